Context: an optimization exercise on an open-source flow, tuned for small area. The choices shown serve that exercise and are no tape-out recipe. At most, simulation tests tie the RTL to the original design; equivalence was not proved. Order is by start time. A run may have started before the one above it ended, and the first run may already hold edits. Some runs may be left out. An edit can pass the tests and still lose a function that they never use. No functional check of the RTL was part of runs 3 to 6, 8 to 15 and 20. Power is estimated from default activity; no workload was simulated.

$ cat flow/config.mk
export PLATFORM = sky130hd
export DESIGN_NAME = planeController
export DESIGN_NICKNAME = planeController
export VERILOG_FILES = /design/flow/design.v
export SDC_FILE = /design/flow/constraint.sdc
export NUM_CORES = 4
export LEC_CHECK = 0
export CAP_MARGIN = 20
export CORE_MARGIN = 2
export CORE_UTILIZATION = 40
export SLEW_MARGIN = 20
$ cat flow/constraint.sdc
create_clock -name core_clock -period 10.0 [get_ports {clk}]
set_input_delay 2.0000 -clock core_clock [delete_from_list [all_inputs] [get_ports {clk}]]
set_output_delay 2.0000 -clock core_clock [all_outputs]
set_load 0.01 [all_outputs]
$ cat flow/design.v
module planeController 
#(
    parameter   OUT_NUM = 64,
    parameter   D_WIDTH = 8,     
    parameter   C_WIDTH = 5,      
    parameter   MCU_CLK_DIVIDER = 2  
)
(
    input       clk,
    input       reset,
    input       [D_WIDTH - 1:0] dataIn,
    input       dataEn,
    input       rs,
    output      [OUT_NUM - 1:0] pwmOut,
    output      mcuClk
);
reg [C_WIDTH - 1:0] mem [0:OUT_NUM - 1];
reg [D_WIDTH - 2:0] memAddr;  
reg [C_WIDTH - 1:0] cnt;  
reg incDec;  
reg pwmEnabled;  
reg prevDataEn;
reg syncDataEn;
reg dataEnNegEdge;
assign mcuClk = cnt[MCU_CLK_DIVIDER];
always @(posedge clk) begin
    if (!reset) begin
        pwmEnabled <= 1'b0;
        memAddr <= 1'b0;
        incDec <= 1'b0;
    end else begin
        if (dataEnNegEdge) begin
            if (rs == 1'b1) begin
                casez(dataIn)  
                    8'b0000_001?: memAddr <= 'b0;  
                    8'b0000_01??: incDec <= dataIn[1];
                    8'b0000_1???: pwmEnabled <= dataIn[2];
                    8'b1???_????: memAddr <= dataIn[D_WIDTH - 2:0];  
                endcase
            end else begin
                if (incDec)
                    memAddr <= memAddr + 1'b1;
                else
                    memAddr <= memAddr - 1'b1;
            end
        end
    end
end
always @(posedge clk) begin
 dataEnNegEdge <= (prevDataEn == 1'b1 && syncDataEn == 1'b0);
end
always @(posedge clk) begin
    syncDataEn <= dataEn;
end
always @(posedge clk) begin
    prevDataEn <= syncDataEn;
end
always @(posedge clk)
begin
    if (!reset) begin
        cnt <= 0;
    end else begin
        if (cnt <= 8'b11101) begin 
            cnt <= cnt + 1'b1;
        end else begin
            cnt <= 0;
        end
    end
end
genvar i;
generate
for (i = 0; i < OUT_NUM; i = i + 1) begin: pwmOuts
    always @(posedge clk) begin
        if (reset) begin
            if (dataEnNegEdge) begin
                if (rs == 1'b1 && dataIn == 8'b0000_0001) begin  
                    mem[i] <= 'b0;
                end else if (rs == 1'b0) begin
                    if (memAddr == i) begin
                        mem[i] <= dataIn[C_WIDTH - 1:0];  
                    end
                end
            end
        end
    end
    assign pwmOut[i] = pwmEnabled ? ({1'b0, cnt} < mem[i]) : 1'b0;
end
endgenerate
endmodule  
$ cat flow/run.sh
#!/bin/bash
# synth_recipe.tcl (not shown) runs the flow's synth.tcl, then flattens the netlist and writes it again
# the make line also repeats each setting of config.mk as NAME=value (left out here)
make -C /OpenROAD-flow-scripts/flow DESIGN_CONFIG=/design/flow/config.mk WORK_HOME=/design/flow/orfs CLKGATE_MAP_FILE= SYNTH_SCRIPT=/design/flow/synth_recipe.tcl finish
==> results.cfg, run 1 <==
[layout]
seq_area_sq_um = 9960
multi_input_area_sq_um = 7090
drive_gt1_share_pct = 4.98
nets = 1876
diodes = 0
area_growth_pct = 13.5
fin_util_pct = 45.8
fin_area_sq_um = 20800
fillers = 4066

[yosys]
syn_area_sq_um = 18300
synth_area_per_cell_sq_um = 12.0
postSynthCellCount = 1526
synth-edff-count = 320
synth_cell_type_count = 49
synth_seq_cells = 337
ys_seq_area_share_pct = 54.4
syn-num-nets = 1801
ys_warn_count = 2
synth-main-ff-cell = edfxtp_1
async_reset_ff_share_pct = 0

[sta]
final-hold-violation-count = 0
fmax_mhz = 175
min_period_over_period_pct = 57.0
fin_tns_setup_ns = 0
tightestPinTransition_ns = 1.08
period_needed_ns = 5.70
setup_viol = 0
rsz0062_at_grt = no
clock_skew_ns = 0.0150
slew_violations = 0
slew_headroom_pct = 28.2

[setup_path]
crit_path_end_kind = primary output
cp_cell_sequence = buf_4 -> ha_1 -> nand2_1 -> nand3b_1 -> a31oi_1 -> clkdlybuf4s50_1
crit_family = buffers and inverters
crit_path_top_delay_cell = dfxtp_2
crit_path_max_fanout = 40
crit_required_ns = 8.00
crit_type = flop to primary output
arrival_ns = 3.70
start_kind = flop
max_stage_delay_ns = 0.85
cp_num_buf_inv = 2

[routing]
wire_per_inst_microns = 18.8
ant_nets = 0
wl_mm = 41.8
via_per_inst = 5.14
vias = 11400
drc = 0
drt_iter0_drc = 805
first_pass_iters = 5

[grt]
grt_max_degree = 72
track_usage_pct = 18.0
grt_pass1_vias = 11500
antenna_found_initial = 0
grt-ovfl-total = 0
grt_pass1_wl_mm = 65.6

[floorplan]
core_area_sq_um = 45300
die_area_sq_um = 47400
die_w_microns = 218
num_rows = 78
boundaryPins = 77
fp.dieH_microns = 218
start_util_pct = 40.4

[clock_network]
clockBufferDepth = 3
numClockSinks = 337
cts_tree = done
clk_latency_ns = 0.53
cts_root_buf = clkbuf_16
postCtsHoldBufs = 0
cts_resized = 0
cts_buffers = 37
cts_setup_buffers = 0
clkTransAtPathRegs_ns = 0.06
h-tree-depth = 2

[power]
p_sw_mw = 0.668
p_comb_share_pct = 6.7
p_seq_share_pct = 51.2
p_leak_nw = 9.41
power.density_nw_per_um2 = 148
ir_drop_v = 0.0000905
power_mw = 3.06
swShare_pct = 21.8
clkPwrFrac_pct = 42.1
internal_power_mw = 2.39

[place]
gp_congestion = 0.755
portBuffers = 76
placed_area_sq_um = 19600
dpl.hpwl_mm = 23.3

[hold_path]
hold_class = flop to flop

[flow_run]
cap_viol_max_count = 0

[status]
status = complete, no violations
[worst reg2reg max path, cell delays in order, from the launching register on]
cell,delay [ns]
dfxtp_2,0.89
buf_4,0.71
nand4b_1,0.18
o21ai_0,0.63
nor2_1,0.11
[layout make-up]
class / count / area share [%]
sequential: 337 / 48.0
tap: 600 / 3.62
clock inverter: 16 / 0.585
inverter: 262 / 4.74
clock buffer: 49 / 4.88
multi-input combinational: 877 / 34.2
timing repair buffer: 86 / 3.98
[layout by cell type (no fill, tap or decap), types with 4 or more instances in the layout]
| cell type | instances |
|---|---|
| and2_1 | 9 |
| inv_1 | 262 |
| clkbuf_1 | 10 |
| a31oi_1 | 66 |
| nand2_1 | 120 |
| nor2b_1 | 6 |
| nand3b_1 | 64 |
| and3_1 | 4 |
| nand4_1 | 4 |
| a21oi_1 | 66 |
| edfxtp_1 | 320 |
| a21o_1 | 129 |
| nor2_1 | 9 |
| clkinv_1 | 10 |
| xor2_1 | 4 |
| nand3_1 | 26 |
| buf_4 | 14 |
| clkbuf_16 | 39 |
| nand2b_1 | 64 |
| dfxtp_1 | 11 |
| ha_1 | 263 |
| clkdlybuf4s50_1 | 72 |
| o21ai_0 | 5 |
[power groups by stage]
stage               Clock (mW)  Combinational, mW  Sequential, mW
floorplan                    0              0.138            1.59
global placement             0              0.201            1.60
detailed placement           0              0.205            1.60
CTS                       1.31              0.208            1.57
global route              1.36              0.230            1.57
finish                    1.29              0.205            1.57
[state kept, by name (all words and copies together), names as in the netlist]
register / flops
mem: 320
memAddr: 7
cnt: 5
dataEnNegEdge: 1
incDec: 1
prevDataEn: 1
pwmEnabled: 1
syncDataEn: 1
[through the flow]
stage          hold WS, ns  worst slack [ns]  cells
4_1_cts              0.355              4.27   2227
3_5_place_dp         0.344              4.64   2162
6_report             0.354              4.30   2227
3_3_place_gp         0.339              4.67   2162
5_1_grt              0.358              4.15   2227
2_1_floorplan        0.331              5.38   1526
[layer usage]
metal / wire length (microns) / global-route usage (%)
met1: 19300 / 25.0
met2: 19500 / 29.5
met3: 2030 / 2.48
met4: 990 / 5.01
met5: 0 / 0
[Yosys cell counts, types with 2 or more instances]
| cell type | count | area [sq um] |
|---|---|---|
| mux2i_1 | 3 | 30.0 |
| nand4_1 | 4 | 25.0 |
| and3_1 | 4 | 25.0 |
| a21o_1 | 129 | 968 |
| a21oi_1 | 66 | 330 |
| clkbuf_8 | 2 | 27.5 |
| o21ai_0 | 5 | 25.0 |
| xor2_1 | 4 | 35.0 |
| a31o_2 | 2 | 17.5 |
| nand3_1 | 26 | 130 |
| nand4b_1 | 3 | 26.3 |
| nor4b_4 | 2 | 47.6 |
| nand3b_1 | 64 | 480 |
| nand2b_1 | 64 | 400 |
| o211ai_1 | 2 | 15.0 |
| a31oi_1 | 66 | 413 |
| inv_1 | 262 | 983 |
| and2_1 | 10 | 62.6 |
| ha_1 | 263 | 3290 |
| nor2b_1 | 6 | 37.5 |
| dfxtp_1 | 17 | 340 |
| buf_6 | 7 | 78.8 |
| a21boi_0 | 2 | 15.0 |
| buf_2 | 7 | 35.0 |
| nor2_1 | 10 | 37.5 |
| edfxtp_1 | 320 | 9610 |
| o211a_1 | 2 | 20.0 |
| nor4bb_1 | 2 | 20.0 |
| nand2_1 | 121 | 454 |
| clkbuf_1 | 32 | 120 |
[cells by family (layout without fill, tap and decap cells)]
family | after synthesis | count (layout) | synth area share (%)
fa+ha+maj | 263 | 263 | 18.0
compound gates | 281 | 281 | 10.2
mux | 4 | 4 | 0.226
buf+inv | 312 | 413 | 6.88
flops | 337 | 337 | 54.4
simple gates | 324 | 324 | 9.99
xor+xnor | 5 | 5 | 0.240
[final timing paths]
path,end,cells past startpoint,slack [ns],startpoint
min reg2reg,prevDataEn,0,0.35,syncDataEn
max,pwmOut[5],6,4.30,cnt[4]
min,prevDataEn,0,0.35,syncDataEn
max reg2reg,cnt[2],4,7.34,cnt[3]
==> run 2, diff against run 1 <==
==> flow/design.v (replaced) <==
module planeController
#(
    parameter   OUT_NUM = 64,
    parameter   D_WIDTH = 8,     
    parameter   C_WIDTH = 5,      
    parameter   MCU_CLK_DIVIDER = 2  
)
(
    input       clk,
    input       reset,
    input       [D_WIDTH - 1:0] dataIn,
    input       dataEn,
    input       rs,
    output      [OUT_NUM - 1:0] pwmOut,
    output      mcuClk
);
reg [C_WIDTH - 1:0] mem [0:OUT_NUM - 1];
reg [D_WIDTH - 2:0] memAddr;  
reg [C_WIDTH - 1:0] cnt;  
reg incDec;  
reg pwmEnabled;  
reg prevDataEn;
reg syncDataEn;
reg dataEnNegEdge;
assign mcuClk = cnt[MCU_CLK_DIVIDER];
wire exec   = reset & dataEnNegEdge;
wire cmd    = exec & rs;
wire wr     = exec & ~rs;
wire clean  = cmd & (dataIn == 8'b0000_0001);
always @(posedge clk) begin
    if (!reset) begin
        pwmEnabled <= 1'b0;
        memAddr <= 1'b0;
        incDec <= 1'b0;
    end else begin
        if (dataEnNegEdge) begin
            if (rs == 1'b1) begin
                casez(dataIn)
                    8'b0000_001?: memAddr <= 'b0;  
                    8'b0000_01??: incDec <= dataIn[1];
                    8'b0000_1???: pwmEnabled <= dataIn[2];
                    8'b1???_????: memAddr <= dataIn[D_WIDTH - 2:0];  
                    default: ;
                endcase
            end else begin
                if (incDec)
                    memAddr <= memAddr + 1'b1;
                else
                    memAddr <= memAddr - 1'b1;
            end
        end
    end
end
always @(posedge clk) begin
    dataEnNegEdge <= prevDataEn & ~syncDataEn;
    syncDataEn <= dataEn;
    prevDataEn <= syncDataEn;
end
always @(posedge clk) begin
    if (!reset)
        cnt <= 0;
    else if (cnt[4] & cnt[3] & cnt[2] & cnt[1])
        cnt <= 0;
    else
        cnt <= cnt + 1'b1;
end
wire [C_WIDTH - 1:0] wdata = {dataIn[C_WIDTH - 1:1] & {(C_WIDTH - 1){~clean}},
                              ~dataIn[0] | clean};
wire [C_WIDTH - 1:0] c = cnt | {C_WIDTH{~pwmEnabled}};
genvar i;
generate
for (i = 0; i < OUT_NUM; i = i + 1) begin: pwmOuts
    wire we = clean | (wr & (memAddr == i));
    always @(posedge clk) begin
        if (we)
            mem[i] <= wdata;
    end
    wire [C_WIDTH - 1:0] s = mem[i];
    wire [C_WIDTH - 1:0] g;
    assign g[0] = ~(s[0] | c[0]);
    planeController_maj m1 (.a(s[1]), .b(~c[1]), .c(g[0]), .o(g[1]));
    planeController_maj m2 (.a(s[2]), .b(~c[2]), .c(g[1]), .o(g[2]));
    planeController_maj m3 (.a(s[3]), .b(~c[3]), .c(g[2]), .o(g[3]));
    planeController_maj m4 (.a(s[4]), .b(~c[4]), .c(g[3]), .o(g[4]));
    assign pwmOut[i] = g[4];
end
endgenerate
endmodule  
module planeController_maj (
    input  a,
    input  b,
    input  c,
    output o
);
    assign o = (a & b) | (a & c) | (b & c);
endmodule
--- a/flow/config.mk
+++ b/flow/config.mk
@@ -9,3 +9,4 @@
 export CORE_MARGIN = 2
 export CORE_UTILIZATION = 40
 export SLEW_MARGIN = 20
+export SYNTH_HIERARCHICAL = 1
==> run 2 against run 1 <==
Against the previous run:
- wire length fell by 26%
- clock power is 4% higher
- core utilization is 0.37 points higher
- flip-flop and latch count stayed put
- clock skew down 0.0064 ns
- first-iteration DRC count down 29%
- non-clock buffer count down 4
- largest cell class unchanged
==> results.cfg, run 2 <==
[yosys]
yosysMostFrequentCell = edfxtp_1
synth_common_cells = 320 x edfxtp_1, 256 x maj3_2, 80 x nor2_1
async_reset_ff_share_pct = 0
synth_fa_ha_area_share_pct = 19.9
synth-edff-count = 320
synthMuxAreaShare_pct = 0.278
synth-main-ff-cell = edfxtp_1
synth_cell_type_count = 47
synth_simple_gate_area_share_pct = 4.89
syn-num-nets = 973
ys_seq_area_share_pct = 67.1
synth_top_area_cell = edfxtp_1
synth-compound-area-share_pct = 3.58
postSynthCellCount = 956
syn_area_sq_um = 14800
synth_top_family_by_area = adder cells
synth_seq_cells = 337
synth_area_per_cell_sq_um = 15.5
synth_xor_area_share_pct = 0.118
ys_warn_count = 8
synth.area.top_cells = edfxtp_1 65%, maj3_2 19%, buf_4 3.3%
synth_top_cell_area_share_pct = 64.8

[floorplan]
core_area_sq_um = 36500
die_area_sq_um = 38600
start_util_pct = 40.6
die_w_microns = 197
num_rows = 70
boundaryPins = 77
fp.dieH_microns = 197

[sta]
period_needed_ns = 5.70
slew_headroom_pct = 28.9
setup_viol = 0
rsz0062_at_grt = no
fmax_mhz = 176
min_period_over_period_pct = 57.0
setup_slack_ns = 4.30
final-hold-violation-count = 0
tightestPinTransition_ns = 1.07
fin_tns_setup_ns = 0
slew_violations = 0
clock_skew_ns = 0.00861

[setup_path]
crit_required_ns = 8.00
crit_type = flop to primary output
crit_path_end_kind = primary output
start_kind = flop
rrSetupSlack_ns = 6.89
crit_path_max_fanout = 44
arrival_ns = 3.70

[power]
p_leak_nw = 5.64
ir_drop_v = 0.0000988
power.density_nw_per_um2 = 176
power_mw = 2.96

[grt]
grt_pass1_wl_mm = 47.2
grt-ovfl-total = 0
grt_pass1_vias = 7977
grt_max_degree = 71
antenna_found_initial = 0
track_usage_pct = 16.1

[clock_network]
numClockSinks = 337
cts_setup_buffers = 0
postCtsHoldBufs = 0
cts_buffers = 38
cts_root_buf = clkbuf_16
cts_tree = done
clk_latency_ns = 0.52
h-tree-depth = 2
clkTransAtPathRegs_ns = 0.05
cts_resized = 0
clockBufferDepth = 3

[place]
dpl.hpwl_mm = 16.1
portBuffers = 76
placed_area_sq_um = 15600
place_ws_ns = 4.78
gp_congestion = 0.740

[layout]
top_register = mem
final_cell_mix = 320 x edfxtp_1, 256 x maj3_2, 80 x nor2_1
largest_reg_flops = 320
diodes = 0
fillers = 3181
drive_gt1_share_pct = 32.7
reg.largest.list = mem: 320 flops, memAddr: 7 flops, cnt: 5 flops
fin_area_sq_um = 16900
area_growth_pct = 13.8
nets = 1000
final_common_cell = edfxtp_1

[routing]
wire_per_inst_microns = 20.8
wl_mm = 30.8
via_per_inst = 5.27
drt_iter0_drc = 573
vias = 7805
drc = 0
first_pass_iters = 5
ant_nets = 0

[hold_path]
hold_class = flop to flop

[flow_run]
cap_viol_max_count = 0

[status]
status = complete, no violations
[run 2: cell types whose count changed in the layout (fill, tap and decap cells not counted), moves of 59 or more]
cell / previous run / this run
a21oi_1: 66 / 7
nand2b_1: 64 / 4
a31oi_1: 66 / 2
ha_1: 263 / 5
nor2_1: 9 / 80
maj3_2: 0 / 256
nand2_1: 120 / 30
o21ai_0: 5 / 66
a21o_1: 129 / 1
inv_1: 262 / 5
nand3b_1: 64 / 0
[run 2: worst max-delay path: stages, from the launching register on]
cell             delay, ns
dfxtp_1               0.46
nor2b_4               0.66
buf_4                 0.73
maj3_2                0.33
maj3_2                0.19
maj3_2                0.22
clkdlybuf4s50_1       0.54
[run 2: power by group]
group          internal (mW)  switching, mW  leakage [nW]  total [mW]
clock network          0.819          0.525         0.600        1.34
registers               1.55        0.00737          3.01        1.56
logic                 0.0174         0.0473          2.03      0.0647
total                   2.39          0.579          5.64        2.96
[run 2: path summary, 6_finish.rpt]
check / from / end / cells past startpoint
worst max register to register: dataEnNegEdge / mem[60][0] / 5
worst min register to register: syncDataEn / prevDataEn / 0
worst min-delay path: syncDataEn / prevDataEn / 0
worst max-delay path: pwmEnabled / pwmOut[32] / 6
[run 2: stage by stage]
step / hold slack [ns] / utilization, % / cells
2_1_floorplan: 0.331 / - / 956
3_3_place_gp: 0.340 / 42.8 / 1411
3_5_place_dp: 0.349 / 42.8 / 1411
4_1_cts: 0.361 / 46.2 / 1480
5_1_grt: 0.371 / 46.2 / 1480
6_report: 0.357 / 46.2 / 1480
[run 2: cells by family after synthesis]
kind of cell	count (synthesis)
flops	337
xor+xnor	2
buf+inv	100
simple gates	157
compound gates	95
mux	4
fa+ha+maj	261
[run 2: layout make-up]
type	instances	area, sq um	share of cell area [%]
clock buffers	54	1100	6.55
clock inverters	15	120	0.712
inverters	5	18.8	0.111
multi-input cells	519	4300	25.5
flip-flops and latches	337	9950	59.0
well taps	468	586	3.47
repair buffers	82	796	4.72
[run 2: per-layer routing]
layer,track usage [%],share of wire (%)
met1,21.9,46
met4,4.60,2.0
met3,2.64,4.5
met2,26.9,48
met5,0,0
[run 2: modules after synthesis (local to each module, per instance)]
module               copies in the design  cells  area (sq um)  flops+latches
planeController                         1    700         11900            337
planeController_maj                   256      1          11.3              0
==> run 3, diff against run 2 <==
--- a/flow/design.v
+++ b/flow/design.v
@@ -67,30 +67,37 @@
 wire [C_WIDTH - 1:0] wdata = {dataIn[C_WIDTH - 1:1] & {(C_WIDTH - 1){~clean}},
                               ~dataIn[0] | clean};
 wire [C_WIDTH - 1:0] c = cnt | {C_WIDTH{~pwmEnabled}};
+wire [C_WIDTH - 1:0] nc = ~c;
+wire [7:0] ga, gb;
+genvar j;
+generate
+for (j = 0; j < 8; j = j + 1) begin: dec
+    assign ga[j] = clean | (wr & ~memAddr[6] & (memAddr[2:0] == j));
+    assign gb[j] = clean | (memAddr[5:3] == j);
+end
+endgenerate
 genvar i;
 generate
 for (i = 0; i < OUT_NUM; i = i + 1) begin: pwmOuts
-    wire we = clean | (wr & (memAddr == i));
+    wire we = ga[i % 8] & gb[i / 8];
     always @(posedge clk) begin
         if (we)
             mem[i] <= wdata;
     end
-    wire [C_WIDTH - 1:0] s = mem[i];
-    wire [C_WIDTH - 1:0] g;
-    assign g[0] = ~(s[0] | c[0]);
-    planeController_maj m1 (.a(s[1]), .b(~c[1]), .c(g[0]), .o(g[1]));
-    planeController_maj m2 (.a(s[2]), .b(~c[2]), .c(g[1]), .o(g[2]));
-    planeController_maj m3 (.a(s[3]), .b(~c[3]), .c(g[2]), .o(g[3]));
-    planeController_maj m4 (.a(s[4]), .b(~c[4]), .c(g[3]), .o(g[4]));
-    assign pwmOut[i] = g[4];
+    wire [C_WIDTH - 1:0] m = mem[i];
+    wire g0 = ~(m[0] | c[0]);
+    wire g2;
+    planeController_cmp2 lo (.m(m[2:1]), .n(nc[2:1]), .ci(g0), .o(g2));
+    planeController_cmp2 hi (.m(m[4:3]), .n(nc[4:3]), .ci(g2), .o(pwmOut[i]));
 end
 endgenerate
 endmodule  
-module planeController_maj (
-    input  a,
-    input  b,
-    input  c,
+module planeController_cmp2 (
+    input  [1:0] m,
+    input  [1:0] n,
+    input  ci,
     output o
 );
-    assign o = (a & b) | (a & c) | (b & c);
+    wire g0 = (m[0] & n[0]) | (m[0] & ci) | (n[0] & ci);
+    assign o = (m[1] & n[1]) | (m[1] & g0) | (n[1] & g0);
 endmodule
--- a/flow/config.mk
+++ b/flow/config.mk
@@ -8,5 +8,7 @@
 export CAP_MARGIN = 20
 export CORE_MARGIN = 2
 export CORE_UTILIZATION = 40
+export CTS_BUF_LIST = sky130_fd_sc_hd__clkbuf_2
+export CTS_CLUSTER_SIZE = 30
 export SLEW_MARGIN = 20
 export SYNTH_HIERARCHICAL = 1
==> run 3 against run 2 <==
Against the previous run:
- count of clock-buffer cells in the layout grew 76
- critical endpoint is now pwmOut[35]
- register-to-register slack gained 0.64 ns
- critical path type unchanged
- non-clock buffer count grew 1
- synthesized area shrank 5.3%
- maximum frequency shrank 7.0%
- setup slack lost 0.43 ns
- largest cell class unchanged
- synthesized cell count grew 17%
- still clean
==> results.cfg, run 3 <==
[status]
status = complete, no violations

[routing]
met2_wirelength_mm = 16.0
wire_per_inst_microns = 18.8
vias = 9916
via_per_inst = 5.56
wl_met3_mm = 1.91
wl_met1_mm = 15.1
wl_mm = 33.6
drt_iter0_drc = 781
routed.top_layer = met4
drc = 0
first_pass_iters = 5
ant_nets = 0

[sta]
slew_violations = 0
clock_skew_ns = 0.0661
tightestPinTransition_ns = 1.06
final-hold-violation-count = 0
slew_headroom_pct = 28.7
fmax_mhz = 163
min_period_over_period_pct = 61.2
period_needed_ns = 6.12
timing.hold.ws_ns = 0.355
rsz0062_at_grt = no
setup_viol = 0
setup_slack_ns = 3.88
fin_tns_setup_ns = 0

[yosys]
synth_cell_type_count = 46
synth_top_cell_area_share_pct = 68.4
async_reset_ff_share_pct = 0
synth_top_area_cell = edfxtp_1
ys_seq_area_share_pct = 70.8
synth_seq_cells = 337
ys_warn_count = 8
synth_common_cells = 320 x edfxtp_1, 135 x nand2_1, 131 x a21oi_1, 131 x nor2_1
yosysMostFrequentCell = edfxtp_1
syn-num-nets = 1140
postSynthCellCount = 1121
synth_area_per_cell_sq_um = 12.5
synth-main-ff-cell = edfxtp_1
synth.area.top_cells = edfxtp_1 68%, o22ai_1 5.7%, a21oi_1 4.7%
syn_area_sq_um = 14000
synth-edff-count = 320

[setup_path]
cp_num_buf_inv = 2
arrival_ns = 4.12
crit_family = buffers and inverters
start_kind = flop
crit_path_max_fanout = 102
max_stage_delay_ns = 0.69
cp_common_cell = o21ai_1
crit_required_ns = 8.00
crit_path_top_delay_cell = buf_6
crit_type = flop to primary output
crit_path_end_kind = primary output
cp_cell_sequence = nor2b_4 -> buf_6 -> o22ai_1 -> o21ai_1 -> a21oi_1 -> o21ai_1 -> clkdlybuf4s50_1

[grt]
grt-ovfl-total = 0
antenna_found_initial = 1
track_usage_pct = 18.4
grt_pass1_wl_mm = 51.4
grt_max_degree = 103
grt_pass1_vias = 9571

[clock_network]
clockBufferDepth = 3
clk_latency_ns = 0.88
clkTransAtPathRegs_ns = 0.10
h-tree-depth = 3
cts_root_buf = clkbuf_2
numClockSinks = 337
cts_buffers = 86
cts_resized = 0
cts_setup_buffers = 0
cts_tree = done
postCtsHoldBufs = 0

[power]
p_leak_nw = 4.85
ir_drop_v = 0.0000718
power_mw = 2.54
power.density_nw_per_um2 = 157

[place]
portBuffers = 76
placed_area_sq_um = 15400
dp_cells = 1643
dpl.hpwl_mm = 17.1
gp_congestion = 0.732
place_ws_ns = 4.52

[floorplan]
die_area_sq_um = 36600
fp.dieH_microns = 191
die_w_microns = 191
core_area_sq_um = 34500
num_rows = 68
boundaryPins = 77
start_util_pct = 40.7

[layout]
fin_area_sq_um = 16200
top_register = mem
reg.largest.list = mem: 320 flops, memAddr: 7 flops, cnt: 5 flops
area_growth_pct = 15.0
final_cell_mix = 320 x edfxtp_1, 135 x nand2_1, 131 x nor2_1, 131 x a21oi_1, 130 x clkbuf_2
drive_gt1_share_pct = 12.7
final_common_cell = edfxtp_1
fin_util_pct = 46.8
nets = 1295
largest_reg_flops = 320
stdcell_count = 1785

[flow_run]
cap_viol_max_count = 0

[hold_path]
hold_class = flop to flop
## run 3: cell count changes after synthesis, sizes merged, moves of 4 or more
cell	change
a21oi	+129
a31oi	+11
buf	-60
clkbuf	-19
maj3	-256
nand2	+105
nor2	+51
nor2b	+4
o21ai	+72
o22ai	+127
## run 3: final cells by class
class / count / area (sq um)
clock inverter: 11 / 113
fill: 3181 / 18400
antenna: 1 / 2.50
timing repair buffer: 83 / 807
sequential: 337 / 9950
inverter: 8 / 30.0
clock buffer: 130 / 651
multi-input combinational: 760 / 4030
tap: 455 / 569
## run 3: cell families (layout without fill, tap and decap cells)
logic type | Yosys count | in the layout | share of synthesized area, %
DFF | 337 | 337 | 70.8
xor gates and xnor gates | 2 | 2 | 0.125
muxes | 3 | 3 | 0.214
AOI/OAI and AO/OA | 437 | 437 | 18.1
adders and majority gates | 7 | 7 | 0.677
other | 0 | 1 | 0
buffers and inverters | 24 | 232 | 0.775
and+or+nand+nor | 311 | 311 | 9.31
## run 3: layer usage
metal  up-vias  track usage, %
li1       4730               -
met1      4835            24.5
met2       295            30.7
met3        56            3.27
met4         0            6.01
met5         -               0
## run 3: power by group
group          switching (mW)  internal, mW
sequential            0.00734          1.55
clock                   0.523         0.392
combinational          0.0548        0.0197
## run 3: Yosys stat by module, one instance, submodules excluded
module	area (sq um)	cells	flops+latches
planeController_cmp2	20.0	4	0
planeController	11500	609	337
## run 3: worst paths after layout
check                 from    endpoint  slack, ns  cells past startpoint
max             pwmEnabled  pwmOut[35]       3.88                      7
min             syncDataEn  prevDataEn       0.36                      0
max reg2reg  dataEnNegEdge  mem[63][3]       7.53                      4
min reg2reg     syncDataEn  prevDataEn       0.36                      0
==> run 4, diff against run 3 <==
--- a/flow/config.mk
+++ b/flow/config.mk
@@ -8,7 +8,6 @@
 export CAP_MARGIN = 20
 export CORE_MARGIN = 2
 export CORE_UTILIZATION = 40
-export CTS_BUF_LIST = sky130_fd_sc_hd__clkbuf_2
-export CTS_CLUSTER_SIZE = 30
+export CTS_BUF_LIST = sky130_fd_sc_hd__clkbuf_4
 export SLEW_MARGIN = 20
 export SYNTH_HIERARCHICAL = 1
==> run 4 against run 3 <==
Against the previous run:
- still clean on timing, DRC and antenna
- clock power is 32% higher
- highest routed layer unchanged
- cell area is 2.4% higher
- sequential share of layout area down 1.5 points
- total power rose by 12%
- non-clock buffer count did not move
- synthesized area did not move
- clock skew is 0.017 ns lower
- sequential power hardly changed
- synthesized cell count is the same
- maximum frequency up 2.8%
==> results.cfg, run 4 <==
[setup_path]
crit_path_max_fanout = 102
crit_path_end_kind = primary output
arrival_ns = 3.95
cp-startpoint = pwmEnabled
crit_required_ns = 8.00
rrSetupSlack_ns = 7.52
crit_type = flop to primary output
cp_common_cell = o21ai_1
rr_endpoint = mem[63][1]
start_kind = flop
endpoint = pwmOut[35]
crit_path_top_delay_cell = buf_6
cp_cell_sequence = nor2b_4 -> buf_6 -> o22ai_1 -> o21ai_1 -> a21oi_1 -> o21ai_1 -> clkdlybuf4s50_1
max_stage_delay_ns = 0.70
r2r_start = dataEnNegEdge
r2r.worst_path.cells = 4

[sta]
period_needed_ns = 5.95
rsz0062_at_grt = no
tightestPinTransition_ns = 1.06
min_period_over_period_pct = 59.5
fin_tns_setup_ns = 0
clock_skew_ns = 0.0494
fmax_mhz = 168
setup_slack_ns = 4.05
final-hold-violation-count = 0
setup_viol = 0
slew_violations = 0
slew_headroom_pct = 28.7

[clock_network]
clkTransAtPathRegs_ns = 0.06
numClockSinks = 337
clockBufferDepth = 3
cts_tree = done
cts_setup_buffers = 0
postCtsHoldBufs = 0
cts_resized = 0
h-tree-depth = 3
cts_root_buf = clkbuf_4
clk_latency_ns = 0.71
cts_buffers = 87

[layout]
area_growth_pct = 17.8
fin_util_pct = 47.9
final_cell_mix = 320 x edfxtp_1, 135 x nand2_1, 131 x nor2_1, 131 x a21oi_1, 130 x clkbuf_4
largest_reg_flops = 320
reg.largest.list = mem: 320 flops, memAddr: 7 flops, cnt: 5 flops
final_common_cell = edfxtp_1
drive_gt1_share_pct = 12.8
top_register = mem
nets = 1296
fin_area_sq_um = 16500

[yosys]
async_reset_ff_share_pct = 0
synth-edff-count = 320
yosysMostFrequentCell = edfxtp_1
synth.area.top_cells = edfxtp_1 68%, o22ai_1 5.7%, a21oi_1 4.7%
synth_seq_cells = 337
synth-main-ff-cell = edfxtp_1
syn-num-nets = 1140
synth_common_cells = 320 x edfxtp_1, 135 x nand2_1, 131 x a21oi_1, 131 x nor2_1
synth_top_area_cell = edfxtp_1
postSynthCellCount = 1121
synth_cell_type_count = 46
synth_top_cell_area_share_pct = 68.4
ys_seq_area_share_pct = 70.8
syn_area_sq_um = 14000
ys_warn_count = 8
synth_area_per_cell_sq_um = 12.5

[status]
status = complete, no violations

[floorplan]
die_area_sq_um = 36600
start_util_pct = 40.7
fp.dieH_microns = 191
num_rows = 68
core_area_sq_um = 34500
boundaryPins = 77
die_w_microns = 191

[grt]
grt_pass1_vias = 9595
grt_pass1_wl_mm = 51.6
grt-ovfl-total = 0
track_usage_pct = 18.5
antenna_found_initial = 1
grt_max_degree = 103

[place]
gp_congestion = 0.732
dpl.hpwl_mm = 17.1
portBuffers = 76
placed_area_sq_um = 15400
place_ws_ns = 4.52

[routing]
drc = 0
wl_mm = 33.8
wire_per_inst_microns = 18.8
drt_iter0_drc = 696
first_pass_iters = 7
ant_nets = 0
vias = 9955
via_per_inst = 5.54

[power]
ir_drop_v = 0.0000756
p_leak_nw = 4.94
power.density_nw_per_um2 = 172

[hold_path]
hold_class = flop to flop

[flow_run]
cap_viol_max_count = 0
## run 4: logic make-up after synthesis
group	share of synthesized area (%)
DFF	70.8
buffers and inverters	0.775
and+or+nand+nor	9.31
adders and majority gates	0.677
AOI/OAI and AO/OA	18.1
xor gates and xnor gates	0.125
muxes	0.214
## run 4: area by class of cell
cell class | count | area [sq um]
multi-input combinational | 760 | 4030
clock inverter | 22 | 179
fill | 3164 | 18000
clock buffer | 130 | 976
tap | 455 | 569
inverter | 8 | 30.0
timing repair buffer | 83 | 807
sequential | 337 | 9950
antenna | 1 | 2.50
## run 4: through the flow
stage,hold slack [ns],total power [mW],instances
after global placement,0.340,1.66,1643
after detailed placement,0.339,1.66,1643
after CTS,0.357,2.87,1795
final,0.356,2.84,1796
after global routing,0.369,2.95,1796
after floorplan,0.331,1.63,1121
## run 4: per-layer routing
metal	GRT usage, %	routed length, microns	vias up
li1	-	-	4743
met1	24.6	15300	4896
met2	30.6	16100	264
met3	3.82	1790	52
met4	5.95	616	0
met5	0	0	-
## run 4: where the power goes
| group | internal [mW] | leakage [nW] | switching [mW] |
|---|---|---|---|
| registers | 1.55 | 3.01 | 0.00737 |
| logic | 0.0197 | 1.24 | 0.0551 |
| clock network | 0.671 | 0.685 | 0.539 |
| total | 2.24 | 4.94 | 0.602 |
## run 4: Yosys stat by module (local to each module, per instance)
module | cells | flip-flops and latches
planeController | 609 | 337
planeController_cmp2 | 4 | 0
## run 4: worst min path at each step
stage	startpoint	to	slack, ns	cells after the start
floorplan	syncDataEn	prevDataEn	0.33	0
global placement	syncDataEn	prevDataEn	0.34	0
detailed placement	syncDataEn	prevDataEn	0.34	0
CTS	syncDataEn	prevDataEn	0.36	0
global route	syncDataEn	prevDataEn	0.37	0
finish	syncDataEn	prevDataEn	0.36	0
## run 4: critical path, delay by kind of cell, from the launching register on
| family | cells | cell delay [ns] |
|---|---|---|
| buffers and inverters | 2 | 1.30 |
| AOI/OAI and AO/OA | 4 | 0.83 |
| and+or+nand+nor | 1 | 0.62 |
| DFF | 1 | 0.47 |
==> run 5, diff against run 4 <==
==> flow/flow/run.sh (new file) <==
#!/bin/bash
# Layout flow: the standard ORFS flow (standard.sh), with
#  - clock tree synthesis of smaller clock buffers in larger clusters and
#    without dummy loads,
#  - port buffers of the smallest buffer cell.
# ORFS writes each step's log under orfs/logs; make's own output goes to
# standard.log.
set -e
export CTS_ARGS="-sink_clustering_enable -repair_clock_nets -dont_use_dummy_load -buf_list sky130_fd_sc_hd__clkbuf_4 -sink_clustering_size 10 -sink_clustering_max_diameter 50"
export BUFFER_PORTS_ARGS="-buffer_cell sky130_fd_sc_hd__buf_1"
bash standard.sh > standard.log 2>&1
==> flow/standard.sh (new file) <==
#!/bin/bash
# synth_recipe.tcl (not shown) runs the flow's synth.tcl, then flattens the netlist and writes it again
# the make line also repeats each setting of config.mk as NAME=value (left out here)
make -C /OpenROAD-flow-scripts/flow DESIGN_CONFIG=/design/flow/config.mk WORK_HOME=/design/flow/orfs CLKGATE_MAP_FILE= SYNTH_SCRIPT=/design/flow/synth_recipe.tcl "${@:-finish}"
--- a/flow/config.mk
+++ b/flow/config.mk
@@ -7,7 +7,6 @@
 export LEC_CHECK = 0
 export CAP_MARGIN = 20
 export CORE_MARGIN = 2
-export CORE_UTILIZATION = 40
-export CTS_BUF_LIST = sky130_fd_sc_hd__clkbuf_4
+export CORE_UTILIZATION = 65
 export SLEW_MARGIN = 20
 export SYNTH_HIERARCHICAL = 1
removed: flow/run.sh
==> run 5 against run 4 <==
Against the previous run:
- critical path depth is the same
- maximum frequency rose by 1.7%
- still clean
- synthesized cell count did not move
- critical endpoint is now pwmOut[45]
- critical path type unchanged
- flip-flop and latch count unchanged
- cell area fell by 9.3%
- first-iteration DRC count grew 19%
==> results.cfg, run 5 <==
[status]
status = complete, no violations

[flow_run]
cap_viol_max_count = 0

[routing]
wire_per_inst_microns = 20.7
drt_iter0_drc = 830
wl_mm = 31.1
vias = 9759
first_pass_iters = 6
via_per_inst = 6.48
drc = 0
ant_nets = 0

[layout]
nets = 1250
area_growth_pct = 6.90
top_register = mem
drive_gt1_share_pct = 5.94
reg.largest.list = mem: 320 flops, memAddr: 7 flops, cnt: 5 flops
largest_reg_flops = 320
final_cell_mix = 320 x edfxtp_1, 135 x nand2_1, 131 x nor2_1, 131 x a21oi_1
final_common_cell = edfxtp_1

[yosys]
synth_fa_ha_area_share_pct = 0.677
synth_area_per_cell_sq_um = 12.5
yosysMostFrequentCell = edfxtp_1
synth_seq_cells = 337
synth_xor_area_share_pct = 0.125
ys_seq_area_share_pct = 70.8
synth-main-ff-cell = edfxtp_1
synth_cell_type_count = 46
syn-num-nets = 1140
ys_warn_count = 8
synth_top_family_by_area = compound AO/OA/AOI/OAI gates
synth_top_cell_area_share_pct = 68.4
synth_simple_gate_area_share_pct = 9.31
synth.area.top_cells = edfxtp_1 68%, o22ai_1 5.7%, a21oi_1 4.7%
synth_top_area_cell = edfxtp_1
synth-compound-area-share_pct = 18.1
synthMuxAreaShare_pct = 0.214
synth-edff-count = 320
postSynthCellCount = 1121
synth_common_cells = 320 x edfxtp_1, 135 x nand2_1, 131 x a21oi_1, 131 x nor2_1
async_reset_ff_share_pct = 0
syn_area_sq_um = 14000

[sta]
period_needed_ns = 5.86
fmax_mhz = 171
final-hold-violation-count = 0
setup_slack_ns = 4.14
setup_viol = 0
tightestPinTransition_ns = 1.08
slew_violations = 0
clock_skew_ns = 0.0479
fin_tns_setup_ns = 0
slew_headroom_pct = 28.3
min_period_over_period_pct = 58.6
rsz0062_at_grt = no

[setup_path]
cp_common_cell = o21ai_1
crit_path_end_kind = primary output
max_stage_delay_ns = 0.93
arrival_ns = 3.86
start_kind = flop
crit_path_top_delay_cell = buf_4
crit_required_ns = 8.00
crit_type = flop to primary output
crit_path_max_fanout = 98
cp_cell_sequence = nor2b_4 -> buf_4 -> o22ai_1 -> o21ai_1 -> a21oi_1 -> o21ai_1 -> buf_1

[clock_network]
numClockSinks = 337
h-tree-depth = 2
clk_latency_ns = 0.66
cts_tree = done
cts_setup_buffers = 0
clkTransAtPathRegs_ns = 0.09
cts_root_buf = clkbuf_4
cts_resized = 0
postCtsHoldBufs = 0
clockBufferDepth = 3
cts_buffers = 39

[floorplan]
start_util_pct = 66.6
boundaryPins = 77
fp.dieH_microns = 151
core_area_sq_um = 21100
die_w_microns = 151
die_area_sq_um = 22800
num_rows = 53

[place]
portBuffers = 76
place_ws_ns = 4.90
dpl.hpwl_mm = 16.2
gp_congestion = 0.791

[power]
power_mw = 2.20
ir_drop_v = 0.000111
power.density_nw_per_um2 = 146
p_leak_nw = 4.28

[grt]
grt-ovfl-total = 0
grt_pass1_wl_mm = 46.6
grt_max_degree = 99
track_usage_pct = 27.3
antenna_found_initial = 1
grt_pass1_vias = 8876

[hold_path]
hold_class = flop to flop
run 5: cell count changes in the layout (fill, tap and decap cells not counted), sizes merged:
cell,delta
buf,+74
bufinv,-3
clkbuf,-91
clkdlybuf4s50,-72
clkinv,-18
inv,-1
run 5: final timing paths:
check	start	end	slack, ns	depth (start not counted)
worst max-delay path	pwmEnabled	pwmOut[45]	4.14	7
worst min-delay path	syncDataEn	prevDataEn	0.37	0
worst max register to register	dataEnNegEdge	mem[59][4]	7.56	5
worst min register to register	syncDataEn	prevDataEn	0.37	0
run 5: stage by stage:
step | area, sq um | hold WS, ns | util (%) | instances
after global placement | 14700 | 0.342 | 69.8 | 1465
final | 15000 | 0.368 | 71.2 | 1505
after CTS | 15000 | 0.373 | 71.2 | 1504
after floorplan | 14000 | 0.331 | - | 1121
after detailed placement | 14700 | 0.360 | 69.8 | 1465
after global routing | 15000 | 0.380 | 71.2 | 1505
run 5: where the power goes:
part / leakage [nW] / internal [mW] / total [mW] / switching (mW)
logic: 1.08 / 0.0170 / 0.0707 / 0.0537
registers: 3.01 / 1.55 / 1.55 / 0.00727
clock network: 0.179 / 0.181 / 0.574 / 0.394
run 5: logic make-up (layout without fill, tap and decap cells):
group	count (synthesis)	after routing
buf+inv	24	132
flops	337	337
mux	3	3
compound gates	437	437
simple gates	311	311
xor+xnor	2	2
other cells	0	1
fa+ha+maj	7	7
run 5: Yosys stat by module, one instance, submodules excluded:
module,flops+latches,times used
planeController_cmp2,0,128
planeController,337,1
run 5: metal layers:
metal	vias up	wire (microns)	share of wire, %	global-route usage [%]
li1	4569	-	-	-
met1	4727	13000	42	38.3
met2	404	14900	48	45.4
met3	59	2440	7.8	3.83
met4	0	743	2.4	8.13
met5	-	0	0	0
run 5: area by class of cell:
cell class                      count  area (sq um)
Tap cell                          275           344
Clock buffer                       39           293
Inverter                            8          30.0
Sequential cell                   337          9950
Timing Repair Buffer               85           368
Antenna cell                        1          2.50
Fill cell                        1494          6080
Multi-Input combinational cell    760          4030
run 5: worst max-delay path, delay by kind of cell, from the launching register on:
kind | cells | cell delay [ns]
DFF | 1 | 0.46
and+or+nand+nor | 1 | 0.72
buffers and inverters | 2 | 1.13
AOI/OAI and AO/OA | 4 | 0.82
==> run 6, diff against run 5 <==
--- a/flow/config.mk
+++ b/flow/config.mk
@@ -7,6 +7,6 @@
 export LEC_CHECK = 0
 export CAP_MARGIN = 20
 export CORE_MARGIN = 2
-export CORE_UTILIZATION = 65
+export CORE_UTILIZATION = 40
 export SLEW_MARGIN = 20
 export SYNTH_HIERARCHICAL = 1
==> run 6 against run 5 <==
Against the previous run:
- global-route usage shrank 9.3 points
- non-clock buffer count stayed put
- die area is 61% higher
- cell area grew 1.8%
- sequential power is essentially flat
==> results.cfg, run 6 <==
[status]
status = complete, no violations

[power]
swShare_pct = 21.1
p_sw_mw = 0.470
power.density_nw_per_um2 = 145
internal_power_mw = 1.75
clkPwrFrac_pct = 26.9
p_leak_nw = 4.30
p_comb_share_pct = 3.2
ir_drop_v = 0.0000824
p_seq_share_pct = 69.9

[layout]
top_register = mem
area_growth_pct = 8.83
nets = 1252
largest_reg_flops = 320
reg.largest.list = mem: 320 flops, memAddr: 7 flops, cnt: 5 flops
final_cell_mix = 320 x edfxtp_1, 135 x nand2_1, 131 x nor2_1, 131 x a21oi_1
final_common_cell = edfxtp_1
drive_gt1_share_pct = 6.17
fillers = 3179

[routing]
wire_per_inst_microns = 19.5
ant_nets = 0
vias = 9552
first_pass_iters = 5
drc = 0
drt_iter0_drc = 702
wl_mm = 33.0
via_per_inst = 5.66

[yosys]
syn_area_sq_um = 14000
postSynthCellCount = 1121
ys_warn_count = 8
ys_seq_area_share_pct = 70.8
synth_area_per_cell_sq_um = 12.5
syn-num-nets = 1140
synth_seq_cells = 337
synth_common_cells = 320 x edfxtp_1, 135 x nand2_1, 131 x a21oi_1, 131 x nor2_1
synth_cell_type_count = 46
yosysMostFrequentCell = edfxtp_1
synth.area.top_cells = edfxtp_1 68%, o22ai_1 5.7%, a21oi_1 4.7%
async_reset_ff_share_pct = 0
synth_top_cell_area_share_pct = 68.4
synth-edff-count = 320
synth_top_area_cell = edfxtp_1
synth-main-ff-cell = edfxtp_1

[hold_path]
holdCritStartpoint = syncDataEn
hold_class = flop to flop
whs_path_depth = 0

[clock_network]
cts_root_buf = clkbuf_4
numClockSinks = 337
clk_latency_ns = 0.64
postCtsHoldBufs = 0
clkTransAtPathRegs_ns = 0.10
h-tree-depth = 2
clockBufferDepth = 3
cts_buffers = 41
cts_resized = 0
cts_setup_buffers = 0
cts_tree = done

[grt]
grt_pass1_vias = 9176
grt_max_degree = 87
antenna_found_initial = 1
track_usage_pct = 18.0
grt-ovfl-total = 0
grt_pass1_wl_mm = 50.3

[floorplan]
fp.dieH_microns = 191
core_area_sq_um = 34500
die_w_microns = 191
num_rows = 68
start_util_pct = 40.7
boundaryPins = 77
die_area_sq_um = 36600

[setup_path]
crit_path_end_kind = primary output
arrival_ns = 3.62
r2r.worst_path.cells = 5
crit_type = flop to primary output
cp-startpoint = pwmEnabled
max_stage_delay_ns = 0.76
crit_path_top_delay_cell = buf_4
cp.depth = 8
crit_path_max_fanout = 86
crit_family = buffers and inverters
start_kind = flop
cp_cell_sequence = nor2b_4 -> buf_16 -> buf_4 -> o22ai_1 -> o21ai_1 -> a21oi_1 -> o21ai_1 -> buf_1
r2r_start = dataEnNegEdge
cp_common_cell = o21ai_1
crit_required_ns = 8.00
cp_num_buf_inv = 3

[place]
gp_congestion = 0.746
place_ws_ns = 4.73
dpl.hpwl_mm = 17.1
portBuffers = 76

[sta]
setup_viol = 0
slew_violations = 0
clock_skew_ns = 0.0525
min_period_over_period_pct = 56.2
setup_slack_ns = 4.38
fmax_mhz = 178
slew_headroom_pct = 31.8
fin_tns_setup_ns = 0
period_needed_ns = 5.62
final-hold-violation-count = 0
rsz0062_at_grt = no
tightestPinTransition_ns = 1.02

[flow_run]
cap_viol_max_count = 0
## run 6: per-layer routing
layer	wire, microns	up-vias	track usage, %
li1	-	4559	-
met1	15100	4699	24.9
met2	15400	237	28.9
met3	1640	57	3.12
met4	809	0	5.62
met5	0	-	0
## run 6: power by group through the flow
stage          Clock [mW]  Sequential (mW)  Combinational, mW
6_report            0.597             1.55             0.0718
5_1_grt             0.675             1.55             0.0797
4_1_cts             0.623             1.55             0.0725
3_5_place_dp            0             1.59             0.0722
3_3_place_gp            0             1.59             0.0716
2_1_floorplan           0             1.58             0.0425
## run 6: cell type report
| cell class | instances | area [sq um] | area share (%) |
|---|---|---|---|
| Sequential cell | 337 | 9950 | 65.1 |
| Multi-Input combinational cell | 760 | 4040 | 26.4 |
| Tap cell | 455 | 569 | 3.72 |
| Timing Repair Buffer | 85 | 388 | 2.54 |
| Clock buffer | 41 | 308 | 2.01 |
| Inverter | 8 | 30.0 | 0.196 |
| Antenna cell | 1 | 2.50 | 0.0164 |
## run 6: cells by family after synthesis
logic type	after synthesis	share of synthesized area, %
compound gates	437	18.1
flops	337	70.8
simple gates	311	9.31
buf+inv	24	0.775
fa+ha+maj	7	0.677
mux	3	0.214
xor+xnor	2	0.125
## run 6: path summary, 6_finish.rpt
check | end | slack [ns]
worst max-delay path | pwmOut[9] | 4.38
worst min register to register | prevDataEn | 0.36
worst max register to register | mem[43][3] | 7.50
worst min-delay path | prevDataEn | 0.36
## run 6: stage by stage
step           area, sq um  cells  util, %  hold slack, ns  power (mW)
2_1_floorplan        14000   1121        -           0.331        1.63
3_3_place_gp         14900   1644     43.2           0.340        1.66
3_5_place_dp         14900   1644     43.2           0.352        1.66
4_1_cts              15200   1685     44.1           0.367        2.25
5_1_grt              15300   1687     44.2           0.373        2.31
6_report             15300   1687     44.2           0.361        2.22
## run 6: Yosys stat by module (local to each module, per instance)
module	flops+latches	times used
planeController_cmp2	0	128
planeController	337	1
==> run 7, diff against run 6 <==
--- a/flow/design.v
+++ b/flow/design.v
@@ -27,6 +27,16 @@
 wire cmd    = exec & rs;
 wire wr     = exec & ~rs;
 wire clean  = cmd & (dataIn == 8'b0000_0001);
+wire [D_WIDTH - 2:0] addrMatch = ~(memAddr ^ {(D_WIDTH - 1){incDec}});
+wire [D_WIDTH - 2:0] addrToggle;
+assign addrToggle[0] = 1'b1;
+genvar k;
+generate
+for (k = 1; k < D_WIDTH - 1; k = k + 1) begin: addrStep
+    assign addrToggle[k] = addrToggle[k - 1] & addrMatch[k - 1];
+end
+endgenerate
+wire [D_WIDTH - 2:0] addrStepped = memAddr ^ addrToggle;
 always @(posedge clk) begin
     if (!reset) begin
         pwmEnabled <= 1'b0;
@@ -43,10 +53,7 @@
                     default: ;
                 endcase
             end else begin
-                if (incDec)
-                    memAddr <= memAddr + 1'b1;
-                else
-                    memAddr <= memAddr - 1'b1;
+                memAddr <= addrStepped;
             end
         end
     end
@@ -56,13 +63,14 @@
     syncDataEn <= dataEn;
     prevDataEn <= syncDataEn;
 end
+wire [C_WIDTH - 1:0] cntToggle = {&cnt[3:0], &cnt[2:0], &cnt[1:0], cnt[0], 1'b1};
 always @(posedge clk) begin
     if (!reset)
         cnt <= 0;
     else if (cnt[4] & cnt[3] & cnt[2] & cnt[1])
         cnt <= 0;
     else
-        cnt <= cnt + 1'b1;
+        cnt <= cnt ^ cntToggle;
 end
 wire [C_WIDTH - 1:0] wdata = {dataIn[C_WIDTH - 1:1] & {(C_WIDTH - 1){~clean}},
                               ~dataIn[0] | clean};
--- a/flow/config.mk
+++ b/flow/config.mk
@@ -7,6 +7,6 @@
 export LEC_CHECK = 0
 export CAP_MARGIN = 20
 export CORE_MARGIN = 2
-export CORE_UTILIZATION = 40
+export CORE_UTILIZATION = 65
 export SLEW_MARGIN = 20
 export SYNTH_HIERARCHICAL = 1
==> run 7 against run 6 <==
Against the previous run:
- still clean on timing, DRC and antenna
- final cell count is 11% lower
- synthesized area is 1.3% lower
- flip-flop and latch count stayed put
- global-route usage is 9.5 points higher
- clock power is 3% lower
- largest cell class unchanged
- largest power group unchanged
==> results.cfg, run 7 <==
[routing]
first_pass_iters = 5
vias = 9617
wl_mm = 30.4
via_per_inst = 6.44
wire_per_inst_microns = 20.4
drt_iter0_drc = 826
drc = 0
ant_nets = 0

[layout]
final_cell_mix = 320 x edfxtp_1, 138 x a21oi_1, 135 x nor2_1
top_register = mem
fin_area_sq_um = 14800
drive_gt1_share_pct = 5.83
area_growth_pct = 6.73
final_common_cell = edfxtp_1
fin_util_pct = 70.6
largest_reg_flops = 320
reg.largest.list = mem: 320 flops, memAddr: 7 flops, cnt: 5 flops
nets = 1234
stdcell_count = 1494

[power]
p_leak_nw = 4.18
ir_drop_v = 0.000113
power_mw = 2.19
power.density_nw_per_um2 = 148

[place]
place_ws_ns = 4.78
placed_area_sq_um = 14500
portBuffers = 76
dpl.hpwl_mm = 16.1
gp_congestion = 0.777
dp_cells = 1453

[flow_run]
cap_viol_max_count = 0

[yosys]
synth_common_cells = 320 x edfxtp_1, 138 x a21oi_1, 135 x nor2_1
synth_seq_cells = 337
synth_area_per_cell_sq_um = 12.5
postSynthCellCount = 1113
yosysMostFrequentCell = edfxtp_1
synth_top_area_cell = edfxtp_1
syn-num-nets = 1127
synth.area.top_cells = edfxtp_1 69%, o22ai_1 5.8%, a21oi_1 5.0%
synth_top_cell_area_share_pct = 69.3
synth_cell_type_count = 46
ys_warn_count = 8
syn_area_sq_um = 13900
ys_seq_area_share_pct = 71.8
synth-main-ff-cell = edfxtp_1
synth-edff-count = 320
async_reset_ff_share_pct = 0

[floorplan]
fp.dieH_microns = 150
start_util_pct = 66.1
boundaryPins = 77
core_area_sq_um = 21000
die_w_microns = 150
die_area_sq_um = 22500
num_rows = 53

[setup_path]
crit_family = buffers and inverters
crit_required_ns = 8.00
crit_path_end_kind = primary output
max_stage_delay_ns = 0.88
start_kind = flop
cp_num_buf_inv = 2
r2r_start = dataEnNegEdge
cp_cell_sequence = nor2b_4 -> buf_4 -> o22ai_1 -> o21ai_1 -> o22ai_1 -> o21ai_1 -> buf_1
cp.depth = 7
r2r.worst_path.cells = 5
rrSetupSlack_ns = 7.20
crit_path_top_delay_cell = nor2b_4
arrival_ns = 3.80
crit_type = flop to primary output
rr_endpoint = mem[25][3]
endpoint = pwmOut[31]
crit_path_max_fanout = 86
cp-startpoint = pwmEnabled

[sta]
slew_violations = 0
period_needed_ns = 5.80
fin_tns_setup_ns = 0
min_period_over_period_pct = 58.0
tightestPinTransition_ns = 1.05
final-hold-violation-count = 0
timing.hold.ws_ns = 0.368
setup_viol = 0
slew_headroom_pct = 29.8
rsz0062_at_grt = no
setup_slack_ns = 4.20
clock_skew_ns = 0.0618
fmax_mhz = 172

[hold_path]
holdCritStartpoint = syncDataEn
hold_class = flop to flop

[grt]
grt_max_degree = 97
antenna_found_initial = 1
grt_pass1_vias = 8990
grt_pass1_wl_mm = 46.6
grt-ovfl-total = 0
track_usage_pct = 27.5

[clock_network]
clockBufferDepth = 3
clk_latency_ns = 0.64
cts_tree = done
cts_setup_buffers = 0
h-tree-depth = 2
numClockSinks = 337
clkTransAtPathRegs_ns = 0.11
postCtsHoldBufs = 0
cts_resized = 0
cts_root_buf = clkbuf_4
cts_buffers = 40

[status]
status = complete, no violations
-- run 7: cell types whose count changed after synthesis, moves of 5 or more --
cell     before  now
buf_6         0    7
a21oi_1     131  138
a21oi_4       6    0
nand3_1      11    6
-- run 7: kinds of logic after synthesis --
kind of cell | synth area share (%)
fa+ha+maj | 0.181
compound gates | 17.1
flops | 71.8
buf+inv | 1.20
simple gates | 9.15
mux | 0.217
xor+xnor | 0.379
-- run 7: how the worst min path moves through the flow --
stage / end / slack, ns / cells after the start
2_1_floorplan: prevDataEn / 0.33 / 0
3_3_place_gp: prevDataEn / 0.34 / 0
3_5_place_dp: prevDataEn / 0.35 / 0
4_1_cts: prevDataEn / 0.38 / 0
5_1_grt: prevDataEn / 0.40 / 0
6_report: prevDataEn / 0.37 / 0
-- run 7: worst register-to-register path: cells and delay by family (launching register included) --
family          cells  cell delay [ns]
buf+inv             1             0.30
flops               1             0.52
simple gates        3             1.17
compound gates      1             0.47
-- run 7: report_power, final --
part           leakage [nW]  internal [mW]  switching, mW
Sequential             3.01           1.55        0.00677
Combinational         0.986         0.0138         0.0462
Clock                 0.184          0.185          0.395
-- run 7: layout make-up --
type / instances / area, sq um
Antenna cell: 1 / 2.50
Multi-Input combinational cell: 749 / 3790
Fill cell: 1490 / 6160
Inverter: 4 / 15.0
Sequential cell: 337 / 9950
Clock buffer: 40 / 300
Timing Repair Buffer: 88 / 390
Tap cell: 275 / 344
-- run 7: Yosys stat by module, one instance, submodules excluded --
| module | flops+latches | cells |
|---|---|---|
| planeController_cmp2 | 0 | 4 |
| planeController | 337 | 601 |
-- run 7: layer usage --
metal | share of wire [%] | GRT usage [%] | up-vias
met2 | 49 | 44.8 | 412
met4 | 2.6 | 9.91 | 0
li1 | - | - | 4520
met1 | 41 | 38.5 | 4627
met3 | 7.7 | 4.05 | 58
met5 | 0 | 0 | -
==> run 8, diff against run 7 <==
--- a/flow/design.v
+++ b/flow/design.v
@@ -72,10 +72,8 @@
     else
         cnt <= cnt ^ cntToggle;
 end
-wire [C_WIDTH - 1:0] wdata = {dataIn[C_WIDTH - 1:1] & {(C_WIDTH - 1){~clean}},
-                              ~dataIn[0] | clean};
-wire [C_WIDTH - 1:0] c = cnt | {C_WIDTH{~pwmEnabled}};
-wire [C_WIDTH - 1:0] nc = ~c;
+wire [C_WIDTH - 1:0] wdata = dataIn[C_WIDTH - 1:0] & {C_WIDTH{~clean}};
+wire [C_WIDTH - 1:0] nc = ~(cnt | {C_WIDTH{~pwmEnabled}});
 wire [7:0] ga, gb;
 genvar j;
 generate
@@ -93,13 +91,22 @@
             mem[i] <= wdata;
     end
     wire [C_WIDTH - 1:0] m = mem[i];
-    wire g0 = ~(m[0] | c[0]);
     wire g2;
-    planeController_cmp2 lo (.m(m[2:1]), .n(nc[2:1]), .ci(g0), .o(g2));
+    planeController_cmp3 lo (.m(m[2:0]), .n(nc[2:0]), .o(g2));
     planeController_cmp2 hi (.m(m[4:3]), .n(nc[4:3]), .ci(g2), .o(pwmOut[i]));
 end
 endgenerate
 endmodule  
+module planeController_cmp3 (
+    input  [2:0] m,
+    input  [2:0] n,
+    output o
+);
+    wire a = ~((m[1] & n[1]) | (m[0] & n[0]));
+    wire b = ~((m[2] | n[2]) & (m[1] | n[1]));
+    wire c = ~(m[2] & n[2]);
+    assign o = ~((a | b) & c);
+endmodule
 module planeController_cmp2 (
     input  [1:0] m,
     input  [1:0] n,
==> run 8 against run 7 <==
Against the previous run:
- synthesized area up 0.27%
- count of clock-buffer cells in the layout stayed put
- combinational power grew 17%
- global-route usage is 0.092 points higher
- synthesized cell count fell by 5.7%
- sequential share of layout area down 0.54 points
- critical path depth unchanged
- worst hold slack gained 0.012 ns
==> results.cfg, run 8 <==
[place]
gp_congestion = 0.758
portBuffers = 76
dp_cells = 1397
placed_area_sq_um = 14600
place_ws_ns = 4.81
dpl.hpwl_mm = 16.0

[floorplan]
die_w_microns = 150
core_area_sq_um = 21000
boundaryPins = 77
num_rows = 53
fp.dieH_microns = 150
start_util_pct = 66.1
die_area_sq_um = 22600

[routing]
wl_mm = 30.6
ant_nets = 0
first_pass_iters = 8
vias = 9500
drt_iter0_drc = 770
drc = 0
via_per_inst = 6.61
wire_per_inst_microns = 21.3

[grt]
grt-ovfl-total = 0
grt_pass1_wl_mm = 46.8
antenna_found_initial = 1
grt_max_degree = 93
track_usage_pct = 27.6
grt_pass1_vias = 8891

[yosys]
syn-num-nets = 1064
synth_cell_type_count = 51
synth.area.top_cells = edfxtp_1 69%, o22ai_1 5.9%, o21ai_1 4.6%
ys_seq_area_share_pct = 71.6
async_reset_ff_share_pct = 0
synth_area_per_cell_sq_um = 13.2
synth-edff-count = 320
synth_seq_cells = 337
postSynthCellCount = 1050
synth_top_area_cell = edfxtp_1
syn_area_sq_um = 13900
yosysMostFrequentCell = edfxtp_1
synth_top_cell_area_share_pct = 69.2
ys_warn_count = 8
synth-main-ff-cell = edfxtp_1
synth_common_cells = 320 x edfxtp_1, 138 x nand2_1, 130 x o22ai_1

[hold_path]
whs_path_depth = 0
hold_class = flop to flop
hold_path_end = prevDataEn
holdCritStartpoint = syncDataEn

[power]
clkPwrFrac_pct = 26.1
ir_drop_v = 0.000125
power.density_nw_per_um2 = 148
p_sw_mw = 0.451
internal_power_mw = 1.75
p_leak_nw = 4.11
p_comb_share_pct = 3.2
swShare_pct = 20.5
p_seq_share_pct = 70.7

[status]
status = complete, no violations

[setup_path]
r2r_start = dataEnNegEdge
max_stage_delay_ns = 0.92
rrSetupSlack_ns = 7.46
r2r.worst_path.cells = 5
crit_type = flop to primary output
cp_common_cell = o21ai_1
cp_cell_sequence = nor2b_4 -> buf_4 -> a22oi_1 -> o21ai_1 -> o22ai_1 -> o21ai_1 -> buf_1
crit_path_max_fanout = 92
crit_path_end_kind = primary output
crit_required_ns = 8.00
rr_endpoint = mem[47][2]
crit_path_top_delay_cell = buf_4
start_kind = flop
arrival_ns = 3.94

[clock_network]
h-tree-depth = 2
cts_setup_buffers = 0
cts_buffers = 40
clkTransAtPathRegs_ns = 0.09
clockBufferDepth = 3
cts_resized = 0
cts_tree = done
cts_root_buf = clkbuf_4
postCtsHoldBufs = 0
clk_latency_ns = 0.65
numClockSinks = 337

[layout]
fillers = 1476
reg.largest.list = mem: 320 flops, memAddr: 7 flops, cnt: 5 flops
stdcell_count = 1438
area_growth_pct = 7.30
top_register = mem
fin_area_sq_um = 14900
nets = 1178
largest_reg_flops = 320
final_common_cell = edfxtp_1
drive_gt1_share_pct = 6.80
final_cell_mix = 320 x edfxtp_1, 138 x nand2_1, 130 x o22ai_1
fin_util_pct = 70.9

[sta]
slew_violations = 0
setup_slack_ns = 4.06
setup_viol = 0
rsz0062_at_grt = no
tightestPinTransition_ns = 1.07
clock_skew_ns = 0.0771
final-hold-violation-count = 0
period_needed_ns = 5.94
fmax_mhz = 168
min_period_over_period_pct = 59.4
fin_tns_setup_ns = 0
slew_headroom_pct = 28.2

[flow_run]
cap_viol_max_count = 0
## run 8: area by class of cell
type	instances	area (sq um)	share of cell area, %
antenna	1	2.50	0.0168
clock buffer	40	300	2.01
inverter	5	18.8	0.126
multi-input combinational	690	3890	26.1
sequential	337	9950	66.7
tap	275	344	2.31
timing repair buffer	90	400	2.69
## run 8: how the worst max path moves through the flow
stage / end / from
4_1_cts: pwmOut[32] / pwmEnabled
5_1_grt: pwmOut[33] / pwmEnabled
3_3_place_gp: pwmOut[40] / pwmEnabled
6_report: pwmOut[25] / pwmEnabled
2_1_floorplan: pwmOut[0] / pwmEnabled
3_5_place_dp: pwmOut[32] / pwmEnabled
## run 8: logic make-up after synthesis
family	synth area share [%]
adders and majority gates	0.180
AOI/OAI and AO/OA	19.1
DFF	71.6
muxes	0.144
xor gates and xnor gates	0.378
and+or+nand+nor	7.85
buffers and inverters	0.783
## run 8: power by group through the flow
stage	combinational [mW]	sequential, mW	clock (mW)
floorplan	0.0450	1.58	0
global placement	0.0700	1.59	0
detailed placement	0.0700	1.59	0
CTS	0.0705	1.55	0.592
global route	0.0776	1.56	0.647
finish	0.0704	1.55	0.574
## run 8: per-module statistics from Yosys (local to each module, per instance)
module                copies in the design  cells  flops+latches  cell area, sq um
planeController_cmp2                    64      4              0              20.0
planeController                          1    538            337             11200
planeController_cmp3                    64      4              0              22.5
## run 8: layer usage
layer / vias up / track usage [%] / wire, microns
li1: 4423 / - / -
met1: 4622 / 39.5 / 13200
met2: 391 / 44.5 / 14500
met3: 64 / 3.85 / 2170
met4: 0 / 9.29 / 791
met5: - / 0 / 0
## run 8: critical path, delay by kind of cell (launching register included)
kind            cells  cell delay [ns]
buf+inv             2             1.11
simple gates        1             0.84
compound gates      4             0.87
flops               1             0.42
## run 8: per-stage QoR
stage          hold WS [ns]  power [mW]
2_1_floorplan         0.331        1.63
3_3_place_gp          0.338        1.66
3_5_place_dp          0.355        1.66
4_1_cts               0.384        2.22
5_1_grt               0.393        2.28
6_report              0.380        2.20
==> run 9, diff against run 8 <==
--- a/flow/design.v
+++ b/flow/design.v
@@ -72,20 +72,18 @@
     else
         cnt <= cnt ^ cntToggle;
 end
-wire [C_WIDTH - 1:0] wdata = dataIn[C_WIDTH - 1:0] & {C_WIDTH{~clean}};
-wire [C_WIDTH - 1:0] nc = ~(cnt | {C_WIDTH{~pwmEnabled}});
-wire [7:0] ga, gb;
-genvar j;
-generate
-for (j = 0; j < 8; j = j + 1) begin: dec
-    assign ga[j] = clean | (wr & ~memAddr[6] & (memAddr[2:0] == j));
-    assign gb[j] = clean | (memAddr[5:3] == j);
-end
-endgenerate
+wire [C_WIDTH - 1:0] wdata;
+wire [C_WIDTH - 1:0] nc;
+wire [7:0] nga, ngb;
+planeController_shared shared (
+    .dataIn(dataIn[C_WIDTH - 1:0]), .clean(clean), .wr(wr), .cnt(cnt),
+    .pwmEnabled(pwmEnabled), .memAddr(memAddr),
+    .wdata(wdata), .nc(nc), .nga(nga), .ngb(ngb)
+);
 genvar i;
 generate
 for (i = 0; i < OUT_NUM; i = i + 1) begin: pwmOuts
-    wire we = ga[i % 8] & gb[i / 8];
+    wire we = ~(nga[i % 8] | ngb[i / 8]);
     always @(posedge clk) begin
         if (we)
             mem[i] <= wdata;
@@ -97,6 +95,26 @@
 end
 endgenerate
 endmodule  
+module planeController_shared (
+    input  [4:0] dataIn,
+    input        clean,
+    input        wr,
+    input  [4:0] cnt,
+    input        pwmEnabled,
+    input  [6:0] memAddr,
+    output [4:0] wdata,
+    output [4:0] nc,
+    output [7:0] nga,
+    output [7:0] ngb
+);
+    assign wdata = dataIn & {5{~clean}};
+    assign nc = ~(cnt | {5{~pwmEnabled}});
+    genvar j;
+    for (j = 0; j < 8; j = j + 1) begin: dec
+        assign nga[j] = ~(clean | (wr & ~memAddr[6] & (memAddr[2:0] == j)));
+        assign ngb[j] = ~(clean | (memAddr[5:3] == j));
+    end
+endmodule
 module planeController_cmp3 (
     input  [2:0] m,
     input  [2:0] n,
==> run 9 against run 8 <==
Against the previous run:
- sequential share of layout area grew 0.12 points
- still clean on timing, DRC and antenna
- cell area decreased by 0.18%
- flip-flop and latch count stayed put
- sequential power about the same
- final cell count rose by 0.49%
- global-route usage decreased by 0.37 points
- critical path depth increased by 1
- via count is essentially flat
- non-clock buffer count up 6
- count of clock-buffer cells in the layout is 1 lower
- maximum frequency grew 7.2%
- largest cell class unchanged
- total power grew 0.58%
==> results.cfg, run 9 <==
[status]
status = complete, no violations

[grt]
grt_pass1_wl_mm = 46.2
grt-ovfl-total = 0
grt_pass1_vias = 8746
antenna_found_initial = 1
grt_max_degree = 81
track_usage_pct = 27.2

[layout]
top_register = mem
nets = 1185
multi_input_area_sq_um = 3830
reg.largest.list = mem: 320 flops, memAddr: 7 flops, cnt: 5 flops
largest_reg_flops = 320
final_cell_mix = 320 x edfxtp_1, 136 x nand2_1, 128 x o22ai_1, 128 x o21ai_1, 76 x buf_1
seq_area_sq_um = 9950
area_growth_pct = 7.78
fillers = 1469
final_common_cell = edfxtp_1
drive_gt1_share_pct = 7.01

[clock_network]
cts_resized = 0
cts_root_buf = clkbuf_4
clockBufferDepth = 3
cts_buffers = 39
h-tree-depth = 2
clk_latency_ns = 0.67
cts_tree = done
cts_setup_buffers = 0
clkTransAtPathRegs_ns = 0.10
numClockSinks = 337
postCtsHoldBufs = 0

[routing]
wl_mm = 30.2
first_pass_iters = 8
ant_nets = 0
drc = 0
wire_per_inst_microns = 20.9
vias = 9498
via_per_inst = 6.57
drt_iter0_drc = 993

[power]
p_seq_share_pct = 70.2
ir_drop_v = 0.000100
power.density_nw_per_um2 = 149
p_leak_nw = 4.16
clkPwrFrac_pct = 26.5
swShare_pct = 21.1
internal_power_mw = 1.74
p_comb_share_pct = 3.2
p_sw_mw = 0.468

[yosys]
syn_area_sq_um = 13800
synth_area_per_cell_sq_um = 13.1
synth_seq_cells = 337
synth_cell_type_count = 48
yosysMostFrequentCell = edfxtp_1
synth_top_cell_area_share_pct = 69.6
synth-edff-count = 320
ys_warn_count = 8
syn-num-nets = 1072
async_reset_ff_share_pct = 0
postSynthCellCount = 1058
synth-main-ff-cell = edfxtp_1
synth_top_area_cell = edfxtp_1
synth_common_cells = 320 x edfxtp_1, 136 x nand2_1, 128 x o21ai_1, 128 x o22ai_1, 74 x a21oi_1
synth.area.top_cells = edfxtp_1 70%, o22ai_1 5.8%, o21ai_1 4.6%
ys_seq_area_share_pct = 72.0

[setup_path]
arrival_ns = 3.54
r2r.worst_path.cells = 7
rrSetupSlack_ns = 7.35
rr_endpoint = mem[30][4]
crit_type = flop to primary output
r2r_start = dataEnNegEdge
crit_family = buffers and inverters
crit_path_top_delay_cell = buf_4
crit_required_ns = 8.00
cp_num_buf_inv = 3
start_kind = flop
crit_path_end_kind = primary output
max_stage_delay_ns = 0.80
crit_path_max_fanout = 80
cp_cell_sequence = nor2b_4 -> buf_4 -> buf_4 -> a22oi_1 -> o21ai_1 -> o22ai_1 -> o21ai_1 -> buf_1

[floorplan]
die_area_sq_um = 22400
die_w_microns = 150
boundaryPins = 77
fp.dieH_microns = 150
num_rows = 53
start_util_pct = 65.9
core_area_sq_um = 21000

[sta]
setup_slack_ns = 4.46
rsz0062_at_grt = no
tightestPinTransition_ns = 1.07
fin_tns_setup_ns = 0
fmax_mhz = 180
final-hold-violation-count = 0
setup_viol = 0
slew_headroom_pct = 28.2
period_needed_ns = 5.54
min_period_over_period_pct = 55.4
clock_skew_ns = 0.0561
slew_violations = 0

[flow_run]
cap_viol_max_count = 0

[hold_path]
holdCritStartpoint = syncDataEn
hold_class = flop to flop
hold_path_end = prevDataEn
whs_path_depth = 0

[place]
portBuffers = 76
gp_congestion = 0.772
dpl.hpwl_mm = 16.2
place_ws_ns = 5.19
## run 9: cell types whose count changed in the layout (fill, tap and decap cells not counted), moves of 4 or more
cell / delta
a21oi_4: -6
buf_4: +4
a21oi_2: +5
nand3_1: +4
buf_1: +4
a21oi_1: +5
nor2b_4: +4
## run 9: metal layers
layer | vias to the layer above | part of all wire, % | global-route usage [%]
li1 | 4430 | - | -
met1 | 4601 | 41 | 39.2
met2 | 400 | 47 | 43.5
met3 | 67 | 8.2 | 3.87
met4 | 0 | 2.9 | 9.58
met5 | - | 0 | 0
## run 9: final cells by class
class | count | share of cell area [%]
flip-flops and latches | 337 | 66.8
inverters | 7 | 0.177
repair buffers | 96 | 2.93
clock buffers | 39 | 1.97
diodes | 1 | 0.0168
multi-input cells | 690 | 25.8
well taps | 275 | 2.31
## run 9: worst max path at each step
| stage | cells past startpoint | startpoint | slack (ns) | endpoint |
|---|---|---|---|---|
| final | 8 | pwmEnabled | 4.46 | pwmOut[24] |
| after global routing | 8 | pwmEnabled | 4.24 | pwmOut[26] |
| after CTS | 8 | pwmEnabled | 4.49 | pwmOut[61] |
| after detailed placement | 8 | pwmEnabled | 5.19 | pwmOut[61] |
| after global placement | 8 | pwmEnabled | 5.27 | pwmOut[26] |
| after floorplan | 5 | pwmEnabled | 2.32 | pwmOut[0] |
## run 9: per-module statistics from Yosys (local to each module, per instance)
| module | cell area (sq um) | times used | flops+latches |
|---|---|---|---|
| planeController | 10900 | 1 | 337 |
| planeController_shared | 216 | 1 | 0 |
| planeController_cmp3 | 22.5 | 64 | 0 |
| planeController_cmp2 | 20.0 | 64 | 0 |
## run 9: cells by family (layout without fill, tap and decap cells)
| family | count (synthesis) | count (layout) | synth area share, % |
|---|---|---|---|
| AO/OA/AOI/OAI | 426 | 426 | 18.3 |
| flip-flops | 337 | 337 | 72.0 |
| AND/OR/NAND/NOR | 255 | 255 | 8.01 |
| buffers and inverters | 31 | 142 | 0.979 |
| XOR/XNOR | 5 | 5 | 0.317 |
| adder cells (fa/ha/maj) | 2 | 2 | 0.181 |
| multiplexers | 2 | 2 | 0.154 |
| other | 0 | 1 | 0 |
## run 9: power groups by stage
| stage | clock, mW | combinational (mW) | sequential, mW |
|---|---|---|---|
| after floorplan | 0 | 0.0406 | 1.58 |
| after global placement | 0 | 0.0712 | 1.59 |
| after detailed placement | 0 | 0.0713 | 1.59 |
| after CTS | 0.597 | 0.0715 | 1.55 |
| after global routing | 0.648 | 0.0778 | 1.56 |
| final | 0.587 | 0.0713 | 1.55 |
## run 9: worst register-to-register path, stage by stage, from the launching register on
cell     delay (ns)
dfxtp_1        0.54
and3b_1        0.27
nand3_1        0.10
nor4_2         0.33
buf_4          0.29
a21oi_1        0.19
buf_4          0.27
nor2_1         0.36
## run 9: through the flow
| stage | hold WS, ns | util, % | instance area (sq um) | power (mW) | instances |
|---|---|---|---|---|---|
| finish | 0.360 | 71.0 | 14900 | 2.21 | 1445 |
| global placement | 0.341 | 69.5 | 14600 | 1.66 | 1405 |
| floorplan | 0.331 | - | 13800 | 1.62 | 1058 |
| CTS | 0.362 | 71.0 | 14900 | 2.22 | 1444 |
| detailed placement | 0.345 | 69.6 | 14600 | 1.66 | 1405 |
| global route | 0.374 | 71.0 | 14900 | 2.28 | 1445 |
==> run 10, diff against run 9 <==
--- a/flow/config.mk
+++ b/flow/config.mk
@@ -5,8 +5,8 @@
 export SDC_FILE = /design/flow/constraint.sdc
 export NUM_CORES = 4
 export LEC_CHECK = 0
-export CAP_MARGIN = 20
+export CAP_MARGIN = 0
 export CORE_MARGIN = 2
 export CORE_UTILIZATION = 65
-export SLEW_MARGIN = 20
+export SLEW_MARGIN = 0
 export SYNTH_HIERARCHICAL = 1
==> run 10 against run 9 <==
Against the previous run:
- critical endpoint unchanged
- clock power about the same
- worst hold slack about the same
- combinational power about the same
- still clean
- non-clock buffer count unchanged
- sequential power about the same
- largest power group unchanged
- maximum frequency down 0.55%
==> results.cfg, run 10 <==
[status]
status = complete, no violations

[yosys]
synth-main-ff-cell = edfxtp_1
synth_top_cell_area_share_pct = 69.6
async_reset_ff_share_pct = 0
synth_seq_cells = 337
synth_top_area_cell = edfxtp_1
synth_area_per_cell_sq_um = 13.1
syn-num-nets = 1072
synth.area.top_cells = edfxtp_1 70%, o22ai_1 5.8%, o21ai_1 4.6%
ys_warn_count = 8
postSynthCellCount = 1058
synth-edff-count = 320
ys_seq_area_share_pct = 72.0
synth_common_cells = 320 x edfxtp_1, 136 x nand2_1, 128 x o21ai_1, 128 x o22ai_1, 74 x a21oi_1
synth_cell_type_count = 48
syn_area_sq_um = 13800
yosysMostFrequentCell = edfxtp_1

[routing]
wl_mm = 30.2
first_pass_iters = 5
via_per_inst = 6.55
drt_iter0_drc = 864
ant_nets = 0
wire_per_inst_microns = 20.9
vias = 9467
drc = 0

[layout]
seq_area_sq_um = 9950
reg.largest.list = mem: 320 flops, memAddr: 7 flops, cnt: 5 flops
multi_input_area_sq_um = 3810
area_growth_pct = 7.63
nets = 1185
final_common_cell = edfxtp_1
fin_util_pct = 70.9
largest_reg_flops = 320
drive_gt1_share_pct = 6.59
top_register = mem
final_cell_mix = 320 x edfxtp_1, 136 x nand2_1, 128 x o22ai_1, 128 x o21ai_1, 76 x buf_1
fillers = 1447

[setup_path]
arrival_ns = 3.57
crit_required_ns = 8.00
crit_type = flop to primary output
crit_path_max_fanout = 80
crit_path_end_kind = primary output
cp-startpoint = pwmEnabled
start_kind = flop
r2r_start = dataEnNegEdge
rrSetupSlack_ns = 7.26

[sta]
clock_skew_ns = 0.0477
slew_violations = 0
final-hold-violation-count = 0
tightestPinTransition_ns = 1.29
min_period_over_period_pct = 55.7
fin_tns_setup_ns = 0
slew_headroom_pct = 13.9
period_needed_ns = 5.57
fmax_mhz = 179
rsz0062_at_grt = no
setup_viol = 0

[place]
portBuffers = 76
gp_congestion = 0.772
dpl.hpwl_mm = 16.2

[clock_network]
cts_buffers = 39
postCtsHoldBufs = 0
h-tree-depth = 2
cts_resized = 0
clk_latency_ns = 0.66
cts_setup_buffers = 0
cts_tree = done
clockBufferDepth = 3
clkTransAtPathRegs_ns = 0.12
cts_root_buf = clkbuf_4
numClockSinks = 337

[hold_path]
hold_class = flop to flop
holdCritStartpoint = syncDataEn

[grt]
grt_max_degree = 81
antenna_found_initial = 1
grt_pass1_vias = 8717
grt-ovfl-total = 0
track_usage_pct = 27.1
grt_pass1_wl_mm = 45.8

[power]
power.density_nw_per_um2 = 149
power_mw = 2.21
ir_drop_v = 0.000124
p_leak_nw = 4.15

[floorplan]
start_util_pct = 65.9
boundaryPins = 77
die_w_microns = 150
fp.dieH_microns = 150
die_area_sq_um = 22400
core_area_sq_um = 21000
num_rows = 53

[flow_run]
cap_viol_max_count = 0
==> run 10: where the power goes <==
part / switching, mW / total, mW / internal, mW
sequential: 0.00792 / 1.55 / 1.55
clock: 0.404 / 0.585 / 0.181
combinational: 0.0530 / 0.0711 / 0.0180
==> run 10: logic make-up after synthesis <==
family	count (synthesis)	synth area share (%)
AOI/OAI and AO/OA	426	18.3
xor gates and xnor gates	5	0.317
adders and majority gates	2	0.181
buffers and inverters	31	0.979
DFF	337	72.0
muxes	2	0.154
and+or+nand+nor	255	8.01
==> run 10: routing by layer <==
layer  share of wire, %  track usage, %  up-vias
met1                 42            37.8     4595
met4                2.4            9.91        0
met3                7.9            4.18       59
met5                  0               0        -
li1                   -               -     4432
met2                 48            44.2      381
==> run 10: per-module statistics from Yosys (local to each module, per instance) <==
module                  cells  flip-flops and latches
planeController           509                     337
planeController_shared     37                       0
planeController_cmp3        4                       0
planeController_cmp2        4                       0
==> run 10: layout make-up <==
cell class	instances	area share, %
clock buffers	39	1.97
inverters	7	0.177
flip-flops and latches	337	66.9
well taps	275	2.32
diodes	1	0.0168
multi-input cells	690	25.7
repair buffers	96	2.93
==> run 10: worst max-delay path: stages (launching register included) <==
cell and delay (ns):
dfxtp_1 0.43, nor2b_4 0.17, buf_4 0.45, buf_4 0.77, a22oi_1 0.20, o21ai_1 0.25
o22ai_1 0.12, o21ai_1 0.28, buf_1 0.19
==> run 10: final timing paths <==
kind | end | cells past startpoint
setup / recovery | pwmOut[24] | 8
hold / removal | prevDataEn | 0
setup reg to reg | mem[61][3] | 6
hold reg to reg | prevDataEn | 0
==> run 10: through the flow <==
stage / setup WS [ns] / hold slack (ns) / cell area, sq um / instances
after floorplan: 2.32 / 0.331 / 13800 / 1058
after global placement: 5.27 / 0.341 / 14600 / 1405
after detailed placement: 5.19 / 0.345 / 14600 / 1405
after CTS: 4.46 / 0.362 / 14900 / 1444
after global routing: 4.23 / 0.373 / 14900 / 1445
final: 4.43 / 0.359 / 14900 / 1445
==> run 11, diff against run 10 <==
--- a/flow/config.mk
+++ b/flow/config.mk
@@ -5,8 +5,9 @@
 export SDC_FILE = /design/flow/constraint.sdc
 export NUM_CORES = 4
 export LEC_CHECK = 0
-export CAP_MARGIN = 0
+export CAP_MARGIN = 5
 export CORE_MARGIN = 2
 export CORE_UTILIZATION = 65
-export SLEW_MARGIN = 0
+export PLACE_DENSITY = 0.8
+export SLEW_MARGIN = 5
 export SYNTH_HIERARCHICAL = 1
==> run 11 against run 10 <==
Against the previous run:
- still clean
- combinational power rose by 0.7%
- clock power fell by 1%
- clock skew rose by 0.0070 ns
- count of clock-buffer cells in the layout did not move
- cell area fell by 0.19%
- first-iteration DRC count rose by 4.1%
- worst hold slack got worse by 0.0024 ns
- register-to-register slack got worse by 0.11 ns
- critical path depth fell by 1
- core utilization fell by 0.14 points
- sequential power barely moved
- largest power group unchanged
- highest routed layer unchanged
==> results.cfg, run 11 <==
[sta]
period_needed_ns = 5.87
slew_violations = 0
fin_tns_setup_ns = 0
rsz0062_at_grt = no
fmax_mhz = 170
slew_headroom_pct = 6.76
setup_viol = 0
min_period_over_period_pct = 58.7
tightestPinTransition_ns = 1.40
clock_skew_ns = 0.0547
final-hold-violation-count = 0

[hold_path]
hold_class = flop to flop
holdCritStartpoint = syncDataEn
hold_path_end = prevDataEn
whs_path_depth = 0

[power]
p_seq_share_pct = 70.6
p_sw_mw = 0.459
clkPwrFrac_pct = 26.2
p_leak_nw = 4.13
power.density_nw_per_um2 = 149
internal_power_mw = 1.74
ir_drop_v = 0.0000972
p_comb_share_pct = 3.2
swShare_pct = 20.8

[clock_network]
clkTransAtPathRegs_ns = 0.11
cts_tree = done
numClockSinks = 337
cts_resized = 0
postCtsHoldBufs = 0
clk_latency_ns = 0.66
cts_buffers = 39
cts_root_buf = clkbuf_4
clockBufferDepth = 3
h-tree-depth = 2
cts_setup_buffers = 0

[floorplan]
boundaryPins = 77
die_w_microns = 150
num_rows = 53
core_area_sq_um = 21000
fp.dieH_microns = 150
die_area_sq_um = 22400
start_util_pct = 65.9

[yosys]
synth_xor_area_share_pct = 0.317
ys_warn_count = 8
synth_simple_gate_area_share_pct = 8.01
postSynthCellCount = 1058
synth_cell_type_count = 48
synth_seq_cells = 337
synth_top_family_by_area = compound AO/OA/AOI/OAI gates
synth_top_cell_area_share_pct = 69.6
synth-edff-count = 320
yosysMostFrequentCell = edfxtp_1
synthMuxAreaShare_pct = 0.154
synth_fa_ha_area_share_pct = 0.181
syn-num-nets = 1072
ys_seq_area_share_pct = 72.0
synth-compound-area-share_pct = 18.3
synth-main-ff-cell = edfxtp_1
synth_common_cells = 320 x edfxtp_1, 136 x nand2_1, 128 x o21ai_1, 128 x o22ai_1, 74 x a21oi_1
syn_area_sq_um = 13800
async_reset_ff_share_pct = 0
synth_area_per_cell_sq_um = 13.1
synth.area.top_cells = edfxtp_1 70%, o22ai_1 5.8%, o21ai_1 4.6%
synth_top_area_cell = edfxtp_1

[place]
gp_congestion = 0.854
dpl.hpwl_mm = 16.4
dp_cells = 1402
portBuffers = 76

[status]
status = complete, no violations

[setup_path]
rrSetupSlack_ns = 7.15
crit_path_end_kind = primary output
crit_path_top_delay_cell = buf_4
crit_path_max_fanout = 91
start_kind = flop
cp_common_cell = o21ai_1
crit_required_ns = 8.00
max_stage_delay_ns = 0.88
crit_type = flop to primary output
cp_cell_sequence = nor2b_4 -> buf_4 -> a22oi_1 -> o21ai_1 -> a21oi_1 -> o21ai_1 -> buf_1
r2r_start = dataEnNegEdge
cp-startpoint = pwmEnabled
rr_endpoint = mem[63][4]
arrival_ns = 3.87
r2r.worst_path.cells = 6

[routing]
drt_iter0_drc = 899
ant_nets = 0
met2_wirelength_mm = 15.4
wl_met1_mm = 11.7
first_pass_iters = 5
wl_mm = 30.9
via_per_inst = 6.68
vias = 9632
drc = 0
wl_met3_mm = 2.84
routed.top_layer = met4
wire_per_inst_microns = 21.4

[grt]
grt_pass1_vias = 9260
grt_pass1_wl_mm = 47.3
grt_max_degree = 97
track_usage_pct = 27.8
grt-ovfl-total = 0
antenna_found_initial = 1

[layout]
final_common_cell = edfxtp_1
top_register = mem
fin_util_pct = 70.8
area_growth_pct = 7.42
reg.largest.list = mem: 320 flops, memAddr: 7 flops, cnt: 5 flops
drive_gt1_share_pct = 6.26
largest_reg_flops = 320
final_cell_mix = 320 x edfxtp_1, 136 x nand2_1, 128 x o22ai_1, 128 x o21ai_1, 76 x buf_1
stdcell_count = 1442
nets = 1182

[flow_run]
cap_viol_max_count = 0
## run 11: cell count changes in the layout (fill, tap and decap cells not counted), sizes merged
cell,previous run,this run
buf,96,93
## run 11: power groups by stage
stage	sequential [mW]	combinational (mW)	clock, mW
detailed placement	1.59	0.0710	0
global route	1.56	0.0777	0.637
floorplan	1.58	0.0406	0
global placement	1.59	0.0703	0
CTS	1.55	0.0713	0.589
finish	1.55	0.0716	0.577
## run 11: how the worst max path moves through the flow
stage                     slack [ns]  cells past startpoint         end
after floorplan                 2.32                      5   pwmOut[0]
after global placement          4.99                      7  pwmOut[18]
after detailed placement        4.88                      7  pwmOut[18]
after CTS                       4.16                      7  pwmOut[18]
after global routing            3.86                      7   pwmOut[8]
final                           4.13                      7  pwmOut[30]
## run 11: cell type report
type / count / area, sq um
clock buffer: 39 / 293
sequential: 337 / 9950
multi-input combinational: 690 / 3810
fill: 1432 / 6120
inverter: 7 / 26.3
tap: 275 / 344
antenna: 1 / 2.50
timing repair buffer: 93 / 413
## run 11: per-stage QoR
step	setup WS, ns	hold slack, ns	instance area (sq um)	power [mW]
CTS	4.16	0.361	14800	2.21
finish	4.13	0.357	14800	2.20
global placement	4.99	0.344	14500	1.66
global route	3.86	0.375	14800	2.27
detailed placement	4.88	0.339	14500	1.66
floorplan	2.32	0.331	13800	1.62
## run 11: cell families after synthesis
group,count (synthesis)
flip-flops,337
AO/OA/AOI/OAI,426
AND/OR/NAND/NOR,255
XOR/XNOR,5
adder cells (fa/ha/maj),2
multiplexers,2
buffers and inverters,31
## run 11: routing by layer
layer  global-route usage, %  vias to the layer above
met4                    10.8                        0
met3                    5.00                       83
li1                        -                     4429
met5                       0                        -
met2                    47.1                      478
met1                    36.3                     4642
## run 11: Yosys stat by module, one instance, submodules excluded
module / flops+latches / copies in the design
planeController: 337 / 1
planeController_shared: 0 / 1
planeController_cmp3: 0 / 64
planeController_cmp2: 0 / 64
## run 11: worst max-delay path: cells and delay by family, from the launching register on
kind	cells	cell delay [ns]
buffers and inverters	2	1.07
DFF	1	0.43
AOI/OAI and AO/OA	4	0.82
and+or+nand+nor	1	0.81
==> run 12, diff against run 11 <==
--- a/flow/design.v
+++ b/flow/design.v
@@ -72,59 +72,33 @@
     else
         cnt <= cnt ^ cntToggle;
 end
-wire [C_WIDTH - 1:0] wdata;
-wire [C_WIDTH - 1:0] nc;
-wire [7:0] nga, ngb;
-planeController_shared shared (
-    .dataIn(dataIn[C_WIDTH - 1:0]), .clean(clean), .wr(wr), .cnt(cnt),
-    .pwmEnabled(pwmEnabled), .memAddr(memAddr),
-    .wdata(wdata), .nc(nc), .nga(nga), .ngb(ngb)
-);
+wire [C_WIDTH - 1:0] wdata = {dataIn[C_WIDTH - 1:1], ~dataIn[0] | clean};
+wire [C_WIDTH - 1:0] c = cnt | {C_WIDTH{~pwmEnabled}};
+wire [C_WIDTH - 1:0] nc = ~c;
+wire [7:0] ga, gb;
+genvar j;
+generate
+for (j = 0; j < 8; j = j + 1) begin: dec
+    assign ga[j] = clean | (wr & ~memAddr[6] & (memAddr[2:0] == j));
+    assign gb[j] = clean | (memAddr[5:3] == j);
+end
+endgenerate
 genvar i;
 generate
 for (i = 0; i < OUT_NUM; i = i + 1) begin: pwmOuts
-    wire we = ~(nga[i % 8] | ngb[i / 8]);
+    wire we = ga[i % 8] & gb[i / 8];
     always @(posedge clk) begin
         if (we)
             mem[i] <= wdata;
     end
     wire [C_WIDTH - 1:0] m = mem[i];
+    wire g0 = ~(m[0] | c[0]);
     wire g2;
-    planeController_cmp3 lo (.m(m[2:0]), .n(nc[2:0]), .o(g2));
+    planeController_cmp2 lo (.m(m[2:1]), .n(nc[2:1]), .ci(g0), .o(g2));
     planeController_cmp2 hi (.m(m[4:3]), .n(nc[4:3]), .ci(g2), .o(pwmOut[i]));
 end
 endgenerate
 endmodule  
-module planeController_shared (
-    input  [4:0] dataIn,
-    input        clean,
-    input        wr,
-    input  [4:0] cnt,
-    input        pwmEnabled,
-    input  [6:0] memAddr,
-    output [4:0] wdata,
-    output [4:0] nc,
-    output [7:0] nga,
-    output [7:0] ngb
-);
-    assign wdata = dataIn & {5{~clean}};
-    assign nc = ~(cnt | {5{~pwmEnabled}});
-    genvar j;
-    for (j = 0; j < 8; j = j + 1) begin: dec
-        assign nga[j] = ~(clean | (wr & ~memAddr[6] & (memAddr[2:0] == j)));
-        assign ngb[j] = ~(clean | (memAddr[5:3] == j));
-    end
-endmodule
-module planeController_cmp3 (
-    input  [2:0] m,
-    input  [2:0] n,
-    output o
-);
-    wire a = ~((m[1] & n[1]) | (m[0] & n[0]));
-    wire b = ~((m[2] | n[2]) & (m[1] | n[1]));
-    wire c = ~(m[2] & n[2]);
-    assign o = ~((a | b) & c);
-endmodule
 module planeController_cmp2 (
     input  [1:0] m,
     input  [1:0] n,
==> run 12 against run 11 <==
Against the previous run:
- still clean
- die area rose by 1.2%
- synthesized area up 1.2%
- total power is 0.35% lower
- clock power barely moved
- synthesized cell count is 5.7% higher
- sequential share of layout area shrank 0.30 points
- setup slack worse by 0.060 ns
- flip-flop and latch count is the same
- count of clock-buffer cells in the layout is the same
- critical path type unchanged
- largest cell class unchanged
==> results.cfg, run 12 <==
[status]
status = complete, no violations

[sta]
tightestPinTransition_ns = 1.19
setup_viol = 0
min_period_over_period_pct = 59.3
slew_headroom_pct = 20.4
clock_skew_ns = 0.0452
rsz0062_at_grt = no
final-hold-violation-count = 0
slew_violations = 0
fmax_mhz = 169
period_needed_ns = 5.93
fin_tns_setup_ns = 0

[place]
gp_congestion = 0.783
dpl.hpwl_mm = 16.3
portBuffers = 76

[yosys]
synth_seq_cells = 337
synth-main-ff-cell = edfxtp_1
yosysMostFrequentCell = edfxtp_1
synth_area_per_cell_sq_um = 12.5
postSynthCellCount = 1118
synth.area.top_cells = edfxtp_1 69%, o22ai_1 5.8%, a21oi_1 4.6%
ys_seq_area_share_pct = 71.2
synth-edff-count = 320
syn-num-nets = 1132
synth_common_cells = 320 x edfxtp_1, 142 x nand2_1, 137 x nor2_1
async_reset_ff_share_pct = 0
syn_area_sq_um = 14000
synth_cell_type_count = 54
synth_top_cell_area_share_pct = 68.8
ys_warn_count = 8
synth_top_area_cell = edfxtp_1

[clock_network]
cts_buffers = 39
postCtsHoldBufs = 0
cts_tree = done
cts_resized = 0
h-tree-depth = 2
clkTransAtPathRegs_ns = 0.11
clk_latency_ns = 0.66
numClockSinks = 337
cts_setup_buffers = 0
clockBufferDepth = 3
cts_root_buf = clkbuf_4

[layout]
reg.largest.list = mem: 320 flops, memAddr: 7 flops, cnt: 5 flops
nets = 1237
drive_gt1_share_pct = 6.14
top_register = mem
largest_reg_flops = 320
final_common_cell = edfxtp_1
area_growth_pct = 6.63
final_cell_mix = 320 x edfxtp_1, 142 x nand2_1, 137 x nor2_1
fillers = 1425

[routing]
wl_mm = 31.0
drt_iter0_drc = 1179
vias = 9776
via_per_inst = 6.53
wire_per_inst_microns = 20.7
ant_nets = 0
drc = 0
first_pass_iters = 6

[flow_run]
cap_viol_max_count = 0

[grt]
antenna_found_initial = 1
track_usage_pct = 27.5
grt_pass1_wl_mm = 47.3
grt_pass1_vias = 9367
grt_max_degree = 101
grt-ovfl-total = 0

[power]
ir_drop_v = 0.000105
power.density_nw_per_um2 = 147
power_mw = 2.20
p_leak_nw = 4.25

[setup_path]
rr_endpoint = mem[40][0]
rrSetupSlack_ns = 6.89
crit_path_end_kind = primary output
r2r.worst_path.cells = 4
crit_path_max_fanout = 100
start_kind = flop
arrival_ns = 3.93
cp-startpoint = pwmEnabled
crit_required_ns = 8.00
r2r_start = dataEnNegEdge
crit_type = flop to primary output

[hold_path]
hold_class = flop to flop
hold_path_end = prevDataEn
holdCritStartpoint = syncDataEn
whs_path_depth = 0

[floorplan]
fp.dieH_microns = 151
core_area_sq_um = 21100
num_rows = 53
die_area_sq_um = 22700
die_w_microns = 151
start_util_pct = 66.3
boundaryPins = 77
run 12: changes by cell type after synthesis, sizes merged, moves of 3 or more:
cell,previous run,this run
a21oi,75,136
a22oi,64,0
buf,5,15
clkbuf,19,6
inv,7,4
nand2,136,142
nand2b,1,4
nand3,9,4
nor2,72,137
run 12: stage by stage:
| step | worst slack, ns | utilization (%) | hold WS (ns) | area (sq um) | instances |
|---|---|---|---|---|---|
| 2_1_floorplan | 2.43 | - | 0.331 | 14000 | 1118 |
| 3_3_place_gp | 4.96 | 69.3 | 0.339 | 14600 | 1457 |
| 3_5_place_dp | 4.88 | 69.3 | 0.347 | 14600 | 1457 |
| 4_1_cts | 4.16 | 70.7 | 0.364 | 14900 | 1496 |
| 5_1_grt | 3.88 | 70.7 | 0.377 | 14900 | 1497 |
| 6_report | 4.07 | 70.7 | 0.361 | 14900 | 1497 |
run 12: logic make-up (layout without fill, tap and decap cells):
kind of cell | Yosys count | count (layout) | share of synthesized area [%]
AND/OR/NAND/NOR | 319 | 319 | 9.55
XOR/XNOR | 6 | 6 | 0.376
adder cells (fa/ha/maj) | 2 | 2 | 0.179
other | 0 | 1 | 0
AO/OA/AOI/OAI | 427 | 427 | 17.6
multiplexers | 2 | 2 | 0.143
buffers and inverters | 25 | 128 | 0.931
flip-flops | 337 | 337 | 71.2
run 12: how the worst max path moves through the flow:
stage | to | cells after the start
after floorplan | pwmOut[0] | 5
after global placement | pwmOut[60] | 7
after detailed placement | mem[42][2] | 6
after CTS | pwmOut[9] | 7
after global routing | pwmOut[52] | 7
final | pwmOut[63] | 7
run 12: area by class of cell:
class | count | area (sq um) | area share, %
Antenna cell | 1 | 2.50 | 0.0168
Clock buffer | 39 | 293 | 1.96
Inverter | 4 | 15.0 | 0.101
Multi-Input combinational cell | 756 | 3940 | 26.4
Sequential cell | 337 | 9950 | 66.8
Tap cell | 275 | 344 | 2.31
Timing Repair Buffer | 85 | 363 | 2.43
run 12: modules after synthesis, one instance, submodules excluded:
module	cell area (sq um)	times used
planeController	11400	1
planeController_cmp2	20.0	128
run 12: worst max-delay path, cell delays in order (launching register included):
cell     delay (ns)
dfxtp_1        0.48
nor2b_4        0.76
buf_4          0.96
o22ai_1        0.20
o21ai_1        0.23
o22ai_1        0.12
o21ai_1        0.32
buf_1          0.19
run 12: layer usage:
layer  up-vias  share of wire [%]  track usage, %
li1       4543                  -               -
met3        62                8.4            4.73
met5         -                  0               0
met4         0                2.8            10.8
met1      4742                 39            37.0
met2       429                 49            45.3
run 12: where the power goes:
| part | leakage, nW | internal, mW | switching (mW) |
|---|---|---|---|
| clock network | 0.179 | 0.181 | 0.393 |
| registers | 3.01 | 1.55 | 0.00821 |
| logic | 1.05 | 0.0170 | 0.0509 |
| total | 4.24 | 1.74 | 0.452 |
==> run 13, diff against run 12 <==
--- a/flow/design.v
+++ b/flow/design.v
@@ -72,33 +72,59 @@
     else
         cnt <= cnt ^ cntToggle;
 end
-wire [C_WIDTH - 1:0] wdata = {dataIn[C_WIDTH - 1:1], ~dataIn[0] | clean};
-wire [C_WIDTH - 1:0] c = cnt | {C_WIDTH{~pwmEnabled}};
-wire [C_WIDTH - 1:0] nc = ~c;
-wire [7:0] ga, gb;
-genvar j;
-generate
-for (j = 0; j < 8; j = j + 1) begin: dec
-    assign ga[j] = clean | (wr & ~memAddr[6] & (memAddr[2:0] == j));
-    assign gb[j] = clean | (memAddr[5:3] == j);
-end
-endgenerate
+wire [C_WIDTH - 1:0] wdata;
+wire [C_WIDTH - 1:0] nc;
+wire [7:0] nga, ngb;
+planeController_shared shared (
+    .dataIn(dataIn[C_WIDTH - 1:0]), .clean(clean), .wr(wr), .cnt(cnt),
+    .pwmEnabled(pwmEnabled), .memAddr(memAddr),
+    .wdata(wdata), .nc(nc), .nga(nga), .ngb(ngb)
+);
 genvar i;
 generate
 for (i = 0; i < OUT_NUM; i = i + 1) begin: pwmOuts
-    wire we = ga[i % 8] & gb[i / 8];
+    wire we = ~(nga[i % 8] | ngb[i / 8]);
     always @(posedge clk) begin
         if (we)
             mem[i] <= wdata;
     end
     wire [C_WIDTH - 1:0] m = mem[i];
-    wire g0 = ~(m[0] | c[0]);
     wire g2;
-    planeController_cmp2 lo (.m(m[2:1]), .n(nc[2:1]), .ci(g0), .o(g2));
+    planeController_cmp3 lo (.m(m[2:0]), .n(nc[2:0]), .o(g2));
     planeController_cmp2 hi (.m(m[4:3]), .n(nc[4:3]), .ci(g2), .o(pwmOut[i]));
 end
 endgenerate
 endmodule  
+module planeController_shared (
+    input  [4:0] dataIn,
+    input        clean,
+    input        wr,
+    input  [4:0] cnt,
+    input        pwmEnabled,
+    input  [6:0] memAddr,
+    output [4:0] wdata,
+    output [4:0] nc,
+    output [7:0] nga,
+    output [7:0] ngb
+);
+    assign wdata = {dataIn[4:1], dataIn[0] & ~clean};
+    assign nc = ~(cnt | {5{~pwmEnabled}});
+    genvar j;
+    for (j = 0; j < 8; j = j + 1) begin: dec
+        assign nga[j] = ~(clean | (wr & ~memAddr[6] & (memAddr[2:0] == j)));
+        assign ngb[j] = ~(clean | (memAddr[5:3] == j));
+    end
+endmodule
+module planeController_cmp3 (
+    input  [2:0] m,
+    input  [2:0] n,
+    output o
+);
+    wire a = ~((m[1] & n[1]) | (m[0] & n[0]));
+    wire b = ~((m[2] | n[2]) & (m[1] | n[1]));
+    wire c = ~(m[2] & n[2]);
+    assign o = ~((a | b) & c);
+endmodule
 module planeController_cmp2 (
     input  [1:0] m,
     input  [1:0] n,
==> run 13 against run 12 <==
Against the previous run:
- die area is 1.0% lower
- count of clock-buffer cells in the layout stayed put
- flip-flop and latch count stayed put
- still clean on timing, DRC and antenna
- setup slack better by 0.20 ns
- non-clock buffer count is 9 higher
- sequential power hardly changed
- critical endpoint is now pwmOut[41]
- cell area is 0.71% lower
- combinational power is 3.8% higher
- via count is 2.1% lower
==> results.cfg, run 13 <==
[status]
status = complete, no violations

[clock_network]
cts_buffers = 39
clkTransAtPathRegs_ns = 0.10
clockBufferDepth = 3
h-tree-depth = 2
cts_tree = done
cts_resized = 0
clk_latency_ns = 0.66
postCtsHoldBufs = 0
cts_root_buf = clkbuf_4
numClockSinks = 337
cts_setup_buffers = 0

[grt]
grt_pass1_vias = 9001
grt_max_degree = 73
antenna_found_initial = 1
grt-ovfl-total = 0
track_usage_pct = 26.7
grt_pass1_wl_mm = 45.9

[routing]
wl_mm = 30.4
first_pass_iters = 5
ant_nets = 0
vias = 9566
via_per_inst = 6.65
wire_per_inst_microns = 21.1
drc = 0
drt_iter0_drc = 895

[place]
dpl.hpwl_mm = 16.2
gp_congestion = 0.771
place_ws_ns = 5.00
portBuffers = 76

[sta]
fin_tns_setup_ns = 0
slew_violations = 0
rsz0062_at_grt = no
setup_viol = 0
period_needed_ns = 5.73
clock_skew_ns = 0.0484
tightestPinTransition_ns = 1.18
fmax_mhz = 175
slew_headroom_pct = 20.7
min_period_over_period_pct = 57.3
setup_slack_ns = 4.27
final-hold-violation-count = 0

[yosys]
synth_seq_cells = 337
synth_common_cells = 320 x edfxtp_1, 136 x nand2_1, 128 x o21ai_1, 128 x o22ai_1, 74 x a21oi_1
syn_area_sq_um = 13800
synth-edff-count = 320
synth_top_area_cell = edfxtp_1
ys_seq_area_share_pct = 71.9
synth_top_cell_area_share_pct = 69.5
yosysMostFrequentCell = edfxtp_1
syn-num-nets = 1072
postSynthCellCount = 1058
synth-main-ff-cell = edfxtp_1
ys_warn_count = 8
synth_cell_type_count = 49
synth.area.top_cells = edfxtp_1 69%, o22ai_1 5.8%, o21ai_1 4.6%
synth_area_per_cell_sq_um = 13.1
async_reset_ff_share_pct = 0

[setup_path]
crit_required_ns = 8.00
rrSetupSlack_ns = 7.35
crit_path_max_fanout = 63
crit_path_end_kind = primary output
crit_path_top_delay_cell = buf_4
r2r.worst_path.cells = 6
crit_type = flop to primary output
rr_endpoint = mem[51][3]
crit_family = buffers and inverters
cp_num_buf_inv = 3
r2r_start = dataEnNegEdge
max_stage_delay_ns = 0.66
arrival_ns = 3.73
cp_cell_sequence = nor2b_4 -> buf_4 -> buf_4 -> o22ai_1 -> o21ai_1 -> a21oi_1 -> o21ai_1 -> buf_1
start_kind = flop

[floorplan]
die_w_microns = 150
num_rows = 53
fp.dieH_microns = 150
boundaryPins = 77
die_area_sq_um = 22500
start_util_pct = 66.0
core_area_sq_um = 21000

[hold_path]
whs_path_depth = 0
hold_class = flop to flop
holdCritStartpoint = syncDataEn
hold_path_end = prevDataEn

[layout]
nets = 1179
final_common_cell = edfxtp_1
reg.largest.list = mem: 320 flops, memAddr: 7 flops, cnt: 5 flops
top_register = mem
drive_gt1_share_pct = 6.28
area_growth_pct = 6.98
largest_reg_flops = 320
final_cell_mix = 320 x edfxtp_1, 136 x nand2_1, 128 x o22ai_1, 128 x o21ai_1, 74 x a21oi_1

[flow_run]
cap_viol_max_count = 0

[power]
ir_drop_v = 0.0000883
p_leak_nw = 4.12
power.density_nw_per_um2 = 149
[run 13: changes by cell type after synthesis, sizes merged, moves of 6 or more]
cell,change
nor2,-65
nand2,-6
buf,-6
a22oi,+64
clkbuf,+13
a21oi,-61
[run 13: how the worst max path moves through the flow]
stage / endpoint / startpoint / depth (start not counted)
global placement: mem[23][4] / dataIn[4] / 8
finish: pwmOut[41] / pwmEnabled / 8
floorplan: pwmOut[0] / pwmEnabled / 5
CTS: pwmOut[41] / pwmEnabled / 8
detailed placement: mem[23][0] / dataIn[4] / 8
global route: pwmOut[41] / pwmEnabled / 8
[run 13: layout make-up]
| type | count | area, sq um |
|---|---|---|
| well taps | 275 | 344 |
| inverters | 7 | 26.3 |
| fillers | 1496 | 6160 |
| clock buffers | 39 | 293 |
| flip-flops and latches | 337 | 9950 |
| diodes | 1 | 2.50 |
| multi-input cells | 686 | 3750 |
| repair buffers | 94 | 430 |
[run 13: layer usage]
| layer | wire length (microns) | GRT usage (%) | vias to the layer above |
|---|---|---|---|
| li1 | - | - | 4416 |
| met1 | 12200 | 36.6 | 4642 |
| met2 | 15200 | 44.2 | 447 |
| met3 | 2330 | 3.51 | 61 |
| met4 | 676 | 10.8 | 0 |
| met5 | 0 | 0 | - |
[run 13: logic make-up after synthesis]
family,share of synthesized area [%]
adders and majority gates,0.181
AOI/OAI and AO/OA,18.3
buffers and inverters,1.31
DFF,71.9
muxes,0.154
and+or+nand+nor,7.81
xor gates and xnor gates,0.317
[run 13: per-module statistics from Yosys (local to each module, per instance)]
| module | area (sq um) | flops+latches | cells |
|---|---|---|---|
| planeController | 10900 | 337 | 509 |
| planeController_shared | 236 | 0 | 37 |
| planeController_cmp3 | 22.5 | 0 | 4 |
| planeController_cmp2 | 20.0 | 0 | 4 |
[run 13: metrics by stage]
stage               std cells  hold WS (ns)  util [%]  total power [mW]  instance area, sq um
finish                   1439         0.364      70.6              2.20                 14800
global route             1439         0.376      70.6              2.27                 14800
CTS                      1438         0.366      70.6              2.21                 14800
detailed placement       1399         0.345      69.2              1.66                 14500
global placement         1399         0.340      69.2              1.66                 14500
floorplan                1058         0.331         -              1.62                 13800
[run 13: power breakdown]
group | internal [mW] | total, mW | switching [mW]
logic | 0.0175 | 0.0705 | 0.0529
registers | 1.55 | 1.55 | 0.00823
clock network | 0.181 | 0.578 | 0.398
==> run 14, diff against run 13 <==
--- a/flow/config.mk
+++ b/flow/config.mk
@@ -8,6 +8,7 @@
 export CAP_MARGIN = 5
 export CORE_MARGIN = 2
 export CORE_UTILIZATION = 65
+export GPL_TIMING_DRIVEN = 0
 export PLACE_DENSITY = 0.8
 export SLEW_MARGIN = 5
 export SYNTH_HIERARCHICAL = 1
==> run 14 against run 13 <==
Against the previous run:
- still clean
- cell area increased by 2.6%
- first-iteration DRC count increased by 1.3%
- setup slack improved by 0.44 ns
- non-clock buffer count increased by 25
- global-route usage increased by 0.10 points
- sequential share of layout area decreased by 1.7 points
- worst hold slack got worse by 0.0089 ns
==> results.cfg, run 14 <==
[setup_path]
crit_path_max_fanout = 40
rr_endpoint = mem[10][0]
arrival_ns = 3.28
rrSetupSlack_ns = 7.34
cp_cell_sequence = nor2b_4 -> buf_12 -> buf_12 -> o22ai_1 -> o21ai_1 -> o22ai_1 -> o21ai_1 -> buf_1
r2r_start = dataEnNegEdge
start_kind = flop
max_stage_delay_ns = 0.66
crit_type = flop to primary output
crit_path_end_kind = primary output
r2r.worst_path.cells = 9
cp_num_buf_inv = 3
crit_required_ns = 8.00
crit_family = compound AO/OA/AOI/OAI gates
crit_path_top_delay_cell = nor2b_4

[power]
internal_power_mw = 1.75
p_seq_share_pct = 70.6
p_leak_nw = 4.25
p_comb_share_pct = 3.4
power.density_nw_per_um2 = 145
ir_drop_v = 0.0000915
clkPwrFrac_pct = 26.0
p_sw_mw = 0.455
power_mw = 2.20
swShare_pct = 20.7

[layout]
reg.largest.list = mem: 320 flops, memAddr: 7 flops, cnt: 5 flops
final_cell_mix = 320 x edfxtp_1, 136 x nand2_1, 128 x o22ai_1, 128 x o21ai_1
top_register = mem
fin_util_pct = 72.5
area_growth_pct = 9.82
nets = 1204
drive_gt1_share_pct = 6.40
largest_reg_flops = 320
final_common_cell = edfxtp_1

[grt]
grtUsageMet2_pct = 41.6
grt_pass1_wl_mm = 45.7
antenna_found_initial = 1
grt_pass1_vias = 9008
grt-ovfl-total = 0
grt.met1_usage_pct = 38.0
met3_usage_pct = 4.24
grt_max_degree = 65
track_usage_pct = 26.8
busiest_layer = met2

[clock_network]
cts_resized = 0
cts_root_buf = clkbuf_4
clockBufferDepth = 3
clk_latency_ns = 0.66
cts_tree = done
numClockSinks = 337
cts_buffers = 39
cts_setup_buffers = 0
postCtsHoldBufs = 0
clkTransAtPathRegs_ns = 0.11
h-tree-depth = 2

[place]
dpl.hpwl_mm = 17.3
portBuffers = 74
gp_congestion = 0.841

[yosys]
synth.area.top_cells = edfxtp_1 69%, o22ai_1 5.8%, o21ai_1 4.6%
synth_area_per_cell_sq_um = 13.1
yosysMostFrequentCell = edfxtp_1
synth_cell_type_count = 49
ys_warn_count = 8
syn_area_sq_um = 13800
postSynthCellCount = 1058
ys_seq_area_share_pct = 71.9
synth-main-ff-cell = edfxtp_1
synth_seq_cells = 337
synth-edff-count = 320
async_reset_ff_share_pct = 0
synth_common_cells = 320 x edfxtp_1, 136 x nand2_1, 128 x o21ai_1, 128 x o22ai_1, 74 x a21oi_1
synth_top_cell_area_share_pct = 69.5
synth_top_area_cell = edfxtp_1
syn-num-nets = 1072

[floorplan]
boundaryPins = 77
fp.dieH_microns = 150
start_util_pct = 66.0
core_area_sq_um = 21000
die_w_microns = 150
die_area_sq_um = 22500
num_rows = 53

[routing]
drt_iter0_drc = 907
vias = 9729
wire_per_inst_microns = 20.7
drc = 0
via_per_inst = 6.64
wl_mm = 30.4
ant_nets = 0
first_pass_iters = 5

[sta]
min_period_over_period_pct = 52.8
final-hold-violation-count = 0
slew_headroom_pct = 43.8
tightestPinTransition_ns = 0.842
slew_violations = 0
rsz0062_at_grt = no
period_needed_ns = 5.28
setup_viol = 0
clock_skew_ns = 0.0396
fmax_mhz = 189

[hold_path]
holdCritStartpoint = syncDataEn
hold_class = flop to flop
hold_path_end = prevDataEn
whs_path_depth = 0

[status]
status = complete, no violations

[flow_run]
cap_viol_max_count = 0
==> run 14: cell counts after synthesis <==
Identical to the previous run, type by type.
==> run 14: power groups by stage <==
stage               Combinational (mW)  Sequential, mW  Clock, mW
finish                          0.0756            1.55      0.572
global route                    0.0811            1.55      0.633
CTS                             0.0743            1.55      0.581
detailed placement              0.0743            1.59          0
global placement                0.0701            1.59          0
floorplan                       0.0413            1.58          0
==> run 14: logic make-up after synthesis <==
| kind of cell | Yosys count | share of synthesized area [%] |
|---|---|---|
| xor gates and xnor gates | 5 | 0.317 |
| buffers and inverters | 35 | 1.31 |
| DFF | 337 | 71.9 |
| adders and majority gates | 2 | 0.181 |
| muxes | 2 | 0.154 |
| and+or+nand+nor | 251 | 7.81 |
| AOI/OAI and AO/OA | 426 | 18.3 |
==> run 14: per-module statistics from Yosys, one instance, submodules excluded <==
module	copies in the design	area [sq um]	flip-flops and latches	cells
planeController	1	10900	337	509
planeController_shared	1	236	0	37
planeController_cmp3	64	22.5	0	4
planeController_cmp2	64	20.0	0	4
==> run 14: metrics by stage <==
stage | setup TNS (ns) | area [sq um] | std cells | hold slack, ns | setup WS [ns]
floorplan | 0 | 13800 | 1058 | 0.331 | 2.32
global placement | -38.79 | 14500 | 1407 | 0.335 | -0.771
detailed placement | 0 | 14900 | 1424 | 0.337 | 5.37
CTS | 0 | 15200 | 1463 | 0.356 | 4.77
global route | 0 | 15200 | 1465 | 0.368 | 4.57
finish | 0 | 15200 | 1465 | 0.355 | 4.72
==> run 14: per-layer routing <==
layer | vias up | share of wire (%)
met5 | - | 0
met4 | 0 | 3.5
met3 | 84 | 9.1
met2 | 522 | 47
met1 | 4651 | 40
li1 | 4472 | -
==> run 14: final cells by class <==
cell class                 count  area, sq um
antenna                        2         5.00
multi-input combinational    686         3740
tap                          275          344
buffer                        28          155
fill                        1387         5770
timing repair buffer          91          671
inverter                       7         26.3
sequential                   337         9950
clock buffer                  39          293
==> run 14: worst max path at each step <==
stage          cells past startpoint  startpoint          to
2_1_floorplan                      5  pwmEnabled   pwmOut[0]
3_3_place_gp                       6  pwmEnabled  pwmOut[41]
3_5_place_dp                       9   dataIn[4]   mem[1][2]
4_1_cts                            8  pwmEnabled  pwmOut[41]
5_1_grt                            8  pwmEnabled  pwmOut[41]
6_report                           8  pwmEnabled  pwmOut[41]
==> run 15, diff against run 14 <==
--- a/flow/config.mk
+++ b/flow/config.mk
@@ -7,8 +7,7 @@
 export LEC_CHECK = 0
 export CAP_MARGIN = 5
 export CORE_MARGIN = 2
-export CORE_UTILIZATION = 65
-export GPL_TIMING_DRIVEN = 0
-export PLACE_DENSITY = 0.8
+export CORE_UTILIZATION = 75
+export PLACE_DENSITY = 0.9
 export SLEW_MARGIN = 5
 export SYNTH_HIERARCHICAL = 1
==> run 15 against run 14 <==
Against the previous run:
- still clean
- final cell count is 5.3% lower
- first-iteration DRC count is 18% higher
- synthesized area stayed put
==> results.cfg, run 15 <==
[floorplan]
core_area_sq_um = 18000
die_area_sq_um = 19500
die_w_microns = 140
boundaryPins = 77
fp.dieH_microns = 140
start_util_pct = 76.7
num_rows = 49

[routing]
via_per_inst = 7.11
met2_wirelength_mm = 15.6
wire_per_inst_microns = 22.9
wl_met3_mm = 3.52
ant_nets = 0
wl_met1_mm = 11.4
drc = 0
first_pass_iters = 7
wl_mm = 31.7
vias = 9861
routed.top_layer = met4
drt_iter0_drc = 1073

[yosys]
synth-edff-count = 320
postSynthCellCount = 1058
syn-num-nets = 1072
syn_area_sq_um = 13800
async_reset_ff_share_pct = 0
synth_common_cells = 320 x edfxtp_1, 136 x nand2_1, 128 x o21ai_1, 128 x o22ai_1, 74 x a21oi_1
synth_top_area_cell = edfxtp_1
synth_seq_cells = 337
synth-main-ff-cell = edfxtp_1
ys_seq_area_share_pct = 71.9
synth.area.top_cells = edfxtp_1 69%, o22ai_1 5.8%, o21ai_1 4.6%
synth_cell_type_count = 49
synth_area_per_cell_sq_um = 13.1
synth_top_cell_area_share_pct = 69.5
yosysMostFrequentCell = edfxtp_1
ys_warn_count = 8

[setup_path]
rr_endpoint = mem[35][1]
rrSetupSlack_ns = 7.07
cp_common_cell = o21ai_1
start_kind = flop
r2r.worst_path.cells = 6
crit_path_end_kind = primary output
endpoint = pwmOut[41]
cp-startpoint = pwmEnabled
crit_family = buffers and inverters
arrival_ns = 4.14
crit_required_ns = 8.00
cp.depth = 7
crit_path_max_fanout = 86
max_stage_delay_ns = 0.95
crit_path_top_delay_cell = nor2b_4
r2r_start = dataEnNegEdge
cp_num_buf_inv = 2
cp_cell_sequence = nor2b_4 -> buf_4 -> a22oi_1 -> o21ai_1 -> o22ai_1 -> o21ai_1 -> buf_1
crit_type = flop to primary output

[layout]
nets = 1173
final_cell_mix = 320 x edfxtp_1, 136 x nand2_1, 128 x o22ai_1, 128 x o21ai_1, 74 x a21oi_1
area_growth_pct = 6.24
drive_gt1_share_pct = 5.79
fin_area_sq_um = 14700
fin_util_pct = 81.5
final_common_cell = edfxtp_1
largest_reg_flops = 320
reg.largest.list = mem: 320 flops, memAddr: 7 flops, cnt: 5 flops
top_register = mem

[clock_network]
postCtsHoldBufs = 0
cts_setup_buffers = 0
cts_buffers = 39
h-tree-depth = 2
cts_tree = done
cts_root_buf = clkbuf_4
numClockSinks = 337
cts_resized = 0
clkTransAtPathRegs_ns = 0.11
clockBufferDepth = 3
clk_latency_ns = 0.66

[sta]
tightestPinTransition_ns = 1.40
fin_tns_setup_ns = 0
setup_viol = 0
clock_skew_ns = 0.0429
fmax_mhz = 163
min_period_over_period_pct = 61.4
slew_headroom_pct = 6.43
slew_violations = 0
rsz0062_at_grt = no
final-hold-violation-count = 0
period_needed_ns = 6.14

[grt]
antenna_found_initial = 1
grt-ovfl-total = 0
grt_max_degree = 111
track_usage_pct = 32.3
grt_pass1_wl_mm = 49.4
grt_pass1_vias = 9909

[place]
gp_congestion = 0.793
dpl.hpwl_mm = 17.5
placed_area_sq_um = 14400
portBuffers = 76

[hold_path]
whs_path_depth = 0
hold_class = flop to flop

[flow_run]
cap_viol_max_count = 0

[power]
power.density_nw_per_um2 = 150
ir_drop_v = 0.000116
p_leak_nw = 4.09

[status]
status = complete, no violations
run 15: cell counts after synthesis:
Identical to the previous run, type by type.
run 15: metrics by stage:
| stage | hold slack, ns | instances | setup WS [ns] | power (mW) |
|---|---|---|---|---|
| after floorplan | 0.331 | 1058 | 2.32 | 1.62 |
| after global placement | 0.342 | 1347 | 4.90 | 1.65 |
| after detailed placement | 0.349 | 1347 | 4.78 | 1.66 |
| after CTS | 0.364 | 1386 | 4.01 | 2.20 |
| after global routing | 0.376 | 1387 | 3.74 | 2.26 |
| final | 0.361 | 1387 | 3.86 | 2.21 |
run 15: final cells by class:
cell class              count  area (sq um)
diodes                      1          2.50
clock buffers              39           293
fillers                   970          3330
inverters                   7          26.3
multi-input cells         686          3750
flip-flops and latches    337          9950
well taps                 229           287
repair buffers             88           385
run 15: per-module statistics from Yosys, one instance, submodules excluded:
| module | cells inside | copies in the design | flip-flops and latches |
|---|---|---|---|
| planeController_shared | 37 | 1 | 0 |
| planeController | 509 | 1 | 337 |
| planeController_cmp3 | 4 | 64 | 0 |
| planeController_cmp2 | 4 | 64 | 0 |
run 15: how the worst min path moves through the flow:
| stage | slack (ns) | endpoint | from |
|---|---|---|---|
| after global routing | 0.38 | prevDataEn | syncDataEn |
| final | 0.36 | prevDataEn | syncDataEn |
| after detailed placement | 0.35 | prevDataEn | syncDataEn |
| after CTS | 0.36 | prevDataEn | syncDataEn |
| after global placement | 0.34 | prevDataEn | syncDataEn |
| after floorplan | 0.33 | prevDataEn | syncDataEn |
run 15: per-layer routing:
metal | vias to the layer above | track usage, %
met2 | 674 | 52.3
li1 | 4400 | -
met4 | 0 | 15.2
met1 | 4687 | 43.0
met3 | 100 | 6.54
met5 | - | 0
run 15: cells by family after synthesis:
kind of cell | count (synthesis) | share of synthesized area [%]
AOI/OAI and AO/OA | 426 | 18.3
DFF | 337 | 71.9
and+or+nand+nor | 251 | 7.81
buffers and inverters | 35 | 1.31
xor gates and xnor gates | 5 | 0.317
muxes | 2 | 0.154
adders and majority gates | 2 | 0.181
run 15: power breakdown:
group          leakage (nW)  switching (mW)  internal [mW]
sequential             3.01         0.00859           1.55
combinational         0.896          0.0529         0.0171
clock                 0.179           0.402          0.181
total                  4.09           0.463           1.74
==> run 16, diff against run 15 <==
--- a/flow/design.v
+++ b/flow/design.v
@@ -27,36 +27,25 @@
 wire cmd    = exec & rs;
 wire wr     = exec & ~rs;
 wire clean  = cmd & (dataIn == 8'b0000_0001);
-wire [D_WIDTH - 2:0] addrMatch = ~(memAddr ^ {(D_WIDTH - 1){incDec}});
+wire hi0    = ~(dataIn[6] | dataIn[5] | dataIn[4]);
+wire setCmd = cmd & dataIn[7];
+wire zeroCmd = cmd & ~dataIn[7] & hi0 & ~dataIn[3] & ~dataIn[2] & dataIn[1];
+wire dirCmd = cmd & ~dataIn[7] & hi0 & ~dataIn[3] & dataIn[2];
+wire enCmd  = cmd & ~dataIn[7] & hi0 & dataIn[3];
 wire [D_WIDTH - 2:0] addrToggle;
-assign addrToggle[0] = 1'b1;
+assign addrToggle[0] = wr;
 genvar k;
 generate
 for (k = 1; k < D_WIDTH - 1; k = k + 1) begin: addrStep
-    assign addrToggle[k] = addrToggle[k - 1] & addrMatch[k - 1];
+    assign addrToggle[k] = addrToggle[k - 1] & ~(memAddr[k - 1] ^ incDec);
 end
 endgenerate
-wire [D_WIDTH - 2:0] addrStepped = memAddr ^ addrToggle;
+wire addrKeep = reset & ~zeroCmd;
 always @(posedge clk) begin
-    if (!reset) begin
-        pwmEnabled <= 1'b0;
-        memAddr <= 1'b0;
-        incDec <= 1'b0;
-    end else begin
-        if (dataEnNegEdge) begin
-            if (rs == 1'b1) begin
-                casez(dataIn)
-                    8'b0000_001?: memAddr <= 'b0;  
-                    8'b0000_01??: incDec <= dataIn[1];
-                    8'b0000_1???: pwmEnabled <= dataIn[2];
-                    8'b1???_????: memAddr <= dataIn[D_WIDTH - 2:0];  
-                    default: ;
-                endcase
-            end else begin
-                memAddr <= addrStepped;
-            end
-        end
-    end
+    memAddr <= {(D_WIDTH - 1){addrKeep}} &
+               (setCmd ? dataIn[D_WIDTH - 2:0] : memAddr ^ addrToggle);
+    incDec <= reset & (dirCmd ? dataIn[1] : incDec);
+    pwmEnabled <= reset & (enCmd ? dataIn[2] : pwmEnabled);
 end
 always @(posedge clk) begin
     dataEnNegEdge <= prevDataEn & ~syncDataEn;
--- a/flow/config.mk
+++ b/flow/config.mk
@@ -7,7 +7,7 @@
 export LEC_CHECK = 0
 export CAP_MARGIN = 5
 export CORE_MARGIN = 2
-export CORE_UTILIZATION = 75
-export PLACE_DENSITY = 0.9
+export CORE_UTILIZATION = 82
+export PLACE_DENSITY = 0.92
 export SLEW_MARGIN = 5
 export SYNTH_HIERARCHICAL = 1
==> run 16 against run 15 <==
Against the previous run:
- clock power shrank 0.7%
- flip-flop and latch count is the same
- worst hold slack gained 0.0055 ns
- critical path depth grew 1
- final cell count shrank 1.6%
- wire length grew 1.1%
- largest cell class unchanged
==> results.cfg, run 16 <==
[clock_network]
cts_setup_buffers = 0
postCtsHoldBufs = 0
clockBufferDepth = 3
clkTransAtPathRegs_ns = 0.10
h-tree-depth = 2
cts_buffers = 39
cts_tree = done
cts_root_buf = clkbuf_4
numClockSinks = 337
cts_resized = 0
clk_latency_ns = 0.66

[yosys]
synth-main-ff-cell = edfxtp_1
synth-edff-count = 320
syn-num-nets = 1050
syn_area_sq_um = 13800
synth_top_cell_area_share_pct = 69.9
ys_seq_area_share_pct = 72.3
async_reset_ff_share_pct = 0
postSynthCellCount = 1036
synth_top_area_cell = edfxtp_1
synth_common_cells = 320 x edfxtp_1, 131 x nand2_1, 128 x o21ai_1, 128 x o22ai_1, 75 x nor2_1
synth_seq_cells = 337
ys_warn_count = 8
synth_cell_type_count = 41
synth.area.top_cells = edfxtp_1 70%, o22ai_1 5.8%, o21ai_1 4.7%
yosysMostFrequentCell = edfxtp_1
synth_area_per_cell_sq_um = 13.3

[sta]
tightestPinTransition_ns = 1.37
min_period_over_period_pct = 57.5
rsz0062_at_grt = no
period_needed_ns = 5.75
setup_viol = 0
fin_tns_setup_ns = 0
final-hold-violation-count = 0
slew_headroom_pct = 7.91
fmax_mhz = 174
slew_violations = 0
clock_skew_ns = 0.0404
timing.hold.ws_ns = 0.366

[floorplan]
num_rows = 47
fp.dieH_microns = 134
start_util_pct = 83.5
die_area_sq_um = 17800
die_w_microns = 134
boundaryPins = 77
core_area_sq_um = 16500

[layout]
fillers = 689
largest_reg_flops = 320
final_cell_mix = 320 x edfxtp_1, 131 x nand2_1, 128 x o22ai_1, 128 x o21ai_1, 75 x nor2_1
nets = 1160
final_common_cell = edfxtp_1
reg.largest.list = mem: 320 flops, memAddr: 7 flops, cnt: 5 flops
top_register = mem
fin_util_pct = 89.1
area_growth_pct = 6.60
drive_gt1_share_pct = 6.82

[status]
status = complete, no violations

[power]
p_sw_mw = 0.448
p_seq_share_pct = 70.9
p_comb_share_pct = 2.6
clkPwrFrac_pct = 26.4
swShare_pct = 20.5
internal_power_mw = 1.74
power.density_nw_per_um2 = 149
p_leak_nw = 4.10
ir_drop_v = 0.000127

[place]
portBuffers = 76
dpl.hpwl_mm = 17.2
gp_congestion = 0.824

[grt]
grt-ovfl-total = 0
grt_pass1_wl_mm = 48.9
grt_pass1_vias = 9579
grt_max_degree = 89
antenna_found_initial = 1
track_usage_pct = 35.9

[routing]
ant_nets = 0
vias = 9897
wire_per_inst_microns = 23.5
drt_iter0_drc = 1268
via_per_inst = 7.25
first_pass_iters = 6
wl_mm = 32.1
drc = 0

[setup_path]
crit_path_max_fanout = 77
crit_required_ns = 8.00
crit_path_end_kind = primary output
arrival_ns = 3.75
start_kind = flop
crit_type = flop to primary output

[hold_path]
hold_class = flop to flop

[flow_run]
cap_viol_max_count = 0
run 16: worst paths after layout:
kind,from,end,slack [ns],cells past startpoint
worst min-delay path,syncDataEn,prevDataEn,0.37,0
worst min register to register,syncDataEn,prevDataEn,0.37,0
worst max register to register,dataEnNegEdge,mem[26][2],7.41,5
worst max-delay path,pwmEnabled,pwmOut[52],4.25,8
run 16: final cells by class:
class	count	area, sq um	area share (%)
Multi-Input combinational cell	671	3710	25.3
Timing Repair Buffer	93	418	2.85
Clock buffer	39	293	2.00
Sequential cell	337	9950	67.8
Antenna cell	1	2.50	0.0171
Tap cell	220	275	1.88
Inverter	4	15.0	0.102
run 16: kinds of logic (layout without fill, tap and decap cells):
| kind of cell | after synthesis | in the layout | synth area share (%) |
|---|---|---|---|
| adders and majority gates | 2 | 2 | 0.182 |
| DFF | 337 | 337 | 72.3 |
| other | 0 | 1 | 0 |
| xor gates and xnor gates | 10 | 10 | 0.637 |
| and+or+nand+nor | 243 | 243 | 7.52 |
| muxes | 2 | 2 | 0.146 |
| buffers and inverters | 28 | 136 | 1.06 |
| AOI/OAI and AO/OA | 414 | 414 | 18.1 |
run 16: per-stage QoR:
| stage | std cells | area, sq um | worst slack, ns | total power [mW] |
|---|---|---|---|---|
| 2_1_floorplan | 1036 | 13800 | 2.32 | 1.61 |
| 3_3_place_gp | 1325 | 14400 | 5.23 | 1.64 |
| 3_5_place_dp | 1325 | 14400 | 5.13 | 1.64 |
| 4_1_cts | 1364 | 14700 | 4.44 | 2.18 |
| 5_1_grt | 1365 | 14700 | 4.13 | 2.24 |
| 6_report | 1365 | 14700 | 4.25 | 2.19 |
run 16: power groups by stage:
| stage | Combinational (mW) | Sequential [mW] | Clock [mW] |
|---|---|---|---|
| 2_1_floorplan | 0.0293 | 1.58 | 0 |
| 3_3_place_gp | 0.0542 | 1.58 | 0 |
| 3_5_place_dp | 0.0554 | 1.58 | 0 |
| 4_1_cts | 0.0555 | 1.55 | 0.575 |
| 5_1_grt | 0.0593 | 1.55 | 0.628 |
| 6_report | 0.0573 | 1.55 | 0.578 |
run 16: layer usage:
layer / share of wire, % / wire [microns] / global-route usage [%]
met5: 0 / 0 / 0
met4: 3.7 / 1180 / 15.2
met3: 13 / 4110 / 7.19
met2: 50 / 16100 / 60.8
met1: 33 / 10700 / 46.3
run 16: critical path: stages (launching register included):
cell and delay, ns:
dfxtp_1 0.44, nor2b_4 0.17, buf_4 0.48, buf_4 0.77, o22ai_1 0.25, o21ai_1 0.31
a21oi_1 0.15, o21ai_1 0.30, buf_1 0.19
run 16: modules after synthesis (local to each module, per instance):
module | area (sq um) | copies in the design
planeController | 10800 | 1
planeController_shared | 236 | 1
planeController_cmp3 | 22.5 | 64
planeController_cmp2 | 20.0 | 64
==> run 17, diff against run 16 <==
--- a/flow/config.mk
+++ b/flow/config.mk
@@ -7,7 +7,7 @@
 export LEC_CHECK = 0
 export CAP_MARGIN = 5
 export CORE_MARGIN = 2
-export CORE_UTILIZATION = 82
-export PLACE_DENSITY = 0.92
+export CORE_UTILIZATION = 75
+export PLACE_DENSITY = 0.9
 export SLEW_MARGIN = 5
 export SYNTH_HIERARCHICAL = 1
==> run 17 against run 16 <==
Against the previous run:
- clock skew shrank 0.018 ns
- via count shrank 3.1%
- worst hold slack lost 0.011 ns
- non-clock buffer count shrank 3
- global-route usage shrank 5.2 points
==> results.cfg, run 17 <==
[status]
status = complete, no violations

[clock_network]
cts_buffers = 39
cts_setup_buffers = 0
cts_resized = 0
cts_root_buf = clkbuf_4
cts_tree = done
postCtsHoldBufs = 0
h-tree-depth = 2
numClockSinks = 337
clkTransAtPathRegs_ns = 0.11
clockBufferDepth = 3
clk_latency_ns = 0.66

[yosys]
synth_top_cell_area_share_pct = 69.9
synthMuxAreaShare_pct = 0.146
synth_common_cells = 320 x edfxtp_1, 131 x nand2_1, 128 x o21ai_1, 128 x o22ai_1, 75 x nor2_1
ys_seq_area_share_pct = 72.3
synth_simple_gate_area_share_pct = 7.52
async_reset_ff_share_pct = 0
synth-main-ff-cell = edfxtp_1
synth_seq_cells = 337
yosysMostFrequentCell = edfxtp_1
syn_area_sq_um = 13800
synth_area_per_cell_sq_um = 13.3
synth-compound-area-share_pct = 18.1
synth_top_family_by_area = compound AO/OA/AOI/OAI gates
synth_top_area_cell = edfxtp_1
synth_fa_ha_area_share_pct = 0.182
synth_cell_type_count = 41
syn-num-nets = 1050
synth-edff-count = 320
postSynthCellCount = 1036
ys_warn_count = 8
synth_xor_area_share_pct = 0.637
synth.area.top_cells = edfxtp_1 70%, o22ai_1 5.8%, o21ai_1 4.7%

[floorplan]
start_util_pct = 76.6
num_rows = 49
die_w_microns = 139
core_area_sq_um = 18000
fp.dieH_microns = 139
boundaryPins = 77
die_area_sq_um = 19400

[setup_path]
start_kind = flop
arrival_ns = 3.87
rr_endpoint = mem[36][3]
r2r_start = dataEnNegEdge
rrSetupSlack_ns = 7.44
r2r.worst_path.cells = 5
crit_path_max_fanout = 96
max_stage_delay_ns = 0.90
cp_cell_sequence = nor2b_4 -> buf_4 -> o22ai_1 -> o21ai_1 -> o22ai_1 -> o21ai_1 -> buf_1
crit_type = flop to primary output
crit_path_end_kind = primary output
crit_path_top_delay_cell = buf_4
crit_required_ns = 8.00

[routing]
vias = 9595
via_per_inst = 7.00
wl_mm = 30.0
wire_per_inst_microns = 21.9
drt_iter0_drc = 1172
drc = 0
first_pass_iters = 5
ant_nets = 0

[layout]
final_cell_mix = 320 x edfxtp_1, 131 x nand2_1, 128 x o22ai_1, 128 x o21ai_1, 75 x nor2_1
nets = 1157
area_growth_pct = 6.54
fin_area_sq_um = 14700
largest_reg_flops = 320
drive_gt1_share_pct = 6.57
final_common_cell = edfxtp_1
fillers = 899
top_register = mem
reg.largest.list = mem: 320 flops, memAddr: 7 flops, cnt: 5 flops

[hold_path]
whs_path_depth = 0
holdCritStartpoint = syncDataEn
hold_path_end = prevDataEn
hold_class = flop to flop

[place]
dpl.hpwl_mm = 15.8
portBuffers = 76
gp_congestion = 0.751
placed_area_sq_um = 14400

[grt]
grt_pass1_vias = 9406
met3_usage_pct = 4.89
grt_max_degree = 112
busiest_layer = met2
grt.met1_usage_pct = 42.1
grtUsageMet2_pct = 50.4
track_usage_pct = 30.8
antenna_found_initial = 1
grt_pass1_wl_mm = 46.8
grt-ovfl-total = 0

[flow_run]
cap_viol_max_count = 0

[sta]
fmax_mhz = 171
setup_viol = 0
fin_tns_setup_ns = 0
tightestPinTransition_ns = 1.30
slew_headroom_pct = 13.4
clock_skew_ns = 0.0228
period_needed_ns = 5.87
slew_violations = 0
final-hold-violation-count = 0
min_period_over_period_pct = 58.7
rsz0062_at_grt = no

[power]
ir_drop_v = 0.000116
power.density_nw_per_um2 = 149
p_leak_nw = 4.09
power_mw = 2.18
==> run 17: critical path: cells and delay by family, from the launching register on <==
kind,cells,cell delay [ns]
compound gates,4,0.85
buf+inv,2,1.11
flops,1,0.43
simple gates,1,0.74
==> run 17: through the flow <==
step | utilization (%) | worst slack [ns] | hold WS [ns] | instances
after floorplan | - | 2.32 | 0.331 | 1036
after global placement | 79.9 | 5.08 | 0.341 | 1331
after detailed placement | 79.9 | 4.94 | 0.353 | 1331
after CTS | 81.6 | 4.22 | 0.361 | 1370
after global routing | 81.6 | 3.91 | 0.369 | 1371
final | 81.6 | 4.13 | 0.355 | 1371
==> run 17: final cells by class <==
| cell class | count | area [sq um] | area share (%) |
|---|---|---|---|
| Antenna cell | 1 | 2.50 | 0.0171 |
| Clock buffer | 39 | 293 | 2.00 |
| Inverter | 4 | 15.0 | 0.102 |
| Multi-Input combinational cell | 671 | 3710 | 25.3 |
| Sequential cell | 337 | 9950 | 67.9 |
| Tap cell | 229 | 287 | 1.96 |
| Timing Repair Buffer | 90 | 398 | 2.71 |
==> run 17: worst max path at each step <==
stage                     slack [ns]         end  startpoint
after global placement          5.08  pwmOut[51]  pwmEnabled
after floorplan                 2.32   pwmOut[0]  pwmEnabled
after global routing            3.91  pwmOut[51]  pwmEnabled
after CTS                       4.22  pwmOut[51]  pwmEnabled
after detailed placement        4.94  pwmOut[51]  pwmEnabled
final                           4.13  pwmOut[51]  pwmEnabled
==> run 17: power by group <==
part | switching [mW] | internal [mW] | total [mW]
clock | 0.392 | 0.181 | 0.573
sequential | 0.00602 | 1.55 | 1.55
combinational | 0.0435 | 0.0125 | 0.0561
==> run 17: modules after synthesis, one instance, submodules excluded <==
module                  copies in the design  cells inside  flops+latches  area, sq um
planeController_cmp3                      64             4              0         22.5
planeController                            1           487            337        10800
planeController_cmp2                      64             4              0         20.0
planeController_shared                     1            37              0          236
==> run 17: cells by family after synthesis <==
kind of cell,after synthesis
XOR/XNOR,10
AND/OR/NAND/NOR,243
flip-flops,337
adder cells (fa/ha/maj),2
AO/OA/AOI/OAI,414
multiplexers,2
buffers and inverters,28
==> run 17: per-layer routing <==
| layer | wire length [microns] | vias up |
|---|---|---|
| li1 | - | 4324 |
| met1 | 10900 | 4540 |
| met2 | 14800 | 632 |
| met3 | 3410 | 99 |
| met4 | 940 | 0 |
| met5 | 0 | - |
==> run 18, diff against run 17 <==
--- a/flow/design.v
+++ b/flow/design.v
@@ -23,43 +23,27 @@
 reg syncDataEn;
 reg dataEnNegEdge;
 assign mcuClk = cnt[MCU_CLK_DIVIDER];
-wire exec   = reset & dataEnNegEdge;
-wire cmd    = exec & rs;
-wire wr     = exec & ~rs;
-wire clean  = cmd & (dataIn == 8'b0000_0001);
-wire hi0    = ~(dataIn[6] | dataIn[5] | dataIn[4]);
-wire setCmd = cmd & dataIn[7];
-wire zeroCmd = cmd & ~dataIn[7] & hi0 & ~dataIn[3] & ~dataIn[2] & dataIn[1];
-wire dirCmd = cmd & ~dataIn[7] & hi0 & ~dataIn[3] & dataIn[2];
-wire enCmd  = cmd & ~dataIn[7] & hi0 & dataIn[3];
-wire [D_WIDTH - 2:0] addrToggle;
-assign addrToggle[0] = wr;
-genvar k;
-generate
-for (k = 1; k < D_WIDTH - 1; k = k + 1) begin: addrStep
-    assign addrToggle[k] = addrToggle[k - 1] & ~(memAddr[k - 1] ^ incDec);
-end
-endgenerate
-wire addrKeep = reset & ~zeroCmd;
+wire clean, wr;
+wire [D_WIDTH - 2:0] memAddrNext;
+wire incDecNext, pwmEnabledNext, dataEnNegEdgeNext;
+wire [C_WIDTH - 1:0] cntNext;
+planeController_ctrl ctrl (
+    .reset(reset), .dataIn(dataIn), .rs(rs),
+    .dataEnNegEdge(dataEnNegEdge), .prevDataEn(prevDataEn), .syncDataEn(syncDataEn),
+    .memAddr(memAddr), .incDec(incDec), .pwmEnabled(pwmEnabled), .cnt(cnt),
+    .clean(clean), .wr(wr),
+    .memAddrNext(memAddrNext), .incDecNext(incDecNext),
+    .pwmEnabledNext(pwmEnabledNext), .dataEnNegEdgeNext(dataEnNegEdgeNext),
+    .cntNext(cntNext)
+);
 always @(posedge clk) begin
-    memAddr <= {(D_WIDTH - 1){addrKeep}} &
-               (setCmd ? dataIn[D_WIDTH - 2:0] : memAddr ^ addrToggle);
-    incDec <= reset & (dirCmd ? dataIn[1] : incDec);
-    pwmEnabled <= reset & (enCmd ? dataIn[2] : pwmEnabled);
-end
-always @(posedge clk) begin
-    dataEnNegEdge <= prevDataEn & ~syncDataEn;
+    memAddr <= memAddrNext;
+    incDec <= incDecNext;
+    pwmEnabled <= pwmEnabledNext;
+    cnt <= cntNext;
+    dataEnNegEdge <= dataEnNegEdgeNext;
     syncDataEn <= dataEn;
     prevDataEn <= syncDataEn;
-end
-wire [C_WIDTH - 1:0] cntToggle = {&cnt[3:0], &cnt[2:0], &cnt[1:0], cnt[0], 1'b1};
-always @(posedge clk) begin
-    if (!reset)
-        cnt <= 0;
-    else if (cnt[4] & cnt[3] & cnt[2] & cnt[1])
-        cnt <= 0;
-    else
-        cnt <= cnt ^ cntToggle;
 end
 wire [C_WIDTH - 1:0] wdata;
 wire [C_WIDTH - 1:0] nc;
@@ -84,6 +68,49 @@
 end
 endgenerate
 endmodule  
+module planeController_ctrl (
+    input        reset,
+    input  [7:0] dataIn,
+    input        rs,
+    input        dataEnNegEdge,
+    input        prevDataEn,
+    input        syncDataEn,
+    input  [6:0] memAddr,
+    input        incDec,
+    input        pwmEnabled,
+    input  [4:0] cnt,
+    output       clean,
+    output       wr,
+    output [6:0] memAddrNext,
+    output       incDecNext,
+    output       pwmEnabledNext,
+    output       dataEnNegEdgeNext,
+    output [4:0] cntNext
+);
+    wire exec = reset & dataEnNegEdge;
+    wire cmd  = exec & rs;
+    assign wr = exec & ~rs;
+    assign clean = cmd & (dataIn == 8'b0000_0001);
+    assign dataEnNegEdgeNext = prevDataEn & ~syncDataEn;
+    wire hi0     = ~(dataIn[6] | dataIn[5] | dataIn[4]);
+    wire setCmd  = cmd & dataIn[7];
+    wire zeroCmd = cmd & ~dataIn[7] & hi0 & ~dataIn[3] & ~dataIn[2] & dataIn[1];
+    wire dirCmd  = cmd & ~dataIn[7] & hi0 & ~dataIn[3] & dataIn[2];
+    wire enCmd   = cmd & ~dataIn[7] & hi0 & dataIn[3];
+    wire [6:0] addrToggle;
+    assign addrToggle[0] = wr;
+    genvar k;
+    for (k = 1; k < 7; k = k + 1) begin: addrStep
+        assign addrToggle[k] = addrToggle[k - 1] & ~(memAddr[k - 1] ^ incDec);
+    end
+    wire addrKeep = reset & ~zeroCmd;
+    assign memAddrNext = {7{addrKeep}} & (setCmd ? dataIn[6:0] : memAddr ^ addrToggle);
+    assign incDecNext = reset & (dirCmd ? dataIn[1] : incDec);
+    assign pwmEnabledNext = reset & (enCmd ? dataIn[2] : pwmEnabled);
+    wire [4:0] cntToggle = {&cnt[3:0], &cnt[2:0], &cnt[1:0], cnt[0], 1'b1};
+    wire cntWrap = cnt[4] & cnt[3] & cnt[2] & cnt[1];
+    assign cntNext = {5{reset & ~cntWrap}} & (cnt ^ cntToggle);
+endmodule
 module planeController_shared (
     input  [4:0] dataIn,
     input        clean,
==> run 18 against run 17 <==
Against the previous run:
- still clean
- total power is essentially flat
- flip-flop and latch count is the same
- final cell count is essentially flat
- sequential share of layout area grew 0.13 points
- critical endpoint is now pwmOut[25]
- largest power group unchanged
==> results.cfg, run 18 <==
[status]
status = complete, no violations

[clock_network]
numClockSinks = 337
postCtsHoldBufs = 0
clkTransAtPathRegs_ns = 0.11
cts_resized = 0
cts_setup_buffers = 0
cts_buffers = 39
h-tree-depth = 2
clk_latency_ns = 0.65
cts_tree = done
clockBufferDepth = 3
cts_root_buf = clkbuf_4

[grt]
antenna_found_initial = 1
grt_pass1_vias = 9750
grt-ovfl-total = 0
track_usage_pct = 31.7
grt_max_degree = 105
grt_pass1_wl_mm = 48.3

[routing]
met2_wirelength_mm = 15.4
vias = 9632
drt_iter0_drc = 1061
via_per_inst = 7.02
first_pass_iters = 5
wl_met1_mm = 11.1
wl_met3_mm = 3.19
drc = 0
wl_mm = 30.9
ant_nets = 0
routed.top_layer = met4
wire_per_inst_microns = 22.5

[flow_run]
cap_viol_max_count = 0

[power]
power.density_nw_per_um2 = 149
ir_drop_v = 0.000132
power_mw = 2.18
p_leak_nw = 4.07

[yosys]
syn_area_sq_um = 13800
synth-edff-count = 320
synth_cell_type_count = 39
ys_seq_area_share_pct = 72.0
synth_top_area_cell = edfxtp_1
synth_top_cell_area_share_pct = 69.5
synth-main-ff-cell = edfxtp_1
syn-num-nets = 1050
ys_warn_count = 8
yosysMostFrequentCell = edfxtp_1
async_reset_ff_share_pct = 0
synth_area_per_cell_sq_um = 13.3
synth_seq_cells = 337
synth_common_cells = 320 x edfxtp_1, 131 x nand2_1, 128 x o21ai_1, 128 x o22ai_1, 75 x nor2_1
synth.area.top_cells = edfxtp_1 70%, o22ai_1 5.8%, o21ai_1 4.6%
postSynthCellCount = 1036

[layout]
drive_gt1_share_pct = 6.13
nets = 1158
reg.largest.list = mem: 320 flops, memAddr: 7 flops, cnt: 5 flops
final_cell_mix = 320 x edfxtp_1, 131 x nand2_1, 128 x o22ai_1, 128 x o21ai_1, 75 x nor2_1
largest_reg_flops = 320
fin_util_pct = 81.2
area_growth_pct = 5.86
final_common_cell = edfxtp_1
top_register = mem
fillers = 982
stdcell_count = 1372

[floorplan]
start_util_pct = 76.7
num_rows = 49
core_area_sq_um = 18000
boundaryPins = 77
die_w_microns = 140
fp.dieH_microns = 140
die_area_sq_um = 19500

[place]
place_ws_ns = 5.00
gp_congestion = 0.742
dp_cells = 1332
portBuffers = 76
dpl.hpwl_mm = 16.9

[sta]
fin_tns_setup_ns = 0
fmax_mhz = 171
clock_skew_ns = 0.0497
final-hold-violation-count = 0
slew_violations = 0
tightestPinTransition_ns = 1.26
period_needed_ns = 5.86
rsz0062_at_grt = no
setup_slack_ns = 4.14
slew_headroom_pct = 15.7
setup_viol = 0
min_period_over_period_pct = 58.6

[setup_path]
r2r_start = dataEnNegEdge
crit_path_end_kind = primary output
cp_cell_sequence = nor2b_4 -> buf_4 -> a22oi_1 -> o21ai_1 -> o22ai_1 -> o21ai_1 -> buf_1
crit_type = flop to primary output
start_kind = flop
crit_path_top_delay_cell = buf_4
rrSetupSlack_ns = 7.39
cp_common_cell = o21ai_1
crit_required_ns = 8.00
cp-startpoint = pwmEnabled
arrival_ns = 3.86
crit_path_max_fanout = 104
max_stage_delay_ns = 0.97

[hold_path]
hold_class = flop to flop
holdCritStartpoint = syncDataEn
[run 18: cell type report]
class | instances | area [sq um] | share of cell area, %
inverters | 4 | 15.0 | 0.103
well taps | 229 | 287 | 1.96
flip-flops and latches | 337 | 9950 | 68.0
diodes | 1 | 2.50 | 0.0171
clock buffers | 39 | 293 | 2.00
multi-input cells | 671 | 3680 | 25.1
repair buffers | 91 | 405 | 2.77
[run 18: layer usage]
layer | vias to the layer above | track usage (%)
met4 | 0 | 14.7
met5 | - | 0
met1 | 4587 | 42.0
met3 | 106 | 5.20
met2 | 612 | 52.5
li1 | 4327 | -
[run 18: final timing paths]
| check | to | cells past startpoint |
|---|---|---|
| hold reg to reg | prevDataEn | 0 |
| hold / removal | prevDataEn | 0 |
| setup / recovery | pwmOut[25] | 7 |
| setup reg to reg | mem[46][4] | 5 |
[run 18: power breakdown]
| part | internal [mW] | total, mW | switching, mW |
|---|---|---|---|
| logic | 0.0121 | 0.0548 | 0.0427 |
| clock network | 0.181 | 0.575 | 0.394 |
| registers | 1.55 | 1.55 | 0.00566 |
| total | 1.74 | 2.18 | 0.442 |
[run 18: critical path: cells and delay by family (launching register included)]
kind	cells	cell delay [ns]
buf+inv	2	1.17
simple gates	1	0.61
flops	1	0.45
compound gates	4	0.93
[run 18: cells by family after synthesis]
| kind of cell | synth area share (%) |
|---|---|
| buf+inv | 1.77 |
| compound gates | 17.8 |
| flops | 72.0 |
| simple gates | 7.39 |
| fa+ha+maj | 0.181 |
| mux | 0.217 |
| xor+xnor | 0.634 |
[run 18: modules after synthesis, one instance, submodules excluded]
module / cells / flops+latches
planeController_cmp3: 4 / 0
planeController: 417 / 337
planeController_shared: 37 / 0
planeController_ctrl: 70 / 0
planeController_cmp2: 4 / 0
[run 18: through the flow]
| stage | hold WS (ns) | cell area (sq um) |
|---|---|---|
| final | 0.361 | 14600 |
| after global routing | 0.376 | 14600 |
| after CTS | 0.364 | 14600 |
| after detailed placement | 0.347 | 14300 |
| after global placement | 0.348 | 14300 |
| after floorplan | 0.331 | 13800 |
==> run 19, diff against run 18 <==
==> flow/flow/run.sh (replaced) <==
#!/bin/bash
# Layout flow: the standard ORFS flow (standard.sh), with
#  - port buffers of the smallest buffer cell,
#  - after placement repair, combinational cells downsized to the smallest
#    drive strength that keeps timing and the slew/capacitance limits met
#    (flow/downsize.tcl),
#  - clock tree synthesis of smaller clock buffers in larger clusters and
#    without dummy loads.
# ORFS writes each step's log under orfs/logs; make's own output goes to
# standard.log.
set -e
export BUFFER_PORTS_ARGS="-buffer_cell sky130_fd_sc_hd__buf_1"
export POST_RESIZE_TCL="$(pwd)/flow/downsize.tcl"
export CTS_ARGS="-sink_clustering_enable -repair_clock_nets -dont_use_dummy_load -buf_list sky130_fd_sc_hd__clkbuf_4 -sink_clustering_size 10 -sink_clustering_max_diameter 50"
bash standard.sh > standard.log 2>&1
==> flow/flow/downsize.tcl (new file) <==
# Downsize combinational cells to the smallest drive strength that keeps
# timing and the slew/capacitance limits met.
proc my_downsize { {slack_min 1.0e-9} } {
  estimate_parasitics -placement
  set slew0 [sta::max_slew_violation_count]
  set cap0 [sta::max_capacitance_violation_count]
  set saved 0.0
  set n 0
  foreach inst [get_cells *] {
    set ref [get_property $inst ref_name]
    if { ![regexp {^(sky130_fd_sc_hd__[a-z0-9]+)_([0-9]+)$} $ref -> base size] } { continue }
    if { $size <= 1 } { continue }
    if { [regexp {clkbuf|clkinv|dfxtp|edfxtp|dfrtp|tap|fill|decap|diode|dly} $base] } { continue }
    set cands {}
    foreach s {0 1 2 4} {
      if { $s >= $size } { break }
      set lc [get_lib_cells -quiet */${base}_$s]
      if { [llength $lc] } { lappend cands [list ${base}_$s [get_property [lindex $lc 0] area]] }
    }
    set a0 [get_property [lindex [get_lib_cells */$ref] 0] area]
    foreach c $cands {
      lassign $c cname carea
      replace_cell $inst [lindex [get_lib_cells */$cname] 0]
      estimate_parasitics -placement
      if { [sta::worst_slack_cmd max] >= $slack_min
           && [sta::max_slew_violation_count] <= $slew0
           && [sta::max_capacitance_violation_count] <= $cap0 } {
        set saved [expr {$saved + $a0 - $carea}]
        incr n
        break
      }
      replace_cell $inst [lindex [get_lib_cells */$ref] 0]
    }
  }
  estimate_parasitics -placement
  puts "my_downsize: resized $n cells, saved $saved um2"
}

my_downsize
==> run 19 against run 18 <==
Against the previous run:
- still clean on timing, DRC and antenna
- wire length decreased by 2.1%
- global-route usage shrank 0.42 points
- flip-flop and latch count did not move
- critical path type unchanged
==> results.cfg, run 19 <==
[status]
status = complete, no violations

[setup_path]
r2r.worst_path.cells = 5
endpoint = pwmOut[25]
crit_path_max_fanout = 104
crit_family = buffers and inverters
cp_num_buf_inv = 2
cp-startpoint = pwmEnabled
crit_type = flop to primary output
cp_common_cell = o21ai_1
cp_cell_sequence = nor2b_2 -> buf_4 -> a22oi_1 -> o21ai_1 -> o22ai_1 -> o21ai_1 -> buf_1
arrival_ns = 4.10
rrSetupSlack_ns = 6.71
crit_path_top_delay_cell = buf_4
r2r_start = dataEnNegEdge
crit_required_ns = 8.00
rr_endpoint = mem[16][0]
crit_path_end_kind = primary output
cp.depth = 7
max_stage_delay_ns = 0.98
start_kind = flop

[routing]
first_pass_iters = 6
vias = 9624
wire_per_inst_microns = 22.0
wl_mm = 30.2
via_per_inst = 7.01
drt_iter0_drc = 1064
ant_nets = 0
drc = 0

[layout]
seq_area_sq_um = 9950
fillers = 1015
final_cell_mix = 320 x edfxtp_1, 131 x nand2_1, 128 x o22ai_1, 128 x o21ai_1, 79 x buf_1
multi_input_area_sq_um = 3590
final_common_cell = edfxtp_1
area_growth_pct = 5.07
reg.largest.list = mem: 320 flops, memAddr: 7 flops, cnt: 5 flops
drive_gt1_share_pct = 4.55
fin_util_pct = 80.5
nets = 1158
largest_reg_flops = 320
top_register = mem

[sta]
min_period_over_period_pct = 61.0
tightestPinTransition_ns = 1.33
slew_headroom_pct = 11.3
final-hold-violation-count = 0
fin_tns_setup_ns = 0
rsz0062_at_grt = no
clock_skew_ns = 0.0646
slew_violations = 0
period_needed_ns = 6.10
setup_viol = 0
fmax_mhz = 164

[yosys]
synth_seq_cells = 337
async_reset_ff_share_pct = 0
synth-compound-area-share_pct = 17.8
synth.area.top_cells = edfxtp_1 70%, o22ai_1 5.8%, o21ai_1 4.6%
synth_top_family_by_area = compound AO/OA/AOI/OAI gates
synth_cell_type_count = 39
ys_warn_count = 8
syn-num-nets = 1050
syn_area_sq_um = 13800
synth_area_per_cell_sq_um = 13.3
synth_top_area_cell = edfxtp_1
synth-edff-count = 320
synth_xor_area_share_pct = 0.634
synthMuxAreaShare_pct = 0.217
synth_top_cell_area_share_pct = 69.5
ys_seq_area_share_pct = 72.0
postSynthCellCount = 1036
synth-main-ff-cell = edfxtp_1
synth_common_cells = 320 x edfxtp_1, 131 x nand2_1, 128 x o21ai_1, 128 x o22ai_1, 75 x nor2_1
yosysMostFrequentCell = edfxtp_1
synth_fa_ha_area_share_pct = 0.181
synth_simple_gate_area_share_pct = 7.39

[clock_network]
h-tree-depth = 2
cts_buffers = 39
clkTransAtPathRegs_ns = 0.10
cts_root_buf = clkbuf_4
clockBufferDepth = 3
postCtsHoldBufs = 0
numClockSinks = 337
cts_tree = done
cts_resized = 0
cts_setup_buffers = 0
clk_latency_ns = 0.68

[floorplan]
die_area_sq_um = 19500
boundaryPins = 77
die_w_microns = 140
fp.dieH_microns = 140
start_util_pct = 76.7
num_rows = 49
core_area_sq_um = 18000

[hold_path]
hold_class = flop to flop
holdCritStartpoint = syncDataEn
whs_path_depth = 0

[place]
gp_congestion = 0.742
portBuffers = 76
dpl.hpwl_mm = 16.5

[grt]
grt_max_degree = 105
grt-ovfl-total = 0
antenna_found_initial = 1
grt_pass1_wl_mm = 47.6
track_usage_pct = 31.3
grt_pass1_vias = 9673

[power]
power.density_nw_per_um2 = 150
ir_drop_v = 0.000106
p_leak_nw = 4.02

[flow_run]
cap_viol_max_count = 0
==> run 19: changes by cell type in the layout (fill, tap and decap cells not counted), moves of 2 or more <==
cell / delta
nor2b_4: -6
buf_4: -7
or4_1: +2
nor2b_1: +5
a211oi_2: -2
a211oi_1: +2
or4_4: -2
buf_1: +7
==> run 19: final cells by class <==
class / count / share of cell area (%)
Sequential cell: 337 / 68.5
Tap cell: 229 / 1.97
Antenna cell: 2 / 0.0345
Inverter: 4 / 0.103
Clock buffer: 39 / 2.02
Multi-Input combinational cell: 671 / 24.7
Timing Repair Buffer: 91 / 2.61
==> run 19: metrics by stage <==
stage	hold WS (ns)	setup slack, ns	power [mW]	instance area, sq um	cells
2_1_floorplan	0.331	2.32	1.61	13800	1036
3_3_place_gp	0.348	5.16	1.64	14300	1332
3_5_place_dp	0.351	3.93	1.63	14200	1332
4_1_cts	0.375	3.63	2.18	14500	1371
5_1_grt	0.372	3.60	2.24	14500	1373
6_report	0.368	3.90	2.18	14500	1373
==> run 19: Yosys stat by module (local to each module, per instance) <==
module | times used | flops+latches | cells | cell area (sq um)
planeController_cmp2 | 64 | 0 | 4 | 20.0
planeController_shared | 1 | 0 | 37 | 236
planeController_cmp3 | 64 | 0 | 4 | 22.5
planeController | 1 | 337 | 417 | 10300
planeController_ctrl | 1 | 0 | 70 | 512
==> run 19: worst min-delay path by stage <==
stage / endpoint / slack [ns]
after floorplan: prevDataEn / 0.33
after CTS: prevDataEn / 0.38
after global placement: prevDataEn / 0.35
after global routing: prevDataEn / 0.37
final: prevDataEn / 0.37
after detailed placement: prevDataEn / 0.35
==> run 19: cell families after synthesis <==
logic type / Yosys count
xor+xnor: 10
flops: 337
fa+ha+maj: 2
buf+inv: 28
compound gates: 413
simple gates: 243
mux: 3
==> run 19: where the power goes <==
part	leakage (nW)	internal (mW)	switching [mW]
sequential	3.01	1.55	0.00497
clock	0.179	0.181	0.394
combinational	0.827	0.00980	0.0416
total	4.02	1.74	0.441
==> run 19: worst reg2reg max path: stages (launching register included) <==
cell and delay, ns:
dfxtp_1 0.33, nand3_1 0.10, nor4_1 0.07, buf_1 0.34, nor2b_1 1.08, buf_2 0.95
==> run 19: metal layers <==
| metal | track usage, % | up-vias | wire length [microns] |
|---|---|---|---|
| met5 | 0 | - | 0 |
| met4 | 13.3 | 0 | 781 |
| met3 | 5.20 | 73 | 3360 |
| met2 | 52.5 | 635 | 15300 |
| met1 | 41.2 | 4594 | 10800 |
| li1 | - | 4322 | - |
==> run 20, diff against run 19 <==
--- a/flow/design.v
+++ b/flow/design.v
@@ -97,19 +97,41 @@
     wire zeroCmd = cmd & ~dataIn[7] & hi0 & ~dataIn[3] & ~dataIn[2] & dataIn[1];
     wire dirCmd  = cmd & ~dataIn[7] & hi0 & ~dataIn[3] & dataIn[2];
     wire enCmd   = cmd & ~dataIn[7] & hi0 & dataIn[3];
+    wire addrKeep = reset & ~zeroCmd & ~setCmd;
     wire [6:0] addrToggle;
     assign addrToggle[0] = wr;
     genvar k;
-    for (k = 1; k < 7; k = k + 1) begin: addrStep
-        assign addrToggle[k] = addrToggle[k - 1] & ~(memAddr[k - 1] ^ incDec);
+    for (k = 0; k < 7; k = k + 1) begin: addrBits
+        if (k > 0) begin: step
+            planeController_astep u (.t(addrToggle[k - 1]), .a(memAddr[k - 1]),
+                                     .incDec(incDec), .o(addrToggle[k]));
+        end
+        planeController_abit u (.a(memAddr[k]), .t(addrToggle[k]), .set(setCmd),
+                                .d(dataIn[k]), .keep(addrKeep), .o(memAddrNext[k]));
     end
-    wire addrKeep = reset & ~zeroCmd;
-    assign memAddrNext = {7{addrKeep}} & (setCmd ? dataIn[6:0] : memAddr ^ addrToggle);
     assign incDecNext = reset & (dirCmd ? dataIn[1] : incDec);
     assign pwmEnabledNext = reset & (enCmd ? dataIn[2] : pwmEnabled);
     wire [4:0] cntToggle = {&cnt[3:0], &cnt[2:0], &cnt[1:0], cnt[0], 1'b1};
     wire cntWrap = cnt[4] & cnt[3] & cnt[2] & cnt[1];
     assign cntNext = {5{reset & ~cntWrap}} & (cnt ^ cntToggle);
+endmodule
+module planeController_astep (
+    input  t,
+    input  a,
+    input  incDec,
+    output o
+);
+    assign o = t & ~(a ^ incDec);
+endmodule
+module planeController_abit (
+    input  a,
+    input  t,
+    input  set,
+    input  d,
+    input  keep,
+    output o
+);
+    assign o = (set & d) | (keep & (a ^ t));
 endmodule
 module planeController_shared (
     input  [4:0] dataIn,
==> run 20 against run 19 <==
Against the previous run:
- largest power group unchanged
- highest routed layer unchanged
- clock skew shrank 0.017 ns
- worst hold slack gained 0.0062 ns
- global-route usage grew 0.43 points
- final cell count shrank 0.80%
- die area shrank 0.54%
- non-clock buffer count shrank 2
- synthesized area shrank 0.56%
- register-to-register slack gained 0.20 ns
- still clean on timing, DRC and antenna
- sequential share of layout area grew 0.21 points
==> results.cfg, run 20 <==
[status]
status = complete, no violations

[routing]
wl_met1_mm = 11.1
via_per_inst = 7.05
wl_mm = 30.5
vias = 9606
routed.top_layer = met4
met2_wirelength_mm = 15.4
drc = 0
drt_iter0_drc = 1304
wire_per_inst_microns = 22.4
first_pass_iters = 8
ant_nets = 0
wl_met3_mm = 3.14

[setup_path]
start_kind = flop
r2r.worst_path.cells = 5
crit_path_max_fanout = 85
cp_cell_sequence = nor2b_4 -> buf_4 -> o22ai_1 -> o21ai_1 -> o22ai_1 -> o21ai_1 -> buf_1
cp-startpoint = pwmEnabled
rrSetupSlack_ns = 6.91
rr_endpoint = mem[12][0]
endpoint = pwmOut[16]
crit_required_ns = 8.00
r2r_start = dataEnNegEdge
crit_path_top_delay_cell = nor2b_4
max_stage_delay_ns = 0.94
crit_type = flop to primary output
crit_path_end_kind = primary output
arrival_ns = 3.94

[grt]
track_usage_pct = 31.7
grt_pass1_wl_mm = 48.0
antenna_found_initial = 1
grt_pass1_vias = 9650
grt_max_degree = 95
grt-ovfl-total = 0

[power]
p_sw_mw = 0.434
ir_drop_v = 0.000104
clkPwrFrac_pct = 26.3
power_mw = 2.17
p_seq_share_pct = 71.5
p_leak_nw = 4.03
swShare_pct = 20.0
p_comb_share_pct = 2.3
power.density_nw_per_um2 = 150
internal_power_mw = 1.74

[sta]
period_needed_ns = 5.94
rsz0062_at_grt = no
setup_viol = 0
timing.hold.ws_ns = 0.374
final-hold-violation-count = 0
fin_tns_setup_ns = 0
setup_slack_ns = 4.06
clock_skew_ns = 0.0478
slew_violations = 0
tightestPinTransition_ns = 1.37
min_period_over_period_pct = 59.4
fmax_mhz = 168
slew_headroom_pct = 9.00

[layout]
drive_gt1_share_pct = 4.69
nets = 1147
area_growth_pct = 5.34
top_register = mem
largest_reg_flops = 320
final_common_cell = edfxtp_1
fin_area_sq_um = 14500
reg.largest.list = mem: 320 flops, memAddr: 7 flops, cnt: 5 flops
fin_util_pct = 80.6
final_cell_mix = 320 x edfxtp_1, 134 x nand2_1, 128 x o22ai_1, 128 x o21ai_1, 78 x buf_1
stdcell_count = 1362

[yosys]
synth_top_area_cell = edfxtp_1
synth_seq_cells = 337
postSynthCellCount = 1026
synth-edff-count = 320
yosysMostFrequentCell = edfxtp_1
synth_area_per_cell_sq_um = 13.4
async_reset_ff_share_pct = 0
syn_area_sq_um = 13700
synth_top_cell_area_share_pct = 69.9
syn-num-nets = 1040
synth-main-ff-cell = edfxtp_1
synth_common_cells = 320 x edfxtp_1, 134 x nand2_1, 128 x o21ai_1, 128 x o22ai_1, 73 x a21oi_1
synth_cell_type_count = 31
synth.area.top_cells = edfxtp_1 70%, o22ai_1 5.8%, o21ai_1 4.7%
ys_warn_count = 8
ys_seq_area_share_pct = 72.4

[clock_network]
cts_setup_buffers = 0
clk_latency_ns = 0.65
numClockSinks = 337
clockBufferDepth = 3
clkTransAtPathRegs_ns = 0.10
cts_tree = done
postCtsHoldBufs = 0
cts_resized = 0
h-tree-depth = 2
cts_buffers = 39
cts_root_buf = clkbuf_4

[flow_run]
cap_viol_max_count = 0

[place]
placed_area_sq_um = 14200
gp_congestion = 0.767
portBuffers = 76
place_ws_ns = 4.01
dp_cells = 1321
dpl.hpwl_mm = 16.6

[floorplan]
die_area_sq_um = 19400
die_w_microns = 139
fp.dieH_microns = 139
num_rows = 49
core_area_sq_um = 18000
start_util_pct = 76.5
boundaryPins = 77

[hold_path]
hold_class = flop to flop
[run 20: critical path: cells and delay by family (launching register included)]
| kind | cells | cell delay [ns] |
|---|---|---|
| AO/OA/AOI/OAI | 4 | 0.86 |
| flip-flops | 1 | 0.41 |
| buffers and inverters | 2 | 1.07 |
| AND/OR/NAND/NOR | 1 | 0.94 |
[run 20: cell type report]
cell class	count	area [sq um]
multi-input combinational	661	3550
fill	965	3490
inverter	5	18.8
antenna	2	5.00
sequential	337	9950
clock buffer	39	293
timing repair buffer	89	370
tap	229	287
[run 20: layer usage]
| layer | vias up | GRT usage [%] |
|---|---|---|
| met5 | - | 0 |
| met4 | 0 | 11.5 |
| met3 | 88 | 4.92 |
| met2 | 655 | 54.1 |
| met1 | 4591 | 42.2 |
| li1 | 4272 | - |
[run 20: worst min-delay path by stage]
stage,cells after the start,start,endpoint
6_report,0,syncDataEn,prevDataEn
3_5_place_dp,0,syncDataEn,prevDataEn
3_3_place_gp,0,syncDataEn,prevDataEn
2_1_floorplan,0,syncDataEn,prevDataEn
4_1_cts,0,syncDataEn,prevDataEn
5_1_grt,0,syncDataEn,prevDataEn
[run 20: power groups by stage]
stage	Sequential (mW)	Combinational [mW]	Clock (mW)
finish	1.55	0.0495	0.570
global route	1.55	0.0533	0.628
CTS	1.55	0.0483	0.572
detailed placement	1.58	0.0481	0
global placement	1.58	0.0495	0
floorplan	1.58	0.0283	0
[run 20: logic make-up (layout without fill, tap and decap cells)]
logic type	Yosys count	after routing	share of synthesized area, %
AOI/OAI and AO/OA	410	410	17.6
adders and majority gates	2	2	0.182
other	0	2	0
buffers and inverters	28	133	1.72
muxes	1	1	0.0728
and+or+nand+nor	233	233	7.09
xor gates and xnor gates	15	15	0.956
DFF	337	337	72.4
[run 20: per-module statistics from Yosys (local to each module, per instance), excerpt]
module | times used | cells inside | area, sq um
planeController_astep | 6 | 2 | 15.0
planeController_cmp2 | 64 | 4 | 20.0
planeController_shared | 1 | 37 | 236
planeController_abit | 7 | 2 | 17.5
planeController_ctrl | 1 | 34 | 221
planeController_cmp3 | 64 | 4 | 22.5
==> run 21, diff against run 20 <==
--- a/flow/design.v
+++ b/flow/design.v
@@ -18,28 +18,28 @@
 reg [D_WIDTH - 2:0] memAddr;  
 reg [C_WIDTH - 1:0] cnt;  
 reg incDec;  
-reg pwmEnabled;  
+reg pwmDisabled;  
 reg prevDataEn;
 reg syncDataEn;
 reg dataEnNegEdge;
 assign mcuClk = cnt[MCU_CLK_DIVIDER];
 wire clean, wr;
 wire [D_WIDTH - 2:0] memAddrNext;
-wire incDecNext, pwmEnabledNext, dataEnNegEdgeNext;
+wire incDecNext, pwmDisabledNext, dataEnNegEdgeNext;
 wire [C_WIDTH - 1:0] cntNext;
 planeController_ctrl ctrl (
     .reset(reset), .dataIn(dataIn), .rs(rs),
     .dataEnNegEdge(dataEnNegEdge), .prevDataEn(prevDataEn), .syncDataEn(syncDataEn),
-    .memAddr(memAddr), .incDec(incDec), .pwmEnabled(pwmEnabled), .cnt(cnt),
+    .memAddr(memAddr), .incDec(incDec), .pwmDisabled(pwmDisabled), .cnt(cnt),
     .clean(clean), .wr(wr),
     .memAddrNext(memAddrNext), .incDecNext(incDecNext),
-    .pwmEnabledNext(pwmEnabledNext), .dataEnNegEdgeNext(dataEnNegEdgeNext),
+    .pwmDisabledNext(pwmDisabledNext), .dataEnNegEdgeNext(dataEnNegEdgeNext),
     .cntNext(cntNext)
 );
 always @(posedge clk) begin
     memAddr <= memAddrNext;
     incDec <= incDecNext;
-    pwmEnabled <= pwmEnabledNext;
+    pwmDisabled <= pwmDisabledNext;
     cnt <= cntNext;
     dataEnNegEdge <= dataEnNegEdgeNext;
     syncDataEn <= dataEn;
@@ -50,7 +50,7 @@
 wire [7:0] nga, ngb;
 planeController_shared shared (
     .dataIn(dataIn[C_WIDTH - 1:0]), .clean(clean), .wr(wr), .cnt(cnt),
-    .pwmEnabled(pwmEnabled), .memAddr(memAddr),
+    .pwmDisabled(pwmDisabled), .memAddr(memAddr),
     .wdata(wdata), .nc(nc), .nga(nga), .ngb(ngb)
 );
 genvar i;
@@ -77,13 +77,13 @@
     input        syncDataEn,
     input  [6:0] memAddr,
     input        incDec,
-    input        pwmEnabled,
+    input        pwmDisabled,
     input  [4:0] cnt,
     output       clean,
     output       wr,
     output [6:0] memAddrNext,
     output       incDecNext,
-    output       pwmEnabledNext,
+    output       pwmDisabledNext,
     output       dataEnNegEdgeNext,
     output [4:0] cntNext
 );
@@ -110,7 +110,7 @@
                                 .d(dataIn[k]), .keep(addrKeep), .o(memAddrNext[k]));
     end
     assign incDecNext = reset & (dirCmd ? dataIn[1] : incDec);
-    assign pwmEnabledNext = reset & (enCmd ? dataIn[2] : pwmEnabled);
+    assign pwmDisabledNext = ~reset | (enCmd ? ~dataIn[2] : pwmDisabled);
     wire [4:0] cntToggle = {&cnt[3:0], &cnt[2:0], &cnt[1:0], cnt[0], 1'b1};
     wire cntWrap = cnt[4] & cnt[3] & cnt[2] & cnt[1];
     assign cntNext = {5{reset & ~cntWrap}} & (cnt ^ cntToggle);
@@ -138,7 +138,7 @@
     input        clean,
     input        wr,
     input  [4:0] cnt,
-    input        pwmEnabled,
+    input        pwmDisabled,
     input  [6:0] memAddr,
     output [4:0] wdata,
     output [4:0] nc,
@@ -146,7 +146,7 @@
     output [7:0] ngb
 );
     assign wdata = {dataIn[4:1], dataIn[0] & ~clean};
-    assign nc = ~(cnt | {5{~pwmEnabled}});
+    assign nc = ~(cnt | {5{pwmDisabled}});
     genvar j;
     for (j = 0; j < 8; j = j + 1) begin: dec
         assign nga[j] = ~(clean | (wr & ~memAddr[6] & (memAddr[2:0] == j)));
--- a/flow/config.mk
+++ b/flow/config.mk
@@ -7,7 +7,7 @@
 export LEC_CHECK = 0
 export CAP_MARGIN = 5
 export CORE_MARGIN = 2
-export CORE_UTILIZATION = 75
-export PLACE_DENSITY = 0.9
+export CORE_UTILIZATION = 82
+export PLACE_DENSITY = 0.93
 export SLEW_MARGIN = 5
 export SYNTH_HIERARCHICAL = 1
==> run 21 against run 20 <==
Against the previous run:
- clock skew down 0.0040 ns
- sequential power about the same
- count of clock-buffer cells in the layout unchanged
- critical path type unchanged
- largest cell class unchanged
==> results.cfg, run 21 <==
[status]
status = complete, no violations

[clock_network]
postCtsHoldBufs = 0
cts_resized = 0
h-tree-depth = 2
clk_latency_ns = 0.67
cts_setup_buffers = 0
cts_root_buf = clkbuf_4
clockBufferDepth = 3
cts_tree = done
cts_buffers = 39
clkTransAtPathRegs_ns = 0.11
numClockSinks = 337

[grt]
grt_pass1_wl_mm = 48.1
track_usage_pct = 35.5
antenna_found_initial = 1
grt_max_degree = 113
grt_pass1_vias = 9654
grt-ovfl-total = 0

[yosys]
async_reset_ff_share_pct = 0
syn_area_sq_um = 13700
synth-main-ff-cell = edfxtp_1
synth_area_per_cell_sq_um = 13.4
postSynthCellCount = 1025
synth_top_area_cell = edfxtp_1
synth_cell_type_count = 30
synth_seq_cells = 337
synth_common_cells = 320 x edfxtp_1, 133 x nand2_1, 128 x o21ai_1, 128 x o22ai_1, 75 x nor2_1
yosysMostFrequentCell = edfxtp_1
synth.area.top_cells = edfxtp_1 70%, o22ai_1 5.8%, o21ai_1 4.7%
ys_warn_count = 8
ys_seq_area_share_pct = 72.5
synth_top_cell_area_share_pct = 70.0
syn-num-nets = 1039
synth-edff-count = 320

[layout]
multi_input_area_sq_um = 3520
reg.largest.list = mem: 320 flops, memAddr: 7 flops, cnt: 5 flops
final_common_cell = edfxtp_1
area_growth_pct = 5.23
drive_gt1_share_pct = 4.60
nets = 1147
largest_reg_flops = 320
final_cell_mix = 320 x edfxtp_1, 133 x nand2_1, 128 x o22ai_1, 128 x o21ai_1, 78 x buf_1
fillers = 693
seq_area_sq_um = 9950
top_register = mem

[sta]
timing.hold.ws_ns = 0.379
clock_skew_ns = 0.0438
final-hold-violation-count = 0
min_period_over_period_pct = 64.8
rsz0062_at_grt = no
tightestPinTransition_ns = 1.38
fmax_mhz = 154
period_needed_ns = 6.48
setup_viol = 0
slew_violations = 0
fin_tns_setup_ns = 0
slew_headroom_pct = 7.49

[routing]
first_pass_iters = 6
wl_mm = 31.6
vias = 9778
drc = 0
drt_iter0_drc = 1382
via_per_inst = 7.23
wire_per_inst_microns = 23.4
ant_nets = 0

[power]
p_leak_nw = 4.04
ir_drop_v = 0.000133
power_mw = 2.18
power.density_nw_per_um2 = 151

[setup_path]
crit_path_top_delay_cell = buf_2
arrival_ns = 4.48
crit_required_ns = 8.00
max_stage_delay_ns = 1.13
crit_family = buffers and inverters
cp_num_buf_inv = 3
crit_path_end_kind = primary output
crit_type = flop to primary output
cp_cell_sequence = nor2_1 -> buf_2 -> buf_2 -> o22ai_1 -> o21ai_1 -> o22ai_1 -> o21ai_1 -> buf_1
start_kind = flop
crit_path_max_fanout = 67

[place]
portBuffers = 76
dpl.hpwl_mm = 17.1
gp_congestion = 0.814

[floorplan]
num_rows = 47
die_area_sq_um = 17800
core_area_sq_um = 16500
boundaryPins = 77
die_w_microns = 133
start_util_pct = 83.3
fp.dieH_microns = 133

[flow_run]
cap_viol_max_count = 0

[hold_path]
hold_class = flop to flop
[run 21: cell types whose count changed after synthesis, sizes merged]
cell	previous run	this run
o31ai	1	0
nand2	134	133
o21ai	128	129
nor2b	8	3
o311ai	0	1
o211ai	1	0
nor2	70	75
[run 21: logic make-up (layout without fill, tap and decap cells)]
family	Yosys count	in the layout	share of synthesized area [%]
mux	1	1	0.0730
buf+inv	28	134	1.72
compound gates	410	410	17.6
flops	337	337	72.5
xor+xnor	15	15	0.958
other cells	0	1	0
fa+ha+maj	2	2	0.182
simple gates	232	232	6.95
[run 21: power by group]
part / total, mW / switching (mW) / internal, mW
Combinational: 0.0519 / 0.0422 / 0.00978
Sequential: 1.55 / 0.00493 / 1.55
Clock: 0.574 / 0.394 / 0.181
Total: 2.18 / 0.441 / 1.74
[run 21: path summary, 6_finish.rpt]
path / start / endpoint / slack, ns / cells past startpoint
hold / removal: syncDataEn / prevDataEn / 0.38 / 0
hold reg to reg: syncDataEn / prevDataEn / 0.38 / 0
setup reg to reg: dataEnNegEdge / mem[48][1] / 7.05 / 5
setup / recovery: pwmDisabled / pwmOut[29] / 3.52 / 8
[run 21: per-stage QoR]
step	setup slack, ns	instance area [sq um]	cells	utilization [%]
finish	3.52	14400	1352	87.7
global placement	4.97	14200	1312	86.3
global route	3.28	14400	1352	87.7
floorplan	2.60	13700	1025	-
CTS	3.60	14400	1351	87.5
detailed placement	3.80	14100	1312	85.8
[run 21: Yosys stat by module, one instance, submodules excluded]
module	copies in the design	cell area (sq um)
planeController_cmp3	64	22.5
planeController_shared	1	224
planeController_ctrl	1	211
planeController_abit	7	17.5
planeController_cmp2	64	20.0
planeController_astep	6	15.0
planeController	1	10300
[run 21: layer usage]
layer  up-vias  global-route usage (%)  wire (microns)
li1       4268                       -               -
met1      4596                    46.2           10800
met2       795                    59.3           15800
met3       119                    7.19            3820
met4         0                    16.1            1120
met5         -                       0               0
[run 21: worst register-to-register path, stage by stage (launching register included)]
cell and delay [ns]:
dfxtp_1 0.39, nand3_1 0.14, nor4_1 0.37, and3b_1 0.70
a31oi_1 0.45, nor2_1 0.54
[run 21: area by class of cell]
| cell class | instances | area share [%] |
|---|---|---|
| flip-flops and latches | 337 | 68.9 |
| multi-input cells | 660 | 24.4 |
| repair buffers | 90 | 2.58 |
| clock buffers | 39 | 2.03 |
| well taps | 220 | 1.91 |
| inverters | 5 | 0.130 |
| diodes | 1 | 0.0173 |
==> run 22, diff against run 21 <==
--- a/flow/design.v
+++ b/flow/design.v
@@ -98,16 +98,23 @@
     wire dirCmd  = cmd & ~dataIn[7] & hi0 & ~dataIn[3] & dataIn[2];
     wire enCmd   = cmd & ~dataIn[7] & hi0 & dataIn[3];
     wire addrKeep = reset & ~zeroCmd & ~setCmd;
-    wire [6:0] addrToggle;
-    assign addrToggle[0] = wr;
+    wire [6:0] tp;
+    assign tp[0] = wr;
     genvar k;
     for (k = 0; k < 7; k = k + 1) begin: addrBits
-        if (k > 0) begin: step
-            planeController_astep u (.t(addrToggle[k - 1]), .a(memAddr[k - 1]),
-                                     .incDec(incDec), .o(addrToggle[k]));
+        if (k % 2 == 0) begin: even
+            if (k > 0) begin: step
+                planeController_astepn u (.nt(tp[k - 1]), .a(memAddr[k - 1]),
+                                          .incDec(incDec), .t(tp[k]));
+            end
+            planeController_abit u (.a(memAddr[k]), .t(tp[k]), .set(setCmd),
+                                    .d(dataIn[k]), .keep(addrKeep), .o(memAddrNext[k]));
+        end else begin: odd
+            planeController_astep s (.t(tp[k - 1]), .a(memAddr[k - 1]),
+                                     .incDec(incDec), .nt(tp[k]));
+            planeController_abitn u (.a(memAddr[k]), .nt(tp[k]), .set(setCmd),
+                                     .d(dataIn[k]), .keep(addrKeep), .o(memAddrNext[k]));
         end
-        planeController_abit u (.a(memAddr[k]), .t(addrToggle[k]), .set(setCmd),
-                                .d(dataIn[k]), .keep(addrKeep), .o(memAddrNext[k]));
     end
     assign incDecNext = reset & (dirCmd ? dataIn[1] : incDec);
     assign pwmDisabledNext = ~reset | (enCmd ? ~dataIn[2] : pwmDisabled);
@@ -119,9 +126,17 @@
     input  t,
     input  a,
     input  incDec,
-    output o
+    output nt
 );
-    assign o = t & ~(a ^ incDec);
+    assign nt = ~(t & ~(a ^ incDec));
+endmodule
+module planeController_astepn (
+    input  nt,
+    input  a,
+    input  incDec,
+    output t
+);
+    assign t = ~(nt | (a ^ incDec));
 endmodule
 module planeController_abit (
     input  a,
@@ -132,6 +147,16 @@
     output o
 );
     assign o = (set & d) | (keep & (a ^ t));
+endmodule
+module planeController_abitn (
+    input  a,
+    input  nt,
+    input  set,
+    input  d,
+    input  keep,
+    output o
+);
+    assign o = (set & d) | (keep & ~(a ^ nt));
 endmodule
 module planeController_shared (
     input  [4:0] dataIn,
--- a/flow/config.mk
+++ b/flow/config.mk
@@ -7,7 +7,7 @@
 export LEC_CHECK = 0
 export CAP_MARGIN = 5
 export CORE_MARGIN = 2
-export CORE_UTILIZATION = 82
-export PLACE_DENSITY = 0.93
+export CORE_UTILIZATION = 75
+export PLACE_DENSITY = 0.9
 export SLEW_MARGIN = 5
 export SYNTH_HIERARCHICAL = 1
==> run 22 against run 21 <==
Against the previous run:
- clock power is 2% lower
- clock skew rose by 0.011 ns
- count of clock-buffer cells in the layout did not move
- flip-flop and latch count stayed put
- sequential power hardly changed
- register-to-register slack improved by 0.09 ns
- sequential share of layout area up 0.090 points
- synthesized area shrank 0.11%
- first-iteration DRC count decreased by 15%
- largest cell class unchanged
==> results.cfg, run 22 <==
[yosys]
synth.area.top_cells = edfxtp_1 70%, o22ai_1 5.8%, o21ai_1 4.7%
synth_area_per_cell_sq_um = 13.4
syn_area_sq_um = 13700
syn-num-nets = 1039
async_reset_ff_share_pct = 0
synth_top_area_cell = edfxtp_1
synth-main-ff-cell = edfxtp_1
postSynthCellCount = 1025
synth_cell_type_count = 29
ys_warn_count = 8
synth_seq_cells = 337
yosysMostFrequentCell = edfxtp_1
synth_common_cells = 320 x edfxtp_1, 136 x nand2_1, 128 x o21ai_1, 128 x o22ai_1, 78 x nor2_1
ys_seq_area_share_pct = 72.6
synth_top_cell_area_share_pct = 70.1
synth-edff-count = 320

[layout]
nets = 1143
largest_reg_flops = 320
seq_area_sq_um = 9950
reg.largest.list = mem: 320 flops, memAddr: 7 flops, cnt: 5 flops
top_register = mem
area_growth_pct = 5.20
fin_util_pct = 80.3
fillers = 950
multi_input_area_sq_um = 3510
drive_gt1_share_pct = 4.61
final_cell_mix = 320 x edfxtp_1, 136 x nand2_1, 128 x o22ai_1, 128 x o21ai_1, 76 x buf_1
stdcell_count = 1357
final_common_cell = edfxtp_1

[setup_path]
crit_path_max_fanout = 100
arrival_ns = 4.17
crit_path_end_kind = primary output
crit_family = buffers and inverters
crit_path_top_delay_cell = nor2_2
max_stage_delay_ns = 0.99
cp_common_cell = o21ai_1
cp-startpoint = pwmDisabled
cp_cell_sequence = nor2_2 -> buf_4 -> o22ai_1 -> o21ai_1 -> a21oi_1 -> o21ai_1 -> buf_1
rr_endpoint = mem[11][1]
r2r.worst_path.cells = 5
r2r_start = dataEnNegEdge
cp_num_buf_inv = 2
endpoint = pwmOut[46]
start_kind = flop
cp.depth = 7
crit_type = flop to primary output
rrSetupSlack_ns = 7.14
crit_required_ns = 8.00

[sta]
period_needed_ns = 6.17
slew_violations = 0
fin_tns_setup_ns = 0
final-hold-violation-count = 0
rsz0062_at_grt = no
fmax_mhz = 162
setup_viol = 0
min_period_over_period_pct = 61.7
slew_headroom_pct = 8.36
clock_skew_ns = 0.0545
tightestPinTransition_ns = 1.37

[place]
dp_cells = 1317
dpl.hpwl_mm = 15.4
gp_congestion = 0.817
portBuffers = 76

[floorplan]
start_util_pct = 76.3
boundaryPins = 77
die_area_sq_um = 19400
die_w_microns = 139
core_area_sq_um = 18000
fp.dieH_microns = 139
num_rows = 49

[clock_network]
clk_latency_ns = 0.64
cts_tree = done
clockBufferDepth = 3
h-tree-depth = 2
cts_root_buf = clkbuf_4
postCtsHoldBufs = 0
cts_setup_buffers = 0
numClockSinks = 337
clkTransAtPathRegs_ns = 0.09
cts_buffers = 39
cts_resized = 0

[grt]
track_usage_pct = 30.1
grt_pass1_vias = 9175
grt-ovfl-total = 0
antenna_found_initial = 1
grt_max_degree = 107
grt_pass1_wl_mm = 45.1

[routing]
first_pass_iters = 6
wire_per_inst_microns = 21.7
drc = 0
via_per_inst = 6.94
wl_mm = 29.5
drt_iter0_drc = 1180
vias = 9418
ant_nets = 0

[power]
swShare_pct = 19.9
ir_drop_v = 0.000124
internal_power_mw = 1.74
power_mw = 2.17
p_leak_nw = 4.01
p_comb_share_pct = 2.4
power.density_nw_per_um2 = 150
clkPwrFrac_pct = 26.1
p_sw_mw = 0.431
p_seq_share_pct = 71.6

[hold_path]
hold_class = flop to flop

[status]
status = complete, no violations

[flow_run]
cap_viol_max_count = 0
## run 22: cell types whose count changed after synthesis, sizes merged
cell / previous run / this run
nor2: 75 / 78
nand2: 133 / 136
and2: 6 / 0
## run 22: logic make-up after synthesis
family / Yosys count / synth area share (%)
mux: 1 / 0.0730
compound gates: 410 / 17.6
flops: 337 / 72.6
fa+ha+maj: 2 / 0.183
buf+inv: 28 / 1.73
xor+xnor: 15 / 0.959
simple gates: 232 / 6.85
## run 22: cell type report
| type | instances | area share, % |
|---|---|---|
| flip-flops and latches | 337 | 69.0 |
| repair buffers | 86 | 2.48 |
| inverters | 5 | 0.130 |
| well taps | 229 | 1.99 |
| diodes | 1 | 0.0174 |
| clock buffers | 39 | 2.03 |
| multi-input cells | 660 | 24.3 |
## run 22: worst min-delay path by stage
stage | end | cells past startpoint | slack (ns) | start
floorplan | prevDataEn | 0 | 0.33 | syncDataEn
global placement | prevDataEn | 0 | 0.34 | syncDataEn
detailed placement | prevDataEn | 0 | 0.34 | syncDataEn
CTS | prevDataEn | 0 | 0.36 | syncDataEn
global route | prevDataEn | 0 | 0.37 | syncDataEn
finish | prevDataEn | 0 | 0.36 | syncDataEn
## run 22: stage by stage
stage          hold WS (ns)  cell area (sq um)  setup slack (ns)
2_1_floorplan         0.331              13700              2.60
3_3_place_gp          0.341              14200              4.93
3_5_place_dp          0.345              14100              4.37
4_1_cts               0.361              14400              3.95
5_1_grt               0.366              14400              3.66
6_report              0.359              14400              3.83
## run 22: Yosys stat by module (local to each module, per instance)
module                  flops+latches  cells  cell area (sq um)  copies in the design
planeController_abit                0      2               17.5                     4
planeController_cmp2                0      4               20.0                    64
planeController_abitn               0      2               17.5                     3
planeController_shared              0     37                224                     1
planeController_astepn              0      2               12.5                     3
planeController_ctrl                0     33                211                     1
planeController_cmp3                0      4               22.5                    64
planeController_astep               0      2               12.5                     3
planeController                   337    417              10300                     1
## run 22: routing by layer
| layer | GRT usage [%] | share of wire, % | vias to the layer above |
|---|---|---|---|
| met1 | 39.5 | 36 | 4441 |
| met5 | 0 | 0 | - |
| met3 | 5.70 | 11 | 96 |
| met2 | 49.7 | 49 | 614 |
| li1 | - | - | 4267 |
| met4 | 14.3 | 3.9 | 0 |
## run 22: power groups by stage
stage | combinational (mW) | clock [mW] | sequential, mW
4_1_cts | 0.0503 | 0.570 | 1.55
5_1_grt | 0.0548 | 0.619 | 1.55
6_report | 0.0516 | 0.564 | 1.55
2_1_floorplan | 0.0298 | 0 | 1.58
3_3_place_gp | 0.0510 | 0 | 1.58
3_5_place_dp | 0.0501 | 0 | 1.58

## what the ideal ports hide
The flow's constraints put no driver on any port. The routed layouts listed below were extracted and timed again, unchanged, in two steps. Step 1 sets driving cells, clkbuf_16 on the clock port and buf_2 on the other inputs (assumed; they add their load-dependent delay and slew). Step 2 also shifts input and output timing later by t, the mid clock arrival at the registers, as if the neighbouring blocks saw the same clock. Three values: no drivers, after step 1, after step 2; two values: the first two.
run | shift t [ns] | slack for setup (ns) | worst data-port slew with drivers (ns) | pins driven straight from the clock port
run 1 | 0.572 | 4.296 / 4.243 / 4.646 | 0.03 | 1
run 2 | 0.564 | 4.305 / 4.253 / 4.728 | 0.05 | 1
run 3 | 0.891 | 3.879 / 3.831 / 4.722 | 0.04 | 1
run 4 | 0.727 | 4.046 / 4.002 / 4.729 | 0.04 | 1
run 5 | 0.681 | 4.144 / 4.099 / 4.780 | 0.03 | 1
run 6 | 0.663 | 4.377 / 4.337 / 5.000 | 0.03 | 1
run 7 | 0.671 | 4.200 / 4.157 / 4.828 | 0.04 | 1
run 8 | 0.650 | 4.058 / 4.019 / 4.669 | 0.03 | 1
run 9 | 0.681 | 4.456 / 4.418 / 5.099 | 0.03 | 1
run 10 | 0.679 | 4.425 / 4.383 / 5.062 | 0.03 | 1
run 11 | 0.676 | 4.128 / 4.085 / 4.761 | 0.03 | 1
run 12 | 0.674 | 4.068 / 4.030 / 4.705 | 0.03 | 1
run 13 | 0.671 | 4.272 / 4.227 / 4.898 | 0.03 | 1
run 14 | 0.677 | 4.716 / 4.674 / 5.351 | 0.03 | 1
run 15 | 0.671 | 3.863 / 3.825 / 4.496 | 0.03 | 1
run 16 | 0.675 | 4.254 / 4.214 / 4.889 | 0.03 | 1
run 17 | 0.678 | 4.135 / 4.098 / 4.776 | 0.04 | 1
run 18 | 0.663 | 4.142 / 4.102 / 4.765 | 0.03 | 1
run 19 | 0.690 | 3.896 / 3.853 / 4.232 | 0.03 | 1
run 20 | 0.665 | 4.064 / 4.025 / 4.418 | 0.03 | 1
run 21 | 0.681 | 3.516 / 3.475 / 4.156 | 0.03 | 1
run 22 | 0.660 | 3.825 / 3.782 / 4.442 | 0.03 | 1
After both steps setup and hold are still met in every run listed.
